What follows belongs to an exercise in optimizing a design on an open flow for small area; a production flow would make more cautious choices. Where RTL was checked, it was by simulation tests only, not by an equivalence proof against the original. Order is by start time. A run may have started before the one above it ended, and the first run may already hold edits. Some runs may be left out. An edit can pass the tests and still lose a function that they never use. Only the layout flow was run in runs 1 to 6, 10, 17, 18 and 25; the RTL was not checked for function there. Power and IR drop assume default switching activity.

[flow/design.v]
module processing_fsm(clock, reset, start_signal, size, done, 
                            buf_0_write_en, buf_1_write_en, error_buf_write_en,
                            buf_0_w_data, buf_1_w_data, error_mem_w_data,
                            buf_0_r_data, buf_1_r_data, error_mem_r_data,
                            buf_0_addr, buf_1_addr, error_mem_addr, buf_sel);
    input clock;
    input reset;
    input start_signal;
    input size;
    output reg done;
    output reg buf_0_write_en;
    output reg buf_1_write_en;
    output error_buf_write_en; 
    output reg [7:0] buf_0_w_data;
    output reg [7:0] buf_1_w_data;
    output [15:0] error_mem_w_data; 
    input  [7:0] buf_0_r_data;
    input  [7:0] buf_1_r_data;
    input  [15:0] error_mem_r_data; 
    output reg [15:0] buf_0_addr;
    output reg [15:0] buf_1_addr;
    output reg [15:0] error_mem_addr; 
    output reg buf_sel;
    assign error_buf_write_en = 1'b0;
    assign error_mem_w_data = 16'b0;
    parameter PIXEL_OFFSET = 1'b1, LINE_OFFSET = 9'd256, LINE_MAX = 8'd239, PIXELS_PER_LINE = 9'd256;
    parameter MAX_ADDRESS = 18'd61439;
    parameter
        WAIT              = 5'b00000,
        LOAD_MID_ERR      = 5'b00001,
        LOAD_BTM_ERR      = 5'b00010,
        CHECK_PACKET_ERR  = 5'b00011,
        NW_PIXEL          = 5'b00100,
        NORTH_PIXEL       = 5'b00101,
        NE_PIXEL          = 5'b00110,
        WEST_PIXEL        = 5'b00111,
        EAST_PIXEL        = 5'b01000,
        SW_PIXEL          = 5'b01001,
        SOUTH_PIXEL       = 5'b01010,
        SE_PIXEL          = 5'b01011,
        MEM_WAIT_1        = 5'b01100,
        MEM_WAIT_2        = 5'b01101,
        MEM_WAIT_3        = 5'b01110,
        SUM               = 5'b01111,
        WRITE_RESULT      = 5'b10000,
        DONE              = 5'b10001;
    reg [7:0] nw_pixel;
    reg [7:0] n_pixel;
    reg [7:0] ne_pixel;
    reg [7:0] w_pixel;
    reg [7:0] e_pixel;
    reg [7:0] sw_pixel;
    reg [7:0] s_pixel;
    reg [7:0] se_pixel;
    reg init;
    reg [15:0] pixel_address;
    reg [10:0] sum; 
    reg [15:0] err_buf_top;
    reg [15:0] err_buf_mid;
    reg [15:0] err_buf_btm;
    reg [1:0] channel_count;
    reg [5:0] pixel_count;
    reg [3:0] packet_count;
    reg [7:0] line_count;
    wire [5:0] pixel_max;
    wire [3:0] packet_max;
    reg at_top;
    reg at_bottom;
    reg at_left;
    reg at_right;
    reg error_line_offset_w;
    reg error_line_offset_e;
    reg [4:0] state;
    reg from_buf_ne;
    reg from_buf_n;
    reg from_buf_nw;
    reg from_buf_w;
    reg from_buf_e;
    reg from_buf_sw;
    reg from_buf_s;
    reg from_buf_se;
    wire [4:0] packet_w = {1'b0, packet_count} - error_line_offset_w;
    wire [4:0] packet_e = {1'b0, packet_count} + error_line_offset_e;
    wire top_err_w = packet_w[4] ? 1'b0 : err_buf_top[4'd15 - packet_w[3:0]];
    wire btm_err_w = packet_w[4] ? 1'b0 : err_buf_btm[4'd15 - packet_w[3:0]];
    wire btm_err_e = packet_e[4] ? 1'b0 : err_buf_btm[4'd15 - packet_e[3:0]];
    assign pixel_max =  (size == 2'b10) ? 63 :
                        (size == 2'b01) ? 31 :
                                          15 ;
    assign packet_max = (size == 2'b10) ? 3 :
                        (size == 2'b01) ? 7 :
                                         15 ;
    always @(posedge clock, negedge reset) begin
        if(!reset) begin
            at_top <= 0;
            at_bottom <= 0;
            at_left <= 0;
            at_right <= 0;
        end
        else begin
            case(state)
                CHECK_PACKET_ERR: begin
                    if (line_count == 0) begin
                        at_top <= 1'b1;
                        at_bottom <= 1'b0;
                    end
                    else if (line_count == 239) begin
                        at_top <= 1'b0;
                        at_bottom <= 1'b1;
                    end
                    else begin 
                        at_top <= 1'b0;
                        at_bottom <= 1'b0;
                    end
                    if (pixel_count == 0 && packet_count == 0) begin
                        at_left <= 1'b1; 
                        at_right <= 1'b0;
                    end 
                    else if (pixel_count == pixel_max && packet_count == packet_max) begin
                        at_left <= 1'b0; 
                        at_right <= 1'b1;
                    end
                    else begin
                        at_left <= 1'b0; 
                        at_right <= 1'b0;
                    end
                end
                default: begin
                    at_top <= at_top;
                    at_bottom <= at_bottom;
                    at_left <= at_left;
                    at_right <= at_right;
                end
            endcase
        end 
    end
    always @(posedge clock, negedge reset) begin
        if(!reset) begin
            error_line_offset_w <= 1'b0;
            error_line_offset_e <= 1'b0;
        end
        else begin
            case(state)
                CHECK_PACKET_ERR: begin
                    if (err_buf_mid[15-packet_count] == 1) begin
                        if (pixel_count == 0) begin
                            error_line_offset_w <= 1'b1;
                            error_line_offset_e <= 1'b0;
                        end
                        else if (pixel_count == pixel_max) begin
                            error_line_offset_e <= 1'b1;
                            error_line_offset_w <= 1'b0;
                        end
                        else begin
                            error_line_offset_w <= 1'b0;
                            error_line_offset_e <= 1'b0;
                        end
                    end
                    else begin
                        error_line_offset_w <= 1'b0;
                        error_line_offset_e <= 1'b0;
                    end
                end
                default: begin
                    error_line_offset_w <= error_line_offset_w;
                    error_line_offset_e <= error_line_offset_e;
                end
            endcase
        end
    end
    always @(posedge clock, negedge reset) begin
        if(!reset) begin
            pixel_address <= 0;
        end
        else begin
            case(state)
                WAIT: begin
                    pixel_address <= 0;
                end
                CHECK_PACKET_ERR: begin
                    pixel_address <= line_count * PIXELS_PER_LINE + 
                                     packet_count * (pixel_max + 1) + 
                                     pixel_count;
                end
                default: begin
                    pixel_address <= pixel_address;
                end
            endcase
        end 
    end
    always @(posedge clock, negedge reset) begin
        if(!reset) begin
            nw_pixel <= 0;
            n_pixel <= 0;
            ne_pixel <= 0;
            w_pixel <= 0;
            e_pixel <= 0;
            sw_pixel <= 0;
            s_pixel <= 0;
            se_pixel <= 0;
        end
        else begin
            case(state)
                WEST_PIXEL: begin
                    if (from_buf_nw) begin
                        nw_pixel <= buf_1_r_data;
                    end
                    else begin
                        nw_pixel <= buf_0_r_data;
                    end
                end
                EAST_PIXEL: begin
                    if (from_buf_n) begin
                        n_pixel <= buf_1_r_data;
                    end
                    else begin
                        n_pixel <= buf_0_r_data;
                    end
                end
                SW_PIXEL: begin
                    if (from_buf_ne) begin
                        ne_pixel <= buf_1_r_data;
                    end
                    else begin
                        ne_pixel <= buf_0_r_data;
                    end
                end
                SOUTH_PIXEL: begin
                    if (from_buf_w) begin
                        w_pixel <= buf_1_r_data;
                    end
                    else begin
                        w_pixel <= buf_0_r_data;
                    end
                end
                SE_PIXEL: begin
                    if (from_buf_e) begin
                        e_pixel <= buf_1_r_data;
                    end
                    else begin
                        e_pixel <= buf_0_r_data;
                    end
                end
                MEM_WAIT_1: begin
                    if (from_buf_sw) begin
                        sw_pixel <= buf_1_r_data;
                    end
                    else begin
                        sw_pixel <= buf_0_r_data;
                    end
                end
                MEM_WAIT_2: begin
                    if (from_buf_s) begin
                        s_pixel <= buf_1_r_data;
                    end
                    else begin
                        s_pixel <= buf_0_r_data;
                    end
                end
                MEM_WAIT_3: begin
                    if (from_buf_se) begin
                        se_pixel <= buf_1_r_data;
                    end
                    else begin
                        se_pixel <= buf_0_r_data;
                    end
                end
                default: begin
                    nw_pixel <= nw_pixel;
                    n_pixel <= n_pixel;
                    ne_pixel <= ne_pixel;
                    w_pixel <= w_pixel;
                    e_pixel <= e_pixel;
                    sw_pixel <= sw_pixel;
                    s_pixel <= s_pixel;
                    se_pixel <= se_pixel;
                end
            endcase
        end
    end
    always @(posedge clock, negedge reset) begin
        if(!reset) begin
            sum <= 0;
        end
        else begin
            case(state)
                SUM: begin
                    if (at_top && at_left) begin
                        sum <= (e_pixel + e_pixel + se_pixel + se_pixel + s_pixel + s_pixel + e_pixel + s_pixel) >> 3;
                    end
                    else if (at_top && at_right) begin
                        sum <= (w_pixel + w_pixel + sw_pixel + sw_pixel + s_pixel + s_pixel + w_pixel + s_pixel) >> 3;
                    end
                    else if (at_top) begin
                        sum <= (w_pixel + w_pixel + sw_pixel + s_pixel + s_pixel + se_pixel + e_pixel + e_pixel) >> 3;
                    end
                    else if (at_bottom && at_left) begin
                        sum <= (n_pixel + n_pixel + ne_pixel + ne_pixel + e_pixel + e_pixel + n_pixel + e_pixel) >> 3;
                    end
                    else if (at_bottom && at_right) begin
                        sum <= (w_pixel + w_pixel + nw_pixel + nw_pixel + n_pixel + n_pixel + w_pixel + n_pixel) >> 3;
                    end
                    else if (at_left) begin
                        sum <= (n_pixel + n_pixel + ne_pixel + e_pixel + e_pixel + se_pixel + s_pixel + s_pixel) >> 3;
                    end
                    else if (at_right) begin
                        sum <= (n_pixel + n_pixel + nw_pixel + w_pixel + w_pixel + sw_pixel + s_pixel + s_pixel) >> 3;
                    end
                    else if (at_bottom) begin
                        sum <= (w_pixel + nw_pixel + n_pixel + ne_pixel + e_pixel + w_pixel + n_pixel + e_pixel) >> 3; 
                    end
                    else begin
                        sum <= (nw_pixel + n_pixel + ne_pixel + w_pixel + e_pixel + sw_pixel + s_pixel + se_pixel) >> 3; 
                    end
                end
                default: begin
                    sum <= sum;
                end
            endcase
        end
    end
    always @(posedge clock, negedge reset) begin
        if(!reset) begin
            line_count <= 0;
            packet_count <= 0;
            pixel_count <= 0;
        end
        else begin
            case(state)
                WAIT: begin
                    pixel_count <= 0;
                    packet_count <= 0;
                    line_count <= 0;
                end
                CHECK_PACKET_ERR: begin
                    if(err_buf_mid[15-packet_count] == 1) begin
                        pixel_count <= pixel_count;
                        packet_count <= packet_count;
                        line_count <= line_count;
                    end
                    else begin
                        if (packet_count == packet_max) begin
                            if (line_count == LINE_MAX) begin
                                pixel_count <= 0;
                                packet_count <= 0;
                                line_count <= 0;
                            end
                            else begin
                                pixel_count <= 0;
                                packet_count <= 0;
                                line_count <= line_count + 1;
                            end
                        end
                        else begin
                            pixel_count <= 0;
                            packet_count <= packet_count + 1;
                            line_count <= line_count;
                        end
                    end
                end
                WRITE_RESULT: begin
                        if (pixel_count == pixel_max) begin
                            pixel_count <= 0;
                            if (packet_count == packet_max) begin
                                packet_count <= 0;
                                if(line_count == LINE_MAX) begin
                                    line_count <= 0;
                                end
                                else begin
                                    line_count <= line_count + 1;
                                end
                            end
                            else begin
                                packet_count <= packet_count + 1;
                                line_count <= line_count;
                            end
                        end
                        else begin
                            pixel_count <= pixel_count + 1;
                            packet_count <= packet_count;
                            line_count <= line_count;
                        end
                    end
                DONE: begin
                    line_count <= 0;
                    packet_count <= 0;
                    pixel_count <= 0;
                end
                default: begin
                    line_count <= line_count;
                    packet_count <= packet_count;
                    pixel_count <= pixel_count;
                end
            endcase
        end
    end
    always @(posedge clock, negedge reset)
    begin
        if(!reset) begin
            buf_0_w_data <= 0;
            buf_0_write_en <= 0;
            buf_1_w_data <= 0;
            buf_1_write_en <= 0;
        end
        else begin
            case(state)
                WRITE_RESULT: begin
                    if (buf_sel) begin
                        buf_1_w_data <= sum;
                        buf_1_write_en <= 1;
                    end
                    else begin
                        buf_0_w_data <= sum;
                        buf_0_write_en <= 1;
                    end
                end
                default: begin
                    buf_0_w_data <= buf_0_w_data;
                    buf_0_write_en <= 0;
                    buf_1_w_data <= buf_1_w_data;
                    buf_1_write_en <= 0;
                end
            endcase
        end
    end
    always @(posedge clock, negedge reset) begin
        if(!reset) begin
            buf_sel <= 0;
            done <= 0;
        end
        else begin
            case(state)
                DONE: begin
                    buf_sel <= ~buf_sel;
                    done <= 1;
                end
                default: begin
                    buf_sel <= buf_sel;
                    done <= 0;
                end
            endcase
        end
    end
    always @(posedge clock, negedge reset) begin
        if(!reset) begin
            buf_0_addr <= 16'b0;
            buf_1_addr <= 16'b0;
            from_buf_nw <= 1'b0;
            from_buf_n <= 1'b0;
            from_buf_ne <= 1'b0;
            from_buf_w <= 1'b0;
            from_buf_e <= 1'b0;
            from_buf_sw <= 1'b0;
            from_buf_s <= 1'b0;
            from_buf_se <= 1'b0;
        end
        else begin
            case(state)
                NW_PIXEL: begin
                    if (buf_sel == 0) begin
                        if (top_err_w) begin
                            buf_0_addr <= buf_0_addr;
                            buf_1_addr <= pixel_address - PIXEL_OFFSET - LINE_OFFSET;
                            from_buf_nw <= 1'b1;
                        end 
                        else begin
                            buf_0_addr <= pixel_address - PIXEL_OFFSET - LINE_OFFSET;
                            buf_1_addr <= buf_1_addr;
                            from_buf_nw <= 1'b0;
                        end
                    end
                    else begin
                        if (top_err_w) begin
                            buf_0_addr <= pixel_address - PIXEL_OFFSET - LINE_OFFSET;
                            buf_1_addr <= buf_1_addr;
                            from_buf_nw <= 1'b0;
                        end 
                        else begin
                            buf_1_addr <= pixel_address - PIXEL_OFFSET - LINE_OFFSET;
                            buf_0_addr <= buf_0_addr;
                            from_buf_nw <= 1'b1;
                        end
                    end
                end
                NORTH_PIXEL: begin
                    if (buf_sel == 0) begin
                        if (err_buf_top[15-packet_count]) begin
                            buf_1_addr <= pixel_address - LINE_OFFSET;
                            buf_0_addr <= buf_0_addr;
                            from_buf_n <= 1'b1;
                        end 
                        else begin
                            buf_0_addr <= pixel_address - LINE_OFFSET;
                            buf_1_addr <= buf_1_addr;
                            from_buf_n <= 1'b0;
                        end
                    end
                    else begin
                        if (err_buf_top[15-packet_count]) begin
                            buf_0_addr <= pixel_address - LINE_OFFSET;
                            buf_1_addr <= buf_1_addr;
                            from_buf_n <= 1'b0;
                        end 
                        else begin
                            buf_1_addr <= pixel_address - LINE_OFFSET;
                            buf_0_addr <= buf_0_addr;
                            from_buf_n <= 1'b1;
                        end
                    end
                end
                NE_PIXEL: begin
                    if (buf_sel == 0) begin
                        if (top_err_w) begin
                            buf_1_addr <= pixel_address + PIXEL_OFFSET - LINE_OFFSET;
                            buf_0_addr <= buf_0_addr;
                            from_buf_ne <= 1'b1;
                        end 
                        else begin
                            buf_0_addr <= pixel_address + PIXEL_OFFSET - LINE_OFFSET;
                            buf_1_addr <= buf_1_addr;
                            from_buf_ne <= 1'b0;
                        end
                    end
                    else begin
                        if (top_err_w) begin
                            buf_0_addr <= pixel_address + PIXEL_OFFSET - LINE_OFFSET;
                            buf_1_addr <= buf_1_addr;
                            from_buf_ne <= 1'b0;
                        end 
                        else begin
                            buf_1_addr <= pixel_address + PIXEL_OFFSET - LINE_OFFSET;
                            buf_0_addr <= buf_0_addr;
                            from_buf_ne <= 1'b1;
                        end
                    end
                end
                WEST_PIXEL: begin
                    if (buf_sel == 0) begin
                        buf_1_addr <= pixel_address - PIXEL_OFFSET;
                        buf_0_addr <= buf_0_addr;
                        from_buf_w <= 1'b1;
                    end
                    else begin
                        buf_0_addr <= pixel_address - PIXEL_OFFSET;
                        buf_1_addr <= buf_1_addr;
                        from_buf_w <= 1'b0;
                    end
                end
                EAST_PIXEL: begin
                    if (buf_sel == 0) begin
                        buf_1_addr <= pixel_address + PIXEL_OFFSET;
                        buf_0_addr <= buf_1_addr;
                        from_buf_e <= 1'b1;
                    end
                    else begin
                        buf_0_addr <= pixel_address + PIXEL_OFFSET;
                        buf_1_addr <= buf_1_addr;
                        from_buf_e <= 1'b0;
                    end
                end
                SW_PIXEL: begin
                    if (buf_sel == 0) begin
                        if (btm_err_w) begin
                            buf_1_addr <= pixel_address - PIXEL_OFFSET + LINE_OFFSET;
                            buf_0_addr <= buf_0_addr;
                            from_buf_sw <= 1'b1;
                        end 
                        else begin
                            buf_0_addr <= pixel_address - PIXEL_OFFSET + LINE_OFFSET;
                            buf_1_addr <= buf_1_addr;
                            from_buf_sw <= 1'b0;
                        end
                    end
                    else begin
                        if (btm_err_w) begin
                            buf_0_addr <= pixel_address - PIXEL_OFFSET + LINE_OFFSET;
                            buf_1_addr <= buf_1_addr;
                            from_buf_sw <= 1'b0;
                        end 
                        else begin
                            buf_1_addr <= pixel_address - PIXEL_OFFSET + LINE_OFFSET;
                            buf_0_addr <= buf_0_addr;
                            from_buf_sw <= 1'b1;
                        end
                    end
                end
                SOUTH_PIXEL: begin
                    if (buf_sel == 0) begin
                        if (err_buf_btm[15-packet_count]) begin
                            buf_1_addr <= pixel_address + LINE_OFFSET;
                            buf_0_addr <= buf_0_addr;
                            from_buf_s <= 1'b1;
                        end 
                        else begin
                            buf_0_addr <= pixel_address + LINE_OFFSET;
                            buf_1_addr <= buf_1_addr;
                            from_buf_s <= 1'b0;
                        end
                    end
                    else begin
                        if (err_buf_btm[15-packet_count]) begin
                            buf_0_addr <= pixel_address + LINE_OFFSET;
                            buf_1_addr <= buf_1_addr;
                            from_buf_s <= 1'b0;
                        end 
                        else begin
                            buf_1_addr <= pixel_address + LINE_OFFSET;
                            buf_0_addr <= buf_0_addr;
                            from_buf_s <= 1'b1;
                        end
                    end
                end
                SE_PIXEL: begin
                    if (buf_sel == 0) begin
                        if (btm_err_e) begin
                            buf_1_addr <= pixel_address + PIXEL_OFFSET + LINE_OFFSET;
                            buf_0_addr <= buf_0_addr;
                            from_buf_se <= 1'b1;
                        end 
                        else begin
                            buf_0_addr <= pixel_address + PIXEL_OFFSET + LINE_OFFSET;
                            buf_1_addr <= buf_1_addr;
                            from_buf_se <= 1'b0;
                        end
                    end
                    else begin
                        if (btm_err_e) begin
                            buf_0_addr <= pixel_address + PIXEL_OFFSET + LINE_OFFSET;
                            buf_1_addr <= buf_1_addr;
                            from_buf_se <= 1'b0;
                        end 
                        else begin
                            buf_1_addr <= pixel_address + PIXEL_OFFSET + LINE_OFFSET;
                            buf_0_addr <= buf_0_addr;
                            from_buf_se <= 1'b1;
                        end
                    end
                end
                default: begin
                    buf_0_addr <= buf_0_addr;
                    buf_1_addr <= buf_1_addr;
                    from_buf_nw <= from_buf_nw;
                    from_buf_n <= from_buf_n;
                    from_buf_ne <= from_buf_ne;
                    from_buf_w <= from_buf_w;
                    from_buf_e <= from_buf_e;
                    from_buf_sw <= from_buf_sw;
                    from_buf_s <= from_buf_s;
                    from_buf_se <= from_buf_se;
                end
            endcase
        end
    end
    always @(posedge clock, negedge reset)
    begin
        if(!reset) begin
            init <= 1'b1;
            err_buf_top <= 16'b0;
            err_buf_mid <= 16'b0;
            err_buf_btm <= 16'b0;
            error_mem_addr <= 16'b0;
        end
        else begin
            case(state)
                WAIT: begin
                    init <= 1'b1;
                    err_buf_top <= 16'b0;
                    err_buf_mid <= error_mem_r_data;
                    err_buf_btm <= 16'b0;
                    if (start_signal) begin
                        error_mem_addr <= 16'b1;
                    end
                    else begin
                        error_mem_addr <= 16'b0;
                    end
                end
                LOAD_MID_ERR: begin
                    init <= 1'b1;
                    err_buf_top <= err_buf_top;
                    err_buf_mid <= err_buf_mid;
                    err_buf_btm <= err_buf_btm;
                    error_mem_addr <= 16'b01;
                end
                LOAD_BTM_ERR: begin
                    init <= 1'b0;
                    if (init == 1'b1) begin
                        err_buf_top <= err_buf_top;
                        err_buf_mid <= err_buf_mid;
                        err_buf_btm <= err_buf_btm;
                        error_mem_addr <= error_mem_addr;
                    end
                    else begin
                        err_buf_top <= err_buf_mid;
                        err_buf_mid <= err_buf_btm;
                        err_buf_btm <= err_buf_btm;
                        error_mem_addr <= error_mem_addr;
                    end
                end
                CHECK_PACKET_ERR: begin
                    err_buf_top <= err_buf_top;
                    err_buf_mid <= err_buf_mid;
                    err_buf_btm <= error_mem_r_data;
                    error_mem_addr <= line_count + 1'b1;
                end
                default: begin
                    err_buf_top <= err_buf_top;
                    err_buf_mid <= err_buf_mid;
                    err_buf_btm <= err_buf_btm;
                    error_mem_addr <= error_mem_addr;
                end
            endcase
        end
    end
    always @ (posedge clock, negedge reset) begin
        if(!reset) begin
            state <= WAIT;
        end
        else begin
            case(state)
                WAIT: begin
                    if(start_signal) begin
                        state <= LOAD_MID_ERR;
                    end
                    else begin
                        state <= WAIT;
                    end
                end
                LOAD_MID_ERR: begin
                    state <= LOAD_BTM_ERR;
                end
                LOAD_BTM_ERR: begin
                    state <= CHECK_PACKET_ERR;
                end
                CHECK_PACKET_ERR: begin
                    if (err_buf_mid[15-packet_count] == 1'b1) begin
                        state <= NW_PIXEL;
                    end
                    else begin
                        if (packet_count == packet_max) begin
                            if (line_count == LINE_MAX) begin
                                state <= DONE;
                            end
                            else begin
                                state <= LOAD_BTM_ERR;
                            end
                        end
                        else begin
                            state <= CHECK_PACKET_ERR;
                        end
                    end
                end
                NW_PIXEL: begin
                    state <= NORTH_PIXEL;
                end
                NORTH_PIXEL: begin
                    state <= NE_PIXEL;
                end
                NE_PIXEL: begin
                    state <= WEST_PIXEL;
                end
                WEST_PIXEL: begin
                    state <= EAST_PIXEL;
                end 
                EAST_PIXEL: begin
                    state <= SW_PIXEL;
                end
                SW_PIXEL: begin
                    state <= SOUTH_PIXEL;
                end
                SOUTH_PIXEL: begin
                    state <= SE_PIXEL;
                end
                SE_PIXEL: begin
                    state <= MEM_WAIT_1;
                end
                MEM_WAIT_1: begin
                    state <= MEM_WAIT_2;
                end
                MEM_WAIT_2: begin
                    state <= MEM_WAIT_3;
                end
                MEM_WAIT_3: begin
                    state <= SUM;
                end
                SUM: begin
                    state <= WRITE_RESULT;
                end
                WRITE_RESULT: begin
                    if (pixel_count == pixel_max) begin
                        if (packet_count == packet_max) begin
                            if(line_count == LINE_MAX) begin
                                state <= DONE;
                            end
                            else begin
                                state <= LOAD_BTM_ERR;
                            end
                        end
                        else begin
                            state <= CHECK_PACKET_ERR;
                        end
                    end
                    else begin
                        state <= CHECK_PACKET_ERR;
                    end
                end
                DONE: begin
                    state <= WAIT;
                end 
            endcase
        end
    end
endmodule
[flow/constraint.sdc]
create_clock -name core_clock -period 7.0 [get_ports {clock}]
set_input_delay 1.4000 -clock core_clock [delete_from_list [all_inputs] [get_ports {clock}]]
set_output_delay 1.4000 -clock core_clock [all_outputs]
set_load 0.01 [all_outputs]
[flow/run.sh]
#!/bin/bash
# synth_recipe.tcl (not shown) runs the flow's synth.tcl, then flattens the netlist and writes it again
# the make line also repeats each setting of config.mk as NAME=value (left out here)
make -C /OpenROAD-flow-scripts/flow DESIGN_CONFIG=/design/flow/config.mk WORK_HOME=/design/flow/orfs CLKGATE_MAP_FILE= SYNTH_SCRIPT=/design/flow/synth_recipe.tcl finish
[flow/config.mk]
export PLATFORM = sky130hd
export DESIGN_NAME = processing_fsm
export DESIGN_NICKNAME = processing_fsm
export VERILOG_FILES = /design/flow/design.v
export SDC_FILE = /design/flow/constraint.sdc
export NUM_CORES = 4
export LEC_CHECK = 0
export CAP_MARGIN = 20
export CORE_MARGIN = 2
export CORE_UTILIZATION = 40
export SLEW_MARGIN = 20
==> results of run 1 <==
## sequential cells by signal, indices dropped and copies added, names as in the netlist, 9 cells and up
name            cells
buf_1_addr         16
pixel_address      16
err_buf_btm        16
buf_0_addr         16
err_buf_mid        16
err_buf_top        16
error_mem_addr      9
## final timing paths
path / endpoint / slack (ns) / from
max in group asynchronous: buf_1_write_en / 4.92 / reset
min: buf_0_addr[10] / 0.48 / buf_0_addr[10]
max: sum[5] / 1.75 / e_pixel[2]
min reg2reg: buf_0_addr[10] / 0.48 / buf_0_addr[10]
min in group asynchronous: sum[1] / 0.80 / reset
max reg2reg: sum[5] / 1.75 / e_pixel[2]
## metal layers
layer,global-route usage (%),vias to the layer above
li1,-,8259
met5,0,-
met1,29.4,8708
met4,8.24,0
met2,38.5,474
met3,2.59,119
## critical path: cells and delay by family (launching register included)
| kind | cells | cell delay (ns) |
|---|---|---|
| simple gates | 2 | 0.16 |
| flops | 1 | 0.60 |
| fa+ha+maj | 5 | 2.52 |
| buf+inv | 3 | 0.28 |
| compound gates | 7 | 1.58 |
## logic make-up after synthesis
family          synth area share [%]
compound gates                  14.2
xor+xnor                        4.85
fa+ha+maj                       26.5
buf+inv                         7.47
flops                           25.9
mux                             8.60
other cells                   0.0165
simple gates                    12.5
## cell usage in the layout (no fill, tap or decap), types with 29 or more instances in the layout
cell type        netlist  routed
clkdlybuf4s50_1        0      95
mux2_2                30      30
fa_1                 207     207
nand2_1              193     193
ha_1                 151     151
a22o_1                39      39
mux2i_1               86      86
inv_1                274     274
o21ai_0              190     190
xor2_1                50      50
clkbuf_16              0      29
nor2_1               173     172
xnor2_1               76      76
mux4_2                33      33
dfrtp_1              234     234
a21oi_1              116     116
nand3_1               52      51
nor3_1                44      43
## per-stage QoR
step	worst slack (ns)	utilization (%)	cells	cell area (um2)
after floorplan	2.26	-	2446	22800
after global placement	1.83	43.1	3166	24200
after detailed placement	1.76	43.1	3166	24200
after CTS	1.78	44.8	3220	25200
after global routing	1.45	44.9	3220	25200
final	1.75	44.9	3220	25200
## cell type report
| class | instances | share of cell area [%] |
|---|---|---|
| Multi-Input combinational cell | 1785 | 60.5 |
| Sequential cell | 235 | 23.3 |
| Timing Repair Buffer | 115 | 4.39 |
| Inverter | 275 | 4.09 |
| Tap cell | 756 | 3.75 |
| Clock buffer | 43 | 3.32 |
| Clock inverter | 11 | 0.669 |
==> results by group, run 1 <==
Clock tree
  • Root Driver: clkbuf_16
  • TritonCTS clock tree: built
  • Setup Buffers After CTS: 0
  • Post-CTS sizing: 0
  • H-Tree Depth: 1
  • CTS Sinks: 235
  • Cts bufs inserted: 29
  • Hold_buf cts: 0
  • Clock latency on the worst-skew pair: 0.59 ns
  • Clock-pin slew on the worst setup and hold paths: 0.07 ns
  • Clock buffer depth: 3

Critical path
  • Cell Chain, Critical Path: inv_1 > fa_1 > inv_1 > fa_1 > fa_1 > inv_1 > fa_1 > nor2_1 > fa_1 > a21o_1 > a21oi_1 > nor2b_1 > o21a_1 > o21a_1 > o41ai_1 > o41ai_1 > o211ai_1
  • FF-to-FF path depth: 17
  • Crit path capture type: flip-flop
  • Crit path top cell by count: fa_1
  • Crit path largest cell delay: 0.60 ns
  • Crit-path slowest cell: dfrtp_1
  • Worst EP required: 7.50 ns
  • Worst Path Arrival: 5.75 ns
  • CP startpoint kind: flip-flop
  • CP max FO: 7
  • Crit path kind: reg -> reg

Synthesis
  • Synth top area share: 25.7%
  • Most numerous cell in the Yosys netlist: inv_1
  • Post-synth top flop: dfrtp_1
  • Yosys top cell by area: dfrtp_1
  • Synth warnings: 1
  • Cells after Synth: approximately 2400
  • Register area share after synthesis: 25.9%
  • Top post-synthesis cells by area: dfrtp_1, fa_1, ha_1
  • FFs w/ async S/R, synth: 100%
  • Number of enable flip-flop cells after synthesis: 0
  • Seq cells post-synth: 235
  • Commonest cells in the synthesized netlist: inv_1, dfrtp_1, fa_1
  • Post-Syn Area: 0.0227 mm2
  • Yosys cell types: 72
  • Syn avg cell area: 9.39 um2

Detailed routing
  • Met1 WL: 28.0 mm
  • Post-route ant nets: 0
  • Top sig layer: met4
  • Post-DR vias/cell: 5.45
  • Detail-routed net length per standard cell: 20.5 um
  • Initial drt markers: between 1000 and 1500
  • First-pass DRT Iterations: 5
  • Met2 WL: 32.7 mm
  • Detailed Route WL: 66.1 mm
  • Met3 Routed Length: 2.87 mm
  • Vias after detailed routing: 17560
  • DRC viols: 0

Min path
  • Min-Delay Path Class: reg -> reg
  • Hold Path Stages: 1

Die
  • Die H: roughly 240 um
  • Num ports: 121
  • Core Footprint: 0.0563 mm2
  • Site row count: 87
  • Die footprint: 0.0588 mm2
  • Die Wd: 242 um
  • Initial Util: 40.4%

Final layout
  • Nets: roughly 2800
  • Sequential cell area: 0.00588 mm2
  • Area growth from synthesis to layout: 11.0%
  • Filler cell count: 5425
  • Multi-input gate area: ~0.015 mm2
  • Share of layout cells above drive strength 1: ~6.0%
  • Antenna Cells: 0

Outcome
  • Run status: complete, no violations

Placed design
  • GPL Wtd Cong: 0.927
  • I/O Buffers: 96
  • Placed wire-length estimate: slightly above 50 mm

STA
  • Final setup violation count: 0
  • Max Freq: around 0.19 GHz
  • Tcrit/Tclk final: 74.9%
  • Clock skew: ~0.018 ns
  • Actual slew at the worst max-slew pin: about 1.1 ns
  • Final hold slack: ~0.48 ns
  • Final Max Slew Viols: 0
  • Final setup TNS: 0 ns
  • Final hold violations: 0
  • Max_slew headroom: 26.0%
  • RSZ-0062 raised after global routing: false
  • Tmin final: approximately 5.2 ns

Global route
  • Global-route wire length before repair: ~100 mm
  • Initial antenna violation count: 0
  • Overflow after GRT: 0
  • Largest net degree at the start of global routing: 91
  • Total track usage: 22.5%
  • Vias in the first global route: approximately 18000

Flow run
  • Max-cap violations: 0
Power of run 1 is left out: the tool's default activity adds up to more than one toggle a clock period on the data nets, which glitch-free logic cannot reach.
==> inputs of run 2 (changes only) <==
==> flow/design.v (replaced) <==
module processing_fsm(clock, reset, start_signal, size, done,
                            buf_0_write_en, buf_1_write_en, error_buf_write_en,
                            buf_0_w_data, buf_1_w_data, error_mem_w_data,
                            buf_0_r_data, buf_1_r_data, error_mem_r_data,
                            buf_0_addr, buf_1_addr, error_mem_addr, buf_sel);
    input clock;
    input reset;
    input start_signal;
    input size;
    output reg done;
    output buf_0_write_en;
    output buf_1_write_en;
    output error_buf_write_en;
    output reg [7:0] buf_0_w_data;
    output reg [7:0] buf_1_w_data;
    output [15:0] error_mem_w_data;
    input  [7:0] buf_0_r_data;
    input  [7:0] buf_1_r_data;
    input  [15:0] error_mem_r_data;
    output reg [15:0] buf_0_addr;
    output reg [15:0] buf_1_addr;
    output [15:0] error_mem_addr;
    output reg buf_sel;
    assign error_buf_write_en = 1'b0;
    assign error_mem_w_data = 16'b0;
    localparam [4:0]
        WAIT  = 5'd0,
        LMID  = 5'd1,
        LBTM1 = 5'd2,    
        LBTM  = 5'd3,    
        CHECK = 5'd4,
        DONE  = 5'd5,
        NW    = 5'd13,
        N     = 5'd14,
        NE    = 5'd15,
        W     = 5'd16,
        E     = 5'd17,
        SW    = 5'd18,
        S     = 5'd19,
        SE    = 5'd20,
        MW1   = 5'd21,
        MW2   = 5'd22,
        MW3   = 5'd23,
        SUM   = 5'd24,
        WR    = 5'd25;
    reg [4:0] state;
    reg [5:0] pixel_count;
    reg [3:0] packet_count;
    reg [7:0] line_count;
    reg       size_r;          
    reg [7:0] ema;             
    assign error_mem_addr = {8'b0, ema};
    reg wr;                    
    assign buf_0_write_en = wr & ~buf_sel;
    assign buf_1_write_en = wr & buf_sel;
    reg [15:0] eb0, eb1, eb2;
    reg [1:0]  ptr;
    reg [2:0]  fp;             
    reg [10:0] acc;
    wire st_addr = (state >= NW) && (state <= SE);
    wire st_data = state[4] && !state[3];       
    wire [2:0] di = state[2:0];                 
    wire [2:0] ai = state - NW;                 
    wire [5:0] pm_live = size ? 6'd31 : 6'd15;
    wire [3:0] km_live = size ? 4'd7  : 4'd15;
    wire [5:0] pm_r    = size_r ? 6'd31 : 6'd15;
    wire [3:0] km_r    = size_r ? 4'd7  : 4'd15;
    wire pix0     = (pixel_count == 6'd0);
    wire at_top   = (line_count == 8'd0);
    wire at_bot   = (line_count == 8'd239);
    wire at_left  = pix0 && (packet_count == 4'd0);
    wire at_right = (pixel_count == pm_r) && (packet_count == km_r);
    wire off_w    = pix0;
    wire off_e    = !pix0 && (pixel_count == pm_r);
    wire use_top = (ai <= 3'd2);
    wire [1:0] role = (state == CHECK) ? 2'd1 : (use_top ? 2'd0 : 2'd2);
    wire [2:0] rsum = {1'b0, ptr} + {1'b0, role};
    wire [1:0] phys = (rsum >= 3'd3) ? rsum[1:0] + 2'd1 : rsum[1:0];
    wire [15:0] word = (phys == 2'd0) ? eb0 : (phys == 2'd1) ? eb1 : eb2;
    wire dec_w = (state == NW) || (state == NE) || (state == SW);
    wire inc_e = (state == SE);
    wire [4:0] pidx = {1'b0, packet_count} - (dec_w & off_w) + (inc_e & off_e);
    wire ebit = !pidx[4] && word[4'd15 - pidx[3:0]];
    wire err_cur = ebit && !((state != CHECK) && use_top && at_top);
    wire err_mid = ebit;
    wire ew   = (state == W) || (state == E);
    wire f    = buf_sel ^ (ew | err_cur);
    wire [1:0] dxs = (ai == 3'd0 || ai == 3'd3 || ai == 3'd5) ? 2'b11 :
                     (ai == 3'd2 || ai == 3'd4 || ai == 3'd7) ? 2'b01 : 2'b00;
    wire [1:0] dys = (ai <= 3'd2) ? 2'b11 : (ai >= 3'd5) ? 2'b01 : 2'b00;
    wire [9:0] lpos = {4'b0, pixel_count} +
                      (size_r ? {1'b0, packet_count, 5'b0} : {2'b0, packet_count, 4'b0});
    wire [10:0] t   = {1'b0, lpos} + {{9{dxs[1]}}, dxs};
    wire [7:0] hi   = line_count + {{5{t[10]}}, t[10:8]} + {{6{dys[1]}}, dys};
    wire [15:0] nbr = {hi, t[7:0]};
    wire [7:0] pix = fp[2] ? buf_1_r_data : buf_0_r_data;
    reg [1:0] wt;
    always @(*) begin
        if (at_top && at_left)       case (di) 4: wt = 3; 6: wt = 3; 7: wt = 2; default: wt = 0; endcase
        else if (at_top && at_right) case (di) 3: wt = 3; 5: wt = 2; 6: wt = 3; default: wt = 0; endcase
        else if (at_top)             case (di) 3: wt = 2; 4: wt = 2; 5: wt = 1; 6: wt = 2; 7: wt = 1; default: wt = 0; endcase
        else if (at_bot && at_left)  case (di) 1: wt = 3; 2: wt = 2; 4: wt = 3; default: wt = 0; endcase
        else if (at_bot && at_right) case (di) 0: wt = 2; 1: wt = 3; 3: wt = 3; default: wt = 0; endcase
        else if (at_left)            case (di) 1: wt = 2; 2: wt = 1; 4: wt = 2; 6: wt = 2; 7: wt = 1; default: wt = 0; endcase
        else if (at_right)           case (di) 0: wt = 1; 1: wt = 2; 3: wt = 2; 5: wt = 1; 6: wt = 2; default: wt = 0; endcase
        else if (at_bot)             case (di) 0: wt = 1; 1: wt = 2; 2: wt = 1; 3: wt = 2; 4: wt = 2; default: wt = 0; endcase
        else                         wt = 1;
        if (!st_data) wt = 0;
    end
    wire [10:0] acc_in = (state == W) ? 11'd0 : acc;
    always @(posedge clock) begin
        acc <= acc_in + (wt[1] ? {2'b0, pix, 1'b0} : 11'd0) + (wt[0] ? {3'b0, pix} : 11'd0);
        fp  <= {fp[1:0], f};
    end
    wire pix_last  = (pixel_count == pm_live);
    wire pkt_last  = (packet_count == km_live);
    wire line_last = (line_count == 8'd239);
    wire [7:0] line_inc = line_count + 8'd1;
    always @(posedge clock) begin
        case (state)
            WAIT, DONE: begin
                pixel_count <= 0;
                packet_count <= 0;
                line_count <= 0;
            end
            CHECK: begin
                size_r <= size;
                if (!err_mid) begin
                    pixel_count <= 0;
                    if (pkt_last) begin
                        packet_count <= 0;
                        line_count <= line_last ? 8'd0 : line_inc;
                    end else
                        packet_count <= packet_count + 4'd1;
                end
            end
            WR: begin
                if (pix_last) begin
                    pixel_count <= 0;
                    if (pkt_last) begin
                        packet_count <= 0;
                        line_count <= line_last ? 8'd0 : line_inc;
                    end else
                        packet_count <= packet_count + 4'd1;
                end else
                    pixel_count <= pixel_count + 6'd1;
            end
            default: ;
        endcase
    end
    always @(posedge clock) begin
        if (state == WAIT) begin
            ptr <= 2'd0;
            eb1 <= error_mem_r_data;
        end else if (state == CHECK) begin
            case (ptr)
                2'd0: eb2 <= error_mem_r_data;
                2'd1: eb0 <= error_mem_r_data;
                default: eb1 <= error_mem_r_data;
            endcase
        end else if (state == LBTM) begin
            ptr <= (ptr == 2'd2) ? 2'd0 : ptr + 2'd1;
        end
    end
    wire end_pkt = (state == CHECK) ? !err_mid : pix_last;
    always @(posedge clock, negedge reset) begin
        if (!reset) begin
            state <= WAIT;
            done <= 1'b0;
            buf_sel <= 1'b0;
            wr <= 1'b0;
            buf_0_w_data <= 8'd0;
            buf_1_w_data <= 8'd0;
            buf_0_addr <= 16'd0;
            buf_1_addr <= 16'd0;
            ema <= 8'd0;
        end else begin
            done <= (state == DONE);
            wr <= (state == WR);
            if (state == DONE) buf_sel <= ~buf_sel;
            if (state == WR) begin
                if (buf_sel) buf_1_w_data <= acc[10:3];
                else         buf_0_w_data <= acc[10:3];
            end
            if (st_addr) begin
                if (f) begin
                    buf_1_addr <= nbr;
                    if (state == E) buf_0_addr <= buf_1_addr;
                end else
                    buf_0_addr <= nbr;
            end
            case (state)
                WAIT:  ema <= {7'b0, start_signal};
                LMID:  ema <= 8'd1;
                CHECK: ema <= line_inc;
                default: ;
            endcase
            case (state)
                WAIT:  state <= start_signal ? LMID : WAIT;
                LMID:  state <= LBTM1;
                LBTM1, LBTM: state <= CHECK;
                DONE:  state <= WAIT;
                CHECK, WR: begin
                    if (state == CHECK && err_mid) state <= NW;
                    else if (state == WR && !pix_last) state <= CHECK;
                    else if (!pkt_last) state <= CHECK;
                    else if (line_last) state <= DONE;
                    else state <= LBTM;
                end
                default: state <= state + 5'd1;
            endcase
        end
    end
endmodule
==> run 2 against run 1 <==
Effect of this change:
- cell count decreased by 62%
- hold slack got worse by 0.15 ns
- die area decreased by 60%
- flip-flop and latch count decreased by 88
- register-to-register slack got worse by 1.1 ns
- count of clock-buffer cells in the layout decreased by 20
- non-clock buffer count decreased by 3
- critical path type unchanged
- area after synthesis decreased by 61%
==> results by group, run 2 <==
Clock tree
  • Root Driver: clkbuf_16
  • Clock buffer depth: 2
  • Clock-pin slew on the worst setup and hold paths: approximately 0.060 ns
  • Setup Buffers After CTS: 0
  • Hold_buf cts: 0
  • H-Tree Depth: 4
  • Post-CTS sizing: 0
  • TritonCTS clock tree: built
  • Cts bufs inserted: 17
  • CTS Sinks: 147
  • Clock latency on the worst-skew pair: 0.43 ns

Critical path
  • Worst Path Arrival: 6.72 ns
  • Crit path top cell by count: a21oi_1
  • CP max FO: 13
  • Crit path largest cell delay: 0.57 ns
  • CP startpoint: state[0]
  • Worst EP required: about 7.3 ns
  • FF-to-FF End: buf_0_addr[15]
  • CP startpoint kind: flip-flop
  • Worst r2r src: state[0]
  • FF-to-FF path depth: 28
  • Crit path capture type: flip-flop
  • Crit-path slowest cell: xnor2_1
  • Crit path kind: reg -> reg
  • FF-to-FF setup slack: 0.60 ns

Synthesis
  • Number of enable flip-flop cells after synthesis: 67
  • Post-synth top flop: edfxtp_1
  • Cells after Synth: 813
  • Yosys top cell by area: edfxtp_1
  • Syn avg cell area: 11.0 um2
  • Most numerous cell in the Yosys netlist: inv_1
  • Register area share after synthesis: ~44%
  • Synth warnings: 1
  • Yosys cell types: 70
  • Seq cells post-synth: 147
  • FFs w/ async S/R, synth: 43.5%
  • Post-Syn Area: 0.00896 mm2
  • Commonest cells in the synthesized netlist: inv_1, edfxtp_1, dfrtp_1
  • Synth top area share: 22.5%
  • Top post-synthesis cells by area: edfxtp_1, dfrtp_1, ha_1

Placed design
  • GPL Wtd Cong: 0.811
  • I/O Buffers: 95
  • Placed wire-length estimate: 14.7 mm
  • Dpl ws: 0.616 ns
  • Post-placement cell area: between 0.01 and 0.015 mm2

Min path
  • Hold endpoint: fp[1]
  • Min-Delay Path Class: reg -> reg
  • Min-delay src: fp[0]
  • Hold Path Stages: 0

Detailed routing
  • DRC viols: 0
  • First-pass DRT Iterations: 5
  • Initial drt markers: 359
  • Detailed Route WL: 19.6 mm
  • Vias after detailed routing: 6105
  • Post-DR vias/cell: around 5
  • Post-route ant nets: 0
  • Detail-routed net length per standard cell: 16.2 um

STA
  • Max_slew headroom: between 30% and 40%
  • Actual slew at the worst max-slew pin: 0.910 ns
  • PnR worst setup slack: roughly 0.6 ns
  • Final setup TNS: 0 ns
  • Final setup violation count: 0
  • Final Max Slew Viols: 0
  • RSZ-0062 raised after global routing: false
  • Tcrit/Tclk final: 91.4%
  • Final hold violations: 0
  • Tmin final: 6.40 ns
  • Clock skew: 0.0117 ns
  • Max Freq: 0.156 GHz

Final layout
  • Antenna Cells: 0
  • Leading cell types in the layout, fill and taps excluded: clkdlybuf4s50_1, inv_1, edfxtp_1
  • Area growth from synthesis to layout: 20.7%
  • Multi-input gate area: 0.00453 mm2
  • Filler cell count: 2009
  • Commonest non-fill, non-tap cell in the layout: clkdlybuf4s50_1
  • Share of layout cells above drive strength 1: around an eighth
  • Nets: 1033
  • Final Instance Area: 0.0108 mm2
  • Sequential cell area: ~0.0039 mm2

Die
  • Num ports: approximately 120
  • Die Wd: 154 um
  • Die H: 154 um
  • Core Footprint: 0.0219 mm2
  • Initial Util: 40.9%
  • Die footprint: 0.0236 mm2
  • Site row count: 54

Global route
  • Total track usage: ~17%
  • Initial antenna violation count: 1
  • Largest net degree at the start of global routing: 65
  • Global-route wire length before repair: ~32 mm
  • Vias in the first global route: 6041
  • Overflow after GRT: 0

Flow run
  • Max-cap violations: 0

Outcome
  • Run status: complete, no violations
run 2: changes by cell type in the layout (fill, tap and decap cells not counted), moves of 43 or more:
| cell | change |
|---|---|
| ha_1 | -93 |
| a21oi_1 | -78 |
| xnor2_1 | -43 |
| edfxtp_1 | +67 |
| nand2_1 | -145 |
| o21ai_0 | -169 |
| inv_1 | -197 |
| mux2i_1 | -66 |
| dfrtp_1 | -170 |
| nor2_1 | -126 |
| fa_1 | -186 |
run 2: how the worst max path moves through the flow:
stage / endpoint / slack [ns] / depth (start not counted)
CTS: buf_0_addr[15] / 0.60 / 28
global route: buf_0_addr[15] / 0.03 / 28
floorplan: buf_0_addr[15] / 0.57 / 27
detailed placement: buf_0_addr[15] / 0.62 / 28
finish: buf_0_addr[15] / 0.60 / 28
global placement: buf_0_addr[15] / 0.84 / 28
run 2: worst max-delay path, delay by kind of cell, from the launching register on:
family                     cells  cell delay (ns)
xor gates and xnor gates       5             1.35
DFF                            1             0.36
AOI/OAI and AO/OA             13             2.33
and+or+nand+nor                1             0.10
adders and majority gates      5             1.57
buffers and inverters          4             0.59
run 2: area by class of cell:
type | instances | area share [%]
inverter | 77 | 2.67
sequential | 147 | 36.4
clock inverter | 9 | 1.01
multi-input combinational | 563 | 41.8
clock buffer | 23 | 4.93
tap | 280 | 3.24
timing repair buffer | 112 | 9.93
run 2: logic make-up (layout without fill, tap and decap cells):
| group | count (synthesis) | after routing | share of synthesized area [%] |
|---|---|---|---|
| xor+xnor | 49 | 49 | 4.79 |
| fa+ha+maj | 79 | 79 | 12.8 |
| simple gates | 204 | 204 | 11.8 |
| flops | 147 | 147 | 43.9 |
| mux | 64 | 64 | 8.56 |
| buf+inv | 127 | 221 | 6.65 |
| compound gates | 142 | 142 | 11.5 |
| other cells | 1 | 25 | 0.0419 |
run 2: layer usage:
layer	wire (um)	global-route usage, %	share of wire (%)
met5	0	0	0
met4	148	3.76	0.75
met3	854	4.06	4.3
met2	9440	27.8	48
met1	9190	23.1	47
run 2: metrics by stage:
| stage | hold slack, ns | instances | utilization, % |
|---|---|---|---|
| 5_1_grt | 0.340 | 1211 | 49.4 |
| 6_report | 0.330 | 1211 | 49.4 |
| 4_1_cts | 0.337 | 1211 | 49.4 |
| 3_5_place_dp | 0.323 | 1179 | 46.5 |
| 3_3_place_gp | 0.314 | 1179 | 46.5 |
| 2_1_floorplan | 0.310 | 837 | - |
Power of run 2 is left out for the same reason.
==> inputs of run 3 (changes only) <==
==> flow/design.v (replaced) <==
module processing_fsm(clock, reset, start_signal, size, done,
                            buf_0_write_en, buf_1_write_en, error_buf_write_en,
                            buf_0_w_data, buf_1_w_data, error_mem_w_data,
                            buf_0_r_data, buf_1_r_data, error_mem_r_data,
                            buf_0_addr, buf_1_addr, error_mem_addr, buf_sel);
    input clock;
    input reset;
    input start_signal;
    input size;
    output reg done;
    output buf_0_write_en;
    output buf_1_write_en;
    output error_buf_write_en;
    output reg [7:0] buf_0_w_data;
    output reg [7:0] buf_1_w_data;
    output [15:0] error_mem_w_data;
    input  [7:0] buf_0_r_data;
    input  [7:0] buf_1_r_data;
    input  [15:0] error_mem_r_data;
    output reg [15:0] buf_0_addr;
    output reg [15:0] buf_1_addr;
    output [15:0] error_mem_addr;
    output reg buf_sel;
    assign error_buf_write_en = 1'b0;
    assign error_mem_w_data = 16'b0;
    localparam [4:0]
        WAIT   = 5'd0,
        LMID   = 5'd1,
        LBTM1  = 5'd2,    
        LBTM   = 5'd3,    
        CHECK  = 5'd4,
        CHECKN = 5'd5,    
        DONE   = 5'd6,
        NW     = 5'd13,
        N      = 5'd14,
        NE     = 5'd15,
        W      = 5'd16,
        E      = 5'd17,
        SW     = 5'd18,
        S      = 5'd19,
        SE     = 5'd20,
        MW1    = 5'd21,
        MW2    = 5'd22,
        MW3    = 5'd23,
        SUM    = 5'd24,
        WR     = 5'd25;
    reg [4:0] state;
    reg [7:0] ema;
    assign error_mem_addr = {8'b0, ema};
    reg [5:0] pixel_count;
    reg [3:0] packet_count;
    reg       size_r;          
    reg wr;                    
    assign buf_0_write_en = wr & ~buf_sel;
    assign buf_1_write_en = wr & buf_sel;
    reg [15:0] eb0, eb1, eb2;
    reg [1:0]  ptr;
    reg [2:0]  fp;             
    reg [10:0] acc;
    wire s_check  = (state == CHECK) || (state == CHECKN);
    wire s_nw = (state == NW), s_n = (state == N), s_ne = (state == NE);
    wire s_w  = (state == W),  s_e = (state == E), s_sw = (state == SW);
    wire s_s  = (state == S),  s_se = (state == SE);
    wire s_top  = s_nw | s_n | s_ne;
    wire s_addr = s_top | s_w | s_e | s_sw | s_s | s_se;
    wire s_data = state[4] && !state[3];           
    wire [2:0] di = state[2:0];                    
    wire pix0    = (pixel_count == 6'd0);
    wire pix_r   = size_r ? (pixel_count == 6'd31) : (pixel_count == 6'd15);
    wire pkt_r   = size_r ? (packet_count == 4'd7) : (packet_count == 4'd15);
    wire at_top  = (ema == 8'd1);
    wire at_bot  = (ema == 8'd240);
    wire at_left = pix0 && (packet_count == 4'd0);
    wire at_right = pix_r && pkt_r;
    wire off_w   = pix0;
    wire off_e   = !pix0 && pix_r;
    reg [1:0] phys;
    always @(*) begin
        case ({s_check, s_top})
            2'b10, 2'b11: phys = (ptr == 2'd0) ? 2'd1 : (ptr == 2'd1) ? 2'd2 : 2'd0;
            2'b01:        phys = ptr;
            default:      phys = (ptr == 2'd0) ? 2'd2 : (ptr == 2'd1) ? 2'd0 : 2'd1;
        endcase
    end
    wire [15:0] word = (phys == 2'd0) ? eb0 : (phys == 2'd1) ? eb1 : eb2;
    wire dec = (s_nw | s_ne | s_sw) & off_w;
    wire inc = s_se & off_e;
    wire [3:0] pidx = packet_count + {dec, dec, dec, dec | inc};
    wire oob = (dec && packet_count == 4'd0) || (inc && packet_count == 4'd15);
    wire ebit = !oob && word[~pidx];
    wire err_mid = ebit;
    wire f = buf_sel ^ (s_w | s_e | (ebit & !(s_top & at_top)));
    wire dxm = s_nw | s_w | s_sw;
    wire dxp = s_ne | s_e | s_se;
    wire dym = s_top;
    wire dyp = s_sw | s_s | s_se;
    wire [6:0] u   = {1'b0, pixel_count} + {{6{dxm}}, dxm | dxp};    
    wire [10:0] t  = {{4{u[6]}}, u} +
                     (size_r ? {1'b0, packet_count, 5'b0} : {2'b0, packet_count, 4'b0});
    wire [2:0] dya  = dym ? 3'b110 : dyp ? 3'b000 : 3'b111;
    wire [2:0] c3   = t[10:8] + dya;
    wire [7:0] hi   = ema + {{5{c3[2]}}, c3};
    wire [15:0] nbr = {hi, t[7:0]};
    wire [7:0] pix = fp[2] ? buf_1_r_data : buf_0_r_data;
    reg [1:0] wt;
    always @(*) begin
        if (at_top && at_left)       case (di) 4: wt = 3; 6: wt = 3; 7: wt = 2; default: wt = 0; endcase
        else if (at_top && at_right) case (di) 3: wt = 3; 5: wt = 2; 6: wt = 3; default: wt = 0; endcase
        else if (at_top)             case (di) 3: wt = 2; 4: wt = 2; 5: wt = 1; 6: wt = 2; 7: wt = 1; default: wt = 0; endcase
        else if (at_bot && at_left)  case (di) 1: wt = 3; 2: wt = 2; 4: wt = 3; default: wt = 0; endcase
        else if (at_bot && at_right) case (di) 0: wt = 2; 1: wt = 3; 3: wt = 3; default: wt = 0; endcase
        else if (at_left)            case (di) 1: wt = 2; 2: wt = 1; 4: wt = 2; 6: wt = 2; 7: wt = 1; default: wt = 0; endcase
        else if (at_right)           case (di) 0: wt = 1; 1: wt = 2; 3: wt = 2; 5: wt = 1; 6: wt = 2; default: wt = 0; endcase
        else if (at_bot)             case (di) 0: wt = 1; 1: wt = 2; 2: wt = 1; 3: wt = 2; 4: wt = 2; default: wt = 0; endcase
        else                         wt = 1;
        if (!s_data) wt = 0;
    end
    wire [10:0] acc_in = s_w ? 11'd0 : acc;
    always @(posedge clock) begin
        acc <= acc_in + (wt[1] ? {2'b0, pix, 1'b0} : 11'd0) + (wt[0] ? {3'b0, pix} : 11'd0);
        fp  <= {fp[1:0], f};
    end
    wire pix_last  = size ? (pixel_count == 6'd31) : (pixel_count == 6'd15);
    wire pkt_last  = size ? (packet_count == 4'd7) : (packet_count == 4'd15);
    wire line_last = (ema == 8'd240);    
    wire next_pkt  = s_check ? !err_mid : pix_last;
    always @(posedge clock) begin
        if (state == WAIT || state == DONE) begin
            pixel_count <= 0;
            packet_count <= 0;
        end else if (s_check || state == WR) begin
            if (next_pkt) begin
                pixel_count <= 0;
                packet_count <= pkt_last ? 4'd0 : packet_count + 4'd1;
            end else if (state == WR)
                pixel_count <= pixel_count + 6'd1;
        end
        if (s_check) size_r <= size;
    end
    always @(posedge clock) begin
        if (state == WAIT) begin
            ptr <= 2'd0;
            eb1 <= error_mem_r_data;
        end else if (s_check) begin
            case (ptr)
                2'd0: eb2 <= error_mem_r_data;
                2'd1: eb0 <= error_mem_r_data;
                default: eb1 <= error_mem_r_data;
            endcase
        end else if (state == LBTM) begin
            ptr <= {ptr == 2'd1, ptr == 2'd0};
        end
    end
    always @(posedge clock, negedge reset) begin
        if (!reset) begin
            state <= WAIT;
            done <= 1'b0;
            buf_sel <= 1'b0;
            wr <= 1'b0;
            buf_0_w_data <= 8'd0;
            buf_1_w_data <= 8'd0;
            buf_0_addr <= 16'd0;
            buf_1_addr <= 16'd0;
            ema <= 8'd0;
        end else begin
            done <= (state == DONE);
            wr <= (state == WR);
            if (state == DONE) buf_sel <= ~buf_sel;
            if (state == WR) begin
                if (buf_sel) buf_1_w_data <= acc[10:3];
                else         buf_0_w_data <= acc[10:3];
            end
            if (s_addr) begin
                if (f) begin
                    buf_1_addr <= nbr;
                    if (s_e) buf_0_addr <= buf_1_addr;
                end else
                    buf_0_addr <= nbr;
            end
            case (state)
                WAIT:   ema <= {7'b0, start_signal};
                LMID:   ema <= 8'd1;
                CHECKN: ema <= ema + 8'd1;
                default: ;
            endcase
            case (state)
                WAIT:   state <= start_signal ? LMID : WAIT;
                LMID:   state <= LBTM1;
                LBTM1:  state <= CHECK;
                LBTM:   state <= CHECKN;
                DONE:   state <= WAIT;
                CHECK, CHECKN, WR: begin
                    if (s_check && err_mid) state <= NW;
                    else if (!next_pkt || !pkt_last) state <= CHECK;
                    else if (line_last) state <= DONE;
                    else state <= LBTM;
                end
                NW:  state <= N;
                N:   state <= NE;
                NE:  state <= W;
                W:   state <= E;
                E:   state <= SW;
                SW:  state <= S;
                S:   state <= SE;
                SE:  state <= MW1;
                MW1: state <= MW2;
                MW2: state <= MW3;
                MW3: state <= SUM;
                SUM: state <= WR;
                default: state <= WAIT;
            endcase
        end
    end
endmodule
==> flow/flow/run.sh (new file) <==
#!/bin/bash
# Standard ORFS layout, with every port buffered by the smallest buffer and
# Yosys/ABC's buffers removed before placement.
set -euo pipefail
export BUFFER_PORTS_ARGS="-buffer_cell sky130_fd_sc_hd__buf_1"
export REMOVE_ABC_BUFFERS=1
bash standard.sh > standard.log 2>&1
==> flow/standard.sh (new file) <==
#!/bin/bash
# synth_recipe.tcl (not shown) runs the flow's synth.tcl, then flattens the netlist and writes it again
# the make line also repeats each setting of config.mk as NAME=value (left out here)
make -C /OpenROAD-flow-scripts/flow DESIGN_CONFIG=/design/flow/config.mk WORK_HOME=/design/flow/orfs CLKGATE_MAP_FILE= SYNTH_SCRIPT=/design/flow/synth_recipe.tcl "${@:-finish}"
--- a/flow/config.mk
+++ b/flow/config.mk
@@ -7,5 +7,7 @@
 export LEC_CHECK = 0
 export CAP_MARGIN = 20
 export CORE_MARGIN = 2
-export CORE_UTILIZATION = 40
+export CORE_UTILIZATION = 60
+export CTS_BUF_LIST = sky130_fd_sc_hd__clkbuf_8
+export CTS_CLUSTER_SIZE = 20
 export SLEW_MARGIN = 20
removed: flow/run.sh
==> run 3 against run 2 <==
Effect of this change:
- still clean on timing, DRC and antenna
- sequential share of layout area grew 2.3 points
- hold slack gained 0.0077 ns
- non-clock buffer count shrank 6
- flip-flop and latch count shrank 8
- global-route usage grew 9.3 points
- critical path depth grew 2
- via count grew 7.9%
- fmax shrank 2.5%
- clock skew grew 0.00058 ns
- register-to-register slack lost 0.16 ns
==> results by group, run 3 <==
Outcome
  • Run status: complete, no violations

Synthesis
  • Yosys top cell by area: dfrtp_1
  • Syn avg cell area: roughly 10 um2
  • Register area share after synthesis: 42.4%
  • Seq cells post-synth: 139
  • Cells after Synth: 829
  • Number of enable flip-flop cells after synthesis: between 40 and 50
  • Top post-synthesis cells by area: dfrtp_1, edfxtp_1, dfxtp_1
  • Synth warnings: 1
  • FFs w/ async S/R, synth: between 40% and 50%
  • Post-Syn Area: 0.00847 mm2
  • Synth top area share: between 10% and 20%
  • Commonest cells in the synthesized netlist: nand2_1, dfrtp_1, inv_1
  • Most numerous cell in the Yosys netlist: nand2_1
  • Yosys cell types: 86
  • Post-synth top flop: dfrtp_1

Power
  • Max rail drop VDD: ~0.25 mV
  • PD cells: 377 mW/mm2
  • Leakage power: about 0.0039 uW

Placed design
  • Dpl ws: 0.443 ns
  • Placed wire-length estimate: 14.0 mm
  • GPL Wtd Cong: 0.941
  • I/O Buffers: 95

STA
  • Clock skew: between 0.01 and 0.015 ns
  • Final setup TNS: 0 ns
  • Max_slew headroom: 39.4%
  • Actual slew at the worst max-slew pin: roughly 0.91 ns
  • Final Max Slew Viols: 0
  • PnR worst setup slack: 0.441 ns
  • Tcrit/Tclk final: 93.7%
  • Final hold violations: 0
  • Max Freq: 0.152 GHz
  • RSZ-0062 raised after global routing: false
  • Tmin final: 6.56 ns
  • Final setup violation count: 0

Die
  • Num ports: approximately 120
  • Die footprint: 0.0151 mm2
  • Die H: between 100 and 150 um
  • Site row count: 43
  • Initial Util: between 60% and 70%
  • Die Wd: between 100 and 150 um
  • Core Footprint: 0.0138 mm2

Critical path
  • Buffers and inverters on the worst path: 4
  • Crit path capture type: flip-flop
  • CP top delay family: adder cells
  • Crit-path slowest cell: dfrtp_1
  • Worst Path Arrival: ~6.9 ns
  • Crit path largest cell delay: ~0.5 ns
  • Crit path top cell by count: ha_1
  • CP startpoint kind: flip-flop
  • CP max FO: 21
  • Worst EP required: 7.38 ns
  • Crit path kind: reg -> reg

Detailed routing
  • Post-route ant nets: 0
  • Post-DR vias/cell: 5.91
  • Initial drt markers: 561
  • DRC viols: 0
  • Detail-routed net length per standard cell: 17.1 um
  • Vias after detailed routing: 6589
  • Detailed Route WL: 19.1 mm
  • First-pass DRT Iterations: 6

Final layout
  • Nets: 1010
  • Area growth from synthesis to layout: 9.58%
  • Multi-input gate area: 0.00439 mm2
  • Commonest non-fill, non-tap cell in the layout: buf_1
  • Leading cell types in the layout, fill and taps excluded: buf_1, nand2_1, dfrtp_1
  • Filler cell count: 1079
  • Sequential cell area: 0.00359 mm2
  • Share of layout cells above drive strength 1: 12.5%
  • Antenna Cells: 0

Global route
  • Overflow after GRT: 0
  • Total track usage: 26.3%
  • Largest net degree at the start of global routing: 65
  • Vias in the first global route: 6221
  • Global-route wire length before repair: roughly 30 mm
  • Initial antenna violation count: 0

Clock tree
  • CTS Sinks: 139
  • Clock buffer depth: 2
  • Clock-pin slew on the worst setup and hold paths: roughly 0.1 ns
  • Root Driver: clkbuf_8
  • Clock latency on the worst-skew pair: around 0.47 ns
  • Cts bufs inserted: 17
  • Hold_buf cts: 0
  • TritonCTS clock tree: built
  • H-Tree Depth: 4

Min path
  • Min-Delay Path Class: reg -> reg

Flow run
  • Max-cap violations: 0
-- run 3: area by class of cell --
class	instances	share of cell area [%]
Multi-Input combinational cell	592	47.2
Sequential cell	139	38.7
Timing Repair Buffer	106	4.74
Inverter	65	2.76
Clock buffer	17	2.52
Tap cell	180	2.43
Clock inverter	15	1.59
-- run 3: repair_timing --
| item | 4_1_cts | 5_1_grt |
|---|---|---|
| resized for setup | 0 | 2 |
| buffers inserted | 0 | 0 |
| setup endpoints to repair | 0 | 2 |
-- run 3: final timing paths --
path                                from             end  slack (ns)  depth (start not counted)
worst min register to register     fp[1]           fp[2]        0.34                          0
worst max-delay path            state[2]  buf_0_addr[15]        0.44                         30
worst max register to register  state[2]  buf_0_addr[15]        0.44                         30
worst min-delay path               fp[1]           fp[2]        0.34                          0
max in group asynchronous          reset        state[3]        5.30                          2
min in group asynchronous          reset  buf_0_addr[11]        1.13                          2
-- run 3: power by group --
| part | switching (uW) | leakage [uW] | internal, uW |
|---|---|---|---|
| Combinational | 950 | 0.00222 | 659 |
| Sequential | 163 | 0.00153 | 1100 |
| Clock | 369 | 0.000195 | 267 |
-- run 3: layer usage --
| layer | vias up | routed length (um) | track usage (%) |
|---|---|---|---|
| met3 | 32 | 1130 | 4.60 |
| met2 | 233 | 8940 | 41.3 |
| li1 | 3096 | - | - |
| met1 | 3228 | 8630 | 36.5 |
| met4 | 0 | 383 | 9.99 |
| met5 | - | 0 | 0 |
-- run 3: cell families after synthesis --
kind of cell	share of synthesized area [%]
compound gates	14.1
xor+xnor	4.19
fa+ha+maj	9.10
buf+inv	6.97
flops	42.4
mux	7.96
other cells	0.0443
simple gates	15.2
-- run 3: metrics by stage --
stage	hold slack (ns)	std cells	power [uW]	utilization [%]	cell area, um2
after floorplan	0.310	796	2410	-	8230
after detailed placement	0.312	1082	2870	64.3	8890
after global routing	0.352	1114	3750	67.1	9280
final	0.338	1114	3500	67.1	9280
after CTS	0.336	1114	3510	67.1	9280
after global placement	0.317	1082	2830	64.3	8890
==> inputs of run 4 (changes only) <==
==> flow/flow/run.sh (replaced) <==
#!/bin/bash
# Standard ORFS layout, with every port buffered by the smallest buffer,
# Yosys/ABC's buffers removed before placement, and one tie cell.
set -euo pipefail
export BUFFER_PORTS_ARGS="-buffer_cell sky130_fd_sc_hd__buf_1"
export REMOVE_ABC_BUFFERS=1
export SKIP_REPAIR_TIE_FANOUT=1
bash standard.sh > standard.log 2>&1
==> flow/config.mk (replaced) <==
export PLATFORM = sky130hd
export DESIGN_NAME = processing_fsm
export DESIGN_NICKNAME = processing_fsm
export VERILOG_FILES = /design/flow/design.v
export SDC_FILE = /design/flow/constraint.sdc
export NUM_CORES = 4
export LEC_CHECK = 0
export ABC_AREA = 1
export CAP_MARGIN = 0
export CORE_MARGIN = 2
export CORE_UTILIZATION = 60
export CTS_BUF_LIST = sky130_fd_sc_hd__clkbuf_4
export CTS_CLUSTER_SIZE = 12
export SLEW_MARGIN = 0
==> run 4 against run 3 <==
Effect of this change:
- highest routed layer unchanged
- design area shrank 1.4%
- flip-flop and latch count stayed put
- still clean
- largest cell class unchanged
- sequential share of layout area up 0.60 points
==> results by group, run 4 <==
Final layout
  • Sequential cell area: 0.00360 mm2
  • Multi-input gate area: 0.00407 mm2
  • Nets: 1211
  • Commonest non-fill, non-tap cell in the layout: nand2_1
  • Area growth from synthesis to layout: 7.45%
  • Finished Layout Cells: 1316
  • Final Instance Area: around 0.009 mm2
  • Filler cell count: 1235
  • Leading cell types in the layout, fill and taps excluded: nand2_1, inv_1, buf_1
  • Share of layout cells above drive strength 1: 9.52%

Detailed routing
  • Detailed Route WL: just under 20 mm
  • Detail-routed net length per standard cell: 14.6 um
  • Post-route ant nets: 0
  • Vias after detailed routing: around 7000
  • First-pass DRT Iterations: 6
  • Post-DR vias/cell: 5.28
  • Initial drt markers: 553
  • DRC viols: 0

Clock tree
  • Clock buffer depth: 2
  • Clock latency on the worst-skew pair: ~0.55 ns
  • H-Tree Depth: 4
  • Cts bufs inserted: 17
  • TritonCTS clock tree: built
  • CTS Sinks: approximately 140
  • Clock-pin slew on the worst setup and hold paths: 0.11 ns
  • Root Driver: clkbuf_4

STA
  • Clock skew: 0.0229 ns
  • Max Freq: 0.157 GHz
  • Tcrit/Tclk final: 90.9%
  • Actual slew at the worst max-slew pin: between 1 and 1.5 ns
  • Tmin final: 6.36 ns
  • Max_slew headroom: 29.6%
  • Final Max Slew Viols: 0
  • Final hold violations: 0
  • Final setup violation count: 0

Placed design
  • Post-placement cell area: 0.00880 mm2
  • Post-Place Cells: around 1300
  • GPL Wtd Cong: 0.931
  • Placed wire-length estimate: 14.0 mm
  • I/O Buffers: 95

Outcome
  • Run status: complete, no violations

Critical path
  • Worst Path Arrival: 6.80 ns
  • Crit-path slowest cell: dfrtp_2
  • FF-to-FF End: buf_0_addr[15]
  • FF-to-FF setup slack: between 0.6 and 0.7 ns
  • FF-to-FF path depth: 47
  • Worst EP required: roughly 7.4 ns
  • Worst r2r src: state[1]
  • CP max FO: 7
  • CP startpoint: state[1]
  • CP startpoint kind: flip-flop
  • Crit path kind: reg -> reg
  • Crit path capture type: flip-flop
  • Crit path top cell by count: nand2_1
  • Crit path largest cell delay: between 0.4 and 0.5 ns

Power
  • Net Switching: 2070 uW
  • Sw frac: 49.9%
  • Seq pwr share: a little under a third
  • PD cells: 454 mW/mm2
  • Leakage power: 0.00454 uW
  • Total power draw: just over 4000 uW
  • Max rail drop VDD: 0.268 mV
  • Int Power: approximately 2100 uW
  • Combinational cell fraction of total power: 57.5%
  • Clock share of power: 12.5%

Global route
  • Initial antenna violation count: 1
  • Largest net degree at the start of global routing: 65
  • Vias in the first global route: around 6500
  • Total track usage: 26.7%
  • Overflow after GRT: 0
  • Global-route wire length before repair: 31.7 mm

Synthesis
  • Register area share after synthesis: 42.2%
  • Yosys cell types: between 50 and 60
  • Cells after Synth: 1050
  • Number of enable flip-flop cells after synthesis: 49
  • Commonest cells in the synthesized netlist: nand2_1, inv_1, nand3_1
  • Top post-synthesis cells by area: dfrtp_1, edfxtp_1, nand2_1
  • Synth warnings: 1
  • FFs w/ async S/R, synth: 46.0%
  • Yosys top cell by area: dfrtp_1
  • Most numerous cell in the Yosys netlist: nand2_1
  • Seq cells post-synth: 139
  • Synth top area share: 18.8%
  • Post-synth top flop: dfrtp_1
  • Syn avg cell area: 8.11 um2
  • Post-Syn Area: 0.00852 mm2

Min path
  • Min-Delay Path Class: reg -> reg
  • Min-delay src: fp[1]
  • Hold Path Stages: 0
  • Hold endpoint: fp[2]

Flow run
  • Max-cap violations: 0

Die
  • Site row count: 43
  • Core Footprint: ~0.014 mm2
  • Initial Util: between 60% and 70%
  • Die H: 123 um
  • Num ports: 121
  • Die footprint: ~0.015 mm2
  • Die Wd: 123 um
[run 4: cell type report]
| class | count | share of cell area, % |
|---|---|---|
| repair buffers | 101 | 4.40 |
| clock inverters | 6 | 0.861 |
| multi-input cells | 710 | 44.5 |
| flip-flops and latches | 139 | 39.3 |
| clock buffers | 26 | 2.13 |
| diodes | 1 | 0.0273 |
| inverters | 153 | 6.33 |
| well taps | 180 | 2.46 |
[run 4: logic make-up (layout without fill, tap and decap cells)]
| group | after synthesis | in the layout | synth area share, % |
|---|---|---|---|
| XOR/XNOR | 28 | 28 | 2.88 |
| buffers and inverters | 201 | 286 | 10.7 |
| adder cells (fa/ha/maj) | 53 | 53 | 8.93 |
| multiplexers | 5 | 5 | 0.646 |
| other | 1 | 2 | 0.0440 |
| AO/OA/AOI/OAI | 120 | 120 | 7.90 |
| AND/OR/NAND/NOR | 503 | 503 | 26.7 |
| flip-flops | 139 | 139 | 42.2 |
[run 4: repair_timing]
action | 4_1_cts | 5_1_grt
setup endpoints to repair | 0 | 8
hold buffers | 0 | 0
gates resized for setup | 0 | 19
setup buffers | 0 | 2
[run 4: how the worst max path moves through the flow]
stage                     slack, ns             end  cells after the start
final                          0.64  buf_0_addr[15]                     47
after global routing          -0.05  buf_0_addr[15]                     47
after CTS                      0.03  buf_0_addr[15]                     47
after detailed placement       0.08  buf_0_addr[15]                     46
after global placement         0.38  buf_0_addr[15]                     47
after floorplan                0.70  buf_0_addr[15]                     44
[run 4: per-stage QoR]
stage	setup TNS, ns	worst slack [ns]	hold WS (ns)	util [%]
global placement	0	0.381	0.313	63.4
CTS	0	0.0340	0.326	65.4
detailed placement	0	0.0816	0.312	63.4
floorplan	0	0.700	0.310	-
finish	0	0.640	0.323	65.9
global route	-0.0453	-0.0453	0.349	65.9
[run 4: per-layer routing]
layer	track usage (%)	part of all wire (%)	up-vias
li1	-	-	3509
met1	37.8	47	3226
met2	41.5	46	190
met3	4.94	5.5	29
met4	9.02	1.7	0
met5	0	0	-
[run 4: power by group through the flow]
| stage | Combinational [uW] | Clock [uW] | Sequential (uW) |
|---|---|---|---|
| after floorplan | 1710 | 0 | 1270 |
| after global placement | 2320 | 0 | 1260 |
| after detailed placement | 2340 | 0 | 1260 |
| after CTS | 2360 | 532 | 1240 |
| after global routing | 2720 | 567 | 1280 |
| final | 2390 | 520 | 1250 |
[run 4: worst max-delay path: cells and delay by family (launching register included)]
| kind | cells | cell delay [ns] |
|---|---|---|
| AO/OA/AOI/OAI | 6 | 0.65 |
| XOR/XNOR | 3 | 0.52 |
| adder cells (fa/ha/maj) | 6 | 1.74 |
| buffers and inverters | 10 | 0.77 |
| flip-flops | 1 | 0.46 |
| AND/OR/NAND/NOR | 22 | 2.07 |
==> inputs of run 5 (changes only) <==
==> flow/config.mk (replaced) <==
export PLATFORM = sky130hd
export DESIGN_NAME = processing_fsm
export DESIGN_NICKNAME = processing_fsm
export VERILOG_FILES = /design/flow/design.v
export SDC_FILE = /design/flow/constraint.sdc
export NUM_CORES = 4
export LEC_CHECK = 0
export CAP_MARGIN = 0
export CORE_MARGIN = 2
export CORE_UTILIZATION = 70
export CTS_BUF_LIST = sky130_fd_sc_hd__clkbuf_8
export CTS_CLUSTER_DIAMETER = 60
export CTS_CLUSTER_SIZE = 40
export SLEW_MARGIN = 0
==> run 5 against run 4 <==
Effect of this change:
- synthesized cell count down 21%
- clock skew down 0.010 ns
- sequential power about the same
- first-iteration DRC count down 2.4%
- total power down 14%
- combinational power down 32%
- count of clock-buffer cells in the layout down 9
- largest power group unchanged
- highest routed layer unchanged
==> results by group, run 5 <==
Outcome
  • Run status: complete, no violations

STA
  • Final setup TNS: 0 ns
  • Tcrit/Tclk final: 93.4%
  • Final setup violation count: 0
  • Max Freq: approximately 0.15 GHz
  • Final Max Slew Viols: 0
  • Tmin final: 6.54 ns
  • Final hold violations: 0
  • RSZ-0062 raised after global routing: false
  • Actual slew at the worst max-slew pin: between 1 and 1.5 ns
  • Clock skew: between 0.01 and 0.015 ns
  • Max_slew headroom: 32.1%
  • Final hold slack: roughly 0.33 ns

Detailed routing
  • Detail-routed net length per standard cell: 18.1 um
  • Post-DR vias/cell: 6.23
  • Detailed Route WL: 19.1 mm
  • DRC viols: 0
  • Post-route ant nets: 0
  • First-pass DRT Iterations: 6
  • Vias after detailed routing: 6590
  • Initial drt markers: 540

Final layout
  • Commonest non-fill, non-tap cell in the layout: buf_1
  • Final Instance Area: between 0.009 and 0.01 mm2
  • Area growth from synthesis to layout: 8.65%
  • Nets: roughly 1000
  • Finished Layout Cells: around 1100
  • Leading cell types in the layout, fill and taps excluded: buf_1, nand2_1, inv_1, dfrtp_1, edfxtp_1
  • Antenna Cells: 0
  • Share of layout cells above drive strength 1: 13.1%

Clock tree
  • Setup Buffers After CTS: 0
  • Clock buffer depth: 2
  • Cts bufs inserted: 17
  • CTS Sinks: 139
  • Hold_buf cts: 0
  • Root Driver: clkbuf_8
  • H-Tree Depth: 4
  • TritonCTS clock tree: built
  • Post-CTS sizing: 0
  • Clock latency on the worst-skew pair: 0.46 ns
  • Clock-pin slew on the worst setup and hold paths: 0.08 ns

Critical path
  • Buffers and inverters on the worst path: 3
  • Crit path largest cell delay: ~0.5 ns
  • Crit path capture type: flip-flop
  • CP startpoint kind: flip-flop
  • Crit path kind: reg -> reg
  • Crit path top cell by count: ha_1
  • CP top delay family: adder cells
  • Worst Path Arrival: about 7 ns
  • Crit-path slowest cell: dfrtp_1
  • CP max FO: 14
  • Worst EP required: 7.37 ns

Min path
  • Min-Delay Path Class: reg -> reg

Global route
  • Overflow after GRT: 0
  • Global-route wire length before repair: 30.6 mm
  • Initial antenna violation count: 0
  • Total track usage: roughly 30%
  • Vias in the first global route: around 6400
  • Largest net degree at the start of global routing: 65

Synthesis
  • Number of enable flip-flop cells after synthesis: 49
  • Syn avg cell area: between 10 and 15 um2
  • Synth top area share: 18.9%
  • Yosys top cell by area: dfrtp_1
  • Top post-synthesis cells by area: dfrtp_1, edfxtp_1, dfxtp_1
  • Commonest cells in the synthesized netlist: nand2_1, dfrtp_1, inv_1
  • Register area share after synthesis: a little over two fifths
  • Post-synth top flop: dfrtp_1
  • Synth warnings: 1
  • Seq cells post-synth: 139
  • FFs w/ async S/R, synth: a little under half
  • Cells after Synth: 829
  • Post-Syn Area: 0.00847 mm2
  • Most numerous cell in the Yosys netlist: nand2_1
  • Yosys cell types: 86

Die
  • Site row count: 40
  • Num ports: 121
  • Die footprint: 0.0130 mm2
  • Core Footprint: 0.0119 mm2
  • Die H: 114 um
  • Die Wd: 114 um
  • Initial Util: 71.1%

Placed design
  • GPL Wtd Cong: 0.921
  • Post-Place Cells: between 1000 and 1500
  • I/O Buffers: 95
  • Post-placement cell area: slightly below 0.009 mm2
  • Placed wire-length estimate: 14.0 mm

Power
  • Leakage power: 0.00389 uW
  • Max rail drop VDD: 0.257 mV
  • PD cells: 389 mW/mm2

Flow run
  • Max-cap violations: 0
==> run 5: cell count changes after synthesis, moves of 23 or more <==
| cell | change |
|---|---|
| nand2_1 | -191 |
| inv_1 | -81 |
| nand3_1 | -74 |
| mux2_2 | +31 |
| nor2_1 | -26 |
| o21ai_0 | -23 |
==> run 5: layout make-up <==
class / instances / area, um2
tap: 147 / 184
timing repair buffer: 106 / 440
fill: 823 / 2710
clock buffer: 17 / 234
sequential: 139 / 3600
multi-input combinational: 568 / 4310
inverter: 65 / 256
clock inverter: 15 / 189
==> run 5: cell families (layout without fill, tap and decap cells) <==
logic type | count (synthesis) | in the layout | share of synthesized area [%]
fa+ha+maj | 54 | 54 | 9.10
mux | 57 | 57 | 7.96
xor+xnor | 39 | 39 | 4.19
simple gates | 251 | 251 | 15.2
compound gates | 166 | 166 | 14.1
buf+inv | 122 | 203 | 6.97
other cells | 1 | 1 | 0.0443
flops | 139 | 139 | 42.4
==> run 5: final timing paths <==
kind | from | to | slack (ns) | cells after the start
hold reg to reg | fp[0] | fp[1] | 0.33 | 0
hold / removal | fp[0] | fp[1] | 0.33 | 0
max in group asynchronous | reset | state[2] | 5.30 | 2
setup / recovery | state[4] | buf_0_addr[15] | 0.46 | 28
setup reg to reg | state[4] | buf_0_addr[15] | 0.46 | 28
min in group asynchronous | reset | ema[3] | 1.12 | 2
==> run 5: worst reg2reg max path, delay by kind of cell (launching register included) <==
kind	cells	cell delay (ns)
fa+ha+maj	5	1.72
compound gates	7	1.42
simple gates	8	1.30
xor+xnor	5	1.15
flops	1	0.51
buf+inv	3	0.36
==> run 5: power breakdown <==
| part | switching (uW) | leakage (uW) | total [uW] | internal, uW |
|---|---|---|---|---|
| clock network | 338 | 0.000211 | 697 | 359 |
| registers | 169 | 0.00153 | 1270 | 1100 |
| logic | 956 | 0.00215 | 1620 | 665 |
==> run 5: per-layer routing <==
| metal | vias to the layer above | wire length (um) | global-route usage (%) |
|---|---|---|---|
| li1 | 3065 | - | - |
| met2 | 286 | 9380 | 48.9 |
| met3 | 32 | 1410 | 7.65 |
| met4 | 0 | 266 | 9.59 |
| met1 | 3207 | 8040 | 39.7 |
| met5 | - | 0 | 0 |
==> run 5: per-stage QoR <==
step | total power (uW) | util [%] | setup WS (ns)
after floorplan | 2410 | - | 0.606
after global placement | 2800 | 73.6 | 0.654
after detailed placement | 2870 | 73.6 | 0.339
after CTS | 3570 | 77.1 | 0.286
after global routing | 3800 | 77.3 | 0.00816
final | 3580 | 77.3 | 0.465
==> inputs of run 6 (changes only) <==
--- a/flow/config.mk
+++ b/flow/config.mk
@@ -8,7 +8,6 @@
 export CAP_MARGIN = 0
 export CORE_MARGIN = 2
 export CORE_UTILIZATION = 70
-export CTS_BUF_LIST = sky130_fd_sc_hd__clkbuf_8
-export CTS_CLUSTER_DIAMETER = 60
-export CTS_CLUSTER_SIZE = 40
+export CTS_BUF_LIST = sky130_fd_sc_hd__clkbuf_4 sky130_fd_sc_hd__clkbuf_8
+export CTS_CLUSTER_SIZE = 20
 export SLEW_MARGIN = 0
==> run 6 against run 5 <==
Effect of this change:
- still clean
- non-clock buffer count is the same
- critical path depth is the same
- first-iteration DRC count is the same
- worst setup slack is the same
- count of clock-buffer cells in the layout is the same
- sequential share of layout area is the same
- flip-flop and latch count is the same
- area after synthesis is the same
- via count is the same
- die area is the same
- clock skew is the same
- largest cell class unchanged
- largest power group unchanged
==> results by group, run 6 <==
Outcome
  • Run status: complete, no violations

Clock tree
  • H-Tree Depth: 4
  • Hold_buf cts: 0
  • CTS Sinks: 139
  • Clock-pin slew on the worst setup and hold paths: about 0.08 ns
  • Root Driver: clkbuf_8
  • Clock buffer depth: 2
  • Clock latency on the worst-skew pair: ~0.46 ns
  • TritonCTS clock tree: built
  • Cts bufs inserted: 17

STA
  • Actual slew at the worst max-slew pin: 1.01 ns
  • PnR worst setup slack: 0.465 ns
  • RSZ-0062 raised after global routing: false
  • Tcrit/Tclk final: 93.4%
  • Final setup violation count: 0
  • Final Max Slew Viols: 0
  • Max Freq: 0.153 GHz
  • Clock skew: 0.0125 ns
  • Final setup TNS: 0 ns
  • Tmin final: 6.54 ns
  • Final hold violations: 0
  • Max_slew headroom: approximately a third

Critical path
  • Crit-path slowest cell: dfrtp_1
  • Worst EP required: around 7.4 ns
  • Crit path capture type: flip-flop
  • Crit path largest cell delay: 0.51 ns
  • Worst r2r src: state[4]
  • Worst Path Arrival: 6.91 ns
  • Crit path kind: reg -> reg
  • CP max FO: 14
  • Crit path top cell by count: ha_1
  • CP startpoint: state[4]
  • CP startpoint kind: flip-flop

Synthesis
  • Yosys cell types: 86
  • Top post-synthesis cells by area: dfrtp_1, edfxtp_1, dfxtp_1
  • Seq cells post-synth: 139
  • Most numerous cell in the Yosys netlist: nand2_1
  • Simple-gate portion of the synthesized area: 15.2%
  • Yosys top cell by area: dfrtp_1
  • Mux contribution to synthesized area: 7.96%
  • Synth top area share: 18.9%
  • Post-synthesis adder-cell area fraction: 9.10%
  • Post-synth top flop: dfrtp_1
  • Post-Syn Area: 0.00847 mm2
  • Register area share after synthesis: 42.4%
  • Number of enable flip-flop cells after synthesis: 49
  • Synth Area in Compound Gates: 14.1%
  • Cells after Synth: 829
  • FFs w/ async S/R, synth: 46.0%
  • Largest family of logic cells by synthesized area: simple AND/OR/NAND/NOR gates
  • Commonest cells in the synthesized netlist: nand2_1, dfrtp_1, inv_1
  • Syn avg cell area: 10.2 um2
  • Synth warnings: 1
  • Synth Area in XOR/XNOR: 4.19%

Die
  • Site row count: 40
  • Initial Util: between 70% and 80%
  • Die H: 114 um
  • Num ports: between 100 and 150
  • Core Footprint: 0.0119 mm2
  • Die footprint: 0.0130 mm2
  • Die Wd: 114 um

Detailed routing
  • Vias after detailed routing: 6590
  • Detail-routed net length per standard cell: roughly 18 um
  • Met3 Routed Length: roughly 1.4 mm
  • Initial drt markers: 540
  • Detailed Route WL: between 15 and 20 mm
  • Top sig layer: met4
  • Met2 WL: 9.38 mm
  • Met1 WL: 8.04 mm
  • DRC viols: 0
  • First-pass DRT Iterations: 6
  • Post-route ant nets: 0
  • Post-DR vias/cell: 6.23

Final layout
  • Share of layout cells above drive strength 1: about an eighth
  • Leading cell types in the layout, fill and taps excluded: buf_1, nand2_1, inv_1, dfrtp_1, edfxtp_1
  • Nets: about 990
  • Filler cell count: 823
  • Antenna Cells: 0
  • Commonest non-fill, non-tap cell in the layout: buf_1
  • Area growth from synthesis to layout: 8.65%

Global route
  • Total track usage: 30.0%
  • Largest net degree at the start of global routing: between 60 and 70
  • Overflow after GRT: 0
  • Global-route wire length before repair: ~30 mm
  • Initial antenna violation count: 0
  • Vias in the first global route: 6389

Placed design
  • I/O Buffers: 95
  • Placed wire-length estimate: 14.0 mm
  • GPL Wtd Cong: ~0.9
  • Dpl ws: 0.339 ns

Min path
  • Min-Delay Path Class: reg -> reg
  • Min-delay src: fp[0]

Power
  • PD cells: 389 mW/mm2
  • Leakage power: 0.00389 uW
  • Max rail drop VDD: ~0.26 mV

Flow run
  • Max-cap violations: 0
## run 6: final timing paths
kind,endpoint,slack (ns),cells after the start
max in group asynchronous,state[2],5.30,2
min,fp[1],0.33,0
max,buf_0_addr[15],0.46,28
min in group asynchronous,ema[3],1.12,2
min reg2reg,fp[1],0.33,0
max reg2reg,buf_0_addr[15],0.46,28
## run 6: cell families after synthesis
kind of cell             Yosys count
adder cells (fa/ha/maj)           54
AND/OR/NAND/NOR                  251
other                              1
AO/OA/AOI/OAI                    166
XOR/XNOR                          39
flip-flops                       139
multiplexers                      57
buffers and inverters            122
## run 6: report_power, final
group	leakage, uW	internal [uW]	switching (uW)
sequential	0.00153	1100	169
clock	0.000211	359	338
combinational	0.00215	665	956
## run 6: layout make-up
cell class | count | area, um2 | share of cell area (%)
multi-input cells | 568 | 4310 | 46.8
flip-flops and latches | 139 | 3600 | 39.1
repair buffers | 106 | 440 | 4.78
inverters | 65 | 256 | 2.79
clock buffers | 17 | 234 | 2.54
clock inverters | 15 | 189 | 2.05
well taps | 147 | 184 | 2.00
## run 6: layer usage
metal  GRT usage [%]  up-vias
li1                -     3065
met1            39.7     3207
met2            48.9      286
met3            7.65       32
met4            9.59        0
met5               0        -
## run 6: worst max-delay path: cells and delay by family (launching register included)
| family | cells | cell delay (ns) |
|---|---|---|
| AOI/OAI and AO/OA | 7 | 1.42 |
| xor gates and xnor gates | 5 | 1.15 |
| adders and majority gates | 5 | 1.72 |
| buffers and inverters | 3 | 0.36 |
| DFF | 1 | 0.51 |
| and+or+nand+nor | 8 | 1.29 |
## run 6: stage by stage
step,area [um2],instances,hold slack (ns),power (uW),util (%)
floorplan,8140,772,0.310,2410,-
global placement,8760,1025,0.318,2800,73.6
detailed placement,8760,1025,0.315,2870,73.6
CTS,9190,1057,0.337,3570,77.1
global route,9210,1057,0.344,3800,77.3
finish,9210,1057,0.333,3580,77.3
## run 6: timing repair
item | CTS | global route
resized for setup | 0 | 5
setup endpoints to repair | 0 | 3
setup buffers | 0 | 0
==> inputs of run 7 (changes only) <==
--- a/flow/design.v
+++ b/flow/design.v
@@ -94,8 +94,8 @@
     wire dxp = s_ne | s_e | s_se;
     wire dym = s_top;
     wire dyp = s_sw | s_s | s_se;
-    wire [6:0] u   = {1'b0, pixel_count} + {{6{dxm}}, dxm | dxp};    
-    wire [10:0] t  = {{4{u[6]}}, u} +
+    wire [7:0] u   = {2'b0, pixel_count} + {{7{dxm}}, dxm | dxp};    
+    wire [10:0] t  = {{3{u[7]}}, u} +
                      (size_r ? {1'b0, packet_count, 5'b0} : {2'b0, packet_count, 4'b0});
     wire [2:0] dya  = dym ? 3'b110 : dyp ? 3'b000 : 3'b111;
     wire [2:0] c3   = t[10:8] + dya;
--- a/flow/config.mk
+++ b/flow/config.mk
@@ -8,6 +8,7 @@
 export CAP_MARGIN = 0
 export CORE_MARGIN = 2
 export CORE_UTILIZATION = 70
-export CTS_BUF_LIST = sky130_fd_sc_hd__clkbuf_4 sky130_fd_sc_hd__clkbuf_8
-export CTS_CLUSTER_SIZE = 20
+export CTS_BUF_LIST = sky130_fd_sc_hd__clkbuf_8
+export CTS_CLUSTER_DIAMETER = 60
+export CTS_CLUSTER_SIZE = 40
 export SLEW_MARGIN = 0
==> run 7 against run 6 <==
Effect of this change:
- combinational power rose by 9%
- area after synthesis fell by 0.55%
- synthesized cell count fell by 3.7%
- critical endpoint unchanged
- largest cell class unchanged
- critical path type unchanged
- hold slack improved by 0.0035 ns
==> results by group, run 7 <==
Critical path
  • Crit path top cell by count: a21oi_1
  • CP max FO: 16
  • Crit-path slowest cell: dfrtp_1
  • Crit path capture type: flip-flop
  • Crit path largest cell delay: 0.60 ns
  • Worst r2r src: state[4]
  • Worst EP required: 7.34 ns
  • Worst Path Arrival: 6.87 ns
  • CP startpoint kind: flip-flop
  • Crit path kind: reg -> reg
  • CP startpoint: state[4]

Placed design
  • Placed wire-length estimate: 13.4 mm
  • Post-placement cell area: ~0.0087 mm2
  • I/O Buffers: 95
  • GPL Wtd Cong: 0.913

Clock tree
  • Clock-pin slew on the worst setup and hold paths: 0.08 ns
  • TritonCTS clock tree: built
  • Clock buffer depth: 2
  • CTS Sinks: 139
  • Cts bufs inserted: 17
  • Root Driver: clkbuf_8
  • Clock latency on the worst-skew pair: roughly 0.45 ns
  • H-Tree Depth: 4
  • Setup Buffers After CTS: 0
  • Hold_buf cts: 0

Detailed routing
  • DRC viols: 0
  • Post-DR vias/cell: 6.27
  • Post-route ant nets: 0
  • Vias after detailed routing: roughly 6400
  • Detail-routed net length per standard cell: 18.4 um
  • Initial drt markers: 513
  • Detailed Route WL: 18.8 mm
  • First-pass DRT Iterations: 5

STA
  • RSZ-0062 raised after global routing: false
  • Max Freq: 0.153 GHz
  • Clock skew: ~0.0095 ns
  • Final Max Slew Viols: 0
  • Final setup TNS: 0 ns
  • Final hold violations: 0
  • Final setup violation count: 0
  • Actual slew at the worst max-slew pin: 1.05 ns
  • Tcrit/Tclk final: 93.3%
  • Tmin final: 6.53 ns
  • Max_slew headroom: roughly 30%

Die
  • Die H: 114 um
  • Die Wd: 114 um
  • Core Footprint: 0.0119 mm2
  • Num ports: 121
  • Die footprint: 0.0129 mm2
  • Site row count: 40
  • Initial Util: 71.0%

Final layout
  • Leading cell types in the layout, fill and taps excluded: buf_1, nand2_1, dfrtp_1
  • Commonest non-fill, non-tap cell in the layout: buf_1
  • Filler cell count: 808
  • Nets: between 900 and 1000
  • Antenna Cells: 0
  • Final Instance Area: just over 0.009 mm2
  • Area growth from synthesis to layout: 8.17%
  • Share of layout cells above drive strength 1: 11.8%

Synthesis
  • Most numerous cell in the Yosys netlist: nand2_1
  • Synth top area share: between 10% and 20%
  • Yosys cell types: 77
  • Seq cells post-synth: 139
  • Post-synth top flop: dfrtp_1
  • Top post-synthesis cells by area: dfrtp_1, edfxtp_1, ha_1
  • Post-Syn Area: 0.00843 mm2
  • Register area share after synthesis: a little over two fifths
  • Yosys top cell by area: dfrtp_1
  • Syn avg cell area: 10.6 um2
  • Commonest cells in the synthesized netlist: nand2_1, dfrtp_1, inv_1
  • FFs w/ async S/R, synth: 46.0%
  • Synth warnings: 1
  • Cells after Synth: 798
  • Number of enable flip-flop cells after synthesis: 49

Min path
  • Min-Delay Path Class: reg -> reg
  • Min-delay src: fp[0]

Global route
  • Overflow after GRT: 0
  • Initial antenna violation count: 0
  • Largest net degree at the start of global routing: between 60 and 70
  • Vias in the first global route: 6128
  • Global-route wire length before repair: approximately 31 mm
  • Total track usage: 30.3%

Power
  • Leakage power: 0.00390 uW
  • PD cells: 409 mW/mm2
  • Max rail drop VDD: 0.304 mV

Flow run
  • Max-cap violations: 0

Outcome
  • Run status: complete, no violations
## run 7: cell count changes after synthesis, moves of 5 or more
cell,delta
nor3_1,-7
nor2b_1,-7
ha_1,+5
nand4_1,+7
xor2_1,-5
inv_1,-11
nor2_1,-5
and2_1,+7
nand2_1,-6
xnor2_1,+6
a221o_1,+7
o22ai_1,-5
or3_1,-6
## run 7: metal layers
metal  track usage, %  vias up  wire (um)
met2             49.9      255       9170
met3             6.38       28       1160
li1                 -     2987          -
met4             9.67        0        295
met5                0        -          0
met1             40.5     3147       8150
## run 7: layout make-up
| cell class | count | area, um2 | share of cell area, % |
|---|---|---|---|
| clock buffers | 17 | 234 | 2.57 |
| clock inverters | 15 | 173 | 1.89 |
| inverters | 54 | 203 | 2.22 |
| multi-input cells | 547 | 4300 | 47.2 |
| flip-flops and latches | 139 | 3590 | 39.4 |
| well taps | 147 | 184 | 2.02 |
| repair buffers | 104 | 425 | 4.67 |
## run 7: through the flow
stage / setup slack [ns] / std cells / utilization, % / hold WS (ns) / total power (uW)
after CTS: 0.306 / 1023 / 76.8 / 0.346 / 3710
after global placement: 0.699 / 991 / 73.3 / 0.312 / 2960
after global routing: 0.0209 / 1023 / 76.8 / 0.348 / 3980
after detailed placement: 0.351 / 991 / 73.3 / 0.322 / 3030
final: 0.470 / 1023 / 76.8 / 0.337 / 3730
after floorplan: 1.06 / 740 / - / 0.310 / 2540
## run 7: path summary, 6_finish.rpt
| path | to | slack, ns | cells past startpoint |
|---|---|---|---|
| setup reg to reg | buf_0_addr[15] | 0.47 | 25 |
| hold reg to reg | fp[1] | 0.34 | 0 |
| min in group asynchronous | buf_0_addr[2] | 1.12 | 2 |
| setup / recovery | buf_0_addr[15] | 0.47 | 25 |
| max in group asynchronous | state[3] | 5.31 | 2 |
| hold / removal | fp[1] | 0.34 | 0 |
## run 7: what timing repair did
| action | CTS | global route |
|---|---|---|
| endpoints found under the setup margin | 0 | 4 |
| gates resized for setup | 0 | 2 |
| endpoints found under the hold margin | 0 | 0 |
## run 7: kinds of logic after synthesis
kind of cell               synth area share, %
and+or+nand+nor                           12.9
buffers and inverters                     6.47
muxes                                     8.49
adders and majority gates                 10.0
other                                   0.0445
xor gates and xnor gates                  4.05
AOI/OAI and AO/OA                         15.4
DFF                                       42.6
## run 7: power breakdown
group / internal (uW) / switching (uW)
registers: 1110 / 185
logic: 701 / 1060
clock network: 351 / 324
total: 2160 / 1570
## run 7: critical path, delay by kind of cell, from the launching register on
kind	cells	cell delay, ns
AOI/OAI and AO/OA	12	2.48
adders and majority gates	5	1.74
xor gates and xnor gates	5	0.89
DFF	1	0.60
and+or+nand+nor	2	0.46
buffers and inverters	1	0.28
==> inputs of run 8 (changes only) <==
==> flow/flow/run.sh (replaced) <==
#!/bin/bash
# Standard ORFS layout, with every port buffered by the smallest buffer,
# Yosys/ABC's buffers removed before placement, one tie cell, and a clock
# tree without dummy loads.
set -euo pipefail
export BUFFER_PORTS_ARGS="-buffer_cell sky130_fd_sc_hd__buf_1"
export REMOVE_ABC_BUFFERS=1
export SKIP_REPAIR_TIE_FANOUT=1
export CTS_ARGS="-sink_clustering_enable -repair_clock_nets -dont_use_dummy_load -buf_list sky130_fd_sc_hd__clkbuf_8 -sink_clustering_size 20"
bash standard.sh > standard.log 2>&1
--- a/flow/config.mk
+++ b/flow/config.mk
@@ -8,7 +8,5 @@
 export CAP_MARGIN = 0
 export CORE_MARGIN = 2
 export CORE_UTILIZATION = 70
-export CTS_BUF_LIST = sky130_fd_sc_hd__clkbuf_8
-export CTS_CLUSTER_DIAMETER = 60
-export CTS_CLUSTER_SIZE = 40
+export GPL_TIMING_DRIVEN = 0
 export SLEW_MARGIN = 0
==> run 8 against run 7 <==
Effect of this change:
- still clean on timing, DRC and antenna
- count of clock-buffer cells in the layout stayed put
- fmax is 2.9% higher
- clock power is 31% lower
- sequential power is 4% higher
- worst setup slack better by 0.18 ns
- combinational power is 3% lower
- total power is 6.3% lower
- critical path type unchanged
- largest cell class unchanged
- highest routed layer unchanged
==> results by group, run 8 <==
Synthesis
  • Post-Syn Area: 0.00843 mm2
  • Synth warnings: 1
  • Commonest cells in the synthesized netlist: nand2_1, dfrtp_1, inv_1
  • Post-synth top flop: dfrtp_1
  • Top post-synthesis cells by area: dfrtp_1, edfxtp_1, ha_1
  • Number of enable flip-flop cells after synthesis: 49
  • Register area share after synthesis: 42.6%
  • Seq cells post-synth: 139
  • Yosys cell types: 77
  • Most numerous cell in the Yosys netlist: nand2_1
  • Synth top area share: 19.0%
  • Syn avg cell area: between 10 and 15 um2
  • Yosys top cell by area: dfrtp_1
  • FFs w/ async S/R, synth: 46.0%
  • Cells after Synth: 798

Global route
  • Vias in the first global route: 6065
  • Total track usage: between 20 and 30%
  • Initial antenna violation count: 0
  • Global-route wire length before repair: between 20 and 30 mm
  • Overflow after GRT: 0
  • Largest net degree at the start of global routing: 32

Detailed routing
  • Post-route ant nets: 0
  • Detail-routed net length per standard cell: 18.0 um
  • Top sig layer: met4
  • Initial drt markers: between 400 and 500
  • Detailed Route WL: 18.0 mm
  • DRC viols: 0
  • Post-DR vias/cell: 6.31
  • Met2 WL: 8.89 mm
  • Vias after detailed routing: 6320
  • Met1 WL: 7.88 mm
  • First-pass DRT Iterations: 5
  • Met3 Routed Length: 999 um

Clock tree
  • Root Driver: clkbuf_8
  • Cts bufs inserted: 17
  • CTS Sinks: 139
  • Clock-pin slew on the worst setup and hold paths: 0.07 ns
  • H-Tree Depth: 4
  • TritonCTS clock tree: built
  • Setup Buffers After CTS: 0
  • Clock latency on the worst-skew pair: about 0.44 ns
  • Clock buffer depth: 2

STA
  • Final setup violation count: 0
  • Max Freq: 0.158 GHz
  • Tmin final: roughly 6.3 ns
  • Actual slew at the worst max-slew pin: 1.25 ns
  • Final hold violations: 0
  • Max_slew headroom: between 10% and 20%
  • Final setup TNS: 0 ns
  • Tcrit/Tclk final: 90.6%
  • Final Max Slew Viols: 0
  • Clock skew: 0.0229 ns
  • RSZ-0062 raised after global routing: false

Final layout
  • Final Instance Area: 0.00895 mm2
  • Commonest non-fill, non-tap cell in the layout: buf_1
  • Finished Core Util: 75.5%
  • Antenna Cells: 0
  • Share of layout cells above drive strength 1: 10.9%
  • Nets: 952
  • Multi-input gate area: 0.00432 mm2
  • Sequential cell area: 0.00360 mm2
  • Leading cell types in the layout, fill and taps excluded: buf_1, nand2_1, dfrtp_1
  • Filler cell count: approximately 860
  • Area growth from synthesis to layout: 6.24%

Critical path
  • CP max FO: 31
  • Crit path top cell by count: a21oi_1
  • CP startpoint: state[2]
  • FF-to-FF setup slack: about 0.65 ns
  • Crit path kind: reg -> reg
  • Worst EP required: 7.34 ns
  • Crit path largest cell delay: around 0.6 ns
  • Worst Path Arrival: around 6.7 ns
  • FF-to-FF End: buf_0_addr[15]
  • FF-to-FF path depth: 25
  • CP startpoint kind: flip-flop
  • Worst r2r src: state[2]
  • Crit-path slowest cell: dfrtp_2
  • Crit path capture type: flip-flop
  • CP endpoint: buf_0_addr[15]

Die
  • Die Wd: 114 um
  • Die H: 114 um
  • Initial Util: 71.0%
  • Core Footprint: ~0.012 mm2
  • Site row count: 40
  • Num ports: 121
  • Die footprint: 0.0129 mm2

Outcome
  • Run status: complete, no violations

Power
  • PD cells: 391 mW/mm2
  • Leakage power: ~0.0038 uW
  • Max rail drop VDD: 0.230 mV

Placed design
  • Post-placement cell area: slightly below 0.009 mm2
  • GPL Wtd Cong: 0.935
  • Placed wire-length estimate: 13.2 mm
  • I/O Buffers: 95

Flow run
  • Max-cap violations: 0

Min path
  • Min-Delay Path Class: reg -> reg
run 8: cell counts after synthesis:
Identical to the previous run, type by type.
run 8: critical path: cells and delay by family (launching register included):
family / cells / cell delay [ns]
AND/OR/NAND/NOR: 2 / 0.49
flip-flops: 1 / 0.60
AO/OA/AOI/OAI: 12 / 2.21
adder cells (fa/ha/maj): 5 / 1.75
buffers and inverters: 1 / 0.24
XOR/XNOR: 5 / 0.96
run 8: area by class of cell:
class / count / share of cell area, %
clock buffer: 17 / 2.61
inverter: 54 / 2.26
multi-input combinational: 547 / 48.3
sequential: 139 / 40.2
tap: 147 / 2.05
timing repair buffer: 98 / 4.61
run 8: what timing repair did:
action	4_1_cts	5_1_grt
setup endpoints to repair	2	6
cloned	0	0
gates resized for setup	3	6
hold buffers	0	0
run 8: power by group:
part | leakage, uW | internal (uW) | total [uW] | switching, uW
combinational | 0.00216 | 689 | 1700 | 1010
sequential | 0.00152 | 1110 | 1340 | 226
clock | 0.000122 | 213 | 465 | 252
total | 0.00380 | 2010 | 3500 | 1490
run 8: through the flow:
step	hold WS, ns	instances	setup WS [ns]	total power, uW
CTS	0.333	1002	0.116	3490
global placement	0.312	982	0.0627	2920
floorplan	0.310	740	1.06	2540
global route	0.344	1002	0.0264	3740
detailed placement	0.317	985	-0.0936	3020
finish	0.332	1002	0.655	3500
run 8: logic make-up after synthesis:
logic type	after synthesis	share of synthesized area [%]
AOI/OAI and AO/OA	172	15.4
xor gates and xnor gates	39	4.05
adders and majority gates	59	10.0
buffers and inverters	112	6.47
DFF	139	42.6
muxes	60	8.49
other	1	0.0445
and+or+nand+nor	216	12.9
run 8: metal layers:
metal  vias to the layer above  GRT usage, %
met5                         -             0
li1                       2975             -
met4                         0          8.13
met3                        26          6.16
met1                      3109          37.7
met2                       210          47.6
run 8: worst min-delay path by stage:
stage / startpoint / to / slack [ns] / cells past startpoint
after CTS: fp[0] / fp[1] / 0.33 / 0
after global routing: fp[0] / fp[1] / 0.34 / 0
after detailed placement: fp[0] / fp[1] / 0.32 / 0
after global placement: fp[1] / fp[2] / 0.31 / 0
final: fp[0] / fp[1] / 0.33 / 0
after floorplan: fp[0] / fp[1] / 0.31 / 0
==> inputs of run 9 (changes only) <==
==> flow/flow/run.sh (replaced) <==
#!/bin/bash
# Standard ORFS layout, with every port buffered by the smallest buffer,
# Yosys/ABC's buffers removed before placement, one tie cell, and a clock
# tree without dummy loads.
set -euo pipefail
export BUFFER_PORTS_ARGS="-buffer_cell sky130_fd_sc_hd__buf_1"
export REMOVE_ABC_BUFFERS=1
export SKIP_REPAIR_TIE_FANOUT=1
export CTS_ARGS="-sink_clustering_enable -repair_clock_nets -dont_use_dummy_load -buf_list {sky130_fd_sc_hd__clkbuf_8 sky130_fd_sc_hd__clkbuf_16} -sink_clustering_size 30 -sink_clustering_max_diameter 150"
bash standard.sh > standard.log 2>&1
==> run 9 against run 8 <==
Effect of this change:
- critical path depth stayed put
- global-route usage is 0.79 points higher
- fmax is 0.42% lower
- largest power group unchanged
==> results by group, run 9 <==
Outcome
  • Run status: complete, no violations

Die
  • Num ports: 121
  • Site row count: 40
  • Die H: 114 um
  • Initial Util: 71.0%
  • Die footprint: ~0.013 mm2
  • Core Footprint: 0.0119 mm2
  • Die Wd: 114 um

Clock tree
  • Clock latency on the worst-skew pair: 0.42 ns
  • Setup Buffers After CTS: 0
  • Cts bufs inserted: 17
  • CTS Sinks: 139
  • Root Driver: clkbuf_16
  • Clock-pin slew on the worst setup and hold paths: 0.05 ns
  • TritonCTS clock tree: built
  • H-Tree Depth: 4
  • Clock buffer depth: 2

Detailed routing
  • Initial drt markers: 499
  • Vias after detailed routing: roughly 6300
  • Detailed Route WL: 18.2 mm
  • First-pass DRT Iterations: 7
  • Detail-routed net length per standard cell: 18.2 um
  • Post-DR vias/cell: 6.32
  • Post-route ant nets: 0
  • DRC viols: 0

STA
  • Max_slew headroom: 16.6%
  • Final hold violations: 0
  • Tcrit/Tclk final: 91.0%
  • Actual slew at the worst max-slew pin: roughly 1.2 ns
  • Max Freq: 0.157 GHz
  • RSZ-0062 raised after global routing: false
  • Tmin final: ~6.4 ns
  • Final setup violation count: 0
  • Clock skew: 0.0169 ns
  • Final Max Slew Viols: 0

Critical path
  • Worst r2r src: state[4]
  • CP endpoint: buf_0_addr[15]
  • FF-to-FF End: buf_0_addr[15]
  • CP max FO: 16
  • FF-to-FF path depth: 25
  • Crit path kind: reg -> reg
  • CP startpoint kind: flip-flop
  • FF-to-FF setup slack: 0.63 ns
  • Crit path capture type: flip-flop
  • Worst EP required: 7.31 ns
  • CP startpoint: state[4]
  • Worst Path Arrival: 6.69 ns

Power
  • Max rail drop VDD: 0.253 mV
  • PD cells: between 400 and 500 mW/mm2
  • Leakage power: ~0.004 uW

Final layout
  • Leading cell types in the layout, fill and taps excluded: buf_1, nand2_1, dfrtp_1
  • Commonest non-fill, non-tap cell in the layout: buf_1
  • Multi-input gate area: 0.00432 mm2
  • Final Instance Area: 0.00914 mm2
  • Area growth from synthesis to layout: 8.51%
  • Share of layout cells above drive strength 1: roughly 11%
  • Filler cell count: 832
  • Sequential cell area: around 0.0036 mm2
  • Antenna Cells: 0
  • Nets: ~950
  • Finished Core Util: 77.1%

Placed design
  • GPL Wtd Cong: 0.935
  • I/O Buffers: 95
  • Post-placement cell area: 0.00869 mm2
  • Placed wire-length estimate: 13.2 mm

Global route
  • Total track usage: 29.2%
  • Overflow after GRT: 0
  • Largest net degree at the start of global routing: 32
  • Vias in the first global route: 6173
  • Global-route wire length before repair: approximately 30 mm
  • Initial antenna violation count: 0

Synthesis
  • Yosys cell types: 77
  • FFs w/ async S/R, synth: 46.0%
  • Register area share after synthesis: 42.6%
  • Synth top area share: 19.0%
  • Cells after Synth: between 700 and 800
  • Post-synth top flop: dfrtp_1
  • Number of enable flip-flop cells after synthesis: a little under 50
  • Commonest cells in the synthesized netlist: nand2_1, dfrtp_1, inv_1
  • Seq cells post-synth: 139
  • Synth warnings: 1
  • Yosys top cell by area: dfrtp_1
  • Most numerous cell in the Yosys netlist: nand2_1
  • Top post-synthesis cells by area: dfrtp_1, edfxtp_1, ha_1
  • Post-Syn Area: 0.00843 mm2
  • Syn avg cell area: 10.6 um2

Flow run
  • Max-cap violations: 0

Min path
  • Min-Delay Path Class: reg -> reg
run 9: layout make-up:
type                       instances  share of cell area [%]
tap                              147                    2.01
clock buffer                      17                    4.65
timing repair buffer              98                    4.52
inverter                          54                    2.22
sequential                       139                    39.4
multi-input combinational        547                    47.2
run 9: critical path, stage by stage, from the launching register on:
cell      delay [ns]
dfrtp_1         0.63
and3b_2         0.37
a21oi_2         0.30
inv_1           0.23
ha_1            0.34
ha_1            0.23
fa_1            0.41
a21o_1          0.17
a21oi_1         0.23
o21ai_0         0.13
a21oi_1         0.24
o21bai_1        0.09
a21oi_1         0.18
xor2_1          0.11
fa_1            0.41
xnor2_1         0.17
xnor2_2         0.39
ha_1            0.35
a21oi_1         0.20
o21ai_0         0.15
o21ai_0         0.16
nand2b_1        0.07
a21oi_1         0.17
xnor2_1         0.16
xnor2_1         0.12
a222oi_1        0.22
run 9: stage by stage:
| step | hold WS, ns | setup TNS [ns] | cells | power [uW] | setup slack, ns |
|---|---|---|---|---|---|
| after global routing | 0.331 | 0 | 1002 | 3990 | 0.0229 |
| after CTS | 0.325 | 0 | 1002 | 3740 | 0.0746 |
| final | 0.326 | 0 | 1002 | 3740 | 0.628 |
| after floorplan | 0.310 | 0 | 740 | 2540 | 1.06 |
| after global placement | 0.312 | 0 | 982 | 2920 | 0.0627 |
| after detailed placement | 0.317 | -0.152 | 985 | 3020 | -0.0936 |
run 9: report_power, final:
| group | total [uW] | internal, uW | switching (uW) |
|---|---|---|---|
| Sequential | 1340 | 1110 | 226 |
| Clock | 702 | 418 | 284 |
| Combinational | 1700 | 689 | 1010 |
| Total | 3740 | 2220 | 1520 |
run 9: how the worst min path moves through the flow:
stage,endpoint,startpoint,cells past startpoint
2_1_floorplan,fp[1],fp[0],0
3_3_place_gp,fp[2],fp[1],0
3_5_place_dp,fp[1],fp[0],0
4_1_cts,fp[1],fp[0],0
5_1_grt,fp[1],fp[0],0
6_report,fp[1],fp[0],0
run 9: cells by family after synthesis:
| group | after synthesis | synth area share [%] |
|---|---|---|
| and+or+nand+nor | 216 | 12.9 |
| DFF | 139 | 42.6 |
| buffers and inverters | 112 | 6.47 |
| xor gates and xnor gates | 39 | 4.05 |
| other | 1 | 0.0445 |
| AOI/OAI and AO/OA | 172 | 15.4 |
| muxes | 60 | 8.49 |
| adders and majority gates | 59 | 10.0 |
run 9: what timing repair did:
action,CTS,global route
resized for setup,3,6
endpoints found under the setup margin,3,7
hold buffers,0,0
run 9: routing by layer:
| metal | global-route usage, % | vias up | wire length, um |
|---|---|---|---|
| li1 | - | 2978 | - |
| met1 | 37.5 | 3067 | 7720 |
| met2 | 49.5 | 246 | 9080 |
| met3 | 5.95 | 37 | 1060 |
| met4 | 10.7 | 0 | 376 |
| met5 | 0 | - | 0 |
==> inputs of run 10 (changes only) <==
--- a/flow/design.v
+++ b/flow/design.v
@@ -31,19 +31,19 @@
         CHECK  = 5'd4,
         CHECKN = 5'd5,    
         DONE   = 5'd6,
-        NW     = 5'd13,
-        N      = 5'd14,
-        NE     = 5'd15,
-        W      = 5'd16,
-        E      = 5'd17,
-        SW     = 5'd18,
-        S      = 5'd19,
-        SE     = 5'd20,
-        MW1    = 5'd21,
-        MW2    = 5'd22,
-        MW3    = 5'd23,
-        SUM    = 5'd24,
-        WR     = 5'd25;
+        NW     = 5'd8,
+        N      = 5'd9,
+        NE     = 5'd10,
+        W      = 5'd11,
+        E      = 5'd12,
+        SW     = 5'd13,
+        S      = 5'd14,
+        SE     = 5'd15,
+        MW1    = 5'd16,
+        MW2    = 5'd17,
+        MW3    = 5'd18,
+        SUM    = 5'd19,
+        WR     = 5'd20;
     reg [4:0] state;
     reg [7:0] ema;
     assign error_mem_addr = {8'b0, ema};
@@ -62,9 +62,23 @@
     wire s_w  = (state == W),  s_e = (state == E), s_sw = (state == SW);
     wire s_s  = (state == S),  s_se = (state == SE);
     wire s_top  = s_nw | s_n | s_ne;
-    wire s_addr = s_top | s_w | s_e | s_sw | s_s | s_se;
-    wire s_data = state[4] && !state[3];           
-    wire [2:0] di = state[2:0];                    
+    wire s_addr = state[4:3] == 2'b01;
+    reg       s_data;
+    reg [2:0] di;                                    
+    always @(*) begin
+        s_data = 1'b1;
+        case (state)
+            W:   di = 3'd0;
+            E:   di = 3'd1;
+            SW:  di = 3'd2;
+            S:   di = 3'd3;
+            SE:  di = 3'd4;
+            MW1: di = 3'd5;
+            MW2: di = 3'd6;
+            MW3: di = 3'd7;
+            default: begin di = 3'd0; s_data = 1'b0; end
+        endcase
+    end
     wire pix0    = (pixel_count == 6'd0);
     wire pix_r   = size_r ? (pixel_count == 6'd31) : (pixel_count == 6'd15);
     wire pkt_r   = size_r ? (packet_count == 4'd7) : (packet_count == 4'd15);
==> flow/flow/run.sh (replaced) <==
#!/bin/bash
# Standard ORFS layout, with every port buffered by the smallest buffer,
# Yosys/ABC's buffers removed before placement, one tie cell, and a clock
# tree without dummy loads.
set -euo pipefail
export BUFFER_PORTS_ARGS="-buffer_cell sky130_fd_sc_hd__buf_1"
export REMOVE_ABC_BUFFERS=1
export SKIP_REPAIR_TIE_FANOUT=1
export CTS_ARGS="-sink_clustering_enable -repair_clock_nets -dont_use_dummy_load -buf_list sky130_fd_sc_hd__clkbuf_8 -sink_clustering_size 20"
bash standard.sh > standard.log 2>&1
==> run 10 against run 9 <==
Effect of this change:
- critical path depth fell by 1
- clock skew grew 0.0076 ns
- design area grew 2.3%
==> results by group, run 10 <==
Outcome
  • Run status: complete, no violations

Critical path
  • CP top delay family: adder cells
  • Crit path capture type: flip-flop
  • Cell Chain, Critical Path: inv_1 > ha_2 > nor3_1 > a211oi_4 > inv_1 > fa_1 > inv_1 > ha_1 > nor2b_1 > o21a_1 > o41ai_2 > xnor2_1 > ha_1 > fa_1 > xor2_1 > xnor2_2 > ha_1 > a21oi_1 > o21bai_1 > a21oi_1 > o21ai_0 > xor2_1 > xnor2_1 > mux2i_1
  • Crit-path slowest cell: fa_1
  • Crit path largest cell delay: 0.53 ns
  • CP max FO: 20
  • CP startpoint kind: flip-flop
  • Buffers and inverters on the worst path: 3
  • Crit path kind: reg -> reg
  • Worst Path Arrival: 6.66 ns
  • Worst EP required: 7.31 ns

Final layout
  • Area growth from synthesis to layout: 6.05%
  • Commonest non-fill, non-tap cell in the layout: buf_1
  • Finished Core Util: a little under 80%
  • Multi-input gate area: around 0.0047 mm2
  • Antenna Cells: 0
  • Leading cell types in the layout, fill and taps excluded: buf_1, nand2_1, dfrtp_1
  • Sequential cell area: 0.00359 mm2
  • Share of layout cells above drive strength 1: 9.26%
  • Filler cell count: 859
  • Finished Layout Cells: ~1100
  • Nets: 1031

Global route
  • Global-route wire length before repair: between 30 and 40 mm
  • Vias in the first global route: 6689
  • Largest net degree at the start of global routing: 34
  • Total track usage: 31.5%
  • Overflow after GRT: 0
  • Initial antenna violation count: 0

Power
  • PD cells: about 400 mW/mm2
  • Seq pwr share: 34.1%
  • Sw frac: 44.7%
  • Combinational cell fraction of total power: a little over half
  • Leakage power: 0.00396 uW
  • Int Power: between 2000 and 2500 uW
  • Net Switching: 1670 uW
  • Max rail drop VDD: about 0.25 mV
  • Total power draw: 3740 uW
  • Clock share of power: between 10 and 15%

STA
  • Clock skew: 0.0245 ns
  • Final Max Slew Viols: 0
  • Max Freq: 0.157 GHz
  • Max_slew headroom: 21.5%
  • Tcrit/Tclk final: about nine tenths
  • Actual slew at the worst max-slew pin: 1.17 ns
  • Final setup violation count: 0
  • Tmin final: 6.35 ns
  • RSZ-0062 raised after global routing: false
  • Final hold violations: 0

Detailed routing
  • Post-route ant nets: 0
  • Initial drt markers: 602
  • Vias after detailed routing: 6861
  • DRC viols: 0
  • Post-DR vias/cell: about 6.3
  • Detail-routed net length per standard cell: between 15 and 20 um
  • First-pass DRT Iterations: 5
  • Detailed Route WL: 20.1 mm

Die
  • Initial Util: between 70% and 80%
  • Num ports: ~120
  • Die footprint: 0.0135 mm2
  • Site row count: 40
  • Die Wd: 116 um
  • Core Footprint: 0.0122 mm2
  • Die H: 116 um

Synthesis
  • Largest family of logic cells by synthesized area: compound AO/OA/AOI/OAI gates
  • Seq cells post-synth: 139
  • FFs w/ async S/R, synth: 46.0%
  • Synth Area in XOR/XNOR: 4.17%
  • Mux contribution to synthesized area: 8.97%
  • Synth warnings: 1
  • Cells after Synth: around 900
  • Post-synth top flop: dfrtp_1
  • Number of enable flip-flop cells after synthesis: 49
  • Most numerous cell in the Yosys netlist: nand2_1
  • Syn avg cell area: 10.1 um2
  • Simple-gate portion of the synthesized area: roughly 14%
  • Register area share after synthesis: 40.8%
  • Top post-synthesis cells by area: dfrtp_1, edfxtp_1, ha_1
  • Commonest cells in the synthesized netlist: nand2_1, dfrtp_1, o21ai_0
  • Yosys top cell by area: dfrtp_1
  • Synth top area share: 18.2%
  • Post-Syn Area: 0.00882 mm2
  • Post-synthesis adder-cell area fraction: between 10 and 15%
  • Synth Area in Compound Gates: 15.4%
  • Yosys cell types: 87

Placed design
  • Placed wire-length estimate: 14.7 mm
  • GPL Wtd Cong: 0.964
  • Post-Place Cells: 1079
  • I/O Buffers: 95

Clock tree
  • Clock-pin slew on the worst setup and hold paths: 0.07 ns
  • Cts bufs inserted: 17
  • CTS Sinks: about 140
  • Hold_buf cts: 0
  • Root Driver: clkbuf_8
  • Clock buffer depth: 2
  • Setup Buffers After CTS: 0
  • TritonCTS clock tree: built
  • Clock latency on the worst-skew pair: 0.46 ns
  • H-Tree Depth: 4

Flow run
  • Max-cap violations: 0

Min path
  • Min-Delay Path Class: reg -> reg
## run 10: kinds of logic after synthesis
family / after synthesis
other: 1
multiplexers: 66
AO/OA/AOI/OAI: 201
flip-flops: 139
buffers and inverters: 116
AND/OR/NAND/NOR: 246
XOR/XNOR: 42
adder cells (fa/ha/maj): 64
## run 10: worst register-to-register path: stages (launching register included)
cell	delay (ns)
dfrtp_1	0.44
inv_1	0.12
ha_2	0.42
nor3_1	0.15
a211oi_4	0.47
inv_1	0.18
fa_1	0.53
inv_1	0.04
ha_1	0.32
nor2b_1	0.14
o21a_1	0.20
o41ai_2	0.41
xnor2_1	0.12
ha_1	0.21
fa_1	0.37
xor2_1	0.19
xnor2_2	0.35
ha_1	0.35
a21oi_1	0.22
o21bai_1	0.10
a21oi_1	0.25
o21ai_0	0.15
xor2_1	0.18
xnor2_1	0.20
mux2i_1	0.11
## run 10: timing repair
| action | 4_1_cts | 5_1_grt |
|---|---|---|
| cloned | 0 | 0 |
| gates resized for setup | 2 | 3 |
| setup endpoints to repair | 8 | 6 |
## run 10: final cells by class
| class | instances | share of cell area (%) |
|---|---|---|
| multi-input cells | 620 | 50.3 |
| flip-flops and latches | 139 | 38.4 |
| repair buffers | 99 | 4.32 |
| clock buffers | 17 | 2.50 |
| well taps | 168 | 2.25 |
| inverters | 54 | 2.17 |
## run 10: metrics by stage
step	cell area, um2	hold slack [ns]	setup slack, ns	setup TNS (ns)
3_3_place_gp	9030	0.311	-0.227	-0.535
5_1_grt	9350	0.324	0.0569	0
6_report	9350	0.315	0.646	0
2_1_floorplan	8460	0.310	0.784	0
3_5_place_dp	9070	0.313	-0.511	-2.07
4_1_cts	9320	0.316	0.0334	0
## run 10: worst paths after layout
kind                       startpoint             end  slack (ns)  cells after the start
setup / recovery             state[0]  buf_1_addr[15]        0.65                     24
hold / removal                  fp[0]           fp[1]        0.31                      0
setup reg to reg             state[0]  buf_1_addr[15]        0.65                     24
hold reg to reg                 fp[0]           fp[1]        0.31                      0
max in group asynchronous       reset        state[1]        5.35                      2
min in group asynchronous       reset  buf_1_addr[13]        1.01                      1
## run 10: metal layers
layer	vias to the layer above	part of all wire, %	global-route usage, %
li1	3214	-	-
met2	309	49	52.6
met5	-	0	0
met3	45	7.1	6.59
met1	3293	42	40.7
met4	0	2.8	11.7
## run 10: power groups by stage
stage	clock network, uW	logic [uW]	registers [uW]
floorplan	0	1380	1280
global placement	0	1840	1270
detailed placement	0	1920	1280
CTS	488	1940	1270
global route	518	2180	1300
finish	482	1980	1270
==> inputs of run 11 (changes only) <==
--- a/flow/design.v
+++ b/flow/design.v
@@ -31,19 +31,19 @@
         CHECK  = 5'd4,
         CHECKN = 5'd5,    
         DONE   = 5'd6,
-        NW     = 5'd8,
-        N      = 5'd9,
-        NE     = 5'd10,
-        W      = 5'd11,
-        E      = 5'd12,
-        SW     = 5'd13,
-        S      = 5'd14,
-        SE     = 5'd15,
-        MW1    = 5'd16,
-        MW2    = 5'd17,
-        MW3    = 5'd18,
-        SUM    = 5'd19,
-        WR     = 5'd20;
+        NW     = 5'd13,
+        N      = 5'd14,
+        NE     = 5'd15,
+        W      = 5'd16,
+        E      = 5'd17,
+        SW     = 5'd18,
+        S      = 5'd19,
+        SE     = 5'd20,
+        MW1    = 5'd21,
+        MW2    = 5'd22,
+        MW3    = 5'd23,
+        SUM    = 5'd24,
+        WR     = 5'd25;
     reg [4:0] state;
     reg [7:0] ema;
     assign error_mem_addr = {8'b0, ema};
@@ -62,23 +62,9 @@
     wire s_w  = (state == W),  s_e = (state == E), s_sw = (state == SW);
     wire s_s  = (state == S),  s_se = (state == SE);
     wire s_top  = s_nw | s_n | s_ne;
-    wire s_addr = state[4:3] == 2'b01;
-    reg       s_data;
-    reg [2:0] di;                                    
-    always @(*) begin
-        s_data = 1'b1;
-        case (state)
-            W:   di = 3'd0;
-            E:   di = 3'd1;
-            SW:  di = 3'd2;
-            S:   di = 3'd3;
-            SE:  di = 3'd4;
-            MW1: di = 3'd5;
-            MW2: di = 3'd6;
-            MW3: di = 3'd7;
-            default: begin di = 3'd0; s_data = 1'b0; end
-        endcase
-    end
+    wire s_addr = s_top | s_w | s_e | s_sw | s_s | s_se;
+    wire s_data = state[4] && !state[3];           
+    wire [2:0] di = state[2:0];                    
     wire pix0    = (pixel_count == 6'd0);
     wire pix_r   = size_r ? (pixel_count == 6'd31) : (pixel_count == 6'd15);
     wire pkt_r   = size_r ? (packet_count == 4'd7) : (packet_count == 4'd15);
==> flow/flow/run.sh (replaced) <==
#!/bin/bash
# Standard ORFS layout, with every port buffered by the smallest buffer,
# Yosys/ABC's buffers removed before placement, one tie cell, and a clock
# tree without dummy loads.
set -euo pipefail
export BUFFER_PORTS_ARGS="-buffer_cell sky130_fd_sc_hd__buf_1"
export REMOVE_ABC_BUFFERS=1
export SKIP_REPAIR_TIE_FANOUT=1
export CTS_ARGS="-sink_clustering_enable -repair_clock_nets -dont_use_dummy_load -buf_list sky130_fd_sc_hd__clkbuf_4 -root_buf sky130_fd_sc_hd__clkbuf_8 -sink_clustering_size 20"
bash standard.sh > standard.log 2>&1
--- a/flow/config.mk
+++ b/flow/config.mk
@@ -5,8 +5,8 @@
 export SDC_FILE = /design/flow/constraint.sdc
 export NUM_CORES = 4
 export LEC_CHECK = 0
-export CAP_MARGIN = 0
+export CAP_MARGIN = 10
 export CORE_MARGIN = 2
 export CORE_UTILIZATION = 70
 export GPL_TIMING_DRIVEN = 0
-export SLEW_MARGIN = 0
+export SLEW_MARGIN = 10
==> run 11 against run 10 <==
Effect of this change:
- flip-flop and latch count stayed put
- area after synthesis is 4.4% lower
- combinational power is 15% lower
- clock skew is 0.0060 ns higher
- synthesized cell count is 8.8% lower
- design area is 5.3% lower
- hold slack better by 0.026 ns
- worst setup slack worse by 0.012 ns
- wire length is 12% lower
- largest cell class unchanged
- global-route usage is 3.1 points lower
- sequential share of layout area is 2.2 points higher
==> results by group, run 11 <==
Min path
  • Hold Path Stages: 0
  • Min-Delay Path Class: reg -> reg

STA
  • Final setup violation count: 0
  • Final Max Slew Viols: 0
  • Clock skew: 0.0305 ns
  • Final hold violations: 0
  • Max Freq: 0.157 GHz
  • Actual slew at the worst max-slew pin: between 1 and 1.5 ns
  • Tmin final: 6.37 ns
  • Max_slew headroom: 15.8%
  • Tcrit/Tclk final: 90.9%

Final layout
  • Multi-input gate area: ~0.0043 mm2
  • Leading cell types in the layout, fill and taps excluded: buf_1, nand2_1, dfrtp_1
  • Nets: 953
  • Share of layout cells above drive strength 1: 11.0%
  • Area growth from synthesis to layout: 5.14%
  • Sequential cell area: roughly 0.0036 mm2
  • Filler cell count: around 880
  • Commonest non-fill, non-tap cell in the layout: buf_1
  • Finished Layout Cells: 1004
  • Finished Core Util: 74.7%

Detailed routing
  • Post-route ant nets: 0
  • Detailed Route WL: 17.8 mm
  • First-pass DRT Iterations: 7
  • Vias after detailed routing: 6315
  • Post-DR vias/cell: 6.29
  • Initial drt markers: 486
  • Detail-routed net length per standard cell: 17.7 um
  • DRC viols: 0

Placed design
  • GPL Wtd Cong: 0.935
  • Placed wire-length estimate: 13.1 mm
  • I/O Buffers: 95
  • Post-Place Cells: 985

Critical path
  • FF-to-FF path depth: 25
  • CP startpoint kind: flip-flop
  • Worst EP required: 7.33 ns
  • Crit-path slowest cell: dfrtp_1
  • Worst Path Arrival: around 6.7 ns
  • Crit path largest cell delay: 0.75 ns
  • CP max FO: 21
  • Crit path capture type: flip-flop
  • Crit path kind: reg -> reg
  • Crit path top cell by count: a21oi_1

Clock tree
  • CTS Sinks: 139
  • H-Tree Depth: 4
  • Clock buffer depth: 2
  • Setup Buffers After CTS: 0
  • Root Driver: clkbuf_8
  • Cts bufs inserted: 17
  • TritonCTS clock tree: built
  • Clock-pin slew on the worst setup and hold paths: 0.11 ns
  • Clock latency on the worst-skew pair: 0.43 ns

Global route
  • Initial antenna violation count: 1
  • Total track usage: between 20% and 30%
  • Global-route wire length before repair: 28.9 mm
  • Largest net degree at the start of global routing: 32
  • Vias in the first global route: 6027
  • Overflow after GRT: 0

Power
  • Leakage power: 0.00376 uW
  • Max rail drop VDD: 0.225 mV
  • PD cells: 382 mW/mm2

Synthesis
  • Yosys top cell by area: dfrtp_1
  • Commonest cells in the synthesized netlist: nand2_1, dfrtp_1, inv_1
  • Synth top area share: a little under a fifth
  • Syn avg cell area: ~11 um2
  • Yosys cell types: 77
  • Number of enable flip-flop cells after synthesis: 49
  • Cells after Synth: approximately 800
  • Seq cells post-synth: approximately 140
  • FFs w/ async S/R, synth: 46.0%
  • Synth warnings: 1
  • Post-synth top flop: dfrtp_1
  • Post-Syn Area: 0.00843 mm2
  • Register area share after synthesis: 42.6%
  • Top post-synthesis cells by area: dfrtp_1, edfxtp_1, ha_1
  • Most numerous cell in the Yosys netlist: nand2_1

Die
  • Core Footprint: 0.0119 mm2
  • Initial Util: 71.0%
  • Die H: 114 um
  • Die footprint: 0.0129 mm2
  • Num ports: 121
  • Die Wd: 114 um
  • Site row count: 40

Flow run
  • Max-cap violations: 0

Outcome
  • Run status: complete, no violations
## run 11: cell count changes in the layout (fill, tap and decap cells not counted), moves of 11 or more
cell      change
a221o_1      +11
clkbuf_4     +16
clkbuf_8     -16
nor2_1       -18
o21ai_0      -30
## run 11: power by group
group          internal, uW  switching, uW
logic                   689           1000
clock network           119            236
registers              1110            227
total                  1920           1470
## run 11: logic make-up after synthesis
kind of cell             count (synthesis)  share of synthesized area, %
flip-flops                             139                          42.6
adder cells (fa/ha/maj)                 59                          10.0
buffers and inverters                  112                          6.47
other                                    1                        0.0445
multiplexers                            60                          8.49
AND/OR/NAND/NOR                        216                          12.9
AO/OA/AOI/OAI                          172                          15.4
XOR/XNOR                                39                          4.05
## run 11: path summary, 6_finish.rpt
path / slack (ns) / from / to
max in group asynchronous: 5.47 / reset / buf_1_addr[6]
min in group asynchronous: 0.85 / reset / buf_0_w_data[6]
setup / recovery: 0.63 / state[3] / buf_0_addr[15]
setup reg to reg: 0.63 / state[3] / buf_0_addr[15]
hold / removal: 0.34 / fp[1] / fp[2]
hold reg to reg: 0.34 / fp[1] / fp[2]
## run 11: area by class of cell
class	instances	share of cell area, %
antenna	1	0.0282
clock buffer	17	1.51
inverter	54	2.29
multi-input combinational	547	48.8
sequential	139	40.6
tap	147	2.08
timing repair buffer	99	4.72
## run 11: what timing repair did
| action | CTS | global route |
|---|---|---|
| endpoints found under the setup margin | 2 | 6 |
| hold buffers | 0 | 0 |
| gates resized for setup | 3 | 6 |
## run 11: routing by layer
layer	share of wire [%]	up-vias	wire length, um	GRT usage (%)
met4	1.7	0	307	8.46
met1	44	3070	7770	38.1
met5	0	-	0	0
li1	-	2984	-	-
met3	5.7	26	1010	5.84
met2	49	235	8660	46.9
## run 11: critical path, delay by kind of cell, from the launching register on
family	cells	cell delay (ns)
AOI/OAI and AO/OA	12	2.06
buffers and inverters	1	0.27
xor gates and xnor gates	5	0.96
DFF	1	0.75
adders and majority gates	5	1.70
and+or+nand+nor	2	0.55
## run 11: through the flow
| stage | power, uW | hold WS [ns] | TNS [ns] | instance area [um2] | worst slack [ns] |
|---|---|---|---|---|---|
| 6_report | 3380 | 0.341 | 0 | 8860 | 0.634 |
| 5_1_grt | 3620 | 0.352 | -0.00164 | 8860 | -0.00164 |
| 4_1_cts | 3370 | 0.342 | 0 | 8830 | 0.162 |
| 3_5_place_dp | 3020 | 0.317 | -0.0982 | 8690 | -0.0689 |
| 3_3_place_gp | 2920 | 0.312 | 0 | 8620 | 0.0627 |
| 2_1_floorplan | 2540 | 0.310 | 0 | 8080 | 1.06 |
==> inputs of run 12 (changes only) <==
==> flow/flow/run.sh (replaced) <==
#!/bin/bash
# Standard ORFS layout, with every port buffered by the smallest buffer,
# Yosys/ABC's buffers removed before placement, one tie cell, and a clock
# tree without dummy loads.
set -euo pipefail
export BUFFER_PORTS_ARGS="-buffer_cell sky130_fd_sc_hd__buf_1"
export REMOVE_ABC_BUFFERS=1
export SKIP_REPAIR_TIE_FANOUT=1
export CTS_ARGS="-sink_clustering_enable -repair_clock_nets -dont_use_dummy_load -buf_list sky130_fd_sc_hd__clkbuf_4 -root_buf sky130_fd_sc_hd__clkbuf_16 -sink_clustering_size 10"
bash standard.sh > standard.log 2>&1
==> run 12 against run 11 <==
Effect of this change:
- still clean on timing, DRC and antenna
- total power up 0.48%
- flip-flop and latch count did not move
- die area stayed put
- via count fell by 0.17%
- core utilization is 0.095 points higher
- global-route usage barely moved
- design area up 0.13%
- wire length hardly changed
- sequential share of layout area is 0.052 points lower
- critical path type unchanged
- largest power group unchanged
==> results by group, run 12 <==
Outcome
  • Run status: complete, no violations

Clock tree
  • Clock-pin slew on the worst setup and hold paths: around 0.11 ns
  • CTS Sinks: 139
  • TritonCTS clock tree: built
  • Clock buffer depth: 2
  • Root Driver: clkbuf_16
  • Cts bufs inserted: 17
  • H-Tree Depth: 4
  • Clock latency on the worst-skew pair: between 0.3 and 0.4 ns
  • Hold_buf cts: 0

Placed design
  • GPL Wtd Cong: 0.935
  • Placed wire-length estimate: 13.1 mm
  • Post-Place Cells: between 900 and 1000
  • Post-placement cell area: 0.00869 mm2
  • I/O Buffers: 95
  • Dpl ws: -0.0689 ns

Detailed routing
  • Detail-routed net length per standard cell: 17.7 um
  • DRC viols: 0
  • First-pass DRT Iterations: 5
  • Initial drt markers: 560
  • Detailed Route WL: 17.8 mm
  • Post-DR vias/cell: between 6 and 7
  • Vias after detailed routing: 6304
  • Post-route ant nets: 0

Critical path
  • Worst Path Arrival: about 6.6 ns
  • FF-to-FF setup slack: 0.64 ns
  • Worst EP required: 7.27 ns
  • CP max FO: 21
  • Crit path capture type: flip-flop
  • CP startpoint kind: flip-flop
  • Crit path kind: reg -> reg

Die
  • Initial Util: 71.0%
  • Die Wd: 114 um
  • Die H: 114 um
  • Site row count: 40
  • Num ports: 121
  • Die footprint: 0.0129 mm2
  • Core Footprint: approximately 0.012 mm2

Synthesis
  • Most numerous cell in the Yosys netlist: nand2_1
  • Commonest cells in the synthesized netlist: nand2_1, dfrtp_1, inv_1
  • Synth top area share: 19.0%
  • Seq cells post-synth: 139
  • Yosys cell types: 77
  • Cells after Synth: 798
  • Number of enable flip-flop cells after synthesis: 49
  • Yosys top cell by area: dfrtp_1
  • Register area share after synthesis: a little over two fifths
  • Synth warnings: 1
  • FFs w/ async S/R, synth: 46.0%
  • Top post-synthesis cells by area: dfrtp_1, edfxtp_1, ha_1
  • Post-Syn Area: around 0.0084 mm2
  • Post-synth top flop: dfrtp_1
  • Syn avg cell area: approximately 11 um2

Global route
  • Total track usage: 28.4%
  • Initial antenna violation count: 1
  • Largest net degree at the start of global routing: 32
  • Vias in the first global route: 6031
  • Global-route wire length before repair: 28.9 mm
  • Overflow after GRT: 0

Final layout
  • Sequential cell area: between 0.003 and 0.004 mm2
  • Leading cell types in the layout, fill and taps excluded: buf_1, nand2_1, dfrtp_1
  • Nets: 953
  • Commonest non-fill, non-tap cell in the layout: buf_1
  • Finished Layout Cells: 1004
  • Final Instance Area: 0.00887 mm2
  • Filler cell count: around 880
  • Area growth from synthesis to layout: 5.27%
  • Share of layout cells above drive strength 1: ~11%
  • Multi-input gate area: 0.00432 mm2

Power
  • Max rail drop VDD: 0.226 mV
  • Total power draw: 3400 uW
  • Leakage power: 0.00377 uW
  • PD cells: about 380 mW/mm2

STA
  • Max_slew headroom: a little under a fifth
  • Clock skew: 0.0305 ns
  • Final setup violation count: 0
  • Final setup TNS: 0 ns
  • PnR worst setup slack: 0.640 ns
  • Max Freq: 0.157 GHz
  • Final Max Slew Viols: 0
  • Final hold violations: 0
  • Tmin final: 6.36 ns
  • Tcrit/Tclk final: 90.9%
  • Actual slew at the worst max-slew pin: 1.21 ns

Flow run
  • Max-cap violations: 0

Min path
  • Min-Delay Path Class: reg -> reg
run 12: cell types whose count changed in the layout (fill, tap and decap cells not counted):
| cell | previous run | this run |
|---|---|---|
| clkbuf_16 | 0 | 1 |
| clkbuf_8 | 1 | 0 |
run 12: timing repair:
action / 4_1_cts / 5_1_grt
buffers inserted: 0 / 0
setup endpoints to repair: 2 / 6
gates resized for setup: 3 / 6
run 12: logic make-up (layout without fill, tap and decap cells):
logic type,count (synthesis),count (layout),synth area share (%)
AND/OR/NAND/NOR,216,216,12.9
adder cells (fa/ha/maj),59,59,10.0
flip-flops,139,139,42.6
XOR/XNOR,39,39,4.05
multiplexers,60,60,8.49
other,1,2,0.0445
buffers and inverters,112,170,6.47
AO/OA/AOI/OAI,172,172,15.4
run 12: metal layers:
metal | vias to the layer above | wire (um) | GRT usage (%)
met2 | 216 | 8690 | 46.9
li1 | 2982 | - | -
met3 | 25 | 990 | 5.84
met4 | 0 | 287 | 8.46
met5 | - | 0 | 0
met1 | 3081 | 7790 | 38.2
run 12: layout make-up:
| class | instances | area share (%) |
|---|---|---|
| Multi-Input combinational cell | 547 | 48.7 |
| Sequential cell | 139 | 40.6 |
| Timing Repair Buffer | 99 | 4.71 |
| Inverter | 54 | 2.29 |
| Tap cell | 147 | 2.07 |
| Clock buffer | 17 | 1.64 |
| Antenna cell | 1 | 0.0282 |
run 12: power by group:
| group | internal (uW) | total (uW) | switching, uW | leakage [uW] |
|---|---|---|---|---|
| registers | 1110 | 1330 | 227 | 0.00152 |
| logic | 689 | 1700 | 1010 | 0.00216 |
| clock network | 133 | 368 | 236 | 0.0000859 |
run 12: through the flow:
step                hold slack (ns)  utilization (%)
floorplan                     0.310                -
global placement              0.312             72.7
detailed placement            0.317             73.2
CTS                           0.342             74.5
global route                  0.352             74.8
finish                        0.341             74.8
run 12: worst max-delay path: stages, from the launching register on:
cell and delay, ns:
dfrtp_1 0.75, and3b_2 0.48, a21oi_2 0.15, inv_1 0.27, ha_1 0.30, ha_1 0.23, fa_1 0.41, a21o_1 0.17
a21oi_1 0.20, o21ai_0 0.12, a21oi_1 0.23, o21bai_1 0.09, a21oi_1 0.18, xor2_1 0.11, fa_1 0.41, xnor2_1 0.18
xnor2_2 0.38, ha_1 0.35, a21oi_1 0.21, o21ai_0 0.16, o21ai_0 0.17, nand2b_1 0.07, a21oi_1 0.17, xnor2_1 0.18
xnor2_1 0.11, a222oi_1 0.21
run 12: worst paths after layout:
check,from,end,cells after the start
min in group asynchronous,reset,buf_0_w_data[6],1
max in group asynchronous,reset,buf_1_addr[6],3
worst min register to register,fp[1],fp[2],0
worst max-delay path,state[3],buf_0_addr[15],25
worst min-delay path,fp[1],fp[2],0
worst max register to register,state[3],buf_0_addr[15],25
==> inputs of run 13 (changes only) <==
==> flow/flow/run.sh (replaced) <==
#!/bin/bash
# The standard ORFS layout with these changes:
#  - synthesis: ABC maps for area (flow/area.abc) and Yosys does not extract
#    full/half adder cells; registers are untouched (same script otherwise);
#  - every port is buffered by the smallest buffer;
#  - Yosys/ABC buffers are removed before placement and one tie cell is kept;
#  - the clock tree uses no dummy loads.
set -euo pipefail
W=$PWD
{
  echo 'proc extract_fa {args} {}'
  echo 'proc abc {args} {'
  echo '  set i [lsearch -exact $args -script]'
  echo "  if {\$i >= 0} { lset args [expr {\$i + 1}] $W/flow/area.abc }"
  echo '  yosys abc {*}$args'
  echo '}'
  cat synth_recipe.tcl
} > flow_synth.tcl
sed "s#SYNTH_SCRIPT=[^ ]*#SYNTH_SCRIPT=$W/flow_synth.tcl#" standard.sh > flow_standard.sh
export BUFFER_PORTS_ARGS="-buffer_cell sky130_fd_sc_hd__buf_1"
export REMOVE_ABC_BUFFERS=1
export SKIP_REPAIR_TIE_FANOUT=1
export CTS_ARGS="-sink_clustering_enable -repair_clock_nets -dont_use_dummy_load -buf_list sky130_fd_sc_hd__clkbuf_8 -sink_clustering_size 20"
bash flow_standard.sh > standard.log 2>&1
==> flow/flow/area.abc (new file) <==
strash
dch -f
map -a
topo
dnsize -c
==> run 13 against run 12 <==
Effect of this change:
- first-iteration DRC count increased by 8.8%
- via count increased by 7.3%
- still clean on timing, DRC and antenna
- clock skew decreased by 0.00083 ns
- non-clock buffer count increased by 1
- sequential power decreased by 6%
- combinational power increased by 22%
- global-route usage increased by 1.4 points
- total power increased by 12%
- sequential share of layout area increased by 2.2 points
- die area decreased by 8.3%
==> results by group, run 13 <==
STA
  • Max Freq: 0.157 GHz
  • Final setup violation count: 0
  • Max_slew headroom: 43.4%
  • Clock skew: roughly 0.03 ns
  • Final hold violations: 0
  • Final Max Slew Viols: 0
  • Tmin final: 6.37 ns
  • PnR worst setup slack: 0.628 ns
  • Actual slew at the worst max-slew pin: 0.842 ns
  • Tcrit/Tclk final: between 90 and 100%
  • RSZ-0062 raised after global routing: false

Placed design
  • Post-Place Cells: between 1000 and 1500
  • Dpl ws: -0.696 ns
  • GPL Wtd Cong: 0.991
  • I/O Buffers: 95
  • Placed wire-length estimate: 12.4 mm

Die
  • Die H: approximately 110 um
  • Initial Util: a little under three quarters
  • Site row count: 38
  • Core Footprint: 0.0108 mm2
  • Die Wd: approximately 110 um
  • Num ports: 121
  • Die footprint: 0.0119 mm2

Synthesis
  • Syn avg cell area: 7.85 um2
  • Post-Syn Area: 0.00770 mm2
  • Most numerous cell in the Yosys netlist: nor2_1
  • Synth top area share: approximately a fifth
  • Top post-synthesis cells by area: dfrtp_1, edfxtp_1, nor2_1
  • Number of enable flip-flop cells after synthesis: 49
  • Seq cells post-synth: 139
  • Register area share after synthesis: 46.6%
  • Yosys cell types: 37
  • Synth warnings: 1
  • Post-synth top flop: dfrtp_1
  • Commonest cells in the synthesized netlist: nor2_1, nand2_1, clkinv_1
  • FFs w/ async S/R, synth: between 40% and 50%
  • Cells after Synth: approximately 1000
  • Yosys top cell by area: dfrtp_1

Critical path
  • Crit path largest cell delay: ~0.57 ns
  • Crit path capture type: flip-flop
  • Crit-path slowest cell: nor2_2
  • Worst Path Arrival: 6.68 ns
  • CP startpoint kind: flip-flop
  • CP max FO: 13
  • Crit path kind: reg -> reg
  • Worst EP required: 7.31 ns
  • FF-to-FF setup slack: 0.63 ns
  • Crit path top cell by count: clkinv_1

Final layout
  • Area growth from synthesis to layout: 9.09%
  • Finished Layout Cells: 1214
  • Filler cell count: about 800
  • Share of layout cells above drive strength 1: 3.72%
  • Leading cell types in the layout, fill and taps excluded: nor2_1, clkinv_1, nand2_1
  • Commonest non-fill, non-tap cell in the layout: nor2_1
  • Nets: 1112
  • Antenna Cells: 0

Detailed routing
  • Detailed Route WL: 16.5 mm
  • Met3 Routed Length: 995 um
  • Top sig layer: met4
  • Vias after detailed routing: 6767
  • Met2 WL: slightly below 8 mm
  • First-pass DRT Iterations: 5
  • Initial drt markers: between 600 and 700
  • Post-route ant nets: 0
  • Detail-routed net length per standard cell: 13.6 um
  • Post-DR vias/cell: 5.57
  • DRC viols: 0
  • Met1 WL: approximately 7.3 mm

Flow run
  • Max-cap violations: 0

Power
  • Max rail drop VDD: around 0.28 mV
  • Seq pwr share: 33.0%
  • Clock share of power: between 10% and 20%
  • Leakage power: ~0.0034 uW
  • Int Power: 2000 uW
  • Combinational cell fraction of total power: between 50% and 60%
  • Sw frac: a little under half
  • Net Switching: 1800 uW
  • PD cells: 452 mW/mm2

Clock tree
  • Cts bufs inserted: 17
  • Clock latency on the worst-skew pair: 0.46 ns
  • H-Tree Depth: 4
  • TritonCTS clock tree: built
  • Clock-pin slew on the worst setup and hold paths: 0.08 ns
  • CTS Sinks: around 140
  • Setup Buffers After CTS: 0
  • Root Driver: clkbuf_8
  • Clock buffer depth: 2

Global route
  • Global-route wire length before repair: 27.3 mm
  • Total track usage: 29.7%
  • Overflow after GRT: 0
  • Initial antenna violation count: 0
  • Largest net degree at the start of global routing: 34
  • Vias in the first global route: 6133

Min path
  • Min-Delay Path Class: reg -> reg

Outcome
  • Run status: complete, no violations
-- run 13: metal layers --
layer	track usage, %	vias to the layer above
li1	-	3462
met1	38.0	3039
met2	48.9	225
met3	6.81	41
met4	12.1	0
met5	0	-
-- run 13: worst paths after layout --
kind	cells past startpoint	start	endpoint
worst max-delay path	32	state[4]	buf_0_addr[15]
worst min-delay path	0	fp[0]	fp[1]
worst max register to register	32	state[4]	buf_0_addr[15]
worst min register to register	0	fp[0]	fp[1]
max in group asynchronous	2	reset	buf_1_w_data[6]
min in group asynchronous	1	reset	buf_0_addr[1]
-- run 13: cell families (layout without fill, tap and decap cells) --
family,after synthesis,count (layout),share of synthesized area (%)
muxes,17,17,2.26
xor gates and xnor gates,45,45,5.12
other,1,1,0.0487
DFF,139,139,46.6
buffers and inverters,169,261,9.45
and+or+nand+nor,389,389,20.4
AOI/OAI and AO/OA,222,222,16.1
-- run 13: what timing repair did --
item / CTS / global route
setup endpoints to repair: 10 / 24
gates resized for setup: 5 / 4
hold endpoints to repair: 0 / 0
hold buffers: 0 / 0
-- run 13: stage by stage --
step	utilization, %	setup TNS, ns	instance area [um2]	total power, uW	hold WS (ns)
finish	77.9	0	8410	3800	0.329
global route	77.9	0	8410	4160	0.342
CTS	77.7	0	8390	3790	0.332
detailed placement	75.4	-5.33	8140	3300	0.317
global placement	74.6	-29.31	8050	3200	0.313
floorplan	-	0	7520	2740	0.310
-- run 13: power by group through the flow --
stage / clock network [uW] / logic, uW / registers [uW]
6_report: 463 / 2080 / 1250
3_5_place_dp: 0 / 2040 / 1260
4_1_cts: 470 / 2070 / 1250
2_1_floorplan: 0 / 1460 / 1280
5_1_grt: 502 / 2370 / 1290
3_3_place_gp: 0 / 1940 / 1260
-- run 13: final cells by class --
cell class	instances	area, um2	area share [%]
tap	140	175	2.08
timing repair buffer	100	430	5.12
sequential	139	3590	42.8
multi-input combinational	674	3430	40.8
inverter	144	541	6.43
clock buffer	17	234	2.78
-- run 13: worst max-delay path, delay by kind of cell (launching register included) --
family | cells | cell delay, ns
simple gates | 14 | 2.30
flops | 1 | 0.40
compound gates | 8 | 1.94
xor+xnor | 3 | 0.53
buf+inv | 7 | 1.04
==> inputs of run 14 (changes only) <==
--- a/flow/flow/run.sh
+++ b/flow/flow/run.sh
@@ -20,5 +20,5 @@
 export BUFFER_PORTS_ARGS="-buffer_cell sky130_fd_sc_hd__buf_1"
 export REMOVE_ABC_BUFFERS=1
 export SKIP_REPAIR_TIE_FANOUT=1
-export CTS_ARGS="-sink_clustering_enable -repair_clock_nets -dont_use_dummy_load -buf_list sky130_fd_sc_hd__clkbuf_8 -sink_clustering_size 20"
+export CTS_ARGS="-sink_clustering_enable -repair_clock_nets -dont_use_dummy_load -buf_list sky130_fd_sc_hd__clkbuf_4 -root_buf sky130_fd_sc_hd__clkbuf_8 -sink_clustering_size 20"
 bash flow_standard.sh > standard.log 2>&1
==> run 14 against run 13 <==
Effect of this change:
- still clean
- clock skew rose by 0.015 ns
- cell count did not move
- clock power fell by 24%
- count of clock-buffer cells in the layout did not move
- area after synthesis did not move
- hold slack improved by 0.0063 ns
- core utilization fell by 0.93 points
- highest routed layer unchanged
==> results by group, run 14 <==
Outcome
  • Run status: complete, no violations

STA
  • Max Freq: 0.157 GHz
  • Final Max Slew Viols: 0
  • Final hold violations: 0
  • Clock skew: 0.0451 ns
  • Max_slew headroom: roughly 43%
  • Final setup TNS: 0 ns
  • RSZ-0062 raised after global routing: false
  • Actual slew at the worst max-slew pin: 0.851 ns
  • Tcrit/Tclk final: about nine tenths
  • Final setup violation count: 0
  • Tmin final: 6.38 ns

Synthesis
  • Seq cells post-synth: 139
  • Yosys top cell by area: dfrtp_1
  • Synth warnings: 1
  • Synth top area share: a little over 20%
  • Commonest cells in the synthesized netlist: nor2_1, nand2_1, clkinv_1
  • Syn avg cell area: 7.85 um2
  • Post-Syn Area: 0.00770 mm2
  • Most numerous cell in the Yosys netlist: nor2_1
  • Number of enable flip-flop cells after synthesis: 49
  • Yosys cell types: 37
  • Post-synth top flop: dfrtp_1
  • Register area share after synthesis: approximately 47%
  • FFs w/ async S/R, synth: a little under half
  • Top post-synthesis cells by area: dfrtp_1, edfxtp_1, nor2_1
  • Cells after Synth: 982

Min path
  • Min-delay src: fp[0]
  • Min-Delay Path Class: reg -> reg

Detailed routing
  • Detailed Route WL: 16.4 mm
  • Initial drt markers: 569
  • Detail-routed net length per standard cell: 13.5 um
  • Post-DR vias/cell: approximately 5.6
  • Post-route ant nets: 0
  • Vias after detailed routing: 6775
  • DRC viols: 0
  • First-pass DRT Iterations: 7

Critical path
  • CP startpoint kind: flip-flop
  • Worst r2r src: state[4]
  • Crit-path slowest cell: nor2_2
  • Crit path largest cell delay: about 0.56 ns
  • Crit path kind: reg -> reg
  • Buffers and inverters on the worst path: 7
  • Worst EP required: 7.29 ns
  • Crit path top cell by count: clkinv_1
  • CP max FO: 13
  • Worst Path Arrival: 6.67 ns
  • CP startpoint: state[4]
  • Crit path capture type: flip-flop
  • FF-to-FF setup slack: 0.62 ns
  • CP top delay family: simple AND/OR/NAND/NOR gates

Clock tree
  • Setup Buffers After CTS: 0
  • Clock-pin slew on the worst setup and hold paths: 0.12 ns
  • Clock buffer depth: 2
  • Root Driver: clkbuf_8
  • Clock latency on the worst-skew pair: 0.44 ns
  • TritonCTS clock tree: built
  • H-Tree Depth: 4
  • Cts bufs inserted: 17
  • CTS Sinks: 139

Placed design
  • Placed wire-length estimate: about 12 mm
  • GPL Wtd Cong: 0.991
  • I/O Buffers: 95

Die
  • Die H: 109 um
  • Die footprint: 0.0119 mm2
  • Core Footprint: 0.0108 mm2
  • Num ports: 121
  • Site row count: 38
  • Initial Util: a little under three quarters
  • Die Wd: 109 um

Global route
  • Largest net degree at the start of global routing: 34
  • Global-route wire length before repair: 27.1 mm
  • Total track usage: a little under 30%
  • Initial antenna violation count: 0
  • Vias in the first global route: roughly 6000
  • Overflow after GRT: 0

Final layout
  • Share of layout cells above drive strength 1: 3.72%
  • Area growth from synthesis to layout: 7.79%
  • Finished Core Util: 77.0%
  • Nets: 1112
  • Commonest non-fill, non-tap cell in the layout: nor2_1
  • Leading cell types in the layout, fill and taps excluded: nor2_1, clkinv_1, nand2_1
  • Antenna Cells: 0

Power
  • PD cells: 442 mW/mm2
  • Leakage power: 0.00331 uW
  • Max rail drop VDD: 0.281 mV

Flow run
  • Max-cap violations: 0
==> run 14: cell count changes in the layout (fill, tap and decap cells not counted) <==
cell and delta:
clkbuf_4 +16, clkbuf_8 -16
==> run 14: stage by stage <==
| step | total power, uW | setup slack, ns | std cells | area [um2] | hold WS, ns |
|---|---|---|---|---|---|
| 4_1_cts | 3670 | 0.118 | 1214 | 8290 | 0.339 |
| 2_1_floorplan | 2740 | 1.12 | 957 | 7520 | 0.310 |
| 5_1_grt | 4040 | 0.0549 | 1214 | 8310 | 0.350 |
| 6_report | 3670 | 0.624 | 1214 | 8310 | 0.335 |
| 3_3_place_gp | 3200 | -1.29 | 1192 | 8050 | 0.313 |
| 3_5_place_dp | 3300 | -0.696 | 1197 | 8140 | 0.317 |
==> run 14: area by class of cell <==
cell class | count | area, um2
clock buffer | 17 | 134
fill | 823 | 2490
inverter | 144 | 541
multi-input combinational | 674 | 3430
sequential | 139 | 3590
tap | 140 | 175
timing repair buffer | 100 | 430
==> run 14: power breakdown <==
part,internal (uW),switching (uW)
combinational,675,1390
clock,119,232
sequential,1110,141
==> run 14: worst paths after layout <==
path,cells after the start,to
max reg2reg,32,buf_0_addr[15]
min,0,fp[1]
max,32,buf_0_addr[15]
min in group asynchronous,1,buf_0_addr[1]
max in group asynchronous,2,buf_1_w_data[6]
min reg2reg,0,fp[1]
==> run 14: cell families after synthesis <==
group / synth area share [%]
flip-flops: 46.6
buffers and inverters: 9.45
AND/OR/NAND/NOR: 20.4
AO/OA/AOI/OAI: 16.1
multiplexers: 2.26
XOR/XNOR: 5.12
other: 0.0487
==> run 14: routing by layer <==
| layer | share of wire, % | track usage, % | vias up |
|---|---|---|---|
| li1 | - | - | 3459 |
| met1 | 44 | 37.1 | 3032 |
| met2 | 47 | 48.8 | 243 |
| met3 | 6.4 | 7.11 | 41 |
| met4 | 2.6 | 12.2 | 0 |
| met5 | 0 | 0 | - |
==> run 14: repair_timing <==
| item | 4_1_cts | 5_1_grt |
|---|---|---|
| resized for setup | 6 | 3 |
| endpoints found under the hold margin | 0 | 0 |
| setup endpoints to repair | 10 | 24 |
| hold buffers | 0 | 0 |
==> run 14: worst register-to-register path: cells and delay by family, from the launching register on <==
kind | cells | cell delay [ns]
xor+xnor | 3 | 0.53
buf+inv | 7 | 1.05
flops | 1 | 0.41
simple gates | 14 | 2.29
compound gates | 8 | 1.95
==> inputs of run 15 (changes only) <==
--- a/flow/flow/run.sh
+++ b/flow/flow/run.sh
@@ -20,5 +20,5 @@
 export BUFFER_PORTS_ARGS="-buffer_cell sky130_fd_sc_hd__buf_1"
 export REMOVE_ABC_BUFFERS=1
 export SKIP_REPAIR_TIE_FANOUT=1
-export CTS_ARGS="-sink_clustering_enable -repair_clock_nets -dont_use_dummy_load -buf_list sky130_fd_sc_hd__clkbuf_4 -root_buf sky130_fd_sc_hd__clkbuf_8 -sink_clustering_size 20"
+export CTS_ARGS="-sink_clustering_enable -repair_clock_nets -dont_use_dummy_load -buf_list sky130_fd_sc_hd__clkbuf_8 -sink_clustering_size 20"
 bash flow_standard.sh > standard.log 2>&1
==> flow/flow/area.abc (replaced) <==
strash
dc2
dch -f
amap
strash
dch -f
amap
topo
dnsize -c
==> run 15 against run 14 <==
Effect of this change:
- still clean on timing, DRC and antenna
- synthesized cell count down 15%
- combinational power down 7%
- sequential share of layout area up 1.5 points
- design area down 3.3%
- global-route usage up 3.6 points
- first-iteration DRC count up 21%
- non-clock buffer count up 13
- clock power up 32%
- flip-flop and latch count unchanged
- clock skew down 0.016 ns
- critical path type unchanged
- critical endpoint is now buf_0_addr[9]
==> results by group, run 15 <==
Detailed routing
  • Vias after detailed routing: 6891
  • First-pass DRT Iterations: 6
  • Initial drt markers: 691
  • Post-route ant nets: 0
  • Detail-routed net length per standard cell: 17.0 um
  • Detailed Route WL: 18.1 mm
  • Post-DR vias/cell: 6.44
  • DRC viols: 0

Clock tree
  • Root Driver: clkbuf_8
  • Cts bufs inserted: 17
  • CTS Sinks: 139
  • H-Tree Depth: 4
  • Clock buffer depth: 2
  • Clock latency on the worst-skew pair: 0.45 ns
  • Hold_buf cts: 0
  • Clock-pin slew on the worst setup and hold paths: ~0.050 ns
  • TritonCTS clock tree: built

Synthesis
  • Synth Area in XOR/XNOR: 0%
  • Simple-gate portion of the synthesized area: 18.0%
  • Register area share after synthesis: 50.3%
  • Syn avg cell area: 8.58 um2
  • Synth warnings: 1
  • Yosys cell types: 42
  • Mux contribution to synthesized area: 0%
  • Top post-synthesis cells by area: dfrtp_1, edfxtp_1, nor2_1
  • Most numerous cell in the Yosys netlist: nor2_1
  • Synth Area in Compound Gates: around a quarter
  • Number of enable flip-flop cells after synthesis: between 40 and 50
  • Largest family of logic cells by synthesized area: compound AO/OA/AOI/OAI gates
  • Post-Syn Area: 0.00714 mm2
  • Post-synthesis adder-cell area fraction: 0%
  • Commonest cells in the synthesized netlist: nor2_1, nand2_1, clkinv_1
  • Cells after Synth: 832
  • Yosys top cell by area: dfrtp_1
  • FFs w/ async S/R, synth: 46.0%
  • Seq cells post-synth: 139
  • Post-synth top flop: dfrtp_1
  • Synth top area share: between 20% and 30%

Die
  • Die H: 105 um
  • Site row count: 36
  • Die Wd: 105 um
  • Die footprint: 0.0110 mm2
  • Initial Util: 72.7%
  • Core Footprint: 0.00982 mm2
  • Num ports: roughly 120

Final layout
  • Sequential cell area: about 0.0036 mm2
  • Filler cell count: between 600 and 700
  • Nets: 975
  • Leading cell types in the layout, fill and taps excluded: nor2_1, buf_1, nand2_1
  • Antenna Cells: 0
  • Share of layout cells above drive strength 1: 6.94%
  • Area growth from synthesis to layout: 12.5%
  • Commonest non-fill, non-tap cell in the layout: nor2_1
  • Multi-input gate area: about 0.0032 mm2

Critical path
  • Cell Chain, Critical Path: clkinv_1 > nand2_1 > nor3_1 > or2_0 > nor2_1 > nand2_1 > o21ai_0 > nor2b_2 > clkinv_1 > a221oi_1 > o21ai_0 > a32o_1 > o221ai_1 > o21bai_1 > a21oi_1 > nor3_1 > a21oi_4 > buf_12 > clkinv_2 > nor2_1 > nor2_4 > clkinv_1 > nand2_1 > o21ai_0
  • Crit-path slowest cell: o21ai_0
  • Crit path kind: reg -> reg
  • CP startpoint kind: flip-flop
  • Crit path capture type: flip-flop
  • Crit path largest cell delay: 0.52 ns
  • Worst EP required: 7.27 ns
  • Worst Path Arrival: 6.94 ns
  • CP top delay family: simple AND/OR/NAND/NOR gates
  • CP max FO: 19
  • Buffers and inverters on the worst path: 5

STA
  • Final setup violation count: 0
  • PnR worst setup slack: 0.333 ns
  • Actual slew at the worst max-slew pin: 1.19 ns
  • Final setup TNS: 0 ns
  • Tmin final: 6.67 ns
  • Max Freq: 0.150 GHz
  • Final Max Slew Viols: 0
  • Tcrit/Tclk final: 95.2%
  • Clock skew: 0.0294 ns
  • Max_slew headroom: 20.1%
  • Final hold violations: 0

Placed design
  • GPL Wtd Cong: slightly below 1
  • I/O Buffers: 95
  • Placed wire-length estimate: 13.0 mm
  • Dpl ws: -2.32 ns

Global route
  • Overflow after GRT: 0
  • Vias in the first global route: 6338
  • Global-route wire length before repair: 29.3 mm
  • Initial antenna violation count: 0
  • Largest net degree at the start of global routing: 38
  • Total track usage: about a third

Power
  • Leakage power: 0.00299 uW
  • Sw frac: 44.7%
  • Seq pwr share: 34.9%
  • Net Switching: 1630 uW
  • Int Power: 2020 uW
  • PD cells: 455 mW/mm2
  • Clock share of power: roughly 13%
  • Combinational cell fraction of total power: 52.5%
  • Max rail drop VDD: 0.261 mV

Outcome
  • Run status: complete, no violations

Flow run
  • Max-cap violations: 0

Min path
  • Min-Delay Path Class: reg -> reg
## run 15: power groups by stage
stage | registers [uW] | clock network [uW] | logic [uW]
floorplan | 1310 | 0 | 1180
global placement | 1270 | 0 | 1610
detailed placement | 1280 | 0 | 1700
CTS | 1270 | 469 | 1740
global route | 1300 | 497 | 2100
finish | 1270 | 462 | 1920
## run 15: worst register-to-register path, cell delays in order (launching register included)
cell and delay [ns]:
dfrtp_1 0.48, clkinv_1 0.23, nand2_1 0.16, nor3_1 0.12, or2_0 0.31, nor2_1 0.33
nand2_1 0.14, o21ai_0 0.52, nor2b_2 0.49, clkinv_1 0.38, a221oi_1 0.32, o21ai_0 0.16
a32o_1 0.24, o221ai_1 0.14, o21bai_1 0.20, a21oi_1 0.07, nor3_1 0.50, a21oi_4 0.13
buf_12 0.17, clkinv_2 0.22, nor2_1 0.12, nor2_4 0.35, clkinv_1 0.42, nand2_1 0.20
o21ai_0 0.14
## run 15: logic make-up (layout without fill, tap and decap cells)
family	Yosys count	in the layout
and+or+nand+nor	310	310
DFF	139	139
other	1	1
AOI/OAI and AO/OA	277	277
buffers and inverters	105	210
## run 15: stage by stage
step / area, um2 / util [%] / power (uW) / cells / hold slack (ns)
after CTS: 7830 / 79.7 / 3480 / 1054 / 0.327
after global routing: 8030 / 81.8 / 3900 / 1070 / 0.335
after detailed placement: 7520 / 76.6 / 2980 / 1037 / 0.314
after global placement: 7470 / 76.1 / 2870 / 1035 / 0.318
after floorplan: 6950 / - / 2480 / 807 / 0.310
final: 8030 / 81.8 / 3650 / 1070 / 0.324
## run 15: what timing repair did
action	4_1_cts	5_1_grt
buffers inserted	0	16
setup endpoints to repair	34	27
gates resized for setup	22	16
pin swaps	0	3
## run 15: cell type report
cell class	count	area share, %
flip-flops and latches	139	44.8
well taps	133	2.07
clock buffers	17	2.91
repair buffers	113	6.55
multi-input cells	588	39.8
inverters	80	3.90
## run 15: final timing paths
check                          from  depth (start not counted)         endpoint  slack, ns
max                        state[1]                         24    buf_0_addr[9]       0.33
min                           fp[0]                          0            fp[1]       0.32
max reg2reg                state[1]                         24    buf_0_addr[9]       0.33
min reg2reg                   fp[0]                          0            fp[1]       0.32
max in group asynchronous     reset                          2    buf_1_addr[6]       5.38
min in group asynchronous     reset                          1  buf_0_w_data[1]       0.97
## run 15: routing by layer
metal / up-vias / track usage [%] / wire length [um]
met5: - / 0 / 0
met4: 0 / 11.9 / 502
met3: 64 / 6.55 / 1640
met2: 450 / 56.1 / 8980
met1: 3176 / 42.4 / 7020
li1: 3201 / - / -
==> inputs of run 16 (changes only) <==
==> flow/flow/area.abc (replaced) <==
strash
&get -n
&deepsyn -T 60
&put
dch -f
amap
strash
dch -f
amap
topo
dnsize -c
==> run 16 against run 15 <==
Effect of this change:
- still clean on timing, DRC and antenna
- sequential power about the same
- worst setup slack better by 0.079 ns
- core utilization shrank 2.8 points
- clock skew shrank 0.0074 ns
- flip-flop and latch count unchanged
- total power is 9.7% lower
- first-iteration DRC count is 33% lower
- combinational power fell by 19%
- largest cell class unchanged
==> results by group, run 16 <==
Final layout
  • Commonest non-fill, non-tap cell in the layout: nor2_1
  • Filler cell count: roughly 640
  • Antenna Cells: 0
  • Leading cell types in the layout, fill and taps excluded: nor2_1, clkinv_1, buf_1
  • Nets: 931
  • Share of layout cells above drive strength 1: 5.49%
  • Area growth from synthesis to layout: 10.9%
  • Finished Core Util: roughly four fifths
  • Finished Layout Cells: 1026
  • Final Instance Area: 0.00761 mm2

Critical path
  • Crit path kind: reg -> reg
  • Buffers and inverters on the worst path: 3
  • CP startpoint kind: flip-flop
  • Crit path largest cell delay: about 0.48 ns
  • Worst EP required: between 7 and 8 ns
  • Worst Path Arrival: 6.92 ns
  • CP top delay family: simple AND/OR/NAND/NOR gates
  • CP max FO: 8
  • Crit-path slowest cell: or4_1
  • Crit path capture type: flip-flop

STA
  • Max_slew headroom: 27.8%
  • Tmin final: 6.59 ns
  • PnR worst setup slack: roughly 0.41 ns
  • Max Freq: 0.152 GHz
  • Final hold violations: 0
  • Final setup violation count: 0
  • Tcrit/Tclk final: 94.1%
  • Clock skew: 0.0220 ns
  • Final Max Slew Viols: 0
  • RSZ-0062 raised after global routing: true
  • Final setup TNS: 0 ns
  • Actual slew at the worst max-slew pin: 1.08 ns

Placed design
  • Dpl ws: -0.343 ns
  • Placed wire-length estimate: between 10 and 15 mm
  • Post-placement cell area: approximately 0.0073 mm2
  • Post-Place Cells: 1006
  • I/O Buffers: 95
  • GPL Wtd Cong: 0.954

Synthesis
  • Commonest cells in the synthesized netlist: nor2_1, clkinv_1, nand2_1
  • Post-synth top flop: dfrtp_1
  • Post-Syn Area: 0.00686 mm2
  • Seq cells post-synth: 139
  • Yosys top cell by area: dfrtp_1
  • Most numerous cell in the Yosys netlist: nor2_1
  • Synth warnings: 1
  • Synth top area share: 23.3%
  • Yosys cell types: 39
  • Top post-synthesis cells by area: dfrtp_1, edfxtp_1, nor2_1
  • Register area share after synthesis: 52.4%
  • FFs w/ async S/R, synth: between 40% and 50%
  • Cells after Synth: 800
  • Syn avg cell area: 8.57 um2
  • Number of enable flip-flop cells after synthesis: 49

Die
  • Site row count: 36
  • Core Footprint: 0.00964 mm2
  • Initial Util: a little under three quarters
  • Die footprint: around 0.011 mm2
  • Die H: about 100 um
  • Num ports: around 120
  • Die Wd: 103 um

Global route
  • Largest net degree at the start of global routing: 35
  • Overflow after GRT: 0
  • Vias in the first global route: 5871
  • Initial antenna violation count: 0
  • Total track usage: 33.0%
  • Global-route wire length before repair: 27.1 mm

Power
  • Clock share of power: 14.3%
  • Int Power: 1840 uW
  • PD cells: 434 mW/mm2
  • Seq pwr share: 38.6%
  • Leakage power: 0.00286 uW
  • Max rail drop VDD: between 0.2 and 0.25 mV
  • Combinational cell fraction of total power: between 40% and 50%
  • Sw frac: around 44%
  • Net Switching: roughly 1500 uW

Flow run
  • Max-cap violations: 0

Detailed routing
  • Post-route ant nets: 0
  • First-pass DRT Iterations: 5
  • DRC viols: 0
  • Post-DR vias/cell: 6.19
  • Detailed Route WL: 17.3 mm
  • Initial drt markers: 460
  • Detail-routed net length per standard cell: 16.9 um
  • Vias after detailed routing: around 6400

Outcome
  • Run status: complete, no violations

Clock tree
  • Hold_buf cts: 0
  • Clock-pin slew on the worst setup and hold paths: 0.08 ns
  • Clock buffer depth: 2
  • Root Driver: clkbuf_8
  • H-Tree Depth: 4
  • TritonCTS clock tree: built
  • Clock latency on the worst-skew pair: 0.44 ns
  • CTS Sinks: 139
  • Cts bufs inserted: 17

Min path
  • Min-Delay Path Class: reg -> reg
==> run 16: metrics by stage <==
stage | hold WS, ns | total power (uW)
3_3_place_gp | 0.312 | 2650
4_1_cts | 0.326 | 3240
2_1_floorplan | 0.310 | 2300
3_5_place_dp | 0.313 | 2760
6_report | 0.326 | 3300
5_1_grt | 0.335 | 3550
==> run 16: cell type report <==
cell class,instances,area [um2],area share (%)
flip-flops and latches,139,3590,47.2
multi-input cells,530,2780,36.6
repair buffers,101,430,5.66
inverters,106,402,5.28
clock buffers,17,234,3.07
well taps,133,166,2.19
==> run 16: per-layer routing <==
metal	vias to the layer above	GRT usage, %	wire length [um]
met3	44	6.58	1340
li1	3007	-	-
met2	337	54.1	8580
met5	-	0	0
met1	2968	42.9	6970
met4	0	14.2	397
==> run 16: repair_timing <==
action,CTS,global route
pin swaps,0,1
buffers inserted,0,3
gates resized for setup,10,19
setup endpoints to repair,13,19
gates cloned,0,0
==> run 16: logic make-up after synthesis <==
logic type      after synthesis  share of synthesized area, %
flops                       139                          52.4
compound gates              251                          22.3
buf+inv                     131                          8.54
other cells                   1                        0.0547
simple gates                278                          16.7
==> run 16: path summary, 6_finish.rpt <==
check | cells after the start | start | slack [ns] | to
max in group asynchronous | 2 | reset | 5.30 | buf_0_addr[3]
worst min-delay path | 0 | fp[1] | 0.33 | fp[2]
worst max register to register | 39 | pixel_count[0] | 0.41 | acc[10]
worst max-delay path | 39 | pixel_count[0] | 0.41 | acc[10]
worst min register to register | 0 | fp[1] | 0.33 | fp[2]
min in group asynchronous | 1 | reset | 1.06 | buf_0_w_data[2]
==> run 16: power groups by stage <==
stage	clock network (uW)	registers [uW]	logic (uW)
2_1_floorplan	0	1300	998
3_3_place_gp	0	1270	1380
3_5_place_dp	0	1280	1480
4_1_cts	473	1270	1500
5_1_grt	506	1300	1740
6_report	471	1280	1550
==> inputs of run 17 (changes only) <==
--- a/flow/design.v
+++ b/flow/design.v
@@ -91,14 +91,15 @@
     wire err_mid = ebit;
     wire f = buf_sel ^ (s_w | s_e | (ebit & !(s_top & at_top)));
     wire dxm = s_nw | s_w | s_sw;
-    wire dxp = s_ne | s_e | s_se;
+    wire s_wr = (state == WR);
+    wire dxp = s_ne | s_e | s_se | s_wr;    
     wire dym = s_top;
     wire dyp = s_sw | s_s | s_se;
     wire [7:0] u   = {2'b0, pixel_count} + {{7{dxm}}, dxm | dxp};    
     wire [10:0] t  = {{3{u[7]}}, u} +
                      (size_r ? {1'b0, packet_count, 5'b0} : {2'b0, packet_count, 4'b0});
     wire [2:0] dya  = dym ? 3'b110 : dyp ? 3'b000 : 3'b111;
-    wire [2:0] c3   = t[10:8] + dya;
+    wire [2:0] c3   = (state == CHECKN) ? 3'd1 : t[10:8] + dya;
     wire [7:0] hi   = ema + {{5{c3[2]}}, c3};
     wire [15:0] nbr = {hi, t[7:0]};
     wire [7:0] pix = fp[2] ? buf_1_r_data : buf_0_r_data;
@@ -133,7 +134,7 @@
                 pixel_count <= 0;
                 packet_count <= pkt_last ? 4'd0 : packet_count + 4'd1;
             end else if (state == WR)
-                pixel_count <= pixel_count + 6'd1;
+                pixel_count <= u[5:0];
         end
         if (s_check) size_r <= size;
     end
@@ -180,7 +181,7 @@
             case (state)
                 WAIT:   ema <= {7'b0, start_signal};
                 LMID:   ema <= 8'd1;
-                CHECKN: ema <= ema + 8'd1;
+                CHECKN: ema <= hi;
                 default: ;
             endcase
             case (state)
--- a/flow/flow/run.sh
+++ b/flow/flow/run.sh
@@ -20,5 +20,5 @@
 export BUFFER_PORTS_ARGS="-buffer_cell sky130_fd_sc_hd__buf_1"
 export REMOVE_ABC_BUFFERS=1
 export SKIP_REPAIR_TIE_FANOUT=1
-export CTS_ARGS="-sink_clustering_enable -repair_clock_nets -dont_use_dummy_load -buf_list sky130_fd_sc_hd__clkbuf_8 -sink_clustering_size 20"
+export CTS_ARGS="-repair_clock_nets -dont_use_dummy_load -buf_list sky130_fd_sc_hd__clkbuf_8"
 bash flow_standard.sh > standard.log 2>&1
==> run 17 against run 16 <==
Effect of this change:
- still clean on timing, DRC and antenna
- count of clock-buffer cells in the layout is the same
- non-clock buffer count is the same
- area after synthesis grew 0.11%
- global-route usage shrank 0.10 points
- largest cell class unchanged
- highest routed layer unchanged
==> results by group, run 17 <==
Placed design
  • GPL Wtd Cong: 0.975
  • Placed wire-length estimate: around 12 mm
  • I/O Buffers: 95
  • Dpl ws: -0.111 ns

Critical path
  • Buffers and inverters on the worst path: 5
  • CP startpoint kind: flip-flop
  • Crit path top cell by count: nor2_1
  • CP top delay family: compound AO/OA/AOI/OAI gates
  • Crit path largest cell delay: 0.52 ns
  • Worst Path Arrival: 6.67 ns
  • Crit path capture type: flip-flop
  • Crit path kind: reg -> reg
  • Crit-path slowest cell: nor2_1
  • CP max FO: 24
  • Worst EP required: 7.28 ns

Synthesis
  • Post-synth top flop: dfrtp_1
  • FFs w/ async S/R, synth: 46.0%
  • Synth warnings: 1
  • Yosys top cell by area: dfrtp_1
  • Synth top area share: 23.3%
  • Cells after Synth: about 800
  • Seq cells post-synth: 139
  • Top post-synthesis cells by area: dfrtp_1, edfxtp_1, nor2_1
  • Syn avg cell area: 8.54 um2
  • Post-Syn Area: between 0.006 and 0.007 mm2
  • Commonest cells in the synthesized netlist: nor2_1, clkinv_1, o21ai_0
  • Number of enable flip-flop cells after synthesis: around 50
  • Register area share after synthesis: between 50 and 60%
  • Most numerous cell in the Yosys netlist: nor2_1
  • Yosys cell types: 40

Die
  • Num ports: 121
  • Initial Util: 71.2%
  • Site row count: 36
  • Die footprint: approximately 0.011 mm2
  • Core Footprint: between 0.009 and 0.01 mm2
  • Die Wd: 103 um
  • Die H: 103 um

Global route
  • Overflow after GRT: 0
  • Largest net degree at the start of global routing: 36
  • Initial antenna violation count: 0
  • Total track usage: 32.9%
  • Vias in the first global route: 5873
  • Global-route wire length before repair: approximately 27 mm

STA
  • Actual slew at the worst max-slew pin: 0.995 ns
  • Clock skew: 0.0322 ns
  • PnR worst setup slack: 0.613 ns
  • Final hold violations: 0
  • Final Max Slew Viols: 0
  • Final setup violation count: 0
  • Tcrit/Tclk final: 91.2%
  • Max Freq: between 0.15 and 0.2 GHz
  • Max_slew headroom: around a third
  • Tmin final: 6.39 ns

Outcome
  • Run status: complete, no violations

Clock tree
  • TritonCTS clock tree: built
  • Clock-pin slew on the worst setup and hold paths: 0.06 ns
  • H-Tree Depth: 4
  • Hold_buf cts: 0
  • Clock buffer depth: 2
  • Cts bufs inserted: 17
  • Root Driver: clkbuf_8
  • CTS Sinks: 139
  • Clock latency on the worst-skew pair: 0.45 ns

Detailed routing
  • Vias after detailed routing: 6200
  • DRC viols: 0
  • First-pass DRT Iterations: 8
  • Initial drt markers: 461
  • Detailed Route WL: between 15 and 20 mm
  • Post-DR vias/cell: 6.02
  • Post-route ant nets: 0
  • Detail-routed net length per standard cell: 16.2 um

Final layout
  • Nets: around 940
  • Leading cell types in the layout, fill and taps excluded: nor2_1, buf_1, clkinv_1
  • Commonest non-fill, non-tap cell in the layout: nor2_1
  • Antenna Cells: 0
  • Area growth from synthesis to layout: 10.2%
  • Share of layout cells above drive strength 1: 4.46%

Min path
  • Min-Delay Path Class: reg -> reg

Flow run
  • Max-cap violations: 0
-- run 17: changes by cell type in the layout (fill, tap and decap cells not counted), sizes merged, moves of 4 or more --
cell	before	now
nand3	12	7
o21ai	71	80
a221oi	7	1
nor3	14	27
a22oi	9	17
clkinv	105	87
a21oi	62	58
and2	1	5
o22ai	55	50
o221ai	9	2
or2	4	11
-- run 17: worst reg2reg max path: cells and delay by family, from the launching register on --
kind	cells	cell delay (ns)
AOI/OAI and AO/OA	12	2.38
DFF	1	0.37
and+or+nand+nor	11	2.28
buffers and inverters	5	1.20
-- run 17: logic make-up (layout without fill, tap and decap cells) --
kind of cell / count (synthesis) / in the layout / share of synthesized area [%]
simple gates: 303 / 303 / 18.5
compound gates: 247 / 247 / 21.5
flops: 139 / 139 / 52.3
buf+inv: 114 / 207 / 7.60
other cells: 1 / 1 / 0.0546
-- run 17: what timing repair did --
action / 4_1_cts / 5_1_grt
resized for setup: 1 / 17
hold endpoints to repair: 0 / 0
gates cloned: 0 / 0
buffers inserted: 0 / 2
setup endpoints to repair: 16 / 25
-- run 17: layer usage --
layer,track usage [%],up-vias,wire (um)
met2,54.7,296,8290
met5,0,-,0
li1,-,3012,-
met4,11.8,0,291
met1,41.9,2867,6640
met3,8.27,25,1460
-- run 17: cell type report --
class,count,area [um2]
well taps,133,166
fillers,702,2070
flip-flops and latches,139,3590
inverters,89,338
clock buffers,17,234
repair buffers,101,424
multi-input cells,551,2810
-- run 17: final timing paths --
check	from	end	slack [ns]	depth (start not counted)
worst max-delay path	state[4]	buf_0_addr[10]	0.61	28
worst min-delay path	fp[1]	fp[2]	0.33	0
worst max register to register	state[4]	buf_0_addr[10]	0.61	28
worst min register to register	fp[1]	fp[2]	0.33	0
max in group asynchronous	reset	buf_0_addr[6]	5.38	2
min in group asynchronous	reset	buf_0_addr[12]	0.98	1
-- run 17: metrics by stage --
step	cell area, um2	TNS, ns	hold WS (ns)	util [%]	std cells
2_1_floorplan	6680	0	0.310	-	779
3_3_place_gp	7200	-9.69	0.312	74.7	1007
3_5_place_dp	7260	-0.366	0.316	75.3	1010
4_1_cts	7500	0	0.328	77.8	1027
5_1_grt	7570	-0.106	0.329	78.5	1030
6_report	7570	0	0.326	78.5	1030
Power of run 17 is not shown: the default activity estimate is doubtful for this run.
==> inputs of run 18 (changes only) <==
--- a/flow/flow/run.sh
+++ b/flow/flow/run.sh
@@ -20,5 +20,5 @@
 export BUFFER_PORTS_ARGS="-buffer_cell sky130_fd_sc_hd__buf_1"
 export REMOVE_ABC_BUFFERS=1
 export SKIP_REPAIR_TIE_FANOUT=1
-export CTS_ARGS="-repair_clock_nets -dont_use_dummy_load -buf_list sky130_fd_sc_hd__clkbuf_8"
+export CTS_ARGS="-sink_clustering_enable -repair_clock_nets -dont_use_dummy_load -buf_list sky130_fd_sc_hd__clkbuf_8 -sink_clustering_size 20"
 bash flow_standard.sh > standard.log 2>&1
==> run 18 against run 17 <==
Effect of this change:
- fmax is the same
- register-to-register slack is essentially flat
- die area is the same
- critical path depth is the same
- first-iteration DRC count is the same
- synthesized cell count is the same
==> results by group, run 18 <==
Clock tree
  • Clock buffer depth: 2
  • CTS Sinks: 139
  • Root Driver: clkbuf_8
  • TritonCTS clock tree: built
  • Clock latency on the worst-skew pair: 0.45 ns
  • Clock-pin slew on the worst setup and hold paths: 0.06 ns
  • Cts bufs inserted: 17
  • Hold_buf cts: 0
  • H-Tree Depth: 4

Synthesis
  • Synth top area share: 23.3%
  • Register area share after synthesis: 52.3%
  • Top post-synthesis cells by area: dfrtp_1, edfxtp_1, nor2_1
  • Post-synth top flop: dfrtp_1
  • Yosys top cell by area: dfrtp_1
  • Yosys cell types: 40
  • Syn avg cell area: 8.54 um2
  • Post-Syn Area: between 0.006 and 0.007 mm2
  • Most numerous cell in the Yosys netlist: nor2_1
  • Commonest cells in the synthesized netlist: nor2_1, clkinv_1, o21ai_0
  • Synth warnings: 1
  • Number of enable flip-flop cells after synthesis: 49
  • FFs w/ async S/R, synth: 46.0%
  • Cells after Synth: 804
  • Seq cells post-synth: between 100 and 150

Die
  • Core Footprint: between 0.009 and 0.01 mm2
  • Die footprint: 0.0106 mm2
  • Initial Util: between 70% and 80%
  • Num ports: 121
  • Die Wd: slightly above 100 um
  • Site row count: 36
  • Die H: 103 um

Critical path
  • Crit-path slowest cell: nor2_1
  • CP startpoint kind: flip-flop
  • Crit path top cell by count: nor2_1
  • Buffers and inverters on the worst path: 5
  • Crit path kind: reg -> reg
  • FF-to-FF End: buf_0_addr[10]
  • CP max FO: 24
  • Worst r2r src: state[4]
  • Crit path largest cell delay: 0.52 ns
  • FF-to-FF setup slack: 0.61 ns
  • Worst Path Arrival: 6.67 ns
  • Worst EP required: 7.28 ns
  • Crit path capture type: flip-flop
  • FF-to-FF path depth: 28
  • CP top delay family: compound AO/OA/AOI/OAI gates

Final layout
  • Share of layout cells above drive strength 1: 4.46%
  • Nets: a little over 900
  • Antenna Cells: 0
  • Leading cell types in the layout, fill and taps excluded: nor2_1, buf_1, clkinv_1
  • Commonest non-fill, non-tap cell in the layout: nor2_1
  • Area growth from synthesis to layout: 10.2%
  • Finished Layout Cells: around 1000

STA
  • Max_slew headroom: 33.6%
  • Final setup violation count: 0
  • Tmin final: 6.39 ns
  • Max Freq: 0.157 GHz
  • Final hold slack: 0.326 ns
  • Tcrit/Tclk final: 91.2%
  • Clock skew: between 0.03 and 0.04 ns
  • Final hold violations: 0
  • Final Max Slew Viols: 0
  • Actual slew at the worst max-slew pin: between 0.9 and 1 ns

Min path
  • Hold endpoint: fp[2]
  • Hold Path Stages: 0
  • Min-delay src: fp[1]
  • Min-Delay Path Class: reg -> reg

Global route
  • Total track usage: around 33%
  • Largest net degree at the start of global routing: 36
  • Overflow after GRT: 0
  • Global-route wire length before repair: 27.0 mm
  • Initial antenna violation count: 0
  • Vias in the first global route: 5873

Placed design
  • Placed wire-length estimate: between 10 and 15 mm
  • GPL Wtd Cong: 0.975
  • I/O Buffers: 95
  • Post-Place Cells: 1010

Detailed routing
  • Initial drt markers: 461
  • Vias after detailed routing: 6200
  • Detailed Route WL: 16.7 mm
  • Post-DR vias/cell: 6.02
  • First-pass DRT Iterations: 8
  • Detail-routed net length per standard cell: 16.2 um
  • DRC viols: 0
  • Post-route ant nets: 0

Outcome
  • Run status: complete, no violations

Flow run
  • Max-cap violations: 0
run 18: cell counts after synthesis:
No cell type changed its count.
run 18: area by class of cell:
cell class / instances / area [um2]
clock buffer: 17 / 234
sequential: 139 / 3590
fill: 702 / 2070
timing repair buffer: 101 / 424
inverter: 89 / 338
tap: 133 / 166
multi-input combinational: 551 / 2810
run 18: cell families after synthesis:
logic type / after synthesis / synth area share, %
compound gates: 247 / 21.5
buf+inv: 114 / 7.60
simple gates: 303 / 18.5
other cells: 1 / 0.0546
flops: 139 / 52.3
run 18: per-layer routing:
layer / vias to the layer above / track usage (%) / routed length (um)
li1: 3012 / - / -
met1: 2867 / 41.9 / 6640
met2: 296 / 54.7 / 8290
met3: 25 / 8.27 / 1460
met4: 0 / 11.8 / 291
met5: - / 0 / 0
run 18: worst register-to-register path, delay by kind of cell, from the launching register on:
kind,cells,cell delay (ns)
flip-flops,1,0.37
AND/OR/NAND/NOR,11,2.28
buffers and inverters,5,1.20
AO/OA/AOI/OAI,12,2.38
run 18: how the worst max path moves through the flow:
stage,start,cells after the start,slack (ns),to
final,state[4],28,0.61,buf_0_addr[10]
after global routing,state[0],40,-0.04,buf_1_addr[13]
after CTS,state[4],24,0.004,buf_0_addr[10]
after detailed placement,state[4],24,-0.11,buf_0_addr[13]
after global placement,state[4],24,-0.76,buf_0_addr[13]
after floorplan,state[4],28,1.55,buf_0_addr[13]
run 18: timing repair:
action                                  4_1_cts  5_1_grt
gates resized for setup                       1       17
endpoints found under the setup margin       16       25
setup buffers                                 0        2
pin swaps                                     0        0
hold endpoints to repair                      0        0
run 18: per-stage QoR:
stage	setup TNS [ns]	utilization [%]	worst slack, ns	area, um2
2_1_floorplan	0	-	1.55	6680
3_3_place_gp	-9.69	74.7	-0.760	7200
3_5_place_dp	-0.366	75.3	-0.111	7260
4_1_cts	0	77.8	0.00424	7500
5_1_grt	-0.106	78.5	-0.0361	7570
6_report	0	78.5	0.613	7570
Power of run 18 is not shown: the default activity estimate is doubtful for this run.
==> inputs of run 19 (changes only) <==
--- a/flow/design.v
+++ b/flow/design.v
@@ -102,20 +102,20 @@
     wire [2:0] c3   = (state == CHECKN) ? 3'd1 : t[10:8] + dya;
     wire [7:0] hi   = ema + {{5{c3[2]}}, c3};
     wire [15:0] nbr = {hi, t[7:0]};
+    wire a0_nbr  = s_addr & !f;
+    wire a0_a1   = s_e & f;
+    wire a0_hold = !(a0_nbr | a0_a1);
     wire [7:0] pix = fp[2] ? buf_1_r_data : buf_0_r_data;
-    reg [1:0] wt;
-    always @(*) begin
-        if (at_top && at_left)       case (di) 4: wt = 3; 6: wt = 3; 7: wt = 2; default: wt = 0; endcase
-        else if (at_top && at_right) case (di) 3: wt = 3; 5: wt = 2; 6: wt = 3; default: wt = 0; endcase
-        else if (at_top)             case (di) 3: wt = 2; 4: wt = 2; 5: wt = 1; 6: wt = 2; 7: wt = 1; default: wt = 0; endcase
-        else if (at_bot && at_left)  case (di) 1: wt = 3; 2: wt = 2; 4: wt = 3; default: wt = 0; endcase
-        else if (at_bot && at_right) case (di) 0: wt = 2; 1: wt = 3; 3: wt = 3; default: wt = 0; endcase
-        else if (at_left)            case (di) 1: wt = 2; 2: wt = 1; 4: wt = 2; 6: wt = 2; 7: wt = 1; default: wt = 0; endcase
-        else if (at_right)           case (di) 0: wt = 1; 1: wt = 2; 3: wt = 2; 5: wt = 1; 6: wt = 2; default: wt = 0; endcase
-        else if (at_bot)             case (di) 0: wt = 1; 1: wt = 2; 2: wt = 1; 3: wt = 2; 4: wt = 2; default: wt = 0; endcase
-        else                         wt = 1;
-        if (!s_data) wt = 0;
-    end
+    wire up  = (di <= 3'd2);                     
+    wire dn  = (di >= 3'd5);                     
+    wire lf  = (di == 3'd0) || (di == 3'd3) || (di == 3'd5);
+    wire rt  = (di == 3'd2) || (di == 3'd4) || (di == 3'd7);
+    wire orth = (di == 3'd1) || (di == 3'd3) || (di == 3'd4) || (di == 3'd6);
+    wire ev  = at_top | at_bot;
+    wire eh  = at_left | at_right;
+    wire off = (at_top & up) | (at_bot & dn) | (at_left & lf) | (at_right & rt);
+    wire [1:0] wt = (!s_data || off) ? 2'd0 :
+                    orth ? 2'd1 + ev + eh : 2'd1 + (ev & eh);
     wire [10:0] acc_in = s_w ? 11'd0 : acc;
     always @(posedge clock) begin
         acc <= acc_in + (wt[1] ? {2'b0, pix, 1'b0} : 11'd0) + (wt[0] ? {3'b0, pix} : 11'd0);
@@ -171,13 +171,8 @@
                 if (buf_sel) buf_1_w_data <= acc[10:3];
                 else         buf_0_w_data <= acc[10:3];
             end
-            if (s_addr) begin
-                if (f) begin
-                    buf_1_addr <= nbr;
-                    if (s_e) buf_0_addr <= buf_1_addr;
-                end else
-                    buf_0_addr <= nbr;
-            end
+            buf_0_addr <= ({16{a0_nbr}} & nbr) | ({16{a0_a1}} & buf_1_addr) | ({16{a0_hold}} & buf_0_addr);
+            if (s_addr && f) buf_1_addr <= nbr;
             case (state)
                 WAIT:   ema <= {7'b0, start_signal};
                 LMID:   ema <= 8'd1;
==> flow/flow/area.abc (replaced) <==
strash
&get -n
&deepsyn -T 300
&put
dch -f
amap
strash
dch -f
amap
topo
dnsize -c
==> run 19 against run 18 <==
Effect of this change:
- wire length fell by 0.12%
- first-iteration DRC count rose by 18%
- core utilization rose by 1.4 points
- die area fell by 1.2%
- global-route usage barely moved
- critical path type unchanged
- largest cell class unchanged
==> results by group, run 19 <==
Placed design
  • Post-Place Cells: 983
  • I/O Buffers: 95
  • Placed wire-length estimate: ~12 mm
  • GPL Wtd Cong: 0.944

Synthesis
  • Synth top area share: 23.6%
  • Register area share after synthesis: 53.0%
  • Seq cells post-synth: 139
  • Cells after Synth: approximately 780
  • Syn avg cell area: 8.71 um2
  • Commonest cells in the synthesized netlist: nor2_1, clkinv_1, o21ai_0
  • Top post-synthesis cells by area: dfrtp_1, edfxtp_1, nor2_1
  • Yosys top cell by area: dfrtp_1
  • Most numerous cell in the Yosys netlist: nor2_1
  • Yosys cell types: 43
  • Synth warnings: 1
  • Post-Syn Area: 0.00678 mm2
  • Post-synth top flop: dfrtp_1
  • Number of enable flip-flop cells after synthesis: 49
  • FFs w/ async S/R, synth: a little under half

Die
  • Die H: 102 um
  • Core Footprint: 0.00933 mm2
  • Die footprint: 0.0105 mm2
  • Num ports: 121
  • Initial Util: 72.7%
  • Site row count: 35
  • Die Wd: 102 um

Detailed routing
  • Post-DR vias/cell: 6.23
  • Detailed Route WL: around 17 mm
  • Detail-routed net length per standard cell: 16.7 um
  • Initial drt markers: 543
  • First-pass DRT Iterations: 5
  • Vias after detailed routing: slightly above 6000
  • DRC viols: 0
  • Post-route ant nets: 0

Power
  • Max rail drop VDD: 0.321 mV
  • Combinational cell fraction of total power: 52.1%
  • Seq pwr share: 35.7%
  • Clock share of power: 12.2%
  • Sw frac: between 40% and 50%
  • Leakage power: roughly 0.0028 uW
  • PD cells: 515 mW/mm2
  • Int Power: 2020 uW
  • Net Switching: roughly 1800 uW

Critical path
  • Crit path kind: reg -> reg
  • Worst Path Arrival: 6.79 ns
  • CP startpoint kind: flip-flop
  • Worst EP required: 7.31 ns
  • Crit path capture type: flip-flop
  • CP max FO: 16

STA
  • Actual slew at the worst max-slew pin: 1.21 ns
  • Final setup violation count: 0
  • Clock skew: 0.0329 ns
  • Tmin final: 6.47 ns
  • Final setup TNS: 0 ns
  • Max_slew headroom: 18.2%
  • Tcrit/Tclk final: 92.5%
  • Final Max Slew Viols: 0
  • RSZ-0062 raised after global routing: false
  • Final hold violations: 0
  • Final hold slack: 0.314 ns
  • Max Freq: 0.155 GHz

Final layout
  • Finished Layout Cells: 1000
  • Multi-input gate area: 0.00269 mm2
  • Area growth from synthesis to layout: 10.0%
  • Commonest non-fill, non-tap cell in the layout: nor2_1
  • Share of layout cells above drive strength 1: under 10%
  • Sequential cell area: 0.00359 mm2
  • Filler cell count: between 600 and 700
  • Antenna Cells: 0
  • Leading cell types in the layout, fill and taps excluded: nor2_1, clkinv_1, buf_1
  • Nets: roughly 910

Clock tree
  • Setup Buffers After CTS: 0
  • Clock latency on the worst-skew pair: 0.44 ns
  • Clock-pin slew on the worst setup and hold paths: approximately 0.080 ns
  • TritonCTS clock tree: built
  • Clock buffer depth: 2
  • Hold_buf cts: 0
  • Post-CTS sizing: 0
  • Root Driver: clkbuf_8
  • CTS Sinks: ~140
  • Cts bufs inserted: 17
  • H-Tree Depth: 4

Min path
  • Min-Delay Path Class: reg -> reg

Flow run
  • Max-cap violations: 0

Global route
  • Vias in the first global route: around 5700
  • Initial antenna violation count: 0
  • Total track usage: 32.9%
  • Largest net degree at the start of global routing: 34
  • Global-route wire length before repair: 26.8 mm
  • Overflow after GRT: 0

Outcome
  • Run status: complete, no violations
## run 19: per-stage QoR
stage | util [%] | total power (uW) | area, um2 | worst slack, ns
floorplan | - | 2710 | 6590 | 1.55
global placement | 76.2 | 3170 | 7110 | 0.117
detailed placement | 77.2 | 3310 | 7200 | 0.199
CTS | 79.7 | 3770 | 7430 | 0.148
global route | 80.0 | 4130 | 7460 | 0.0311
finish | 80.0 | 3840 | 7460 | 0.528
## run 19: cells by family (layout without fill, tap and decap cells)
logic type      after synthesis  after routing  share of synthesized area (%)
simple gates                272            272                           16.7
compound gates              246            246                           22.1
flops                       139            139                           53.0
buf+inv                     120            212                           8.03
other cells                   1              1                         0.0553
xor+xnor                      1              1                          0.129
## run 19: layout make-up
cell class / instances / area share [%]
Sequential cell: 139 / 48.2
Timing Repair Buffer: 100 / 5.67
Clock buffer: 17 / 3.14
Inverter: 95 / 4.78
Multi-Input combinational cell: 520 / 36.1
Tap cell: 129 / 2.16
## run 19: routing by layer
| layer | vias up | share of wire, % | wire length, um | global-route usage, % |
|---|---|---|---|---|
| li1 | 2935 | - | - | - |
| met4 | 0 | 2.7 | 451 | 13.3 |
| met2 | 348 | 48 | 8060 | 53.9 |
| met3 | 53 | 8.3 | 1390 | 5.68 |
| met1 | 2892 | 41 | 6770 | 43.7 |
| met5 | - | 0 | 0 | 0 |
## run 19: worst max-delay path: stages, from the launching register on
cell and delay (ns):
dfrtp_1 0.39, clkinv_1 0.09, nor2_1 0.32, clkinv_1 0.23, nor2_1 0.21, o21bai_1 0.16, o21ai_0 0.25, nor2_1 0.06
a21oi_1 0.41, clkinv_1 0.41, nor2_1 0.57, clkinv_1 0.22, o22ai_1 0.22, nor3_1 0.07, o21ai_0 0.15, a31oi_1 0.13
nor3_1 0.25, nor3_1 0.07, a31oi_1 0.44, o21ai_0 0.22, a21oi_1 0.39, nor2_1 0.21, nor2_2 0.60, a22oi_1 0.17
o21ai_0 0.11
## run 19: power by group through the flow
stage | logic [uW] | registers [uW] | clock network, uW
finish | 2000 | 1370 | 468
global route | 2240 | 1400 | 496
CTS | 1940 | 1370 | 468
detailed placement | 1920 | 1380 | 0
global placement | 1800 | 1370 | 0
floorplan | 1310 | 1400 | 0
## run 19: worst paths after layout
| check | from | endpoint | slack, ns | cells past startpoint |
|---|---|---|---|---|
| max | state[4] | buf_0_addr[4] | 0.53 | 24 |
| min | fp[1] | fp[2] | 0.31 | 0 |
| max reg2reg | state[4] | buf_0_addr[4] | 0.53 | 24 |
| min reg2reg | fp[1] | fp[2] | 0.31 | 0 |
| max in group asynchronous | reset | state[2] | 5.30 | 2 |
| min in group asynchronous | reset | buf_1_addr[12] | 1.03 | 1 |
==> inputs of run 20 (changes only) <==
==> flow/flow/area.abc (replaced) <==
strash
&get -n
&deepsyn -T 60
&put
dch -f
amap
strash
dch -f
amap
topo
dnsize -c
==> run 20 against run 19 <==
Effect of this change:
- flip-flop and latch count stayed put
- via count stayed put
- cell count stayed put
- hold slack stayed put
- sequential power hardly changed
- first-iteration DRC count stayed put
- worst setup slack stayed put
- still clean on timing, DRC and antenna
- largest power group unchanged
- critical endpoint unchanged
- critical path depth stayed put
- fmax stayed put
==> results by group, run 20 <==
Outcome
  • Run status: complete, no violations

Synthesis
  • Yosys cell types: 43
  • Cells after Synth: 779
  • Synth top area share: 23.6%
  • Seq cells post-synth: between 100 and 150
  • Post-synth top flop: dfrtp_1
  • Yosys top cell by area: dfrtp_1
  • Synth warnings: 1
  • Commonest cells in the synthesized netlist: nor2_1, clkinv_1, o21ai_0
  • Most numerous cell in the Yosys netlist: nor2_1
  • FFs w/ async S/R, synth: between 40 and 50%
  • Number of enable flip-flop cells after synthesis: 49
  • Syn avg cell area: 8.71 um2
  • Register area share after synthesis: 53.0%
  • Top post-synthesis cells by area: dfrtp_1, edfxtp_1, nor2_1
  • Post-Syn Area: approximately 0.0068 mm2

Clock tree
  • Post-CTS sizing: 0
  • Clock-pin slew on the worst setup and hold paths: 0.08 ns
  • Cts bufs inserted: 17
  • TritonCTS clock tree: built
  • Clock latency on the worst-skew pair: 0.44 ns
  • H-Tree Depth: 4
  • Root Driver: clkbuf_8
  • CTS Sinks: 139
  • Setup Buffers After CTS: 0
  • Clock buffer depth: 2
  • Hold_buf cts: 0

Global route
  • Overflow after GRT: 0
  • Vias in the first global route: approximately 5700
  • Largest net degree at the start of global routing: 34
  • Global-route wire length before repair: 26.8 mm
  • Total track usage: 32.9%
  • Initial antenna violation count: 0

STA
  • RSZ-0062 raised after global routing: false
  • Final setup TNS: 0 ns
  • Clock skew: 0.0329 ns
  • Tmin final: 6.47 ns
  • Final hold slack: 0.314 ns
  • Final setup violation count: 0
  • Actual slew at the worst max-slew pin: 1.21 ns
  • Final hold violations: 0
  • Max_slew headroom: 18.2%
  • Max Freq: 0.155 GHz
  • Tcrit/Tclk final: 92.5%
  • Final Max Slew Viols: 0

Critical path
  • CP startpoint kind: flip-flop
  • CP max FO: 16
  • FF-to-FF End: buf_0_addr[4]
  • Worst r2r src: state[4]
  • Worst EP required: 7.31 ns
  • Crit path kind: reg -> reg
  • FF-to-FF path depth: 24
  • Crit path capture type: flip-flop
  • FF-to-FF setup slack: 0.53 ns
  • Worst Path Arrival: 6.79 ns

Min path
  • Hold Path Stages: 0
  • Hold endpoint: fp[2]
  • Min-delay src: fp[1]
  • Min-Delay Path Class: reg -> reg

Die
  • Num ports: 121
  • Core Footprint: 0.00933 mm2
  • Die H: 102 um
  • Site row count: 35
  • Initial Util: 72.7%
  • Die Wd: 102 um
  • Die footprint: ~0.010 mm2

Flow run
  • Max-cap violations: 0

Placed design
  • Post-placement cell area: 0.00720 mm2
  • GPL Wtd Cong: 0.944
  • I/O Buffers: 95
  • Placed wire-length estimate: 12.3 mm

Detailed routing
  • Detailed Route WL: about 17 mm
  • First-pass DRT Iterations: 5
  • Vias after detailed routing: slightly above 6000
  • Detail-routed net length per standard cell: 16.7 um
  • Initial drt markers: around 540
  • Post-DR vias/cell: 6.23
  • Post-route ant nets: 0
  • DRC viols: 0

Final layout
  • Final Instance Area: 0.00746 mm2
  • Leading cell types in the layout, fill and taps excluded: nor2_1, clkinv_1, buf_1
  • Filler cell count: 657
  • Antenna Cells: 0
  • Share of layout cells above drive strength 1: 3.90%
  • Area growth from synthesis to layout: 10.0%
  • Nets: around 910
  • Commonest non-fill, non-tap cell in the layout: nor2_1

Power
  • Leakage power: 0.00283 uW
  • Max rail drop VDD: 0.321 mV
  • PD cells: 515 mW/mm2
==> run 20: cell counts after synthesis <==
No cell type changed its count.
==> run 20: metal layers <==
metal / vias up / part of all wire [%] / GRT usage [%]
li1: 2935 / - / -
met1: 2892 / 41 / 43.7
met2: 348 / 48 / 53.9
met3: 53 / 8.3 / 5.68
met4: 0 / 2.7 / 13.3
met5: - / 0 / 0
==> run 20: cells by family after synthesis <==
kind of cell / after synthesis / share of synthesized area [%]
AND/OR/NAND/NOR: 272 / 16.7
AO/OA/AOI/OAI: 246 / 22.1
flip-flops: 139 / 53.0
buffers and inverters: 120 / 8.03
XOR/XNOR: 1 / 0.129
other: 1 / 0.0553
==> run 20: worst max-delay path by stage <==
stage               slack [ns]  cells past startpoint        endpoint      from
finish                    0.53                     24   buf_0_addr[4]  state[4]
detailed placement        0.20                     38          ema[7]  state[2]
global placement          0.12                     24   buf_1_addr[5]  state[4]
CTS                       0.15                     38  buf_1_addr[15]  state[2]
floorplan                 1.55                     38  buf_1_addr[15]  state[2]
global route              0.03                     24   buf_0_addr[9]  state[4]
==> run 20: area by class of cell <==
cell class / count / area (um2) / area share, %
inverter: 95 / 357 / 4.78
sequential: 139 / 3590 / 48.2
multi-input combinational: 520 / 2690 / 36.1
clock buffer: 17 / 234 / 3.14
timing repair buffer: 100 / 423 / 5.67
tap: 129 / 161 / 2.16
==> run 20: critical path, cell delays in order, from the launching register on <==
cell,delay (ns)
dfrtp_1,0.39
clkinv_1,0.09
nor2_1,0.32
clkinv_1,0.23
nor2_1,0.21
o21bai_1,0.16
o21ai_0,0.25
nor2_1,0.06
a21oi_1,0.41
clkinv_1,0.41
nor2_1,0.57
clkinv_1,0.22
o22ai_1,0.22
nor3_1,0.07
o21ai_0,0.15
a31oi_1,0.13
nor3_1,0.25
nor3_1,0.07
a31oi_1,0.44
o21ai_0,0.22
a21oi_1,0.39
nor2_1,0.21
nor2_2,0.60
a22oi_1,0.17
o21ai_0,0.11
==> run 20: through the flow <==
step                util (%)  cells  setup WS (ns)  power (uW)
finish                  80.0   1000          0.528        3840
global route            80.0   1000         0.0311        4130
CTS                     79.7   1000          0.148        3770
detailed placement      77.2    983          0.199        3310
global placement        76.2    978          0.117        3170
floorplan                  -    754           1.55        2710
==> run 20: where the power goes <==
group          internal, uW  switching [uW]  total, uW
logic                   628            1380       2000
clock network           214             254        468
registers              1180             195       1370
==> inputs of run 21 (changes only) <==
--- a/flow/flow/run.sh
+++ b/flow/flow/run.sh
@@ -20,5 +20,5 @@
 export BUFFER_PORTS_ARGS="-buffer_cell sky130_fd_sc_hd__buf_1"
 export REMOVE_ABC_BUFFERS=1
 export SKIP_REPAIR_TIE_FANOUT=1
-export CTS_ARGS="-sink_clustering_enable -repair_clock_nets -dont_use_dummy_load -buf_list sky130_fd_sc_hd__clkbuf_8 -sink_clustering_size 20"
+export CTS_ARGS="-sink_clustering_enable -repair_clock_nets -dont_use_dummy_load -buf_list sky130_fd_sc_hd__clkbuf_8 -sink_clustering_size 20 -sink_buffer_max_cap_derate 0.5"
 bash flow_standard.sh > standard.log 2>&1
==> run 21 against run 20 <==
Effect of this change:
- non-clock buffer count did not move
- fmax did not move
- die area did not move
- critical endpoint unchanged
==> results by group, run 21 <==
Outcome
  • Run status: complete, no violations

Critical path
  • Crit path largest cell delay: 0.60 ns
  • Cell Chain, Critical Path: clkinv_1 > nor2_1 > clkinv_1 > nor2_1 > o21bai_1 > o21ai_0 > nor2_1 > a21oi_1 > clkinv_1 > nor2_1 > clkinv_1 > o22ai_1 > nor3_1 > o21ai_0 > a31oi_1 > nor3_1 > nor3_1 > a31oi_1 > o21ai_0 > a21oi_1 > nor2_1 > nor2_2 > a22oi_1 > o21ai_0
  • CP max FO: 16
  • Worst r2r src: state[4]
  • CP startpoint: state[4]
  • Worst EP required: around 7.3 ns
  • Crit-path slowest cell: nor2_2
  • Worst Path Arrival: 6.79 ns
  • Crit path kind: reg -> reg
  • CP startpoint kind: flip-flop
  • Crit path top cell by count: nor2_1
  • Crit path capture type: flip-flop

STA
  • Final hold slack: 0.314 ns
  • Final setup TNS: 0 ns
  • Clock skew: 0.0329 ns
  • Max_slew headroom: 18.2%
  • Actual slew at the worst max-slew pin: roughly 1.2 ns
  • Final hold violations: 0
  • Max Freq: 0.155 GHz
  • Final Max Slew Viols: 0
  • Tcrit/Tclk final: 92.5%
  • Final setup violation count: 0
  • RSZ-0062 raised after global routing: false
  • Tmin final: around 6.5 ns

Final layout
  • Antenna Cells: 0
  • Commonest non-fill, non-tap cell in the layout: nor2_1
  • Leading cell types in the layout, fill and taps excluded: nor2_1, clkinv_1, buf_1
  • Area growth from synthesis to layout: 10.0%
  • Nets: 909
  • Final Instance Area: 0.00746 mm2
  • Filler cell count: 657
  • Share of layout cells above drive strength 1: 3.90%
  • Finished Layout Cells: 1000

Placed design
  • I/O Buffers: 95
  • GPL Wtd Cong: 0.944
  • Post-placement cell area: 0.00720 mm2
  • Post-Place Cells: just under 1000
  • Placed wire-length estimate: approximately 12 mm

Synthesis
  • Syn avg cell area: around 8.7 um2
  • Top post-synthesis cells by area: dfrtp_1, edfxtp_1, nor2_1
  • Post-Syn Area: 0.00678 mm2
  • Synth warnings: 1
  • Register area share after synthesis: a little over half
  • Seq cells post-synth: 139
  • Yosys cell types: 43
  • Commonest cells in the synthesized netlist: nor2_1, clkinv_1, o21ai_0
  • Most numerous cell in the Yosys netlist: nor2_1
  • Synth top area share: 23.6%
  • Post-synth top flop: dfrtp_1
  • Yosys top cell by area: dfrtp_1
  • FFs w/ async S/R, synth: ~46%
  • Number of enable flip-flop cells after synthesis: 49
  • Cells after Synth: about 800

Global route
  • Largest net degree at the start of global routing: 34
  • Global-route wire length before repair: roughly 27 mm
  • Initial antenna violation count: 0
  • Vias in the first global route: 5724
  • Total track usage: 32.9%
  • Overflow after GRT: 0

Clock tree
  • Cts bufs inserted: 17
  • H-Tree Depth: 4
  • Clock latency on the worst-skew pair: 0.44 ns
  • Setup Buffers After CTS: 0
  • Hold_buf cts: 0
  • CTS Sinks: between 100 and 150
  • TritonCTS clock tree: built
  • Clock buffer depth: 2
  • Clock-pin slew on the worst setup and hold paths: roughly 0.080 ns
  • Root Driver: clkbuf_8

Min path
  • Min-delay src: fp[1]
  • Min-Delay Path Class: reg -> reg

Detailed routing
  • Post-DR vias/cell: 6.23
  • Initial drt markers: about 540
  • First-pass DRT Iterations: 5
  • DRC viols: 0
  • Post-route ant nets: 0
  • Detail-routed net length per standard cell: 16.7 um
  • Detailed Route WL: between 15 and 20 mm
  • Vias after detailed routing: 6228

Die
  • Die H: approximately 100 um
  • Num ports: 121
  • Site row count: 35
  • Die Wd: a little over 100 um
  • Core Footprint: about 0.0093 mm2
  • Die footprint: 0.0105 mm2
  • Initial Util: 72.7%

Power
  • Leakage power: 0.00283 uW
  • Max rail drop VDD: 0.321 mV
  • Total power draw: 3840 uW
  • PD cells: 515 mW/mm2

Flow run
  • Max-cap violations: 0
[run 21: logic make-up after synthesis]
group	Yosys count	synth area share, %
AOI/OAI and AO/OA	246	22.1
xor gates and xnor gates	1	0.129
buffers and inverters	120	8.03
DFF	139	53.0
other	1	0.0553
and+or+nand+nor	272	16.7
[run 21: where the power goes]
group / total [uW] / switching (uW) / internal, uW
clock: 468 / 254 / 214
combinational: 2000 / 1380 / 628
sequential: 1370 / 195 / 1180
[run 21: worst max-delay path: cells and delay by family, from the launching register on]
family,cells,cell delay (ns)
AOI/OAI and AO/OA,11,2.65
buffers and inverters,4,0.95
DFF,1,0.39
and+or+nand+nor,9,2.36
[run 21: stage by stage]
step / util [%] / setup WS, ns
2_1_floorplan: - / 1.55
4_1_cts: 79.7 / 0.148
6_report: 80.0 / 0.528
3_3_place_gp: 76.2 / 0.117
3_5_place_dp: 77.2 / 0.199
5_1_grt: 80.0 / 0.0311
[run 21: per-layer routing]
layer  up-vias  wire length (um)  global-route usage [%]
met5         -                 0                       0
met3        53              1390                    5.68
met2       348              8060                    53.9
met4         0               451                    13.3
met1      2892              6770                    43.7
li1       2935                 -                       -
[run 21: final timing paths]
check	endpoint	slack, ns	depth (start not counted)
hold / removal	fp[2]	0.31	0
hold reg to reg	fp[2]	0.31	0
setup reg to reg	buf_0_addr[4]	0.53	24
max in group asynchronous	state[2]	5.30	2
setup / recovery	buf_0_addr[4]	0.53	24
min in group asynchronous	buf_1_addr[12]	1.03	1
[run 21: repair_timing]
| item | in CTS | in global routing |
|---|---|---|
| endpoints found under the hold margin | 0 | 0 |
| gates resized for setup | 0 | 9 |
| endpoints found under the setup margin | 0 | 29 |
[run 21: layout make-up]
cell class	instances	area, um2	share of cell area (%)
multi-input cells	520	2690	36.1
well taps	129	161	2.16
flip-flops and latches	139	3590	48.2
inverters	95	357	4.78
repair buffers	100	423	5.67
clock buffers	17	234	3.14
==> inputs of run 22 (changes only) <==
--- a/flow/flow/run.sh
+++ b/flow/flow/run.sh
@@ -20,5 +20,5 @@
 export BUFFER_PORTS_ARGS="-buffer_cell sky130_fd_sc_hd__buf_1"
 export REMOVE_ABC_BUFFERS=1
 export SKIP_REPAIR_TIE_FANOUT=1
-export CTS_ARGS="-sink_clustering_enable -repair_clock_nets -dont_use_dummy_load -buf_list sky130_fd_sc_hd__clkbuf_8 -sink_clustering_size 20 -sink_buffer_max_cap_derate 0.5"
+export CTS_ARGS="-sink_clustering_enable -repair_clock_nets -dont_use_dummy_load -buf_list sky130_fd_sc_hd__clkbuf_8 -sink_buffer_max_cap_derate 0.5"
 bash flow_standard.sh > standard.log 2>&1
==> run 22 against run 21 <==
Effect of this change:
- cell count is the same
- critical path depth unchanged
- wire length did not move
- area after synthesis unchanged
- largest power group unchanged
- total power is the same
- via count stayed put
- non-clock buffer count unchanged
- largest cell class unchanged
- sequential share of layout area unchanged
- synthesized cell count is the same
- critical path type unchanged
==> results by group, run 22 <==
Outcome
  • Run status: complete, no violations

Min path
  • Min-Delay Path Class: reg -> reg

Critical path
  • Crit path top cell by count: nor2_1
  • Worst Path Arrival: 6.79 ns
  • CP top delay family: compound AO/OA/AOI/OAI gates
  • Cell Chain, Critical Path: clkinv_1 > nor2_1 > clkinv_1 > nor2_1 > o21bai_1 > o21ai_0 > nor2_1 > a21oi_1 > clkinv_1 > nor2_1 > clkinv_1 > o22ai_1 > nor3_1 > o21ai_0 > a31oi_1 > nor3_1 > nor3_1 > a31oi_1 > o21ai_0 > a21oi_1 > nor2_1 > nor2_2 > a22oi_1 > o21ai_0
  • Crit path kind: reg -> reg
  • Crit path largest cell delay: 0.60 ns
  • CP startpoint kind: flip-flop
  • CP max FO: 16
  • Crit-path slowest cell: nor2_2
  • Crit path capture type: flip-flop
  • Buffers and inverters on the worst path: 4
  • Worst EP required: 7.31 ns

STA
  • Final Max Slew Viols: 0
  • Actual slew at the worst max-slew pin: roughly 1.2 ns
  • Max Freq: roughly 0.15 GHz
  • Max_slew headroom: 18.2%
  • Final setup TNS: 0 ns
  • RSZ-0062 raised after global routing: false
  • Tcrit/Tclk final: between 90% and 100%
  • Clock skew: 0.0329 ns
  • Final hold slack: about 0.31 ns
  • Final setup violation count: 0
  • Tmin final: around 6.5 ns
  • Final hold violations: 0

Die
  • Site row count: 35
  • Die H: 102 um
  • Core Footprint: 0.00933 mm2
  • Num ports: 121
  • Die Wd: 102 um
  • Die footprint: between 0.01 and 0.015 mm2
  • Initial Util: 72.7%

Synthesis
  • Number of enable flip-flop cells after synthesis: about 50
  • Post-Syn Area: about 0.0068 mm2
  • Seq cells post-synth: 139
  • Commonest cells in the synthesized netlist: nor2_1, clkinv_1, o21ai_0
  • Yosys top cell by area: dfrtp_1
  • Top post-synthesis cells by area: dfrtp_1, edfxtp_1, nor2_1
  • Yosys cell types: 43
  • Cells after Synth: approximately 800
  • Synth warnings: 1
  • Syn avg cell area: 8.71 um2
  • Synth top area share: 23.6%
  • Register area share after synthesis: 53.0%
  • Most numerous cell in the Yosys netlist: nor2_1
  • FFs w/ async S/R, synth: 46.0%
  • Post-synth top flop: dfrtp_1

Placed design
  • GPL Wtd Cong: around 0.94
  • Placed wire-length estimate: 12.3 mm
  • I/O Buffers: 95

Clock tree
  • H-Tree Depth: 4
  • Clock-pin slew on the worst setup and hold paths: 0.08 ns
  • Cts bufs inserted: 17
  • Hold_buf cts: 0
  • CTS Sinks: approximately 140
  • Clock buffer depth: 2
  • TritonCTS clock tree: built
  • Clock latency on the worst-skew pair: 0.44 ns
  • Root Driver: clkbuf_8

Detailed routing
  • Detail-routed net length per standard cell: 16.7 um
  • Vias after detailed routing: approximately 6200
  • Post-route ant nets: 0
  • DRC viols: 0
  • Initial drt markers: 543
  • Detailed Route WL: roughly 17 mm
  • Post-DR vias/cell: 6.23
  • First-pass DRT Iterations: 5

Power
  • Total power draw: 3840 uW
  • Max rail drop VDD: ~0.32 mV
  • PD cells: 515 mW/mm2
  • Leakage power: roughly 0.0028 uW

Global route
  • Vias in the first global route: between 5000 and 6000
  • Initial antenna violation count: 0
  • Overflow after GRT: 0
  • Global-route wire length before repair: 26.8 mm
  • Total track usage: approximately a third
  • Largest net degree at the start of global routing: 34

Final layout
  • Filler cell count: between 600 and 700
  • Commonest non-fill, non-tap cell in the layout: nor2_1
  • Area growth from synthesis to layout: 10.0%
  • Antenna Cells: 0
  • Share of layout cells above drive strength 1: 3.90%
  • Multi-input gate area: 0.00269 mm2
  • Nets: slightly above 900
  • Leading cell types in the layout, fill and taps excluded: nor2_1, clkinv_1, buf_1
  • Sequential cell area: 0.00359 mm2

Flow run
  • Max-cap violations: 0
run 22: cell counts after synthesis:
Identical to the previous run, type by type.
run 22: kinds of logic after synthesis:
| group | synth area share, % |
|---|---|
| XOR/XNOR | 0.129 |
| flip-flops | 53.0 |
| AND/OR/NAND/NOR | 16.7 |
| AO/OA/AOI/OAI | 22.1 |
| buffers and inverters | 8.03 |
| other | 0.0553 |
run 22: path summary, 6_finish.rpt:
check                         start        endpoint  slack (ns)  depth (start not counted)
setup / recovery           state[4]   buf_0_addr[4]        0.53                         24
hold / removal                fp[1]           fp[2]        0.31                          0
setup reg to reg           state[4]   buf_0_addr[4]        0.53                         24
hold reg to reg               fp[1]           fp[2]        0.31                          0
max in group asynchronous     reset        state[2]        5.30                          2
min in group asynchronous     reset  buf_1_addr[12]        1.03                          1
run 22: cell type report:
type,instances,area share (%)
clock buffer,17,3.14
inverter,95,4.78
multi-input combinational,520,36.1
sequential,139,48.2
tap,129,2.16
timing repair buffer,100,5.67
run 22: timing repair:
action,4_1_cts,5_1_grt
resized for setup,0,9
buffers inserted,0,0
setup endpoints to repair,0,29
run 22: layer usage:
| metal | vias to the layer above | track usage, % | part of all wire, % |
|---|---|---|---|
| met5 | - | 0 | 0 |
| met1 | 2892 | 43.7 | 41 |
| met3 | 53 | 5.68 | 8.3 |
| met2 | 348 | 53.9 | 48 |
| met4 | 0 | 13.3 | 2.7 |
| li1 | 2935 | - | - |
run 22: power breakdown:
part / internal [uW] / switching [uW] / leakage [uW]
sequential: 1180 / 195 / 0.00151
combinational: 628 / 1380 / 0.00120
clock: 214 / 254 / 0.000122
total: 2020 / 1820 / 0.00283
run 22: through the flow:
stage	std cells	area (um2)	util [%]	setup slack, ns
finish	1000	7460	80.0	0.528
global route	1000	7460	80.0	0.0311
CTS	1000	7430	79.7	0.148
detailed placement	983	7200	77.2	0.199
global placement	978	7110	76.2	0.117
floorplan	754	6590	-	1.55
==> inputs of run 23 (changes only) <==
--- a/flow/flow/run.sh
+++ b/flow/flow/run.sh
@@ -20,5 +20,5 @@
 export BUFFER_PORTS_ARGS="-buffer_cell sky130_fd_sc_hd__buf_1"
 export REMOVE_ABC_BUFFERS=1
 export SKIP_REPAIR_TIE_FANOUT=1
-export CTS_ARGS="-sink_clustering_enable -repair_clock_nets -dont_use_dummy_load -buf_list sky130_fd_sc_hd__clkbuf_8 -sink_buffer_max_cap_derate 0.5"
+export CTS_ARGS="-sink_clustering_enable -repair_clock_nets -dont_use_dummy_load -buf_list sky130_fd_sc_hd__buf_6 -sink_clustering_size 20"
 bash flow_standard.sh > standard.log 2>&1
==> run 23 against run 22 <==
Effect of this change:
- total power shrank 0.68%
- design area shrank 0.57%
- still clean
- sequential share of layout area rose by 0.28 points
- first-iteration DRC count up 2.6%
==> results by group, run 23 <==
Outcome
  • Run status: complete, no violations

Placed design
  • Placed wire-length estimate: 12.3 mm
  • GPL Wtd Cong: 0.944
  • Post-Place Cells: just under 1000
  • Dpl ws: 0.199 ns
  • I/O Buffers: 95

Detailed routing
  • Post-route ant nets: 0
  • DRC viols: 0
  • Detail-routed net length per standard cell: 16.7 um
  • First-pass DRT Iterations: 6
  • Detailed Route WL: 16.7 mm
  • Vias after detailed routing: 6253
  • Initial drt markers: 557
  • Post-DR vias/cell: 6.25

STA
  • Final setup violation count: 0
  • Tcrit/Tclk final: 93.3%
  • Tmin final: 6.53 ns
  • Max_slew headroom: a little under a fifth
  • Final hold violations: 0
  • PnR worst setup slack: 0.469 ns
  • Final Max Slew Viols: 0
  • Final setup TNS: 0 ns
  • Actual slew at the worst max-slew pin: 1.22 ns
  • Clock skew: 0.0347 ns
  • RSZ-0062 raised after global routing: false
  • Max Freq: 0.153 GHz

Final layout
  • Share of layout cells above drive strength 1: just under 4%
  • Finished Layout Cells: 1000
  • Commonest non-fill, non-tap cell in the layout: nor2_1
  • Antenna Cells: 0
  • Nets: 909
  • Area growth from synthesis to layout: 9.37%
  • Leading cell types in the layout, fill and taps excluded: nor2_1, clkinv_1, buf_1
  • Finished Core Util: 79.5%

Critical path
  • Crit path top cell by count: nor2_1
  • CP startpoint kind: flip-flop
  • Buffers and inverters on the worst path: 4
  • Crit path largest cell delay: 0.60 ns
  • Worst Path Arrival: 6.82 ns
  • Worst EP required: 7.29 ns
  • Crit path kind: reg -> reg
  • CP max FO: 16
  • Cell Chain, Critical Path: clkinv_1 > nor2_1 > clkinv_1 > nor2_1 > o21bai_1 > o21ai_0 > nor2_1 > a21oi_1 > clkinv_1 > nor2_1 > clkinv_1 > o22ai_1 > nor3_1 > o21ai_0 > a31oi_1 > nor3_1 > nor3_1 > a31oi_1 > o21ai_0 > a21oi_1 > nor2_1 > nor2_2 > a22oi_1 > o21ai_0
  • Crit-path slowest cell: nor2_2
  • Crit path capture type: flip-flop
  • CP top delay family: compound AO/OA/AOI/OAI gates

Synthesis
  • Post-Syn Area: ~0.0068 mm2
  • Post-synthesis adder-cell area fraction: 0%
  • Synth Area in Compound Gates: 22.1%
  • Most numerous cell in the Yosys netlist: nor2_1
  • Simple-gate portion of the synthesized area: roughly 17%
  • Register area share after synthesis: 53.0%
  • Commonest cells in the synthesized netlist: nor2_1, clkinv_1, o21ai_0
  • Seq cells post-synth: 139
  • Synth warnings: 1
  • Largest family of logic cells by synthesized area: compound AO/OA/AOI/OAI gates
  • Yosys cell types: 43
  • Synth top area share: 23.6%
  • Yosys top cell by area: dfrtp_1
  • Post-synth top flop: dfrtp_1
  • Cells after Synth: 779
  • Synth Area in XOR/XNOR: 0.129%
  • Syn avg cell area: 8.71 um2
  • Top post-synthesis cells by area: dfrtp_1, edfxtp_1, nor2_1
  • FFs w/ async S/R, synth: 46.0%
  • Mux contribution to synthesized area: 0%
  • Number of enable flip-flop cells after synthesis: between 40 and 50

Power
  • Combinational cell fraction of total power: between 50% and 60%
  • Total power draw: about 3800 uW
  • Sw frac: roughly 48%
  • Max rail drop VDD: 0.324 mV
  • Int Power: around 2000 uW
  • Seq pwr share: 36.0%
  • Clock share of power: between 10% and 20%
  • PD cells: 515 mW/mm2
  • Net Switching: 1830 uW
  • Leakage power: 0.00281 uW

Clock tree
  • Setup Buffers After CTS: 0
  • Hold_buf cts: 0
  • Root Driver: buf_6
  • Cts bufs inserted: 17
  • Clock buffer depth: 2
  • Clock latency on the worst-skew pair: 0.41 ns
  • TritonCTS clock tree: built
  • CTS Sinks: 139
  • H-Tree Depth: 4
  • Clock-pin slew on the worst setup and hold paths: 0.08 ns

Global route
  • Overflow after GRT: 0
  • Vias in the first global route: 5741
  • Largest net degree at the start of global routing: 34
  • Global-route wire length before repair: 26.9 mm
  • Total track usage: 32.8%
  • Initial antenna violation count: 0

Die
  • Die H: ~100 um
  • Num ports: around 120
  • Site row count: 35
  • Initial Util: just over 70%
  • Die footprint: 0.0105 mm2
  • Core Footprint: roughly 0.0093 mm2
  • Die Wd: 102 um

Min path
  • Min-Delay Path Class: reg -> reg

Flow run
  • Max-cap violations: 0
run 23: cell counts after synthesis:
Identical to the previous run, type by type.
run 23: area by class of cell:
cell class	count	area, um2
flip-flops and latches	139	3590
multi-input cells	520	2690
fillers	669	1910
repair buffers	100	423
inverters	95	357
clock buffers	17	191
well taps	129	161
run 23: metrics by stage:
step | cell area, um2 | hold slack [ns]
6_report | 7420 | 0.317
5_1_grt | 7420 | 0.336
4_1_cts | 7390 | 0.318
3_5_place_dp | 7200 | 0.315
3_3_place_gp | 7110 | 0.313
2_1_floorplan | 6590 | 0.310
run 23: logic make-up (layout without fill, tap and decap cells):
family / after synthesis / after routing
buffers and inverters: 120 / 212
DFF: 139 / 139
xor gates and xnor gates: 1 / 1
and+or+nand+nor: 272 / 272
AOI/OAI and AO/OA: 246 / 246
other: 1 / 1
run 23: what timing repair did:
| item | CTS | global route |
|---|---|---|
| endpoints found under the setup margin | 0 | 29 |
| hold endpoints to repair | 0 | 0 |
| resized for setup | 0 | 9 |
run 23: path summary, 6_finish.rpt:
kind	from	to	cells past startpoint	slack, ns
setup / recovery	state[4]	buf_0_addr[4]	24	0.47
hold / removal	fp[1]	fp[2]	0	0.32
setup reg to reg	state[4]	buf_0_addr[4]	24	0.47
hold reg to reg	fp[1]	fp[2]	0	0.32
max in group asynchronous	reset	state[2]	2	5.28
min in group asynchronous	reset	buf_1_addr[12]	1	1.06
run 23: per-layer routing:
layer  global-route usage (%)  share of wire, %
met1                     43.7                41
met2                     53.7                48
met3                     6.36               8.4
met4                     12.9               2.8
met5                        0                 0
run 23: power groups by stage:
stage | Clock, uW | Combinational (uW) | Sequential, uW
global placement | 0 | 1800 | 1370
global route | 474 | 2230 | 1400
finish | 444 | 2000 | 1370
detailed placement | 0 | 1920 | 1380
CTS | 446 | 1940 | 1370
floorplan | 0 | 1310 | 1400
run 23: worst register-to-register path: cells and delay by family, from the launching register on:
family                 cells  cell delay [ns]
flip-flops                 1             0.40
buffers and inverters      4             0.98
AO/OA/AOI/OAI             11             2.64
AND/OR/NAND/NOR            9             2.40
==> inputs of run 24 (changes only) <==
--- a/flow/flow/run.sh
+++ b/flow/flow/run.sh
@@ -4,7 +4,7 @@
 #    full/half adder cells; registers are untouched (same script otherwise);
 #  - every port is buffered by the smallest buffer;
 #  - Yosys/ABC buffers are removed before placement and one tie cell is kept;
-#  - the clock tree uses no dummy loads.
+#  - the clock tree uses no dummy loads and is built from buf_6 cells.
 set -euo pipefail
 W=$PWD
 {
==> run 24 against run 23 <==
Effect of this change:
- total power did not move
- critical path depth unchanged
- wire length stayed put
- non-clock buffer count stayed put
- hold slack stayed put
- fmax is the same
- largest cell class unchanged
- register-to-register slack barely moved
- synthesized cell count unchanged
- still clean
- sequential power is essentially flat
- largest power group unchanged
- flip-flop and latch count is the same
- critical endpoint unchanged
- first-iteration DRC count stayed put
==> results by group, run 24 <==
Synthesis
  • Cells after Synth: 779
  • Synth warnings: 1
  • Yosys top cell by area: dfrtp_1
  • Top post-synthesis cells by area: dfrtp_1, edfxtp_1, nor2_1
  • Largest family of logic cells by synthesized area: compound AO/OA/AOI/OAI gates
  • Commonest cells in the synthesized netlist: nor2_1, clkinv_1, o21ai_0
  • Post-synth top flop: dfrtp_1
  • Register area share after synthesis: 53.0%
  • Synth top area share: 23.6%
  • Synth Area in Compound Gates: roughly 22%
  • Yosys cell types: between 40 and 50
  • Synth Area in XOR/XNOR: 0.129%
  • Mux contribution to synthesized area: 0%
  • Number of enable flip-flop cells after synthesis: 49
  • Most numerous cell in the Yosys netlist: nor2_1
  • Syn avg cell area: 8.71 um2
  • FFs w/ async S/R, synth: 46.0%
  • Post-synthesis adder-cell area fraction: 0%
  • Seq cells post-synth: 139
  • Simple-gate portion of the synthesized area: approximately 17%
  • Post-Syn Area: around 0.0068 mm2

Power
  • Leakage power: 0.00281 uW
  • Max rail drop VDD: 0.324 mV
  • PD cells: 515 mW/mm2

Final layout
  • Nets: 909
  • Antenna Cells: 0
  • Leading cell types in the layout, fill and taps excluded: nor2_1, clkinv_1, buf_1
  • Commonest non-fill, non-tap cell in the layout: nor2_1
  • Filler cell count: 669
  • Share of layout cells above drive strength 1: under 10%
  • Area growth from synthesis to layout: 9.37%

Global route
  • Total track usage: 32.8%
  • Overflow after GRT: 0
  • Global-route wire length before repair: ~27 mm
  • Vias in the first global route: 5741
  • Largest net degree at the start of global routing: 34
  • Initial antenna violation count: 0

STA
  • Max_slew headroom: a little under a fifth
  • Clock skew: between 0.03 and 0.04 ns
  • Final hold violations: 0
  • Tcrit/Tclk final: 93.3%
  • Actual slew at the worst max-slew pin: 1.22 ns
  • Final Max Slew Viols: 0
  • Tmin final: ~6.5 ns
  • Final setup TNS: 0 ns
  • Final hold slack: approximately 0.32 ns
  • RSZ-0062 raised after global routing: false
  • Final setup violation count: 0
  • Max Freq: roughly 0.15 GHz

Min path
  • Min-Delay Path Class: reg -> reg

Die
  • Core Footprint: 0.00933 mm2
  • Die footprint: 0.0105 mm2
  • Die Wd: ~100 um
  • Die H: 102 um
  • Site row count: 35
  • Initial Util: 72.7%
  • Num ports: 121

Detailed routing
  • Post-DR vias/cell: 6.25
  • DRC viols: 0
  • Initial drt markers: around 560
  • Vias after detailed routing: 6253
  • First-pass DRT Iterations: 6
  • Detailed Route WL: ~17 mm
  • Detail-routed net length per standard cell: 16.7 um
  • Post-route ant nets: 0

Clock tree
  • Cts bufs inserted: 17
  • H-Tree Depth: 4
  • Setup Buffers After CTS: 0
  • CTS Sinks: between 100 and 150
  • Clock buffer depth: 2
  • Hold_buf cts: 0
  • Clock latency on the worst-skew pair: around 0.4 ns
  • TritonCTS clock tree: built
  • Root Driver: buf_6
  • Clock-pin slew on the worst setup and hold paths: 0.08 ns
  • Post-CTS sizing: 0

Placed design
  • I/O Buffers: 95
  • GPL Wtd Cong: 0.944
  • Placed wire-length estimate: 12.3 mm

Critical path
  • Worst Path Arrival: 6.82 ns
  • Crit path kind: reg -> reg
  • CP max FO: 16
  • Crit path capture type: flip-flop
  • CP startpoint kind: flip-flop
  • Worst EP required: roughly 7.3 ns

Outcome
  • Run status: complete, no violations

Flow run
  • Max-cap violations: 0
run 24: cell counts in the layout (fill, tap and decap cells not counted):
Identical to the previous run, type by type.
run 24: worst max-delay path, cell delays in order, from the launching register on:
cell and delay (ns):
dfrtp_1 0.40, clkinv_1 0.10, nor2_1 0.34, clkinv_1 0.23, nor2_1 0.21, o21bai_1 0.16, o21ai_0 0.25, nor2_1 0.06
a21oi_1 0.42, clkinv_1 0.42, nor2_1 0.59, clkinv_1 0.22, o22ai_1 0.22, nor3_1 0.07, o21ai_0 0.15, a31oi_1 0.13
nor3_1 0.25, nor3_1 0.07, a31oi_1 0.42, o21ai_0 0.21, a21oi_1 0.39, nor2_1 0.21, nor2_2 0.60, a22oi_1 0.18
o21ai_0 0.11
run 24: where the power goes:
part | internal (uW) | leakage [uW] | switching (uW)
clock | 184 | 0.000103 | 260
sequential | 1180 | 0.00151 | 195
combinational | 628 | 0.00120 | 1370
total | 1990 | 0.00281 | 1830
run 24: final cells by class:
class	count	area, um2	share of cell area, %
multi-input combinational	520	2690	36.3
inverter	95	357	4.81
tap	129	161	2.18
clock buffer	17	191	2.58
sequential	139	3590	48.5
timing repair buffer	100	423	5.70
run 24: path summary, 6_finish.rpt:
path                       startpoint        endpoint  slack (ns)  cells past startpoint
hold / removal                  fp[1]           fp[2]        0.32                      0
setup reg to reg             state[4]   buf_0_addr[4]        0.47                     24
max in group asynchronous       reset        state[2]        5.28                      2
setup / recovery             state[4]   buf_0_addr[4]        0.47                     24
hold reg to reg                 fp[1]           fp[2]        0.32                      0
min in group asynchronous       reset  buf_1_addr[12]        1.06                      1
run 24: logic make-up after synthesis:
kind of cell | after synthesis
other | 1
XOR/XNOR | 1
flip-flops | 139
AO/OA/AOI/OAI | 246
buffers and inverters | 120
AND/OR/NAND/NOR | 272
run 24: per-stage QoR:
stage	total power, uW	setup WS, ns	std cells	area [um2]	util (%)
floorplan	2710	1.55	754	6590	-
global placement	3170	0.117	978	7110	76.2
detailed placement	3310	0.199	983	7200	77.2
CTS	3750	0.163	1000	7390	79.2
global route	4110	0.0624	1000	7420	79.5
finish	3820	0.469	1000	7420	79.5
run 24: metal layers:
layer,track usage [%],up-vias,share of wire (%)
met5,0,-,0
li1,-,2932,-
met2,53.7,375,48
met4,12.9,0,2.8
met3,6.36,65,8.4
met1,43.7,2881,41
==> inputs of run 25 (changes only) <==
--- a/flow/design.v
+++ b/flow/design.v
@@ -7,7 +7,7 @@
     input reset;
     input start_signal;
     input size;
-    output reg done;
+    output done;
     output buf_0_write_en;
     output buf_1_write_en;
     output error_buf_write_en;
@@ -70,6 +70,7 @@
     wire pkt_r   = size_r ? (packet_count == 4'd7) : (packet_count == 4'd15);
     wire at_top  = (ema == 8'd1);
     wire at_bot  = (ema == 8'd240);
+    assign done = (state == WAIT) && at_bot;
     wire at_left = pix0 && (packet_count == 4'd0);
     wire at_right = pix_r && pkt_r;
     wire off_w   = pix0;
@@ -155,7 +156,6 @@
     always @(posedge clock, negedge reset) begin
         if (!reset) begin
             state <= WAIT;
-            done <= 1'b0;
             buf_sel <= 1'b0;
             wr <= 1'b0;
             buf_0_w_data <= 8'd0;
@@ -164,7 +164,6 @@
             buf_1_addr <= 16'd0;
             ema <= 8'd0;
         end else begin
-            done <= (state == DONE);
             wr <= (state == WR);
             if (state == DONE) buf_sel <= ~buf_sel;
             if (state == WR) begin
==> run 25 against run 24 <==
Effect of this change:
- critical path depth rose by 11
- cell count rose by 1.1%
- flip-flop and latch count fell by 1
- synthesized cell count rose by 1.3%
- hold slack got worse by 0.0024 ns
- die area barely moved
- largest cell class unchanged
- worst setup slack improved by 0.15 ns
- global-route usage fell by 0.25 points
- first-iteration DRC count fell by 30%
==> results by group, run 25 <==
Detailed routing
  • Initial drt markers: around 390
  • Detail-routed net length per standard cell: 16.4 um
  • Vias after detailed routing: 6160
  • First-pass DRT Iterations: 7
  • DRC viols: 0
  • Post-DR vias/cell: between 6 and 7
  • Detailed Route WL: 16.5 mm
  • Post-route ant nets: 0

Clock tree
  • H-Tree Depth: 4
  • CTS Sinks: 138
  • Cts bufs inserted: 17
  • Clock latency on the worst-skew pair: 0.41 ns
  • Hold_buf cts: 0
  • Clock buffer depth: 2
  • TritonCTS clock tree: built
  • Root Driver: buf_6
  • Clock-pin slew on the worst setup and hold paths: 0.08 ns

Min path
  • Hold Path Stages: 0
  • Min-Delay Path Class: reg -> reg
  • Min-delay src: fp[1]
  • Hold endpoint: fp[2]

Critical path
  • Buffers and inverters on the worst path: 1
  • FF-to-FF setup slack: 0.62 ns
  • Crit path kind: reg -> reg
  • Crit path top cell by count: nor2_1
  • CP max FO: 6
  • CP top delay family: simple AND/OR/NAND/NOR gates
  • Crit path largest cell delay: 0.67 ns
  • Worst Path Arrival: between 6 and 7 ns
  • FF-to-FF path depth: 35
  • FF-to-FF End: acc[10]
  • Crit-path slowest cell: nor4_1
  • Worst EP required: around 7.3 ns
  • CP startpoint kind: flip-flop
  • Crit path capture type: flip-flop
  • Worst r2r src: pixel_count[0]

Placed design
  • I/O Buffers: 95
  • Placed wire-length estimate: 12.1 mm
  • GPL Wtd Cong: 0.963

STA
  • Clock skew: 0.0350 ns
  • Final hold violations: 0
  • Max_slew headroom: 29.2%
  • Tmin final: 6.38 ns
  • Final setup violation count: 0
  • Final Max Slew Viols: 0
  • Actual slew at the worst max-slew pin: about 1.1 ns
  • Max Freq: around 0.16 GHz
  • Tcrit/Tclk final: 91.2%

Synthesis
  • Yosys cell types: 42
  • Post-synth top flop: dfrtp_1
  • Yosys top cell by area: dfrtp_1
  • Top post-synthesis cells by area: dfrtp_1, edfxtp_1, nor2_1
  • Most numerous cell in the Yosys netlist: nor2_1
  • Syn avg cell area: 8.60 um2
  • Post-Syn Area: between 0.006 and 0.007 mm2
  • Cells after Synth: 789
  • Commonest cells in the synthesized netlist: nor2_1, clkinv_1, o21ai_0
  • Register area share after synthesis: 52.6%
  • Synth top area share: 23.2%
  • Number of enable flip-flop cells after synthesis: 49
  • FFs w/ async S/R, synth: 45.7%
  • Synth warnings: 1
  • Seq cells post-synth: 138

Die
  • Die H: 102 um
  • Die footprint: 0.0105 mm2
  • Initial Util: 72.8%
  • Site row count: 35
  • Die Wd: between 100 and 150 um
  • Core Footprint: 0.00933 mm2
  • Num ports: 121

Flow run
  • Max-cap violations: 0

Global route
  • Initial antenna violation count: 0
  • Total track usage: 32.6%
  • Overflow after GRT: 0
  • Global-route wire length before repair: 26.7 mm
  • Largest net degree at the start of global routing: 36
  • Vias in the first global route: 5827

Final layout
  • Area growth from synthesis to layout: 9.49%
  • Leading cell types in the layout, fill and taps excluded: nor2_1, clkinv_1, buf_1
  • Antenna Cells: 0
  • Finished Core Util: 79.7%
  • Nets: 920
  • Share of layout cells above drive strength 1: 4.54%
  • Commonest non-fill, non-tap cell in the layout: nor2_1

Outcome
  • Run status: complete, no violations
-- run 25: metal layers --
metal | up-vias | track usage [%] | share of wire, %
met5 | - | 0 | 0
met4 | 0 | 13.9 | 2.1
met3 | 36 | 6.09 | 8.5
met2 | 307 | 54.2 | 49
met1 | 2862 | 42.0 | 40
li1 | 2955 | - | -
-- run 25: per-stage QoR --
step                setup WS, ns  setup TNS, ns  hold slack [ns]  instance area (um2)  instances
floorplan                   1.11              0            0.310                 6600        764
global placement           -1.09         -18.25            0.316                 7120        988
detailed placement        -0.248         -0.774            0.315                 7190        993
CTS                      0.00119              0            0.310                 7400       1011
global route             -0.0537        -0.0537            0.325                 7430       1011
finish                     0.616              0            0.315                 7430       1011
-- run 25: worst max-delay path by stage --
| stage | start | to | slack (ns) | cells after the start |
|---|---|---|---|---|
| final | pixel_count[0] | acc[10] | 0.62 | 35 |
| after global routing | pixel_count[0] | acc[10] | -0.05 | 37 |
| after CTS | state[0] | buf_1_addr[15] | 0.001 | 39 |
| after detailed placement | state[0] | ema[7] | -0.25 | 39 |
| after global placement | state[1] | buf_1_addr[8] | -1.09 | 23 |
| after floorplan | state[0] | buf_1_addr[15] | 1.11 | 39 |
-- run 25: logic make-up (layout without fill, tap and decap cells) --
| logic type | count (synthesis) | count (layout) | share of synthesized area, % |
|---|---|---|---|
| AO/OA/AOI/OAI | 253 | 253 | 22.4 |
| other | 1 | 1 | 0.0552 |
| flip-flops | 138 | 138 | 52.6 |
| buffers and inverters | 123 | 216 | 8.18 |
| AND/OR/NAND/NOR | 274 | 274 | 16.8 |
-- run 25: timing repair --
item,in CTS,in global routing
setup buffers,1,0
pin swaps,1,0
setup endpoints to repair,6,25
gates resized for setup,2,15
-- run 25: final cells by class --
class                      count  area [um2]
inverter                      98         368
multi-input combinational    528        2720
clock buffer                  17         191
timing repair buffer         101         423
fill                         626        1900
sequential                   138        3570
tap                          129         161
Power of run 25 is not shown: the default activity estimate is doubtful for this run.

==> re-timing with driven ports <==
Ports are ideal in the flow. The routed layouts listed here were re-timed in OpenROAD.
Step 1 sets driving cells, clkbuf_16 on the clock port and buf_2 on the other inputs (assumed; they add their load-dependent delay and slew).
Step 2 adds t to the input delays and takes it off the output delays; t is the mean of the earliest and latest rising clock arrival at the registers after step 1. Input paths then give back, and output paths get back, about the clock's delay inside the block.
Three values: no drivers, after step 1, after step 2; two values: the first two.
run	t, ns	setup WS [ns]	hold slack, ns	worst setup path at the end	clock arrival spread, ns
run 1	0.641	1.754 / 1.754 / 1.754	0.476 / 0.476 / 0.476	register to register	0.019 / 0.020
run 2	0.471	0.605 / 0.605 / 0.605	0.330 / 0.330 / 0.330	register to register	0.012 / 0.011
run 3	0.502	0.441 / 0.441 / 0.441	0.338 / 0.338 / 0.338	register to register	0.012 / 0.012
run 4	0.574	0.640 / 0.640 / 0.640	0.323 / 0.323 / 0.323	register to register	0.023 / 0.023
run 5	0.498	0.465 / 0.465 / 0.465	0.333 / 0.333 / 0.333	register to register	0.012 / 0.012
run 6	0.498	0.465 / 0.465 / 0.465	0.333 / 0.333 / 0.333	register to register	0.012 / 0.012
run 7	0.483	0.470 / 0.470 / 0.470	0.337 / 0.337 / 0.337	register to register	0.010 / 0.010
run 8	0.469	0.655 / 0.655 / 0.655	0.332 / 0.332 / 0.332	register to register	0.022 / 0.023
run 9	0.460	0.628 / 0.628 / 0.628	0.326 / 0.326 / 0.326	register to register	0.017 / 0.017
run 10	0.490	0.646 / 0.646 / 0.646	0.315 / 0.315 / 0.315	register to register	0.024 / 0.025
run 11	0.455	0.634 / 0.634 / 0.634	0.341 / 0.341 / 0.341	register to register	0.031 / 0.030
run 12	0.399	0.640 / 0.640 / 0.640	0.341 / 0.341 / 0.341	register to register	0.030 / 0.030
run 13	0.481	0.628 / 0.628 / 0.628	0.329 / 0.329 / 0.329	register to register	0.030 / 0.029
run 14	0.459	0.624 / 0.624 / 0.624	0.335 / 0.335 / 0.335	register to register	0.045 / 0.045
run 15	0.473	0.333 / 0.333 / 0.333	0.324 / 0.324 / 0.324	register to register	0.029 / 0.030
run 16	0.457	0.411 / 0.411 / 0.411	0.326 / 0.326 / 0.326	register to register	0.022 / 0.022
run 17	0.465	0.613 / 0.613 / 0.613	0.326 / 0.326 / 0.326	register to register	0.032 / 0.032
run 18	0.465	0.613 / 0.613 / 0.613	0.326 / 0.326 / 0.326	register to register	0.032 / 0.032
run 19	0.456	0.528 / 0.528 / 0.528	0.314 / 0.314 / 0.314	register to register	0.033 / 0.033
run 20	0.456	0.528 / 0.528 / 0.528	0.314 / 0.314 / 0.314	register to register	0.033 / 0.033
run 21	0.456	0.528 / 0.528 / 0.528	0.314 / 0.314 / 0.314	register to register	0.033 / 0.033
run 22	0.456	0.528 / 0.528 / 0.528	0.314 / 0.314 / 0.314	register to register	0.033 / 0.033
run 23	0.431	0.469 / 0.469 / 0.469	0.317 / 0.317 / 0.317	register to register	0.035 / 0.035
run 24	0.431	0.469 / 0.469 / 0.469	0.317 / 0.317 / 0.317	register to register	0.035 / 0.035
run 25	0.426	0.616 / 0.616 / 0.616	0.315 / 0.315 / 0.315	register to register	0.036 / 0.036
After both steps every run listed still meets setup and hold.
